What follows belongs to an exercise in optimizing a design on an open flow for small area; a production flow would make more cautious choices. RTL that was checked went through simulation tests only; none was proved equivalent to the original. Runs are listed by start time; runs that overlapped did not see each other's results, and the first one shown may already differ from the original design. Some runs may be left out. An edit can pass the tests and still lose a function that they never use. Function not checked in runs 1 and 2: the RTL went through the layout flow alone. The clock port is modelled as an ideal driver; clocking choices that lean on that would not hold on a real chip. No activity file was given, so power comes from the tool's default toggle rates.

===== run.sh =====
#!/bin/bash
# synth_recipe.tcl (not shown) runs the flow's synth.tcl, then flattens the netlist and writes it again
# the make line also repeats each setting of config.mk as NAME=value (left out here)
make -C /OpenROAD-flow-scripts/flow DESIGN_CONFIG=/design/flow/config.mk WORK_HOME=/design/flow/orfs CLKGATE_MAP_FILE= SYNTH_SCRIPT=/design/flow/synth_recipe.tcl finish

===== config.mk =====
export PLATFORM = sky130hd
export DESIGN_NAME = main
export DESIGN_NICKNAME = main
export VERILOG_FILES = /design/flow/design.v
export SDC_FILE = /design/flow/constraint.sdc
export NUM_CORES = 4
export LEC_CHECK = 0
export CAP_MARGIN = 20
export CORE_MARGIN = 2
export CORE_UTILIZATION = 40
export PLACE_DENSITY = 0.6
export SLEW_MARGIN = 20

===== constraint.sdc =====
create_clock -name core_clock -period 20.0 [get_ports {clk}]
set_input_delay 4.0000 -clock core_clock [delete_from_list [all_inputs] [get_ports {clk}]]
set_output_delay 4.0000 -clock core_clock [all_outputs]
set_load 0.01 [all_outputs]

===== design.v =====
module SEG7_LUT(oSEG, iDIG) ;
	input wire[3:0]iDIG;  
	output reg [7:0] oSEG; 
	always@(iDIG)
	begin
		case (iDIG)
			4'h0: oSEG <= 8'b0000_0011; 
			4'h1: oSEG <= 8'b1001_1111; 
			4'h2: oSEG <= 8'b0010_0101; 
			4'h3: oSEG <= 8'b0000_1101; 
			4'h4: oSEG <= 8'b1001_1001; 
			4'h5: oSEG <= 8'b0100_1001; 
			4'h6: oSEG <= 8'b0100_0001; 
			4'h7: oSEG <= 8'b0001_1111; 
			4'h8: oSEG <= 8'b0000_0001; 
			4'h9: oSEG <= 8'b0000_1001; 
			4'ha: oSEG <= 8'b0001_0001; 
			4'hb: oSEG <= 8'b1100_0001; 
			4'hc: oSEG <= 8'b0110_0011; 
			4'hd: oSEG <= 8'b1000_0101; 
			4'he: oSEG <= 8'b0110_0001; 
			4'hf: oSEG <= 8'b0111_0001; 
		endcase
	end
endmodule
module _8bitmultclk(z,x,y,clk,en,rst_n);
	input [7:0]x,y;
	input clk,en,rst_n;
	output wire[15:0]z;
	reg [7:0]a,b;
	always@(posedge clk)
	begin
		if(!rst_n)
		begin
			a<=0;
			b<=0;
		end
		else if(en)
		begin
			a<=x;
			b<=y;
		end
	end
	assign z=x*y;
endmodule
module debounce(opt,ipt,clk,en,rst_n);
	input ipt;
	input clk,en,rst_n;
	output opt;
	reg delay0;
	reg delay1;
	reg delay2;
	always@(posedge clk or negedge rst_n)
	begin
		if(~rst_n)
		begin
			delay0<=0;
			delay1<=0;
			delay2<=0;
		end
		else if(en)
		begin
			delay0<=ipt;
			delay1<=delay0;
			delay2<=delay1;
		end
	end
	assign opt=delay0&delay1&delay2;
endmodule
module displayhex(clk,tick,seg_leds,seg_nCS,krst,rst_n,number);
	input clk,tick;
	input [23:0]number;
	input krst,rst_n;
	output wire [7:0]seg_leds;
	output reg [5:0]seg_nCS;
	reg [3:0]data;
	reg [5:0]times;
	always @ (posedge clk)
	begin
	if(~krst)
	begin
		times<=0;
		data<=0;
	end
	else if(tick)
	begin
		if(times == 0)
		begin
		data <= number[3:0];
		times<=1;
		end
		else if(times == 1)
		begin
		data <= number[7:4];
		times<=2;
		end
		else if(times == 2)
		begin
		data <= number[11:8];
		times<=3;
		end
		else if(times == 3)
		begin
		data <= number[15:12];
		times<=4;
		end
		else if(times == 4)
		begin
		data <= number[19:16];
		times<=5;
		end
		else if(times == 5)
		begin
		data <= number[23:20];
		times<=0;
		end
	end
	end
	always @ (posedge clk or negedge rst_n)
	begin
	if(~rst_n)
		seg_nCS <= 6'b11_11_11;
	else if(krst&&tick)
	begin
		if(times == 0)
		seg_nCS <= 6'b01_11_11;
		else if(times == 1)
		seg_nCS <= 6'b10_11_11;
		else if(times == 2)
		seg_nCS <= 6'b11_01_11;
		else if(times == 3)
		seg_nCS <= 6'b11_10_11;
		else if(times == 4)
		seg_nCS <= 6'b11_11_01;
		else if(times == 5)
		seg_nCS <= 6'b11_11_10;
	end
	end
	SEG7_LUT seg_leds0(seg_leds,data);
endmodule
module frediv(CLK_50M,nCR,CLK_Out,Tick);
	parameter N=25; 
	parameter CLK_Freq=50000000; 
	parameter OUT_Freq=1; 
	input nCR,CLK_50M;
	output reg CLK_Out;
	output wire Tick;
	reg[N-1:0] Count_DIV;
	wire wrap;
	assign wrap=!(Count_DIV<(CLK_Freq/(2*OUT_Freq)-1));
	assign Tick=wrap&&!CLK_Out;
	always@(posedge CLK_50M or negedge nCR)
	begin
	if(~nCR) begin 
	CLK_Out<=0;
	Count_DIV<=0;
	end
	else begin
	if(Count_DIV<(CLK_Freq/(2*OUT_Freq)-1))
	Count_DIV<=Count_DIV+1'b1;
	else begin
	Count_DIV<=0;
	CLK_Out<=~CLK_Out;
	end
	end
	end
endmodule
module ledshow(en,clk,tick,krst,rst_n,led);
	input en,clk,tick,krst,rst_n;
	output reg [7:0]led;
	reg [7:0]warfarin;
	always @ (posedge clk or negedge rst_n)
	begin
		if(!rst_n)
			led<=8'b0000_0000;
		else if(krst&&tick)
		begin
			if(en==1)
			begin
				if(warfarin==0)
					led<=8'b1000_0001;
				else if(warfarin==1)
					led<=8'b0100_0010;
				else if(warfarin==2)
					led<=8'b0010_0100;
				else if(warfarin==3)
					led<=8'b0001_1000;
				else if(warfarin==4)
					led<=8'b0010_0100;
				else if(warfarin==5)
					led<=8'b0100_0010;
				else if(warfarin==6)
					led<=8'b1000_0001;
				else if(warfarin==7)
					led<=8'b0000_0000;
			end
			else
				led<=8'b0000_0000;
		end
	end
	always @ (posedge clk)
	begin
		if(!krst)
			warfarin<=0;
		else if(tick&&en==1)
		begin
			if(warfarin==0)
				warfarin<=1;
			else if(warfarin==1)
				warfarin<=2;
			else if(warfarin==2)
				warfarin<=3;
			else if(warfarin==3)
				warfarin<=4;
			else if(warfarin==4)
				warfarin<=5;
			else if(warfarin==5)
				warfarin<=6;
			else if(warfarin==6)
				warfarin<=7;
			else if(warfarin==7)
				warfarin<=0;
		end
	end
endmodule
module main(rst_n,clk,keys,leds,seg_nCS,seg_leds);
	input rst_n;	 
	input clk;	 
	input [7:0]keys; 
	output wire  [7:0]leds; 
	output wire [5:0]seg_nCS; 
	output wire [7:0]seg_leds; 
	parameter CLK_Freq=10000;
	wire krst,key1, key2, key3, key4, key5, key6, key7; 
	wire fre1k,fre10,fre2,fre100; 
	wire tk1k,tk10,tk2,tk100; 
	reg [23:0]number; 
	reg [2:0]crtsta,nxtsta,nktsta; 
	localparam [2:0]rststa=3'b000,dpysta=3'b001,mulsta=3'b010,mdpsta=3'b011,atosta=3'b100,adpsta=3'b101;
	reg [7:0]in1,in2,atoin1,atoin2,atoin3,atoin4;
	wire [15:0]out,atoout; 
	reg en; 
	reg flag1,flag2,flag3,flag4,flag5; 
	wire [7:0]hung,melantha; 
	reg folinic; 
	assign hung=8'h00;
	assign melantha=8'h00;
	frediv #(.N(3),.CLK_Freq(CLK_Freq),.OUT_Freq(1000)) exusiai(.CLK_50M(clk),.nCR(rst_n),.CLK_Out(fre1k),.Tick(tk1k));
	frediv #(.N(6),.CLK_Freq(CLK_Freq),.OUT_Freq(100)) platinum(.CLK_50M(clk),.nCR(rst_n),.CLK_Out(fre100),.Tick(tk100));
	frediv #(.N(9),.CLK_Freq(CLK_Freq),.OUT_Freq(10)) texas(.CLK_50M(clk),.nCR(rst_n),.CLK_Out(fre10),.Tick(tk10));
	frediv #(.N(12),.CLK_Freq(CLK_Freq),.OUT_Freq(2)) cuora(.CLK_50M(clk),.nCR(rst_n),.CLK_Out(fre2),.Tick(tk2));
	debounce k1(krst,keys[0],clk,tk100,rst_n);
	debounce k2(key1,keys[1],clk,tk100,rst_n);
	debounce k3(key2,keys[2],clk,tk100,rst_n);
	debounce k4(key3,keys[3],clk,tk100,rst_n);
	debounce k5(key4,keys[4],clk,tk100,rst_n);
	debounce k6(key5,keys[5],clk,tk100,rst_n);
	debounce k7(key6,keys[6],clk,tk100,rst_n);
	debounce k8(key7,keys[7],clk,tk100,rst_n);
	always@(posedge clk)
		if(!krst)
			crtsta<=rststa;
		else if(tk1k)
		begin
			if(!key1||!key2||!key3||!key4)
				crtsta<=nxtsta;
			else if(!key5||folinic)
				crtsta<=nktsta;
		end
	always@(posedge clk or negedge rst_n)
		if(!rst_n)
		begin
			flag1<=0;
			flag2<=0;
			flag3<=0;
			flag4<=0;
		end
		else if(krst&&tk1k)
		begin
			flag1<=!key1;
			flag2<=!key2;
			flag3<=!key3;
			flag4<=!key4;
		end
	always@(posedge clk)
	begin
		if(!krst)
		begin
			in1<=0;
			in2<=0;
			nxtsta<=rststa;
		end
		else if(tk1k)
		begin
			if(!key1)
			begin
				if(!flag1)
				begin
					if(crtsta==rststa)
						nxtsta<=dpysta;
					else
						nxtsta<=rststa;
				end
			end
			if(!key2)
			begin
				if(!flag2)
				begin
					if(crtsta==mulsta)
					in1<=in1+1; 
					nxtsta<=mdpsta;
				end
				else
					nxtsta<=mulsta;
			end
			if(!key3)
			begin
				if(!flag3)
				begin
					if(crtsta==mulsta)
					in2<=in2+1; 
					nxtsta<=mdpsta;
				end
				else
					nxtsta<=mulsta;
			end
			if(!key4) 
			begin
				if(!flag4)
				begin
					if(crtsta==mdpsta)
						nxtsta<=atosta;
					else
						nxtsta<=mdpsta;
				end
			end
		end
	end
	always@(posedge clk or negedge rst_n)
		if(!rst_n)
			flag5<=0;
		else if(key7&&tk2)
			flag5<=!key5;
	always@(posedge clk)
	begin
		if(!key7)
		begin
			atoin1<=1;
			atoin2<=2;
			atoin3<=0;
			atoin4<=0;
			nktsta<=atosta;
			folinic<=0;
		end
		else if(tk2)
		begin
			if(key5)
			begin
				if(crtsta==atosta)
				begin
					atoin3<=atoin1;
					atoin4<=atoin2;
					atoin1<=atoin1+1;
					atoin2<=atoin2+1;
					folinic<=1;
					nktsta<=adpsta;
				end
				else
					nktsta<=atosta;
			end
			if(!key5) 
			begin
				if(!flag5)
				begin
					if(crtsta==atosta||crtsta==adpsta)
					begin
						nktsta<=dpysta;
						folinic<=0;
					end
					else
						nktsta<=rststa;
				end
			end
		end
	end
	_8bitmultclk poca(out,in1,in2,clk,tk10,krst);
	_8bitmultclk beagle(atoout,atoin3,atoin4,clk,tk10,key7);
	always@(*)
	begin
		number=24'h000000;
		en=0;
		if(crtsta==dpysta)
		begin
			number=24'h332002;
			en=1;
		end
		else if(crtsta==mulsta)
			number={in1,in2,hung};
		else if(crtsta==mdpsta)
			number={8'h00,out};
		else if(crtsta==atosta)
			number={atoin1,atoin2,melantha};
		else if(crtsta==adpsta)
			number={8'h00,atoout};
	end
	ledshow slience(en,clk,tk10,krst,rst_n,leds);
	displayhex magallan(clk,tk1k,seg_leds,seg_nCS,krst,rst_n,number);
endmodule

==> impl_results.md, run 1 <==
- # fillers: 2808
- Syn_nets: 1462
- R2R Path Start: in1[1]
- Library cells used by synthesis: 70
- CTS tree: built
- Drt drc: 0
- Largest net degree at the start of global routing: 71
- Synth async-reset ratio: 48.3%
- Endpoints failing setup: 0
- Hold path endpoint: exusiai.Count_DIV[0]
- Antenna violations before repair: 0
- Synth warn: 10
- Synth Flop Type: dfxtp_1
- Final ANT Viol Nets: 0
- Post-synth top area share: 14.2%
- Critical Path RT: 20340 ps
- Crit end category: flip-flop
- Vias: 8776
- Clock Path Buffers: 2
- Clock latency on the worst-skew pair: 420 ps
- HP Start: exusiai.Count_DIV[0]
- Die H: 172 um
- Postcts setup bufs: 0
- Top post-synthesis cells by area: dfrtp_1 14%, dfxtp_1 13%, fa_1 13%
- Worst reg2reg path endpoint: seg_leds[7]
- Clock transition at the registers of the reported paths: 60 ps
- WL final: 25800 um
- EDFF count, synth: 0
- Sequence of cells on the critical path: nand2_1 -> fa_1 -> fa_1 -> inv_1 -> fa_1 -> inv_1 -> fa_1 -> inv_1 -> ha_1 -> and3_1 -> a22o_1 -> or3_1 -> a31oi_1 -> nor3_1 -> a311oi_1 -> a21oi_1 -> inv_1 -> ha_1 -> nor2_1 -> mux2_2 -> a211oi_2
- Crit. Startpoint: in1[1]
- Maximum clock rate: 157 MHz
- Seq cells post-synth: 145
- Initial Util: 40.6%
- Fraction of layout cells with a size suffix above 1: 6.07%
- DR pass1 iterations: 5
- Worst setup SP type: flip-flop
- Crit Path Category: flip-flop to flip-flop
- Core Util, Final: 44.6%
- Status: no timing/DRC/antenna violations
- Final hold violation count: 0
- Most frequent cells after synthesis: 140 x nand2_1, 124 x inv_1, 107 x nor2_1, 87 x and2_1, 87 x ha_1
- 1st-iter DRT viols: 425
- HPWL after detailed placement: 19100 um
- Placed cell areas: 11800 um2
- Port Buffer Count: 29
- Cts hold-fix bufs: 0
- DR vias/cell: 5.23
- R2R depth: 21
- Diode count: 0
- RSZ-0062 raised after global routing: false
- Post_cts resized: 0
- First-pass GRT wire length: 43200 um
- Final instance area: 12400 um2
- Worst slew pin tran: 1000 ps
- DR WL/cell: 15.3 um
- Crit-path max cell delay: 740 ps
- CP arrival: 6720 ps
- Synth Area per Inst: 8.72 um2
- Syn Inst Count: 1293
- Sequential cell area: 3260 um2
- Worst hold path class: flip-flop to flip-flop
- Skew final: 8.05 ps
- Sequential element share of the synthesized area: 28.9%
- Max Cap Viol: 0
- # rows: 61
- CTS Buf Count: 17
- DIE AREA: 29500 um2
- Gp weighted congestion: 0.900
- Slowest-stage cell, CP: dfxtp_1
- Most numerous cell in the Yosys netlist: nand2_1
- Clk root buf: clkbuf_16
- Slew Viols, Final: 0
- Core area: 27800 um2
- Worst hold path depth: 1
- Min Tclk post-route: 6390 ps
- Slew margin rel.: 33.1%
- CP max FO: 12
- Die Wd: 172 um
- Grt ovf: 0
- # IOs: 32
- Number of global-route vias before repair: 8507
- H-tree depth: 4
- Setup Total Neg Slack: 0 ps
- Biggest area consumer among synthesized cells: dfrtp_1
- Clk sinks: 145
- Period Utilization, post-route: 31.9%
- Post-Syn Area: 11300 um2
- Reg2Reg Setup Slack: 13610 ps
- Area Growth Syn to Fin: 9.89%
- Total track usage: 18.3%
- Multi-input gate area: 7300 um2
- Final nets: 1458
==> worst max-delay path by stage <==
stage                   to  slack, ps  cells after the start
4_1_cts        seg_leds[4]      13660                     20
6_report       seg_leds[7]      13610                     21
2_1_floorplan  seg_leds[3]      14350                     24
3_3_place_gp   seg_leds[4]      13660                     20
5_1_grt        seg_leds[3]      13280                     22
3_5_place_dp   seg_leds[3]      13690                     22
==> final cells by class <==
type	count	area share [%]
clock inverters	9	0.465
repair buffers	36	2.73
inverters	125	3.79
well taps	378	3.82
multi-input cells	964	58.9
flip-flops and latches	145	26.3
clock buffers	22	4.01
==> layout by cell type (no fill, tap or decap), drive strengths merged, types with 9 or more instances in the layout <==
cell type,n
a211oi,12
a21oi,77
a31oi,11
and2,87
and3,22
clkbuf,22
clkdlybuf4s50,28
dfrtp,64
dfxtp,75
fa,72
ha,87
inv,125
mux2,25
mux2i,14
nand2,140
nand3,30
nand4,13
nor2,107
nor2b,15
nor3,21
o211ai,9
o21ai,47
o22ai,9
xnor2,27
xor2,36
==> critical path, delay by kind of cell (launching register included) <==
family                     cells  cell delay, ps
and+or+nand+nor                5             800
buffers and inverters          4             370
DFF                            1             740
muxes                          1             260
AOI/OAI and AO/OA              5            1460
adders and majority gates      6            2670
==> registers in the layout, indices dropped and copies added (netlist names), 7 cells and up <==
| register | cells |
|---|---|
| atoin2 | 8 |
| cuora.Count_DIV | 12 |
| atoin1 | 8 |
| atoin3 | 8 |
| atoin4 | 8 |
| seg_leds | 7 |
| in1 | 8 |
| texas.Count_DIV | 9 |
| in2 | 8 |
==> cells by family after synthesis <==
logic type / synth area share [%]
and+or+nand+nor: 20.5
AOI/OAI and AO/OA: 13.0
buffers and inverters: 6.40
adders and majority gates: 22.4
DFF: 28.9
xor gates and xnor gates: 4.89
muxes: 3.77
other: 0.0333
==> stage by stage <==
step	hold WS, ps	setup slack (ps)	std cells
after global routing	478	13280	1679
after floorplan	403	14350	1293
after CTS	430	13660	1679
final	426	13610	1679
after detailed placement	422	13690	1648
after global placement	414	13660	1648
==> per-layer routing <==
layer,vias up,track usage (%),part of all wire [%]
li1,4341,-,-
met1,4255,25.2,47
met2,151,30.7,48
met3,29,1.99,3.5
met4,0,5.01,1.5
met5,-,0,0
Power of run 1 is not shown: the default activity estimate is doubtful for this run.
==> inputs of run 2 (changes only) <==
==> design.v (replaced) <==
module debounce(opt,ipt,clk,en,rst_n);
	input ipt;
	input clk,en,rst_n;
	output opt;
	reg [1:0] cnt;
	always@(posedge clk or negedge rst_n)
		if(~rst_n)
			cnt<=2'd0;
		else if(en)
			cnt<=ipt ? {cnt[1]|cnt[0], cnt[1]|~cnt[0]} : 2'd0;
	assign opt=cnt[1]&cnt[0];
endmodule
module main(rst_n,clk,keys,leds,seg_nCS,seg_leds);
	input rst_n;
	input clk;
	input [7:0]keys;
	output wire [7:0]leds;
	output wire [5:0]seg_nCS;
	output wire [7:0]seg_leds;
	localparam [2:0]rststa=3'b000,dpysta=3'b001,mulsta=3'b010,mdpsta=3'b011,atosta=3'b100,adpsta=3'b101;
	reg [3:0]ca; 
	reg [3:0]cb; 
	reg [3:0]cc; 
	reg [2:0]cd; 
	wire a3=~ca[3]&~ca[2]&ca[1]&ca[0];
	wire a9=ca[3]&ca[0];
	wire b4=cb[2]&~cb[1]&~cb[0];
	wire b9=cb[3]&cb[0];
	wire c4=cc[2]&~cc[1]&~cc[0];
	wire c9=cc[3]&cc[0];
	wire d4=cd[2];
	wire d2=cd[1]&~cd[0];
	always@(posedge clk or negedge rst_n)
		if(!rst_n)
		begin
			ca<=4'd4;
			cb<=0;
			cc<=0;
			cd<=0;
		end
		else
		begin
			ca<=a9 ? 4'd0 : ca+1'b1;
			if(a3)
			begin
				cb<=b9 ? 4'd0 : cb+1'b1;
				if(b9)
				begin
					cc<=c9 ? 4'd0 : cc+1'b1;
					if(c9)
						cd<=d4 ? 3'd0 : cd+1'b1;
				end
			end
		end
	wire tk1k=ca[3]&~ca[0]; 
	wire tk100=a3&b4; 
	wire tk10=a3&b9&c4; 
	wire tk2=tk10&d2; 
	wire krst,key1,key2,key3,key4,key5,key7;
	debounce k1(krst,keys[0],clk,tk100,rst_n);
	debounce k2(key1,keys[1],clk,tk100,rst_n);
	debounce k3(key2,keys[2],clk,tk100,rst_n);
	debounce k4(key3,keys[3],clk,tk100,rst_n);
	debounce k5(key4,keys[4],clk,tk100,rst_n);
	debounce k6(key5,keys[5],clk,tk100,rst_n);
	debounce k8(key7,keys[7],clk,tk100,rst_n);
	reg [2:0]crtsta,nxtsta;
	reg [1:0]nktsta; 
	reg folinic;
	reg flag1,flag2,flag3,flag4,flag5;
	reg [7:0]in1,in2,atoin1;
	reg [2:0]nkt3;
	always@(*)
		case(nktsta)
			2'd0: nkt3=atosta;
			2'd1: nkt3=adpsta;
			2'd2: nkt3=dpysta;
			default: nkt3=rststa;
		endcase
	always@(posedge clk)
		if(!krst)
			crtsta<=rststa;
		else if(tk1k)
		begin
			if(!key1||!key2||!key3||!key4)
				crtsta<=nxtsta;
			else if(!key5||folinic)
				crtsta<=nkt3;
		end
	always@(posedge clk or negedge rst_n)
		if(!rst_n)
		begin
			flag1<=0;
			flag2<=0;
			flag3<=0;
			flag4<=0;
		end
		else if(krst&&tk1k)
		begin
			flag1<=!key1;
			flag2<=!key2;
			flag3<=!key3;
			flag4<=!key4;
		end
	always@(posedge clk)
	begin
		if(!krst)
		begin
			in1<=0;
			in2<=0;
			nxtsta<=rststa;
		end
		else if(tk1k)
		begin
			if(!key1&&!flag1)
				nxtsta<=(crtsta==rststa) ? dpysta : rststa;
			if(!key2)
			begin
				if(!flag2)
				begin
					if(crtsta==mulsta)
						in1<=in1+1'b1;
					nxtsta<=mdpsta;
				end
				else
					nxtsta<=mulsta;
			end
			if(!key3)
			begin
				if(!flag3)
				begin
					if(crtsta==mulsta)
						in2<=in2+1'b1;
					nxtsta<=mdpsta;
				end
				else
					nxtsta<=mulsta;
			end
			if(!key4&&!flag4)
				nxtsta<=(crtsta==mdpsta) ? atosta : mdpsta;
		end
	end
	always@(posedge clk or negedge rst_n)
		if(!rst_n)
			flag5<=0;
		else if(key7&&tk2)
			flag5<=!key5;
	wire [7:0]atoinc=atoin1+1'b1;
	always@(posedge clk)
	begin
		if(!key7)
		begin
			atoin1<=1;
			nktsta<=2'd0;
			folinic<=0;
		end
		else if(tk2)
		begin
			if(key5)
			begin
				if(crtsta==atosta)
				begin
					atoin1<=atoinc;
					folinic<=1;
					nktsta<=2'd1;
				end
				else
					nktsta<=2'd0;
			end
			else if(!flag5)
			begin
				if(crtsta==atosta||crtsta==adpsta)
				begin
					nktsta<=2'd2;
					folinic<=0;
				end
				else
					nktsta<=2'd3;
			end
		end
	end
	wire sel=(crtsta==adpsta);
	wire [7:0]xm=sel ? atoin1 : in2;
	wire [7:0]ym=sel ? atoin1 : in1;
	wire yraw=ym[ca[2:0]];
	reg bor;
	reg [7:0]acu; 
	reg [3:0]cap; 
	wire ybit=yraw^bor;
	wire [8:0]acc={1'b0,acu}+(ybit ? xm : 8'd0);
	wire zap=sel&!key7; 
	wire [2:0]times;
	wire t1=(times==3'd1);
	always@(posedge clk)
	begin
		bor<=ca[3] ? sel : bor&!yraw;
		acu<=(ca[3]|zap) ? 8'd0 : acc[8:1];
		if(zap)
			cap<=4'd0;
		else if(!ca[3]&&(!ca[2]||t1))
			cap<={acc[0],cap[3:1]};
	end
	reg [2:0]s; 
	reg g; 
	assign times=g ? ((s==3'd5) ? 3'd0 : s+1'b1) : 3'd0;
	always@(posedge clk or negedge rst_n)
		if(!rst_n)
			s<=3'd7;
		else if(krst&&tk1k)
			s<=times;
	always@(posedge clk)
		if(!krst)
			g<=0;
		else if(tk1k)
			g<=1;
	reg [3:0]nib;
	always@(*)
	begin
		nib=4'h0;
		case(crtsta)
			dpysta: case(times)
				3'd0,3'd3: nib=4'h2;
				3'd4,3'd5: nib=4'h3;
				default: nib=4'h0;
			endcase
			mulsta: case(times)
				3'd2: nib=in2[3:0];
				3'd3: nib=in2[7:4];
				3'd4: nib=in1[3:0];
				3'd5: nib=in1[7:4];
				default: nib=4'h0;
			endcase
			mdpsta,adpsta: case(times)
				3'd0,3'd1: nib=cap;
				3'd2: nib=acu[3:0];
				3'd3: nib=acu[7:4];
				default: nib=4'h0;
			endcase
			atosta: case(times)
				3'd2: nib=atoinc[3:0];
				3'd3: nib=atoinc[7:4];
				3'd4: nib=atoin1[3:0];
				3'd5: nib=atoin1[7:4];
				default: nib=4'h0;
			endcase
			default: nib=4'h0;
		endcase
	end
	reg [3:0]data;
	always@(posedge clk)
		if(!krst)
			data<=0;
		else if(tk1k)
			data<=nib;
	assign seg_nCS={s!=3'd0,s!=3'd1,s!=3'd2,s!=3'd3,s!=3'd4,s!=3'd5};
	reg [7:0]seg;
	always@(*)
		case(data)
			4'h0: seg=8'b0000_0011;
			4'h1: seg=8'b1001_1111;
			4'h2: seg=8'b0010_0101;
			4'h3: seg=8'b0000_1101;
			4'h4: seg=8'b1001_1001;
			4'h5: seg=8'b0100_1001;
			4'h6: seg=8'b0100_0001;
			4'h7: seg=8'b0001_1111;
			4'h8: seg=8'b0000_0001;
			4'h9: seg=8'b0000_1001;
			4'ha: seg=8'b0001_0001;
			4'hb: seg=8'b1100_0001;
			4'hc: seg=8'b0110_0011;
			4'hd: seg=8'b1000_0101;
			4'he: seg=8'b0110_0001;
			default: seg=8'b0111_0001;
		endcase
	assign seg_leds=seg;
	wire en=(crtsta==dpysta);
	reg [2:0]w; 
	reg [2:0]l; 
	always@(posedge clk)
		if(!krst)
			w<=0;
		else if(tk10&&en)
			w<=w+1'b1;
	always@(posedge clk or negedge rst_n)
		if(!rst_n)
			l<=3'd7;
		else if(krst&&tk10)
			l<=en ? w : 3'd7;
	wire p0=(l==3'd0)|(l==3'd6);
	wire p1=(l==3'd1)|(l==3'd5);
	wire p2=(l==3'd2)|(l==3'd4);
	wire p3=(l==3'd3);
	assign leds={p0,p1,p2,p3,p3,p2,p1,p0};
endmodule
==> run 2 against run 1 <==
Compared with the run above: clock skew is 2.9 ps lower; still clean; synthesized cell count is 48% lower; final cell count is 49% lower; global-route usage is 0.35 points lower; wire length is 47% lower.
==> impl_results.md, run 2 <==
- Setup Total Neg Slack: 0 ps (unchanged)
- Postcts setup bufs: 0 (unchanged)
- Library cells used by synthesis: 80 (was 70)
- Syn Inst Count: 675 (was 1293)
- Number of global-route vias before repair: 4477 (was 8507)
- CTS Buf Count: 9 (was 17)
- Synth Flop Type: dfxtp_1 (unchanged)
- Status: no timing/DRC/antenna violations (unchanged)
- Worst hold path class: flip-flop to flip-flop (unchanged)
- DR vias/cell: 5.49 (was 5.23)
- WL final: 13800 um (was 25800 um)
- Sequence of cells on the critical path: nor3b_4 -> inv_4 -> clkdlybuf4s50_1 (was nand2_1 -> fa_1 -> fa_1 -> inv_1 -> fa_1 -> inv_1 -> fa_1 -> inv_1 -> ha_1 -> and3_1 -> a22o_1 -> or3_1 -> a31oi_1 -> nor3_1 -> a311oi_1 -> a21oi_1 -> inv_1 -> ha_1 -> nor2_1 -> mux2_2 -> a211oi_2)
- Pre-CTS setup slack: 14280 ps (was 13690 ps)
- Final nets: 717 (was 1458)
- Crit end category: output pin (was flip-flop)
- Maximum clock rate: 164 MHz (was 157 MHz)
- DR WL/cell: 16.0 um (was 15.3 um)
- Reg2Reg Setup Slack: 15710 ps (was 13610 ps)
- Post-Syn Area: 5780 um2 (was 11300 um2)
- Synth Area per Inst: 8.57 um2 (was 8.72 um2)
- Slowest-stage cell, CP: dfstp_2 (was dfxtp_1)
- Sequential element share of the synthesized area: 38.6% (was 28.9%)
- Slew Viols, Final: 0 (unchanged)
- Post_cts resized: 0 (unchanged)
- CP arrival: 2110 ps (was 6720 ps)
- Clock Path Buffers: 2 (unchanged)
- Core area: 14000 um2 (was 27800 um2)
- Crit Path Category: flip-flop to output pin (was flip-flop to flip-flop)
- Worst vdd ir: 0.0370 mV
- Seq cells post-synth: 101 (was 145)
- Area Growth Syn to Fin: 9.93% (was 9.89%)
- Clk sinks: 101 (was 145)
- H-tree depth: 3 (was 4)
- CP max FO: 21 (was 12)
- Final setup margin: 13890 ps (was 13610 ps)
- Grt ovf: 0 (unchanged)
- Biggest area consumer among synthesized cells: dfxtp_1 (was dfrtp_1)
- Slew margin rel.: 38.5% (was 33.1%)
- DR pass1 iterations: 8 (was 5)
- Gp weighted congestion: 0.947 (was 0.900)
- Max Cap Viol: 0 (unchanged)
- Endpoints failing setup: 0 (unchanged)
- Worst setup SP type: flip-flop (unchanged)
- Clock latency on the worst-skew pair: 350 ps (was 420 ps)
- Vias: 4735 (was 8776)
- Period Utilization, post-route: 30.5% (was 31.9%)
- Post-synth top area share: 21.1% (was 14.2%)
- RSZ-0062 raised after global routing: false (unchanged)
- Diode count: 0 (unchanged)
- EDFF count, synth: 0 (unchanged)
- Synth async-reset ratio: 39.6% (was 48.3%)
- Most numerous cell in the Yosys netlist: nor2_1 (was nand2_1)
- Largest net degree at the start of global routing: 41 (was 71)
- Clk root buf: clkbuf_16 (unchanged)
- Crit-path max cell delay: 770 ps (was 740 ps)
- Port Buffer Count: 29 (unchanged)
- Total track usage: 18.0% (was 18.3%)
- Syn_nets: 714 (was 1462)
- Skew final: 5.17 ps (was 8.05 ps)
- Cts hold-fix bufs: 0 (unchanged)
- Most frequent cells after synthesis: 86 x nor2_1, 84 x nand2_1, 61 x dfxtp_1, 57 x a21oi_1, 35 x o21ai_0 (was 140 x nand2_1, 124 x inv_1, 107 x nor2_1, 87 x and2_1, 87 x ha_1)
- Critical Path RT: 16000 ps (was 20340 ps)
- Final hold violation count: 0 (unchanged)
- Synth warn: 2 (was 10)
- Die H: 124 um (was 172 um)
- Final ANT Viol Nets: 0 (unchanged)
- Most common cell after layout, fill and taps aside: nor2_1 (was nand2_1)
- # fillers: 1368 (was 2808)
- CTS tree: built (unchanged)
- # IOs: 32 (unchanged)
- DIE AREA: 15400 um2 (was 29500 um2)
- Drt drc: 0 (unchanged)
- Pwr/cell area: 60.3 nW/um2
- Worst slew pin tran: 922 ps (was 1000 ps)
- 1st-iter DRT viols: 401 (was 425)
- HPWL after detailed placement: 10100 um (was 19100 um)
- Initial Util: 41.3% (was 40.6%)
- Fraction of layout cells with a size suffix above 1: 7.47% (was 6.07%)
- Die Wd: 124 um (was 172 um)
- # rows: 43 (was 61)
- Top post-synthesis cells by area: dfxtp_1 21%, dfrtp_1 14%, ha_1 6.1% (was dfrtp_1 14%, dfxtp_1 13%, fa_1 13%)
- P_leak: 2.40 nW
- Min Tclk post-route: 6110 ps (was 6390 ps)
- Antenna violations before repair: 0 (unchanged)
- First-pass GRT wire length: 22800 um (was 43200 um)
- Commonest cells after routing, fill and taps aside: 86 x nor2_1, 84 x nand2_1, 61 x dfxtp_1 (was 140 x nand2_1, 124 x inv_1, 107 x nor2_1)
- Clock transition at the registers of the reported paths: 70 ps (was 60 ps)
run 2: changes by cell type after synthesis, sizes merged, moves of 15 or more:
cell	before	now
fa	72	1
nor2	107	87
and2	87	6
nand2	140	85
clkbuf	45	13
a21oi	77	57
dfrtp	64	33
mux2	25	3
xnor2	27	12
inv	125	27
ha	87	28
xor2	36	18
run 2: critical path: cells and delay by family (launching register included):
kind                   cells  cell delay [ps]
AND/OR/NAND/NOR            1              360
buffers and inverters      2              620
flip-flops                 1              770
run 2: area by class of cell:
type	instances	area, um2	area share (%)
well taps	180	225	3.54
inverters	28	109	1.71
clock inverters	1	7.51	0.118
flip-flops and latches	101	2230	35.1
repair buffers	30	293	4.61
clock buffers	15	268	4.21
multi-input cells	508	3220	50.7
run 2: worst paths after layout:
| check | from | end | depth (start not counted) |
|---|---|---|---|
| worst max-delay path | s[0] | seg_nCS[4] | 3 |
| worst min-delay path | nxtsta[0] | nxtsta[0] | 2 |
| worst max register to register | s[1] | seg_leds[4] | 11 |
| worst min register to register | nxtsta[0] | nxtsta[0] | 2 |
| max in group asynchronous | rst_n | ca[3] | 1 |
| min in group asynchronous | rst_n | cb[0] | 1 |
run 2: kinds of logic (layout without fill, tap and decap cells):
logic type               count (synthesis)  after routing  share of synthesized area [%]
AND/OR/NAND/NOR                        277            277                           23.9
AO/OA/AOI/OAI                          154            154                           17.3
flip-flops                             101            101                           38.6
buffers and inverters                   66             74                           5.67
XOR/XNOR                                30             30                           4.67
adder cells (fa/ha/maj)                 29             29                           6.41
multiplexers                            17             17                           3.44
other                                    1              1                         0.0649
run 2: report_power, final:
group | internal [W] | switching, W | total [W] | leakage, nW
Clock | 0.0000915 | 0.0000747 | 0.000166 | 0.130
Combinational | 0.00000346 | 0.00000584 | 0.00000930 | 1.30
Sequential | 0.000205 | 0.00000306 | 0.000208 | 0.969
Total | 0.000300 | 0.0000836 | 0.000383 | 2.40
run 2: stage by stage:
| stage | util (%) | std cells | hold slack (ps) | power, W | area [um2] |
|---|---|---|---|---|---|
| 2_1_floorplan | - | 675 | 432 | 0.000216 | 5780 |
| 3_3_place_gp | 43.5 | 847 | 449 | 0.000221 | 6080 |
| 3_5_place_dp | 43.5 | 847 | 448 | 0.000222 | 6080 |
| 4_1_cts | 45.4 | 863 | 457 | 0.000386 | 6360 |
| 5_1_grt | 45.4 | 863 | 478 | 0.000397 | 6360 |
| 6_report | 45.4 | 863 | 457 | 0.000383 | 6360 |
run 2: per-layer routing:
metal | wire length [um] | vias to the layer above | GRT usage, %
met1 | 6510 | 2214 | 24.9
met2 | 6190 | 137 | 28.0
met4 | 291 | 0 | 6.28
met3 | 774 | 21 | 3.57
li1 | - | 2363 | -
met5 | 0 | - | 0
==> inputs of run 3 (changes only) <==
==> design.v (replaced) <==
module _8bitmultclk(clk,ca,auto,zap,hinib,x,lo,acu,cap);
	input clk;
	input [3:0]ca;
	input auto,zap,hinib;
	input [7:0]x,lo;
	output reg [7:0]acu;
	output reg [3:0]cap;
	reg bor;
	wire yraw=lo[ca[2:0]];
	wire ybit=yraw^bor;
	wire [7:0]xe=x&{8{ybit}};
	wire [8:0]cy;
	wire [8:0]acc;
	assign cy[0]=1'b0;
	genvar i;
	generate
		for(i=0;i<8;i=i+1)
		begin:rc
			assign acc[i]=acu[i]^xe[i]^cy[i];
			assign cy[i+1]=(acu[i]&xe[i])|(cy[i]&(acu[i]^xe[i]));
		end
	endgenerate
	assign acc[8]=cy[8];
	always@(posedge clk)
	begin
		bor<=~ca[3]&((bor&~yraw)|(auto&(ca[2:0]==3'd0)));
		acu<=(ca[3]|zap) ? 8'd0 : acc[8:1];
		if(zap)
			cap<=4'd0;
		else if(~ca[3]&(~ca[2]|hinib))
			cap<={acc[0],cap[3:1]};
	end
endmodule
module debounce(opt,ipt,clk,en,rst_n);
	input ipt;
	input clk,en,rst_n;
	output opt;
	reg [1:0]cnt;
	always@(posedge clk or negedge rst_n)
		if(~rst_n)
			cnt<=2'b00;
		else if(en)
			cnt<={ipt&(cnt[1]|cnt[0]),ipt&~cnt[1]};
	assign opt=cnt[1]&~cnt[0];
endmodule
module displayhex(clk,tick,krst,rst_n,times,nib,seg_leds,seg_nCS);
	input clk,tick,krst,rst_n;
	input [3:0]nib;
	output wire [2:0]times;
	output wire [7:0]seg_leds;
	output wire [5:0]seg_nCS;
	reg [2:0]s;
	reg g;
	reg [3:0]data;
	assign times=g ? {s[1],s[0],~s[2]} : 3'b000;
	always@(posedge clk or negedge rst_n)
		if(!rst_n)
			s<=3'b101;
		else if(krst&&tick)
			s<=times;
	always@(posedge clk)
	begin
		if(!krst)
		begin
			g<=0;
			data<=0;
		end
		else if(tick)
		begin
			g<=1;
			data<=nib;
		end
	end
	assign seg_nCS={s!=3'b000,s!=3'b001,s!=3'b011,s!=3'b111,s!=3'b110,s!=3'b100};
	wire [15:0]sg7=16'h2812,sg6=16'hd860,sg5=16'hd004,sg4=16'h8492,sg3=16'h02ba,sg2=16'h208e,sg1=16'h1083;
	assign seg_leds={sg7[data],sg6[data],sg5[data],sg4[data],sg3[data],sg2[data],sg1[data],1'b1};
endmodule
module frediv(clk,rst_n,ca,tk1k,tk100,tk10,tk2);
	input clk,rst_n;
	output reg [3:0]ca; 
	output wire tk1k,tk100,tk10,tk2;
	reg [3:0]cb; 
	reg [3:0]cc; 
	reg [2:0]cd; 
	wire a3=~ca[2]&ca[1]&ca[0];
	wire b9=cb[3]&cb[0];
	wire c9=cc[3]&cc[0];
	always@(posedge clk or negedge rst_n)
		if(!rst_n)
		begin
			ca<=4'd4;
			cb<=0;
			cc<=0;
			cd<=0;
		end
		else
		begin
			ca<=(ca[3]&ca[0]) ? 4'd0 : ca+1'b1;
			if(a3)
			begin
				cb<=b9 ? 4'd0 : cb+1'b1;
				if(b9)
				begin
					cc<=c9 ? 4'd0 : cc+1'b1;
					if(c9)
						cd<=cd[2] ? 3'd0 : cd+1'b1;
				end
			end
		end
	assign tk1k=ca[3]&~ca[0];
	assign tk100=a3&cb[2]&~cb[1]&~cb[0];
	assign tk10=a3&b9&cc[2]&~cc[1]&~cc[0];
	assign tk2=tk10&cd[1]&~cd[0];
endmodule
module ledshow(en,clk,tick,krst,rst_n,led);
	input en,clk,tick,krst,rst_n;
	output wire [7:0]led;
	reg [2:0]w;
	reg [2:0]l;
	always@(posedge clk)
		w<={3{krst}}&(w+(tick&en));
	always@(posedge clk or negedge rst_n)
		if(!rst_n)
			l<=3'd7;
		else if(krst&&tick)
			l<=en ? w : 3'd7;
	wire p0=(l==3'd0)|(l==3'd6);
	wire p1=(l==3'd1)|(l==3'd5);
	wire p2=(l==3'd2)|(l==3'd4);
	wire p3=(l==3'd3);
	assign led={p0,p1,p2,p3,p3,p2,p1,p0};
endmodule
module main(rst_n,clk,keys,leds,seg_nCS,seg_leds);
	input rst_n;
	input clk;
	input [7:0]keys;
	output wire [7:0]leds;
	output wire [5:0]seg_nCS;
	output wire [7:0]seg_leds;
	localparam [2:0]rststa=3'b000,dpysta=3'b001,atosta=3'b010,adpsta=3'b011,mulsta=3'b110,mdpsta=3'b111;
	wire [3:0]ca;
	wire tk1k,tk100,tk10,tk2;
	frediv tb0(clk,rst_n,ca,tk1k,tk100,tk10,tk2);
	wire krst,key1,key2,key3,key4,key5,key7;
	debounce k1(krst,keys[0],clk,tk100,rst_n);
	debounce k2(key1,keys[1],clk,tk100,rst_n);
	debounce k3(key2,keys[2],clk,tk100,rst_n);
	debounce k4(key3,keys[3],clk,tk100,rst_n);
	debounce k5(key4,keys[4],clk,tk100,rst_n);
	debounce k6(key5,keys[5],clk,tk100,rst_n);
	debounce k8(key7,keys[7],clk,tk100,rst_n);
	reg [2:0]crtsta,nxtsta;
	reg [1:0]nktsta; 
	reg folinic;
	reg flag1,flag2,flag3,flag4,flag5;
	reg [7:0]in1,in2,atoin1;
	always@(posedge clk)
		if(!krst)
			crtsta<=rststa;
		else if(tk1k)
		begin
			if(!key1||!key2||!key3||!key4)
				crtsta<=nxtsta;
			else if(!key5||folinic)
				crtsta<={1'b0,nktsta};
		end
	always@(posedge clk or negedge rst_n)
		if(!rst_n)
		begin
			flag1<=0;
			flag2<=0;
			flag3<=0;
			flag4<=0;
		end
		else if(krst&&tk1k)
		begin
			flag1<=!key1;
			flag2<=!key2;
			flag3<=!key3;
			flag4<=!key4;
		end
	wire mulnow=(crtsta==mulsta);
	wire inc1=tk1k&!key2&!flag2&mulnow;
	wire inc2=tk1k&!key3&!flag3&mulnow;
	always@(posedge clk)
	begin
		in1<={8{krst}}&(in1+inc1);
		in2<={8{krst}}&(in2+inc2);
	end
	always@(posedge clk)
	begin
		if(!krst)
			nxtsta<=rststa;
		else if(tk1k)
		begin
			if(!key4&&!flag4)
				nxtsta<=(crtsta==mdpsta) ? atosta : mdpsta;
			else if(!key3)
				nxtsta<=flag3 ? mulsta : mdpsta;
			else if(!key2)
				nxtsta<=flag2 ? mulsta : mdpsta;
			else if(!key1&&!flag1)
				nxtsta<=(crtsta==rststa) ? dpysta : rststa;
		end
	end
	always@(posedge clk or negedge rst_n)
		if(!rst_n)
			flag5<=0;
		else if(key7&&tk2)
			flag5<=!key5;
	wire atonow=(crtsta==atosta);
	wire [7:0]atoinc=atoin1+1'b1;
	wire inca=tk2&key5&atonow;
	always@(posedge clk)
		atoin1<=key7 ? atoin1+inca : 8'd1;
	always@(posedge clk)
	begin
		if(!key7)
		begin
			nktsta<=atosta[1:0];
			folinic<=0;
		end
		else if(tk2)
		begin
			if(key5)
			begin
				nktsta<=atonow ? adpsta[1:0] : atosta[1:0];
				if(atonow)
					folinic<=1;
			end
			else if(!flag5)
			begin
				if(crtsta==atosta||crtsta==adpsta)
				begin
					nktsta<=dpysta[1:0];
					folinic<=0;
				end
				else
					nktsta<=rststa[1:0];
			end
		end
	end
	wire [7:0]hi=crtsta[2] ? in1 : atoin1; 
	wire [7:0]lo=crtsta[2] ? in2 : atoinc; 
	wire [2:0]times;
	wire [7:0]acu;
	wire [3:0]cap;
	wire auto=!crtsta[2];
	_8bitmultclk mul0(clk,ca,auto,auto&!key7,times==3'b001,hi,lo,acu,cap);
	reg [3:0]nib;
	always@(*)
	begin
		nib=4'h0;
		if(!crtsta[1])
		begin
			if(crtsta[0]) 
				case(times)
					3'b000,3'b111: nib=4'h2;
					3'b110,3'b100: nib=4'h3;
					default: nib=4'h0;
				endcase
		end
		else if(crtsta[0]) 
			case(times)
				3'b000,3'b001: nib=cap;
				3'b011: nib=acu[3:0];
				3'b111: nib=acu[7:4];
				default: nib=4'h0;
			endcase
		else 
			case(times)
				3'b011: nib=lo[3:0];
				3'b111: nib=lo[7:4];
				3'b110: nib=hi[3:0];
				3'b100: nib=hi[7:4];
				default: nib=4'h0;
			endcase
	end
	displayhex magallan(clk,tk1k,krst,rst_n,times,nib,seg_leds,seg_nCS);
	ledshow slience(crtsta==dpysta,clk,tk10,krst,rst_n,leds);
endmodule
==> run 3 against run 2 <==
Compared with the run above: hold slack about the same; utilization increased by 0.81 points; final cell count is 8.5% lower; highest routed layer unchanged; first-iteration DRC count down 48%; global-route usage fell by 0.41 points; clock skew is 1.4 ps higher; combinational power is 22% higher; flip-flop and latch count is 7 lower; still clean on timing, DRC and antenna.
==> impl_results.md, run 3 <==
- Maximum clock rate: 162 MHz (was 164 MHz)
- Min Tclk post-route: 6170 ps (was 6110 ps)
- Buf/Inv on CP: 2 (unchanged)
- Skew final: 6.55 ps (was 5.17 ps)
- RSZ-0062 raised after global routing: false (unchanged)
- CP max FO: 7 (was 21)
- Worst hold path class: flip-flop to flip-flop (unchanged)
- Library cells used by synthesis: 59 (was 80)
- Post-synth top area share: 20.7% (was 21.1%)
- Biggest area consumer among synthesized cells: dfxtp_1 (unchanged)
- P_leak: 2.32 nW (was 2.40 nW)
- Final hold violation count: 0 (unchanged)
- Cts hold-fix bufs: 0 (unchanged)
- # IOs: 32 (unchanged)
- DR pass1 iterations: 4 (was 8)
- Die H: 118 um (was 124 um)
- Max Cap Viol: 0 (unchanged)
- 1st-iter DRT viols: 207 (was 401)
- Post_cts resized: 0 (unchanged)
- Number of global-route vias before repair: 4149 (was 4477)
- Gp weighted congestion: 0.828 (was 0.947)
- Crit Path Category: flip-flop to output pin (unchanged)
- Status: no timing/DRC/antenna violations (unchanged)
- Vias: 4182 (was 4735)
- Period Utilization, post-route: 30.9% (was 30.5%)
- Placed Instances: 774 (was 847)
- Seq cells post-synth: 94 (was 101)
- Pwr/cell area: 63.5 nW/um2 (was 60.3 nW/um2)
- # fillers: 1250 (was 1368)
- Crit-path max cell delay: 500 ps (was 770 ps)
- Worst slew pin tran: 947 ps (was 922 ps)
- WL final: 11500 um (was 13800 um)
- Core area: 12700 um2 (was 14000 um2)
- Top post-synthesis cells by area: dfxtp_1 21%, dfrtp_1 16%, nor2_1 5.5% (was dfxtp_1 21%, dfrtp_1 14%, ha_1 6.1%)
- Delay-heaviest family, CP: buffers and inverters (was flip-flops)
- CP arrival: 2170 ps (was 2110 ps)
- Final std cells w/o fill: 790 (was 863)
- Final nets: 652 (was 717)
- Synth warn: 6 (was 2)
- CTS tree: built (unchanged)
- Postcts setup bufs: 0 (unchanged)
- Most frequent cells after synthesis: 77 x nor2_1, 69 x nand2_1, 54 x dfxtp_1, 34 x dfrtp_1, 29 x a21oi_1 (was 86 x nor2_1, 84 x nand2_1, 61 x dfxtp_1, 57 x a21oi_1, 35 x o21ai_0)
- Sequence of cells on the critical path: inv_1 -> ha_1 -> nor2b_1 -> a211oi_1 -> a21oi_1 -> clkdlybuf4s50_1 (was nor3b_4 -> inv_4 -> clkdlybuf4s50_1)
- Syn Inst Count: 606 (was 675)
- Post-Syn Area: 5220 um2 (was 5780 um2)
- EDFF count, synth: 0 (unchanged)
- Crit end category: output pin (unchanged)
- Most common cell after layout, fill and taps aside: nor2_1 (unchanged)
- Slowest-stage cell, CP: clkdlybuf4s50_1 (was dfstp_2)
- Sequential element share of the synthesized area: 40.0% (was 38.6%)
- Clk root buf: clkbuf_16 (unchanged)
- Clock transition at the registers of the reported paths: 60 ps (was 70 ps)
- Port Buffer Count: 29 (unchanged)
- DR vias/cell: 5.29 (was 5.49)
- Total track usage: 17.6% (was 18.0%)
- Drt drc: 0 (unchanged)
- Worst setup SP type: flip-flop (unchanged)
- Setup Total Neg Slack: 0 ps (unchanged)
- Largest net degree at the start of global routing: 41 (unchanged)
- HPWL after detailed placement: 8290 um (was 10100 um)
- DR WL/cell: 14.5 um (was 16.0 um)
- Initial Util: 41.2% (was 41.3%)
- DIE AREA: 14000 um2 (was 15400 um2)
- Commonest cells after routing, fill and taps aside: 77 x nor2_1, 69 x nand2_1, 54 x dfxtp_1 (was 86 x nor2_1, 84 x nand2_1, 61 x dfxtp_1)
- Clock latency on the worst-skew pair: 360 ps (was 350 ps)
- Grt ovf: 0 (unchanged)
- Clk sinks: 94 (was 101)
- First-pass GRT wire length: 19800 um (was 22800 um)
- Fraction of layout cells with a size suffix above 1: 7.28% (was 7.47%)
- Syn_nets: 645 (was 714)
- CTS Buf Count: 9 (unchanged)
- Slew Viols, Final: 0 (unchanged)
- Area Growth Syn to Fin: 12.2% (was 9.93%)
- Final ANT Viol Nets: 0 (unchanged)
- Slew margin rel.: 36.0% (was 38.5%)
- Synth Area per Inst: 8.62 um2 (was 8.57 um2)
- Die Wd: 118 um (was 124 um)
- Endpoints failing setup: 0 (unchanged)
- Antenna violations before repair: 0 (unchanged)
- Synth Flop Type: dfxtp_1 (unchanged)
- Most numerous cell in the Yosys netlist: nor2_1 (unchanged)
- Clock Path Buffers: 2 (unchanged)
- Diode count: 0 (unchanged)
- # rows: 41 (was 43)
- Worst vdd ir: 0.0398 mV (was 0.0370 mV)
- Critical Path RT: 16000 ps (about the same)
- H-tree depth: 3 (unchanged)
- Synth async-reset ratio: 42.6% (was 39.6%)
==> run 3: report_power, final <==
part | internal (W) | switching, W
Sequential | 0.000191 | 0.00000232
Clock | 0.0000945 | 0.0000730
Combinational | 0.00000416 | 0.00000716
==> run 3: worst paths after layout <==
| path | start | end | slack (ps) | cells after the start |
|---|---|---|---|---|
| max | magallan.data[1] | seg_leds[7] | 13830 | 6 |
| min | nxtsta[1] | nxtsta[1] | 460 | 2 |
| max reg2reg | crtsta[2] | mul0.acu[6] | 14720 | 19 |
| min reg2reg | nxtsta[1] | nxtsta[1] | 460 | 2 |
| max in group asynchronous | rst_n | flag2 | 15660 | 1 |
| min in group asynchronous | rst_n | tb0.cd[2] | 3770 | 1 |
==> run 3: cell type report <==
cell class,count,area [um2],area share (%)
multi-input cells,451,2870,48.9
flip-flops and latches,94,2090,35.7
repair buffers,33,315,5.38
clock buffers,15,278,4.74
well taps,172,215,3.67
inverters,24,90.1,1.54
clock inverters,1,5.00,0.0854
==> run 3: worst reg2reg max path, stage by stage, from the launching register on <==
cell and delay [ps]:
dfxtp_1 640, buf_4 380, mux4_2 550, nor2_1 100
nor2_1 50, a2bb2oi_1 170, ha_1 330, or2_2 350
fa_1 420, fa_1 400, fa_1 360, inv_1 80
fa_1 160, inv_1 50, fa_1 350, inv_1 70
fa_1 150, inv_1 50, fa_1 470, nor2_1 50
==> run 3: kinds of logic after synthesis <==
kind of cell	after synthesis	share of synthesized area [%]
multiplexers	23	4.74
other	1	0.0718
AO/OA/AOI/OAI	104	12.6
adder cells (fa/ha/maj)	29	7.95
flip-flops	94	40.0
AND/OR/NAND/NOR	268	25.2
buffers and inverters	61	5.10
XOR/XNOR	26	4.36
==> run 3: layer usage <==
| layer | part of all wire (%) | vias up | GRT usage [%] |
|---|---|---|---|
| li1 | - | 2088 | - |
| met1 | 44 | 1969 | 21.2 |
| met2 | 47 | 92 | 28.6 |
| met3 | 4.7 | 33 | 4.20 |
| met4 | 3.8 | 0 | 9.86 |
| met5 | 0 | - | 0 |
==> run 3: stage by stage <==
step                hold WS (ps)  area [um2]  setup slack, ps  utilization, %  total power, W
finish                       457        5860            13830            46.3        0.000372
global route                 492        5860            13680            46.3        0.000389
floorplan                    434        5220            14770               -        0.000203
detailed placement           451        5580            14190            44.0        0.000209
global placement             449        5580            14260            44.0        0.000208
CTS                          460        5860            13800            46.3        0.000376
==> inputs of run 4 (changes only) <==
--- a/design.v
+++ b/design.v
@@ -9,17 +9,5 @@
 	wire yraw=lo[ca[2:0]];
 	wire ybit=yraw^bor;
-	wire [7:0]xe=x&{8{ybit}};
-	wire [8:0]cy;
-	wire [8:0]acc;
-	assign cy[0]=1'b0;
-	genvar i;
-	generate
-		for(i=0;i<8;i=i+1)
-		begin:rc
-			assign acc[i]=acu[i]^xe[i]^cy[i];
-			assign cy[i+1]=(acu[i]&xe[i])|(cy[i]&(acu[i]^xe[i]));
-		end
-	endgenerate
-	assign acc[8]=cy[8];
+	wire [8:0]acc={1'b0,acu}+(ybit ? x : 8'd0);
 	always@(posedge clk)
 	begin
==> flow/run.sh (new file) <==
#!/bin/bash
# Own layout flow: the standard flow (standard.sh) with
#  - the standard synthesis, except that ABC maps the combinational logic
#    with flow/area.abc (own_synth.tcl); registers are mapped before ABC and
#    so are exactly the standard synthesis's;
#  - port buffers of the smallest buffer cell instead of the flow's default;
#  - power recovery (downsizing of cells off the critical paths) after
#    global routing.
set -euo pipefail
W=$(pwd)
bash "$W/standard.sh" \
  "SYNTH_SCRIPT=$W/flow/own_synth.tcl" \
  "BUFFER_PORTS_ARGS=-buffer_cell sky130_fd_sc_hd__buf_1" \
  "RECOVER_POWER=100" \
  finish > "$W/orfs_make.log" 2>&1
==> flow/area.abc (new file) <==
strash
ifraig
scorr
dc2
strash
&get -n
&dch -f
&nf -R 1000
&put
==> flow/own_synth.tcl (new file) <==
# Standard synthesis (synth_recipe.tcl) with one change: the ABC pass that maps
# the combinational logic uses area.abc instead of ORFS's script. Registers
# are mapped before ABC runs, so they are the standard synthesis's.
set ::own_abc_script [file join [file dirname [file normalize [info script]]] area.abc]
proc abc {args} {
  set i [lsearch -exact $args -script]
  if { $i >= 0 } {
    set args [lreplace $args [expr {$i + 1}] [expr {$i + 1}] $::own_abc_script]
  }
  yosys abc {*}$args
}
source [file join [file dirname [file dirname $::own_abc_script]] synth_recipe.tcl]
==> standard.sh (new file) <==
#!/bin/bash
# synth_recipe.tcl (not shown) runs the flow's synth.tcl, then flattens the netlist and writes it again
# the make line also repeats each setting of config.mk as NAME=value (left out here)
make -C /OpenROAD-flow-scripts/flow DESIGN_CONFIG=/design/flow/config.mk WORK_HOME=/design/flow/orfs CLKGATE_MAP_FILE= SYNTH_SCRIPT=/design/flow/synth_recipe.tcl "${@:-finish}"
removed: run.sh
==> run 4 against run 3 <==
Compared with the run above: now fails the layout checks on capacitance limit, slew limit; via count down 3.2%; combinational power up 15%; clock power is 6% lower; largest cell class unchanged; largest power group unchanged.
==> impl_results.md, run 4 <==
- Cts hold-fix bufs: 0 (unchanged)
- # IOs: 32 (unchanged)
- Gp weighted congestion: 0.870 (was 0.828)
- Syn Inst Count: 553 (was 606)
- Most frequent CP cell: clkinv_1
- Endpoints failing setup: 0 (unchanged)
- Vias: 4048 (was 4182)
- Final hold violation count: 0 (unchanged)
- DR pass1 iterations: 5 (was 4)
- CP max FO: 6 (was 7)
- First-pass GRT wire length: 17900 um (was 19800 um)
- HPWL after detailed placement: 7890 um (was 8290 um)
- Min Tclk post-route: 5940 ps (was 6170 ps)
- Post-Syn Area: 4870 um2 (was 5220 um2)
- Delay-heaviest family, CP: multiplexers (was buffers and inverters)
- Grt ovf: 0 (unchanged)
- Status: failed layout checks (was no timing/DRC/antenna violations)
- Crit end category: output pin (unchanged)
- Placed cell areas: 5110 um2 (was 5580 um2)
- Fraction of layout cells with a size suffix above 1: 2.88% (was 7.28%)
- Seq cells post-synth: 94 (unchanged)
- WL final: 10700 um (was 11500 um)
- DIE AREA: 13100 um2 (was 14000 um2)
- Final ANT Viol Nets: 0 (unchanged)
- Sequential element share of the synthesized area: 42.9% (was 40.0%)
- Sequential cell area: 2090 um2 (unchanged)
- Final nets: 626 (was 652)
- Number of global-route vias before repair: 3734 (was 4149)
- Sequence of cells on the critical path: clkinv_1 -> ha_1 -> clkinv_1 -> mux4_2 -> buf_1 (was inv_1 -> ha_1 -> nor2b_1 -> a211oi_1 -> a21oi_1 -> clkdlybuf4s50_1)
- Initial Util: 40.7% (was 41.2%)
- Clk sinks: 94 (unchanged)
- Biggest area consumer among synthesized cells: dfxtp_1 (unchanged)
- Core area: 12000 um2 (was 12700 um2)
- Max Cap Viol: 1 (was 0)
- Most common cell after layout, fill and taps aside: nor2_1 (unchanged)
- Period Utilization, post-route: 29.7% (was 30.9%)
- H-tree depth: 3 (unchanged)
- Multi-input gate area: 2680 um2 (was 2870 um2)
- # fillers: 1163 (was 1250)
- Power Total: 0.000366 W (was 0.000372 W)
- Worst setup SP type: flip-flop (unchanged)
- Synth Area per Inst: 8.81 um2 (was 8.62 um2)
- Postcts setup bufs: 0 (unchanged)
- 1st-iter DRT viols: 246 (was 207)
- # rows: 40 (was 41)
- Clock transition at the registers of the reported paths: 60 ps (about the same)
- Clock Path Buffers: 2 (unchanged)
- DR vias/cell: 5.49 (was 5.29)
- Slew Viols, Final: 41 (was 0)
- DR WL/cell: 14.4 um (was 14.5 um)
- Slew margin rel.: -43.6% (was 36.0%)
- Total track usage: 17.5% (was 17.6%)
- Placed Instances: 722 (was 774)
- Pwr/cell area: 68.0 nW/um2 (was 63.5 nW/um2)
- Clock latency on the worst-skew pair: 350 ps (was 360 ps)
- Final std cells w/o fill: 738 (was 790)
- Port Buffer Count: 29 (unchanged)
- Synth Flop Type: dfxtp_1 (unchanged)
- Die Wd: 114 um (was 118 um)
- Worst vdd ir: 0.0358 mV (was 0.0398 mV)
- Core Util, Final: 44.9% (was 46.3%)
- Diode count: 0 (unchanged)
- Final instance area: 5380 um2 (was 5860 um2)
- Crit-path max cell delay: 440 ps (was 500 ps)
- Antenna violations before repair: 0 (unchanged)
- Post-synth top area share: 22.2% (was 20.7%)
- Area Growth Syn to Fin: 10.3% (was 12.2%)
- Commonest cells after routing, fill and taps aside: 75 x nor2_1, 60 x a21oi_1, 54 x dfxtp_1 (was 77 x nor2_1, 69 x nand2_1, 54 x dfxtp_1)
- Most numerous cell in the Yosys netlist: nor2_1 (unchanged)
- Synth async-reset ratio: 42.6% (unchanged)
- EDFF count, synth: 0 (unchanged)
- RSZ-0062 raised after global routing: false (unchanged)
- Maximum clock rate: 168 MHz (was 162 MHz)
- Die H: 114 um (was 118 um)
- Synth warn: 6 (unchanged)
- Setup Total Neg Slack: 0 ps (unchanged)
- Drt drc: 0 (unchanged)
- Crit Path Category: flip-flop to output pin (unchanged)
- Library cells used by synthesis: 47 (was 59)
- Violated checks: capacitance limit, slew limit
- CTS Buf Count: 9 (unchanged)
- Clk root buf: clkbuf_16 (unchanged)
- CTS tree: built (unchanged)
- Slowest-stage cell, CP: mux4_2 (was clkdlybuf4s50_1)
- CP arrival: 1940 ps (was 2170 ps)
- Most frequent cells after synthesis: 75 x nor2_1, 60 x a21oi_1, 54 x dfxtp_1, 51 x nand2_1, 36 x o21ai_0 (was 77 x nor2_1, 69 x nand2_1, 54 x dfxtp_1, 34 x dfrtp_1, 29 x a21oi_1)
- Largest net degree at the start of global routing: 41 (unchanged)
- Skew final: 6.75 ps (was 6.55 ps)
- Top post-synthesis cells by area: dfxtp_1 22%, dfrtp_1 17%, ha_1 7.4% (was dfxtp_1 21%, dfrtp_1 16%, nor2_1 5.5%)
- Post_cts resized: 0 (unchanged)
- P_leak: 2.19 nW (was 2.32 nW)
- Critical Path RT: 16000 ps (about the same)
- Syn_nets: 593 (was 645)
- Worst slew pin tran: 2150 ps (was 947 ps)
- Worst hold path class: flip-flop to flip-flop (unchanged)
- Buf/Inv on CP: 3 (was 2)
-- run 4: cell count changes in the layout (fill, tap and decap cells not counted), moves of 9 or more --
cell | before | now
a21oi_1 | 29 | 60
buf_1 | 0 | 28
and2_0 | 0 | 13
inv_1 | 24 | 0
nor3_1 | 15 | 26
xor2_1 | 16 | 5
o21ai_0 | 27 | 36
nand2_1 | 69 | 51
clkinv_1 | 0 | 11
clkdlybuf4s50_1 | 28 | 0
and2_1 | 10 | 0
-- run 4: worst min-delay path, delay by kind of cell, from the launching register on --
family | cells | cell delay, ps
AOI/OAI and AO/OA | 1 | 50
DFF | 1 | 310
buffers and inverters | 1 | 50
-- run 4: metrics by stage --
step           hold slack (ps)  setup WS, ps
2_1_floorplan              428         14640
3_3_place_gp               439         14450
3_5_place_dp               444         14430
4_1_cts                    458         14050
5_1_grt                    485         13960
6_report                   452         14060
-- run 4: kinds of logic after synthesis --
group | synth area share, %
AND/OR/NAND/NOR | 24.0
AO/OA/AOI/OAI | 16.8
adder cells (fa/ha/maj) | 7.86
XOR/XNOR | 1.62
buffers and inverters | 2.23
flip-flops | 42.9
multiplexers | 4.47
other | 0.0769
-- run 4: final cells by class --
| type | instances | share of cell area (%) |
|---|---|---|
| inverter | 11 | 0.768 |
| timing repair buffer | 31 | 2.30 |
| tap | 147 | 3.42 |
| sequential | 94 | 38.9 |
| clock inverter | 1 | 0.0931 |
| clock buffer | 15 | 4.79 |
| multi-input combinational | 439 | 49.8 |
-- run 4: power by group --
group	internal, W	switching, W
Combinational	0.00000403	0.00000894
Sequential	0.000192	0.00000313
Clock	0.0000878	0.0000701
Total	0.000283	0.0000822
-- run 4: per-layer routing --
| layer | routed length (um) | global-route usage, % | part of all wire [%] | vias to the layer above |
|---|---|---|---|---|
| met5 | 0 | 0 | 0 | - |
| met4 | 292 | 9.02 | 2.7 | 0 |
| li1 | - | - | - | 2050 |
| met2 | 4900 | 27.0 | 46 | 78 |
| met1 | 5120 | 23.6 | 48 | 1900 |
| met3 | 352 | 2.81 | 3.3 | 20 |
-- run 4: path summary, 6_finish.rpt --
| check | endpoint | depth (start not counted) | startpoint | slack (ps) |
|---|---|---|---|---|
| max | seg_leds[4] | 5 | magallan.data[0] | 14060 |
| min | in1[7] | 2 | in1[7] | 450 |
| max reg2reg | mul0.acu[6] | 19 | atoin1[2] | 15680 |
| min reg2reg | in1[7] | 2 | in1[7] | 450 |
| max in group asynchronous | tb0.cd[1] | 1 | rst_n | 14490 |
| min in group asynchronous | k4.cnt[1] | 1 | rst_n | 4270 |
==> inputs of run 5 (changes only) <==
==> flow/run.sh (replaced) <==
#!/bin/bash
# Own layout flow: the standard flow (standard.sh) with
#  - the standard synthesis, except that ABC maps the combinational logic
#    with flow/area.abc (own_synth.tcl); registers are mapped before ABC and
#    so are exactly the standard synthesis's; full-adder extraction is
#    skipped so that ABC sees all of the logic;
#  - port buffers of the smallest buffer cell instead of the flow's default.
set -euo pipefail
W=$(pwd)
bash "$W/standard.sh" \
  "SYNTH_SCRIPT=$W/flow/own_synth.tcl" \
  "BUFFER_PORTS_ARGS=-buffer_cell sky130_fd_sc_hd__buf_1" \
  finish > "$W/orfs_make.log" 2>&1
--- a/flow/own_synth.tcl
+++ b/flow/own_synth.tcl
@@ -10,3 +10,4 @@
   yosys abc {*}$args
 }
+proc extract_fa {args} { puts "own flow: extract_fa skipped" }
 source [file join [file dirname [file dirname $::own_abc_script]] synth_recipe.tcl]
==> run 5 against run 4 <==
Compared with the run above: now clean on timing, DRC and antenna; worst setup slack better by 180 ps; combinational power hardly changed; total power is 4.0% higher; utilization is 0.34 points higher; global-route usage is 0.17 points higher; non-clock buffer count stayed put; wire length is 2.5% lower; clock skew is 1.6 ps higher; via count is 2.9% lower; hold slack hardly changed; synthesized cell count is 0.90% lower; critical endpoint unchanged.
==> impl_results.md, run 5 <==
- Clock transition at the registers of the reported paths: 70 ps (was 60 ps)
- Fin Hold WS: 452 ps (about the same)
- Final hold violation count: 0 (unchanged)
- CTS tree: built (unchanged)
- Power Total: 0.000380 W (was 0.000366 W)
- Clk sinks: 94 (unchanged)
- Core Util, Final: 45.3% (was 44.9%)
- DIE AREA: 12300 um2 (was 13100 um2)
- Clock Path Buffers: 2 (unchanged)
- Sequential element share of the synthesized area: 45.7% (was 42.9%)
- RSZ-0062 raised after global routing: false (unchanged)
- Final nets: 591 (was 626)
- Post-synth top area share: 23.7% (was 22.2%)
- Synth Area per Inst: 8.34 um2 (was 8.81 um2)
- Syn_nets: 558 (was 593)
- Worst slew pin tran: 944 ps (was 2150 ps)
- CP arrival: 1750 ps (was 1940 ps)
- Slew Viols, Final: 0 (was 41)
- Period Utilization, post-route: 28.8% (was 29.7%)
- Number of global-route vias before repair: 3776 (was 3734)
- CP max FO: 6 (unchanged)
- M1 WL: 4860 um (was 5120 um)
- First-pass GRT wire length: 18000 um (was 17900 um)
- Pwr/cell area: 74.4 nW/um2 (was 68.0 nW/um2)
- WL met2: 4950 um (was 4900 um)
- Post_cts resized: 0 (unchanged)
- 1st-iter DRT viols: 258 (was 246)
- Fraction of layout cells with a size suffix above 1: 4.27% (was 2.88%)
- Critical Path RT: 16000 ps (about the same)
- Initial Util: 40.5% (was 40.7%)
- Port Buffer Count: 29 (unchanged)
- Final setup margin: 14250 ps (was 14060 ps)
- Worst vdd ir: 0.0348 mV (was 0.0358 mV)
- EDFF count, synth: 0 (unchanged)
- Met3 wire length: 400 um (was 352 um)
- # fillers: 1125 (was 1163)
- Postcts setup bufs: 0 (unchanged)
- Core area: 11300 um2 (was 12000 um2)
- Library cells used by synthesis: 48 (was 47)
- Most frequent cells after synthesis: 76 x nand2_1, 72 x a21oi_1, 71 x nor2_1, 54 x dfxtp_1, 35 x o21ai_0 (was 75 x nor2_1, 60 x a21oi_1, 54 x dfxtp_1, 51 x nand2_1, 36 x o21ai_0)
- HPWL after detailed placement: 7510 um (was 7890 um)
- Vias: 3930 (was 4048)
- Commonest cells after routing, fill and taps aside: 76 x nand2_1, 72 x a21oi_1, 71 x nor2_1 (was 75 x nor2_1, 60 x a21oi_1, 54 x dfxtp_1)
- Clk root buf: clkbuf_16 (unchanged)
- Crit Path Category: flip-flop to output pin (unchanged)
- Final ANT Viol Nets: 0 (unchanged)
- Status: no timing/DRC/antenna violations (was failed layout checks)
- Cts hold-fix bufs: 0 (unchanged)
- Synth async-reset ratio: 42.6% (unchanged)
- DR vias/cell: 5.39 (was 5.49)
- Most common cell after layout, fill and taps aside: nand2_1 (was nor2_1)
- Sequential cell area: 2090 um2 (unchanged)
- DR pass1 iterations: 7 (was 5)
- Drt drc: 0 (unchanged)
- # rows: 39 (was 40)
- Skew final: 8.32 ps (was 6.75 ps)
- Crit end category: output pin (unchanged)
- H-tree depth: 3 (unchanged)
- P_leak: 1.96 nW (was 2.19 nW)
- CTS Buf Count: 9 (unchanged)
- Pre-CTS setup slack: 14600 ps (was 14430 ps)
- Area Growth Syn to Fin: 11.7% (was 10.3%)
- Largest net degree at the start of global routing: 41 (unchanged)
- Multi-input gate area: 2380 um2 (was 2680 um2)
- Endpoints failing setup: 0 (unchanged)
- Worst hold path class: flip-flop to flip-flop (unchanged)
- Synth Flop Type: dfxtp_1 (unchanged)
- Syn Inst Count: 548 (was 553)
- DR WL/cell: 14.3 um (was 14.4 um)
- Maximum clock rate: 174 MHz (was 168 MHz)
- Most numerous cell in the Yosys netlist: nand2_1 (was nor2_1)
- Setup Total Neg Slack: 0 ps (unchanged)
- Biggest area consumer among synthesized cells: dfxtp_1 (unchanged)
- Diode count: 0 (unchanged)
- Synth warn: 6 (unchanged)
- Max Cap Viol: 0 (was 1)
- Top post-synthesis cells by area: dfxtp_1 24%, dfrtp_1 19%, a21oi_1 7.9% (was dfxtp_1 22%, dfrtp_1 17%, ha_1 7.4%)
- Antenna violations before repair: 0 (unchanged)
- Post-Syn Area: 4570 um2 (was 4870 um2)
- Total track usage: 17.6% (was 17.5%)
- Gp weighted congestion: 0.866 (was 0.870)
- Clock latency on the worst-skew pair: 340 ps (was 350 ps)
- Seq cells post-synth: 94 (unchanged)
- Die H: 111 um (was 114 um)
- Die Wd: 111 um (was 114 um)
- Min Tclk post-route: 5750 ps (was 5940 ps)
- Grt ovf: 0 (unchanged)
- Uppermost routed layer: met4 (unchanged)
- Slew margin rel.: 36.6% (was -43.6%)
- Worst setup SP type: flip-flop (unchanged)
- WL final: 10400 um (was 10700 um)
- # IOs: 32 (unchanged)
run 5: layer usage:
metal  track usage [%]  up-vias
met4              7.25        0
met3              2.46       15
met5                 0        -
li1                  -     2026
met2              28.6       89
met1              23.8     1800
run 5: logic make-up after synthesis:
group | synth area share [%]
xor gates and xnor gates | 2.88
AOI/OAI and AO/OA | 20.2
other | 0.0821
and+or+nand+nor | 25.5
muxes | 3.50
DFF | 45.7
buffers and inverters | 2.14
run 5: path summary, 6_finish.rpt:
kind | start | endpoint | slack (ps) | cells past startpoint
setup / recovery | magallan.data[2] | seg_leds[4] | 14250 | 6
hold / removal | in1[7] | in1[7] | 450 | 1
setup reg to reg | atoin1[0] | mul0.acu[7] | 14980 | 19
hold reg to reg | in1[7] | in1[7] | 450 | 1
max in group asynchronous | rst_n | tb0.ca[0] | 15680 | 1
min in group asynchronous | rst_n | k2.cnt[1] | 3770 | 1
run 5: critical path, stage by stage (launching register included):
cell and delay [ps]:
dfxtp_1 410, clkinv_1 160, nor2_1 240, nor2_1 90, a211o_1 290, nand3_1 80, buf_1 150
run 5: area by class of cell:
class	instances	area share (%)
flip-flops and latches	94	40.9
multi-input cells	437	46.7
well taps	143	3.50
repair buffers	31	2.45
clock inverters	6	1.37
inverters	8	0.588
clock buffers	10	4.49
run 5: where the power goes:
part,switching [W],total [W],internal (W)
registers,0.00000281,0.000194,0.000192
clock network,0.0000748,0.000172,0.0000976
logic,0.00000909,0.0000132,0.00000415
run 5: metrics by stage:
stage | cells | area [um2]
final | 729 | 5100
after global placement | 713 | 4810
after global routing | 729 | 5100
after detailed placement | 713 | 4810
after CTS | 729 | 5100
after floorplan | 548 | 4570
==> inputs of run 6 (changes only) <==
--- a/design.v
+++ b/design.v
@@ -9,5 +9,17 @@
 	wire yraw=lo[ca[2:0]];
 	wire ybit=yraw^bor;
-	wire [8:0]acc={1'b0,acu}+(ybit ? x : 8'd0);
+	wire [7:0]xe=x&{8{ybit}};
+	wire [8:0]cy;
+	wire [8:0]acc;
+	assign cy[0]=1'b0;
+	genvar i;
+	generate
+		for(i=0;i<8;i=i+1)
+		begin:rc
+			assign acc[i]=acu[i]^xe[i]^cy[i];
+			assign cy[i+1]=(acu[i]&xe[i])|(cy[i]&(acu[i]^xe[i]));
+		end
+	endgenerate
+	assign acc[8]=cy[8];
 	always@(posedge clk)
 	begin
==> run.sh (new file) <==
#!/bin/bash
# synth_recipe.tcl (not shown) runs the flow's synth.tcl, then flattens the netlist and writes it again
# the make line also repeats each setting of config.mk as NAME=value (left out here)
make -C /OpenROAD-flow-scripts/flow DESIGN_CONFIG=/design/flow/config.mk WORK_HOME=/design/flow/orfs CLKGATE_MAP_FILE= SYNTH_SCRIPT=/design/flow/synth_recipe.tcl finish
--- a/config.mk
+++ b/config.mk
@@ -9,4 +9,5 @@
 export CORE_MARGIN = 2
 export CORE_UTILIZATION = 40
+export CTS_BUF_LIST = sky130_fd_sc_hd__clkbuf_4 sky130_fd_sc_hd__clkbuf_8
 export PLACE_DENSITY = 0.6
 export SLEW_MARGIN = 20
removed: flow/run.sh
removed: flow/area.abc
removed: flow/own_synth.tcl
removed: standard.sh
==> run 6 against run 5 <==
Compared with the run above: still clean on timing, DRC and antenna; maximum frequency down 7.2%; non-clock buffer count up 2; clock-buffer cell count up 5; register-to-register slack worse by 250 ps; critical path type unchanged.
==> impl_results.md, run 6 <==
- Status: no timing/DRC/antenna violations (unchanged)
- Period Utilization, post-route: 31.0% (was 28.8%)
- Cts hold-fix bufs: 0 (unchanged)
- Placed cell areas: 5580 um2 (was 4810 um2)
- Top post-synthesis cells by area: dfxtp_1 21%, dfrtp_1 16%, nor2_1 5.5% (was dfxtp_1 24%, dfrtp_1 19%, a21oi_1 7.9%)
- Delay-heaviest family, CP: buffers and inverters (was flip-flops)
- # fillers: 1266 (was 1125)
- Sequence of cells on the critical path: inv_1 -> ha_1 -> nor2b_1 -> a211oi_1 -> a21oi_1 -> clkdlybuf4s50_1 (was clkinv_1 -> nor2_1 -> nor2_1 -> a211o_1 -> nand3_1 -> buf_1)
- Biggest area consumer among synthesized cells: dfxtp_1 (unchanged)
- R2R depth: 21 (was 19)
- Post-Syn Area: 5220 um2 (was 4570 um2)
- Largest net degree at the start of global routing: 41 (unchanged)
- # IOs: 32 (unchanged)
- Worst slew pin tran: 950 ps (was 944 ps)
- Clk sinks: 94 (unchanged)
- Synth Area per Inst: 8.62 um2 (was 8.34 um2)
- Clock transition at the registers of the reported paths: 90 ps (was 70 ps)
- Initial Util: 41.2% (was 40.5%)
- Crit end category: output pin (unchanged)
- Worst vdd ir: 0.0358 mV (was 0.0348 mV)
- Total track usage: 17.1% (was 17.6%)
- R2R Path Start: crtsta[2] (was atoin1[0])
- Seq cells post-synth: 94 (unchanged)
- Syn Inst Count: 606 (was 548)
- Sequential cell area: 2090 um2 (unchanged)
- Final instance area: 5770 um2 (was 5100 um2)
- Final ANT Viol Nets: 0 (unchanged)
- Diode count: 0 (unchanged)
- Multi-input gate area: 2870 um2 (was 2380 um2)
- Worst hold path class: flip-flop to flip-flop (unchanged)
- Die H: 118 um (was 111 um)
- Reg2Reg Setup Slack: 14730 ps (was 14980 ps)
- CP max FO: 7 (was 6)
- EDFF count, synth: 0 (unchanged)
- Slew Viols, Final: 0 (unchanged)
- Syn_nets: 645 (was 558)
- Clock latency on the worst-skew pair: 380 ps (was 340 ps)
- Port Buffer Count: 29 (unchanged)
- Clk root buf: clkbuf_8 (was clkbuf_16)
- 1st-iter DRT viols: 201 (was 258)
- Pwr/cell area: 57.3 nW/um2 (was 74.4 nW/um2)
- Hold path endpoint: nxtsta[1] (was in1[7])
- Number of global-route vias before repair: 4179 (was 3776)
- Most numerous cell in the Yosys netlist: nor2_1 (was nand2_1)
- Final nets: 652 (was 591)
- Worst reg2reg path endpoint: mul0.acu[6] (was mul0.acu[7])
- Crit Path Category: flip-flop to output pin (unchanged)
- # rows: 41 (was 39)
- First-pass GRT wire length: 19500 um (was 18000 um)
- Gp weighted congestion: 0.828 (was 0.866)
- Area Growth Syn to Fin: 10.5% (was 11.7%)
- Most common cell after layout, fill and taps aside: nor2_1 (was nand2_1)
- Worst setup SP type: flip-flop (unchanged)
- DR WL/cell: 14.4 um (was 14.3 um)
- Post-synth top area share: 20.7% (was 23.7%)
- Sequential element share of the synthesized area: 40.0% (was 45.7%)
- Commonest cells after routing, fill and taps aside: 77 x nor2_1, 69 x nand2_1, 54 x dfxtp_1 (was 76 x nand2_1, 72 x a21oi_1, 71 x nor2_1)
- CP arrival: 2200 ps (was 1750 ps)
- Crit-path max cell delay: 500 ps (was 410 ps)
- DIE AREA: 14000 um2 (was 12300 um2)
- Synth Flop Type: dfxtp_1 (unchanged)
- Critical Path RT: 16000 ps (about the same)
- Final hold violation count: 0 (unchanged)
- DR vias/cell: 5.30 (was 5.39)
- HPWL after detailed placement: 8290 um (was 7510 um)
- DR pass1 iterations: 5 (was 7)
- Drt drc: 0 (unchanged)
- Synth async-reset ratio: 42.6% (unchanged)
- Most frequent cells after synthesis: 77 x nor2_1, 69 x nand2_1, 54 x dfxtp_1, 34 x dfrtp_1, 29 x a21oi_1 (was 76 x nand2_1, 72 x a21oi_1, 71 x nor2_1, 54 x dfxtp_1, 35 x o21ai_0)
- Slew margin rel.: 35.8% (was 36.6%)
- P_leak: 2.28 nW (was 1.96 nW)
- Fraction of layout cells with a size suffix above 1: 7.77% (was 4.27%)
- Maximum clock rate: 161 MHz (was 174 MHz)
- HP Start: nxtsta[1] (was in1[7])
- Core area: 12700 um2 (was 11300 um2)
- Setup Total Neg Slack: 0 ps (unchanged)
- RSZ-0062 raised after global routing: false (unchanged)
- Post_cts resized: 0 (unchanged)
- Vias: 4186 (was 3930)
- CTS tree: built (unchanged)
- H-tree depth: 3 (unchanged)
- WL final: 11400 um (was 10400 um)
- CTS Buf Count: 9 (unchanged)
- Buf/Inv on CP: 2 (unchanged)
- Max Cap Viol: 0 (unchanged)
- Die Wd: 118 um (was 111 um)
- Grt ovf: 0 (unchanged)
- Skew final: 13.1 ps (was 8.32 ps)
- Worst hold path depth: 2 (was 1)
- Postcts setup bufs: 0 (unchanged)
- Antenna violations before repair: 0 (unchanged)
- Library cells used by synthesis: 59 (was 48)
- Synth warn: 6 (unchanged)
- Endpoints failing setup: 0 (unchanged)
- Min Tclk post-route: 6200 ps (was 5750 ps)
- Clock Path Buffers: 2 (unchanged)
- Slowest-stage cell, CP: clkdlybuf4s50_1 (was dfxtp_1)
-- run 6: cell count changes in the layout (fill, tap and decap cells not counted), sizes merged, moves of 8 or more --
cell,delta
inv,+23
o21ai,-8
xor2,+9
nor3,-8
and3,-9
buf,-26
mux2i,+11
clkinv,-8
clkdlybuf4s50,+28
a21oi,-43
ha,+22
-- run 6: logic make-up (layout without fill, tap and decap cells) --
kind of cell    after synthesis  count (layout)  synth area share (%)
other cells                   1               1                0.0718
flops                        94              94                  40.0
xor+xnor                     26              26                  4.36
simple gates                268             268                  25.2
fa+ha+maj                    29              29                  7.95
mux                          23              23                  4.74
buf+inv                      61              73                  5.10
compound gates              104             104                  12.6
-- run 6: metal layers --
| metal | track usage [%] | vias up | part of all wire, % |
|---|---|---|---|
| met5 | 0 | - | 0 |
| met4 | 10.1 | 0 | 4.0 |
| met3 | 3.19 | 36 | 4.1 |
| met2 | 28.4 | 87 | 47 |
| met1 | 20.7 | 1973 | 45 |
| li1 | - | 2090 | - |
-- run 6: how the worst max path moves through the flow --
stage / startpoint / endpoint / slack [ps] / cells after the start
5_1_grt: magallan.data[0] / seg_leds[4] / 13640 / 6
6_report: magallan.data[1] / seg_leds[7] / 13800 / 6
3_3_place_gp: magallan.data[0] / seg_leds[4] / 14260 / 6
2_1_floorplan: magallan.s[2] / seg_nCS[0] / 14770 / 2
3_5_place_dp: magallan.data[1] / seg_leds[7] / 14190 / 6
4_1_cts: magallan.data[1] / seg_leds[7] / 13770 / 6
-- run 6: cell type report --
cell class / instances / share of cell area [%]
multi-input cells: 451 / 49.7
flip-flops and latches: 94 / 36.2
repair buffers: 33 / 5.46
well taps: 172 / 3.73
clock buffers: 15 / 3.25
inverters: 24 / 1.56
clock inverters: 1 / 0.0867
-- run 6: per-stage QoR --
step	total power, W	utilization [%]	instances	hold slack, ps	setup WS (ps)
2_1_floorplan	0.000203	-	606	434	14770
3_3_place_gp	0.000208	44.0	774	449	14260
3_5_place_dp	0.000209	44.0	774	451	14190
4_1_cts	0.000334	45.5	790	463	13770
5_1_grt	0.000347	45.5	790	496	13640
6_report	0.000331	45.5	790	462	13800
-- run 6: tightest hold or removal path: cells and delay by family (launching register included) --
kind / cells / cell delay, ps
flops: 1 / 320
simple gates: 1 / 50
compound gates: 1 / 50
-- run 6: power breakdown --
part,total (W),internal (W),switching (W)
combinational,0.0000114,0.00000416,0.00000720
sequential,0.000193,0.000191,0.00000230
clock,0.000126,0.0000596,0.0000667
total,0.000331,0.000255,0.0000762
==> inputs of run 7 (changes only) <==
--- a/design.v
+++ b/design.v
@@ -9,17 +9,5 @@
 	wire yraw=lo[ca[2:0]];
 	wire ybit=yraw^bor;
-	wire [7:0]xe=x&{8{ybit}};
-	wire [8:0]cy;
-	wire [8:0]acc;
-	assign cy[0]=1'b0;
-	genvar i;
-	generate
-		for(i=0;i<8;i=i+1)
-		begin:rc
-			assign acc[i]=acu[i]^xe[i]^cy[i];
-			assign cy[i+1]=(acu[i]&xe[i])|(cy[i]&(acu[i]^xe[i]));
-		end
-	endgenerate
-	assign acc[8]=cy[8];
+	wire [8:0]acc={1'b0,acu}+(ybit ? x : 8'd0);
 	always@(posedge clk)
 	begin
==> flow/run.sh (new file) <==
#!/bin/bash
# Own layout flow: the standard flow (standard.sh) with
#  - the standard synthesis, except that ABC maps the combinational logic
#    with flow/area.abc (own_synth.tcl); registers are mapped before ABC and
#    so are exactly the standard synthesis's; full-adder extraction is
#    skipped so that ABC sees all of the logic;
#  - port buffers of the smallest buffer cell instead of the flow's default.
set -euo pipefail
W=$(pwd)
bash "$W/standard.sh" \
  "SYNTH_SCRIPT=$W/flow/own_synth.tcl" \
  "BUFFER_PORTS_ARGS=-buffer_cell sky130_fd_sc_hd__buf_1" \
  "CTS_ARGS=-sink_clustering_enable -repair_clock_nets -dont_use_dummy_load -buf_list {sky130_fd_sc_hd__clkbuf_2 sky130_fd_sc_hd__clkbuf_4 sky130_fd_sc_hd__clkbuf_8} -sink_clustering_size 16" \
  finish > "$W/orfs_make.log" 2>&1
==> flow/area.abc (new file) <==
strash
ifraig
scorr
dc2
strash
&get -n
&dch -f
&nf -R 1000
&put
==> flow/own_synth.tcl (new file) <==
# Standard synthesis (synth_recipe.tcl) with one change: the ABC pass that maps
# the combinational logic uses area.abc instead of ORFS's script. Registers
# are mapped before ABC runs, so they are the standard synthesis's.
set ::own_abc_script [file join [file dirname [file normalize [info script]]] area.abc]
proc abc {args} {
  set i [lsearch -exact $args -script]
  if { $i >= 0 } {
    set args [lreplace $args [expr {$i + 1}] [expr {$i + 1}] $::own_abc_script]
  }
  yosys abc {*}$args
}
proc extract_fa {args} { puts "own flow: extract_fa skipped" }
source [file join [file dirname [file dirname $::own_abc_script]] synth_recipe.tcl]
==> standard.sh (new file) <==
#!/bin/bash
# synth_recipe.tcl (not shown) runs the flow's synth.tcl, then flattens the netlist and writes it again
# the make line also repeats each setting of config.mk as NAME=value (left out here)
make -C /OpenROAD-flow-scripts/flow DESIGN_CONFIG=/design/flow/config.mk WORK_HOME=/design/flow/orfs CLKGATE_MAP_FILE= SYNTH_SCRIPT=/design/flow/synth_recipe.tcl "${@:-finish}"
--- a/config.mk
+++ b/config.mk
@@ -9,5 +9,5 @@
 export CORE_MARGIN = 2
 export CORE_UTILIZATION = 40
-export CTS_BUF_LIST = sky130_fd_sc_hd__clkbuf_4 sky130_fd_sc_hd__clkbuf_8
+export GPL_TIMING_DRIVEN = 0
 export PLACE_DENSITY = 0.6
 export SLEW_MARGIN = 20
removed: run.sh
==> run 7 against run 6 <==
Compared with the run above: flip-flop and latch count unchanged; design area decreased by 13%; total power decreased by 6.8%; synthesized cell count decreased by 9.6%; first-iteration DRC count decreased by 2.0%; worst setup slack improved by 420 ps; clock-buffer cell count decreased by 6; die area decreased by 12%; clock power decreased by 21%; final cell count decreased by 7.6%; maximum frequency increased by 7.3%.
==> impl_results.md, run 7 <==
- Slowest-stage cell, CP: dfxtp_1 (was clkdlybuf4s50_1)
- Most common cell after layout, fill and taps aside: nand2_1 (was nor2_1)
- Worst setup SP type: flip-flop (unchanged)
- First-pass GRT wire length: 17700 um (was 19500 um)
- Buf/Inv on CP: 2 (unchanged)
- Fin Hold WS: 448 ps (was 462 ps)
- Most frequent cells after synthesis: 76 x nand2_1, 72 x a21oi_1, 71 x nor2_1, 54 x dfxtp_1, 35 x o21ai_0 (was 77 x nor2_1, 69 x nand2_1, 54 x dfxtp_1, 34 x dfrtp_1, 29 x a21oi_1)
- Fraction of layout cells with a size suffix above 1: 4.94% (was 7.77%)
- Drt drc: 0 (unchanged)
- Core area: 11300 um2 (was 12700 um2)
- GR Layer Usage met3: 3.50% (was 3.19%)
- EDFF count, synth: 0 (unchanged)
- P_leak: 1.94 nW (was 2.28 nW)
- Clk root buf: clkbuf_8 (unchanged)
- Placed Instances: 721 (was 774)
- Endpoints failing setup: 0 (unchanged)
- Met1 Use GR: 23.2% (was 20.7%)
- 1st-iter DRT viols: 197 (was 201)
- Final ANT Viol Nets: 0 (unchanged)
- Synth async-reset ratio: 42.6% (unchanged)
- Synth Flop Type: dfxtp_1 (unchanged)
- Setup Total Neg Slack: 0 ps (unchanged)
- Sequential element share of the synthesized area: 45.7% (was 40.0%)
- # IOs: 32 (unchanged)
- Worst hold path class: flip-flop to flip-flop (unchanged)
- Top post-synthesis cells by area: dfxtp_1 24%, dfrtp_1 19%, a21oi_1 7.9% (was dfxtp_1 21%, dfrtp_1 16%, nor2_1 5.5%)
- CP max FO: 6 (was 7)
- Number of global-route vias before repair: 3635 (was 4179)
- Crit-path max cell delay: 420 ps (was 500 ps)
- Min Tclk post-route: 5780 ps (was 6200 ps)
- Grt ovf: 0 (unchanged)
- Total track usage: 17.5% (was 17.1%)
- Area Growth Syn to Fin: 9.72% (was 10.5%)
- DR pass1 iterations: 4 (was 5)
- Final instance area: 5010 um2 (was 5770 um2)
- RSZ-0062 raised after global routing: false (unchanged)
- Critical Path RT: 16000 ps (about the same)
- Most crowded layer after global routing: met2 (unchanged)
- Pwr/cell area: 61.5 nW/um2 (was 57.3 nW/um2)
- Max Cap Viol: 0 (unchanged)
- Die Wd: 111 um (was 118 um)
- Status: no timing/DRC/antenna violations (unchanged)
- Maximum clock rate: 173 MHz (was 161 MHz)
- Slew margin rel.: 38.5% (was 35.8%)
- Cts hold-fix bufs: 0 (unchanged)
- Post-synth top area share: 23.7% (was 20.7%)
- Port Buffer Count: 29 (unchanged)
- Post_cts resized: 0 (unchanged)
- Grt met2 use: 29.2% (was 28.4%)
- DIE AREA: 12300 um2 (was 14000 um2)
- Sequence of cells on the critical path: clkinv_1 -> nor2_1 -> nor2_1 -> a211o_1 -> nand3_1 -> buf_1 (was inv_1 -> ha_1 -> nor2b_1 -> a211oi_1 -> a21oi_1 -> clkdlybuf4s50_1)
- Most frequent CP cell: nor2_1
- Biggest area consumer among synthesized cells: dfxtp_1 (unchanged)
- Synth warn: 6 (unchanged)
- Clock latency on the worst-skew pair: 380 ps (about the same)
- Antenna violations before repair: 0 (unchanged)
- Diode count: 0 (unchanged)
- Most numerous cell in the Yosys netlist: nand2_1 (was nor2_1)
- Vias: 3958 (was 4186)
- Initial Util: 40.5% (was 41.2%)
- Placed cell areas: 4890 um2 (was 5580 um2)
- HPWL after detailed placement: 7620 um (was 8290 um)
- Gp weighted congestion: 0.862 (was 0.828)
- Seq cells post-synth: 94 (unchanged)
- Period Utilization, post-route: 28.9% (was 31.0%)
- Crit end category: output pin (unchanged)
- CTS tree: built (unchanged)
- Synth Area per Inst: 8.34 um2 (was 8.62 um2)
- WL final: 10300 um (was 11400 um)
- Slew Viols, Final: 0 (unchanged)
- # rows: 39 (was 41)
- Syn_nets: 558 (was 645)
- Clk sinks: 94 (unchanged)
- Commonest cells after routing, fill and taps aside: 76 x nand2_1, 72 x a21oi_1, 71 x nor2_1 (was 77 x nor2_1, 69 x nand2_1, 54 x dfxtp_1)
- Library cells used by synthesis: 48 (was 59)
- DR WL/cell: 14.1 um (was 14.4 um)
- Crit Path Category: flip-flop to output pin (unchanged)
- H-tree depth: 3 (unchanged)
- Final std cells w/o fill: 730 (was 790)
- Worst slew pin tran: 916 ps (was 950 ps)
- Syn Inst Count: 548 (was 606)
- Skew final: 34.3 ps (was 13.1 ps)
- Final hold violation count: 0 (unchanged)
- Postcts setup bufs: 0 (unchanged)
- Clock transition at the registers of the reported paths: 110 ps (was 90 ps)
- Worst vdd ir: 0.0521 mV (was 0.0358 mV)
- DR vias/cell: 5.42 (was 5.30)
- Die H: 111 um (was 118 um)
- Delay-heaviest family, CP: flip-flops (was buffers and inverters)
- CP arrival: 1780 ps (was 2200 ps)
- Largest net degree at the start of global routing: 36 (was 41)
- CTS Buf Count: 9 (unchanged)
- Clock Path Buffers: 2 (unchanged)
- Final nets: 599 (was 652)
- Post-Syn Area: 4570 um2 (was 5220 um2)
[run 7: changes by cell type after synthesis, moves of 11 or more]
cell and delta:
mux2i_1 -11, ha_1 -22, clkbuf_1 -23, inv_1 -24
a21oi_1 +43
[run 7: area by class of cell]
type	count	area, um2
plain buffers	9	67.6
clock buffers	9	124
fillers	1135	6260
inverters	8	30.0
multi-input cells	437	2380
flip-flops and latches	94	2090
well taps	143	179
repair buffers	30	138
[run 7: per-stage QoR]
step	power (W)	setup WS, ps	utilization [%]
global placement	0.000211	14010	43.1
detailed placement	0.000212	14590	43.4
global route	0.000321	14080	44.5
finish	0.000308	14220	44.5
floorplan	0.000206	14830	-
CTS	0.000311	14200	44.5
[run 7: where the power goes]
part / total (W) / internal, W / switching (W)
registers: 0.000194 / 0.000192 / 0.00000283
clock network: 0.000100 / 0.0000404 / 0.0000596
logic: 0.0000138 / 0.00000470 / 0.00000910
total: 0.000308 / 0.000237 / 0.0000716
[run 7: worst register-to-register path, cell delays in order (launching register included)]
cell	delay, ps
dfxtp_1	500
and3_1	340
and3_1	290
nand3_1	160
xnor2_1	150
o21ai_0	340
mux4_2	320
a22oi_1	110
xnor2_1	740
nor2b_1	330
xor2_1	250
nand2_1	110
a21oi_1	200
a21o_1	120
nand2_1	90
a21o_1	220
a21o_1	210
a21o_1	200
a21o_1	190
a21boi_0	150
[run 7: cells by family (layout without fill, tap and decap cells)]
group	after synthesis	count (layout)	share of synthesized area, %
buffers and inverters	17	56	2.14
AO/OA/AOI/OAI	157	157	20.2
multiplexers	14	14	3.50
XOR/XNOR	15	15	2.88
flip-flops	94	94	45.7
other	1	1	0.0821
AND/OR/NAND/NOR	250	250	25.5
[run 7: path summary, 6_finish.rpt]
check                                 start      endpoint  slack, ps  cells past startpoint
min reg2reg                    slience.w[2]  slience.l[2]        450                      1
max reg2reg                       atoin1[0]   mul0.acu[7]      14880                     19
min                            slience.w[2]  slience.l[2]        450                      1
max                        magallan.data[2]   seg_leds[4]      14220                      6
max in group asynchronous             rst_n  slience.l[2]      15910                      2
min in group asynchronous             rst_n     k2.cnt[0]       3560                      1
[run 7: metal layers]
metal | wire length [um] | vias to the layer above
met5 | 0 | -
met4 | 124 | 0
met3 | 295 | 12
met2 | 4980 | 59
met1 | 4920 | 1851
li1 | - | 2036
==> inputs of run 8 (changes only) <==
--- a/flow/run.sh
+++ b/flow/run.sh
@@ -11,4 +11,4 @@
   "SYNTH_SCRIPT=$W/flow/own_synth.tcl" \
   "BUFFER_PORTS_ARGS=-buffer_cell sky130_fd_sc_hd__buf_1" \
-  "CTS_ARGS=-sink_clustering_enable -repair_clock_nets -dont_use_dummy_load -buf_list {sky130_fd_sc_hd__clkbuf_2 sky130_fd_sc_hd__clkbuf_4 sky130_fd_sc_hd__clkbuf_8} -sink_clustering_size 16" \
+  "CTS_ARGS=-sink_clustering_enable -repair_clock_nets -dont_use_dummy_load -buf_list {sky130_fd_sc_hd__clkbuf_4 sky130_fd_sc_hd__clkbuf_8}" \
   finish > "$W/orfs_make.log" 2>&1
==> run 8 against run 7 <==
Compared with the run above: total power is the same; hold slack is the same; largest cell class unchanged; synthesized cell count is the same; largest power group unchanged; first-iteration DRC count is the same; combinational power is essentially flat; still clean; worst setup slack is the same; global-route usage is the same.
==> impl_results.md, run 8 <==
- DR pass1 iterations: 4 (unchanged)
- EDFF count, synth: 0 (unchanged)
- Core Util, Final: 44.5% (unchanged)
- Pwr/cell area: 61.5 nW/um2 (unchanged)
- CP arrival: 1780 ps (about the same)
- Logic pwr share: 4.5% (about the same)
- Final instance area: 5010 um2 (unchanged)
- Synth Flop Type: dfxtp_1 (unchanged)
- Total track usage: 17.5% (unchanged)
- Sw frac: 23.2% (unchanged)
- CTS tree: built (unchanged)
- Synth async-reset ratio: 42.6% (unchanged)
- Maximum clock rate: 173 MHz (unchanged)
- Sequential element share of the synthesized area: 45.7% (unchanged)
- HPWL after detailed placement: 7620 um (unchanged)
- # rows: 39 (unchanged)
- Number of global-route vias before repair: 3635 (unchanged)
- # IOs: 32 (unchanged)
- Syn_nets: 558 (unchanged)
- Cts hold-fix bufs: 0 (unchanged)
- DR vias/cell: 5.42 (unchanged)
- Slew Viols, Final: 0 (unchanged)
- Diode count: 0 (unchanged)
- Syn Inst Count: 548 (unchanged)
- Commonest cells after routing, fill and taps aside: 76 x nand2_1, 72 x a21oi_1, 71 x nor2_1 (unchanged)
- Post_cts resized: 0 (unchanged)
- Post-Syn Area: 4570 um2 (unchanged)
- Fraction of layout cells with a size suffix above 1: 4.94% (unchanged)
- Slowest-stage cell, CP: dfxtp_1 (unchanged)
- 1st-iter DRT viols: 197 (unchanged)
- Core area: 11300 um2 (unchanged)
- Largest net degree at the start of global routing: 36 (unchanged)
- Most frequent CP cell: nor2_1 (unchanged)
- Worst vdd ir: 0.0521 mV (unchanged)
- Clk sinks: 94 (unchanged)
- Vias: 3958 (unchanged)
- Max Cap Viol: 0 (unchanged)
- Placed Instances: 721 (unchanged)
- Synth Area per Inst: 8.34 um2 (unchanged)
- Pint: 0.000237 W (unchanged)
- DIE AREA: 12300 um2 (unchanged)
- # fillers: 1135 (unchanged)
- Post-Synth Adder-Cell Area: 0% (unchanged)
- Setup Total Neg Slack: 0 ps (unchanged)
- Top post-synthesis cells by area: dfxtp_1 24%, dfrtp_1 19%, a21oi_1 7.9% (unchanged)
- Status: no timing/DRC/antenna violations (unchanged)
- Synth Area in Compound Gates: 20.2% (unchanged)
- Post-Synth XOR/XNOR Area: 2.88% (unchanged)
- Critical Path RT: 16000 ps (about the same)
- Placed cell areas: 4890 um2 (unchanged)
- Largest family of logic cells by synthesized area: simple AND/OR/NAND/NOR gates (unchanged)
- Area Growth Syn to Fin: 9.72% (unchanged)
- Skew final: 34.3 ps (unchanged)
- Clk root buf: clkbuf_8 (unchanged)
- RSZ-0062 raised after global routing: false (unchanged)
- P_leak: 1.94 nW (unchanged)
- Clock network fraction of total power: 32.5% (about the same)
- Synth warn: 6 (unchanged)
- CP max FO: 6 (unchanged)
- Crit end category: output pin (unchanged)
- First-pass GRT wire length: 17700 um (unchanged)
- Grt ovf: 0 (unchanged)
- DR WL/cell: 14.1 um (unchanged)
- Die Wd: 111 um (unchanged)
- Mux share of post-synthesis cell area: 3.50% (unchanged)
- Most frequent cells after synthesis: 76 x nand2_1, 72 x a21oi_1, 71 x nor2_1, 54 x dfxtp_1, 35 x o21ai_0 (unchanged)
- Final std cells w/o fill: 730 (unchanged)
- Most common cell after layout, fill and taps aside: nand2_1 (unchanged)
- Worst slew pin tran: 916 ps (unchanged)
- Final ANT Viol Nets: 0 (unchanged)
- Worst hold path class: flip-flop to flip-flop (unchanged)
- Final hold violation count: 0 (unchanged)
- Seq cells post-synth: 94 (unchanged)
- Clock Path Buffers: 2 (unchanged)
- Port Buffer Count: 29 (unchanged)
- H-tree depth: 3 (unchanged)
- CTS Buf Count: 9 (unchanged)
- Library cells used by synthesis: 48 (unchanged)
- NetSw: 0.0000716 W (unchanged)
- Initial Util: 40.5% (unchanged)
- Period Utilization, post-route: 28.9% (unchanged)
- Die H: 111 um (unchanged)
- Crit-path max cell delay: 420 ps (about the same)
- Flop pwr share: 63.1% (about the same)
- Gp weighted congestion: 0.862 (unchanged)
- Drt drc: 0 (unchanged)
- Min Tclk post-route: 5780 ps (unchanged)
- Worst setup SP type: flip-flop (unchanged)
- Crit Path Category: flip-flop to output pin (unchanged)
- Post-synth top area share: 23.7% (unchanged)
- WL final: 10300 um (unchanged)
- Endpoints failing setup: 0 (unchanged)
- Clock latency on the worst-skew pair: 380 ps (about the same)
- Clock transition at the registers of the reported paths: 110 ps (about the same)
- Sequence of cells on the critical path: clkinv_1 -> nor2_1 -> nor2_1 -> a211o_1 -> nand3_1 -> buf_1 (unchanged)
- Most numerous cell in the Yosys netlist: nand2_1 (unchanged)
- Postcts setup bufs: 0 (unchanged)
- Slew margin rel.: 38.5% (unchanged)
- Final nets: 599 (unchanged)
- Biggest area consumer among synthesized cells: dfxtp_1 (unchanged)
- Post-synthesis simple-gate area fraction: 25.5% (unchanged)
- Antenna violations before repair: 0 (unchanged)
-- run 8: worst max-delay path: cells and delay by family (launching register included) --
family,cells,cell delay (ps)
AND/OR/NAND/NOR,3,400
buffers and inverters,2,310
flip-flops,1,420
AO/OA/AOI/OAI,1,290
-- run 8: layout make-up --
cell class | count | area [um2] | area share (%)
Multi-Input combinational cell | 437 | 2380 | 47.6
Buffer | 9 | 67.6 | 1.35
Inverter | 8 | 30.0 | 0.599
Clock buffer | 9 | 124 | 2.47
Sequential cell | 94 | 2090 | 41.7
Tap cell | 143 | 179 | 3.57
Timing Repair Buffer | 30 | 138 | 2.75
-- run 8: path summary, 6_finish.rpt --
kind,from,endpoint,slack (ps),cells past startpoint
worst min register to register,slience.w[2],slience.l[2],450,1
max in group asynchronous,rst_n,slience.l[2],15910,2
worst max register to register,atoin1[0],mul0.acu[7],14880,19
worst min-delay path,slience.w[2],slience.l[2],450,1
worst max-delay path,magallan.data[2],seg_leds[4],14220,6
min in group asynchronous,rst_n,k2.cnt[0],3560,1
-- run 8: power groups by stage --
| stage | registers [W] | logic [W] | clock network, W |
|---|---|---|---|
| after floorplan | 0.000198 | 0.00000802 | 0 |
| after global placement | 0.000198 | 0.0000131 | 0 |
| after detailed placement | 0.000198 | 0.0000140 | 0 |
| after CTS | 0.000194 | 0.0000141 | 0.000103 |
| after global routing | 0.000195 | 0.0000158 | 0.000111 |
| final | 0.000194 | 0.0000138 | 0.000100 |
-- run 8: routing by layer --
metal | part of all wire [%] | GRT usage [%] | vias to the layer above
li1 | - | - | 2036
met2 | 48 | 29.2 | 59
met1 | 48 | 23.2 | 1851
met4 | 1.2 | 5.00 | 0
met3 | 2.9 | 3.50 | 12
met5 | 0 | 0 | -
-- run 8: kinds of logic (layout without fill, tap and decap cells) --
logic type,after synthesis,after routing
other cells,1,1
flops,94,94
xor+xnor,15,15
buf+inv,17,56
compound gates,157,157
mux,14,14
simple gates,250,250
-- run 8: through the flow --
step                      hold WS (ps)  power (W)  worst slack (ps)
after floorplan                    423   0.000206             14830
after global placement             442   0.000211             14010
after detailed placement           444   0.000212             14590
after CTS                          445   0.000311             14200
after global routing               463   0.000321             14080
final                              448   0.000308             14220
==> inputs of run 9 (changes only) <==
--- a/config.mk
+++ b/config.mk
@@ -9,5 +9,4 @@
 export CORE_MARGIN = 2
 export CORE_UTILIZATION = 40
-export GPL_TIMING_DRIVEN = 0
 export PLACE_DENSITY = 0.6
 export SLEW_MARGIN = 20
==> run 9 against run 8 <==
Compared with the run above: worst setup slack better by 18 ps; still clean; wire length is 0.70% higher; highest routed layer unchanged; flip-flop and latch count is the same; final cell count fell by 1.1%; synthesized area unchanged; combinational power decreased by 4%.
==> impl_results.md, run 9 <==
- Status: no timing/DRC/antenna violations (unchanged)
- Most common cell after layout, fill and taps aside: nand2_1 (unchanged)
- Top post-synthesis cells by area: dfxtp_1 24%, dfrtp_1 19%, a21oi_1 7.9% (unchanged)
- EDFF count, synth: 0 (unchanged)
- Crit-path max cell delay: 420 ps (about the same)
- Area Growth Syn to Fin: 7.89% (was 9.72%)
- Number of global-route vias before repair: 3767 (was 3635)
- Library cells used by synthesis: 48 (unchanged)
- WL final: 10400 um (was 10300 um)
- Most numerous cell in the Yosys netlist: nand2_1 (unchanged)
- Slowest-stage cell, CP: dfxtp_1 (unchanged)
- NetSw: 0.0000714 W (was 0.0000716 W)
- Clk sinks: 94 (unchanged)
- Post-synth top area share: 23.7% (unchanged)
- First-pass GRT wire length: 17900 um (was 17700 um)
- Seq cells post-synth: 94 (unchanged)
- Slew margin rel.: 37.2% (was 38.5%)
- Worst hold path class: flip-flop to flip-flop (unchanged)
- Final hold violation count: 0 (unchanged)
- Diode count: 0 (unchanged)
- # IOs: 32 (unchanged)
- Vias: 3897 (was 3958)
- Max Cap Viol: 0 (unchanged)
- Power Total: 0.000308 W (about the same)
- Uppermost routed layer: met4 (unchanged)
- Skew final: 24.2 ps (was 34.3 ps)
- Crit Path Category: flip-flop to output pin (unchanged)
- Maximum clock rate: 174 MHz (was 173 MHz)
- Largest net degree at the start of global routing: 41 (was 36)
- Die H: 111 um (unchanged)
- 1st-iter DRT viols: 209 (was 197)
- M1 WL: 4940 um (was 4920 um)
- H-tree depth: 3 (unchanged)
- DR WL/cell: 14.4 um (was 14.1 um)
- Synth warn: 6 (unchanged)
- Commonest cells after routing, fill and taps aside: 76 x nand2_1, 72 x a21oi_1, 71 x nor2_1 (unchanged)
- Antenna violations before repair: 0 (unchanged)
- Most frequent cells after synthesis: 76 x nand2_1, 72 x a21oi_1, 71 x nor2_1, 54 x dfxtp_1, 35 x o21ai_0 (unchanged)
- Most frequent CP cell: nor2_1 (unchanged)
- Final nets: 591 (was 599)
- Final setup margin: 14240 ps (was 14220 ps)
- Pwr/cell area: 62.4 nW/um2 (was 61.5 nW/um2)
- # fillers: 1147 (was 1135)
- Postcts setup bufs: 0 (unchanged)
- Flop pwr share: 63.2% (was 63.1%)
- Syn Inst Count: 548 (unchanged)
- Biggest area consumer among synthesized cells: dfxtp_1 (unchanged)
- Worst setup SP type: flip-flop (unchanged)
- Clk root buf: clkbuf_8 (unchanged)
- Sequence of cells on the critical path: clkinv_1 -> nor2_1 -> nor2_1 -> a211o_1 -> nand3_1 -> buf_1 (unchanged)
- Multi-input gate area: 2380 um2 (about the same)
- Placed cell areas: 4810 um2 (was 4890 um2)
- Synth async-reset ratio: 42.6% (unchanged)
- Synth Area per Inst: 8.34 um2 (unchanged)
- HPWL after detailed placement: 7510 um (was 7620 um)
- Core area: 11300 um2 (unchanged)
- DR vias/cell: 5.40 (was 5.42)
- Slew Viols, Final: 0 (unchanged)
- Clock network fraction of total power: 32.5% (about the same)
- P_leak: 1.89 nW (was 1.94 nW)
- Pint: 0.000236 W (was 0.000237 W)
- Sequential cell area: 2090 um2 (about the same)
- Endpoints failing setup: 0 (unchanged)
- Period Utilization, post-route: 28.8% (was 28.9%)
- Placed Instances: 713 (was 721)
- Total track usage: 17.6% (was 17.5%)
- Logic pwr share: 4.3% (was 4.5%)
- Drt drc: 0 (unchanged)
- Syn_nets: 558 (unchanged)
- Met3 wire length: 389 um (was 295 um)
- Final instance area: 4930 um2 (was 5010 um2)
- Final ANT Viol Nets: 0 (unchanged)
- Pre-CTS setup slack: 14600 ps (was 14590 ps)
- # rows: 39 (unchanged)
- Clock transition at the registers of the reported paths: 80 ps (was 110 ps)
- Post-Syn Area: 4570 um2 (unchanged)
- Die Wd: 111 um (unchanged)
- CP max FO: 6 (unchanged)
- Fraction of layout cells with a size suffix above 1: 3.28% (was 4.94%)
- Clock latency on the worst-skew pair: 360 ps (was 380 ps)
- DIE AREA: 12300 um2 (unchanged)
- Buf/Inv on CP: 2 (unchanged)
- CTS tree: built (unchanged)
- Clock Path Buffers: 2 (unchanged)
- CP arrival: 1760 ps (was 1780 ps)
- DR pass1 iterations: 4 (unchanged)
- Crit end category: output pin (unchanged)
- Initial Util: 40.5% (unchanged)
- Final std cells w/o fill: 722 (was 730)
- Delay-heaviest family, CP: flip-flops (unchanged)
- WL met2: 4850 um (was 4980 um)
- Worst slew pin tran: 935 ps (was 916 ps)
- Grt ovf: 0 (unchanged)
- Sw frac: 23.2% (about the same)
- Cts hold-fix bufs: 0 (unchanged)
- Critical Path RT: 16000 ps (about the same)
- RSZ-0062 raised after global routing: false (unchanged)
- Post_cts resized: 0 (unchanged)
- Min Tclk post-route: 5760 ps (was 5780 ps)
- Synth Flop Type: dfxtp_1 (unchanged)
- Sequential element share of the synthesized area: 45.7% (unchanged)
- Setup Total Neg Slack: 0 ps (unchanged)
- Port Buffer Count: 29 (unchanged)
- Gp weighted congestion: 0.866 (was 0.862)
- CTS Buf Count: 9 (unchanged)
- Worst vdd ir: 0.0334 mV (was 0.0521 mV)
[run 9: cell counts after synthesis]
Identical to the previous run, type by type.
[run 9: logic make-up after synthesis]
group | Yosys count | share of synthesized area, %
AO/OA/AOI/OAI | 157 | 20.2
XOR/XNOR | 15 | 2.88
buffers and inverters | 17 | 2.14
flip-flops | 94 | 45.7
multiplexers | 14 | 3.50
other | 1 | 0.0821
AND/OR/NAND/NOR | 250 | 25.5
[run 9: final cells by class]
class	count	share of cell area, %
Clock buffer	9	2.51
Multi-Input combinational cell	437	48.3
Tap cell	143	3.63
Inverter	8	0.609
Timing Repair Buffer	31	2.54
Sequential cell	94	42.4
[run 9: path summary, 6_finish.rpt]
kind / cells past startpoint / end / from / slack, ps
setup / recovery: 6 / seg_leds[4] / magallan.data[2] / 14240
hold / removal: 1 / in1[7] / in1[7] / 460
setup reg to reg: 19 / mul0.acu[7] / atoin1[0] / 14940
hold reg to reg: 1 / in1[7] / in1[7] / 460
max in group asynchronous: 1 / tb0.ca[0] / rst_n / 15680
min in group asynchronous: 1 / k2.cnt[1] / rst_n / 3750
[run 9: stage by stage]
stage                     hold WS, ps  util, %
after floorplan                   423        -
after global placement            439     42.6
after detailed placement          447     42.6
after CTS                         460     43.7
after global routing              485     43.7
final                             458     43.7
[run 9: worst register-to-register path, cell delays in order (launching register included)]
cell and delay (ps):
dfxtp_1 480, and3_1 370, and3_1 290, nand3_1 150, xnor2_1 150, o21ai_0 310, mux4_2 320, a22oi_1 110
xnor2_1 750, nor2b_1 330, xor2_1 250, nand2_1 110, a21oi_1 190, a21o_1 120, nand2_1 80, a21o_1 220
a21o_1 210, a21o_1 210, a21o_1 190, a21boi_0 160
[run 9: per-layer routing]
metal  up-vias  track usage (%)
li1       2010                -
met4         0             7.25
met1      1791             23.4
met3        21             2.35
met2        75             28.8
met5         -                0
[run 9: power groups by stage]
stage                     sequential, W  combinational, W  clock [W]
after global routing           0.000195         0.0000153   0.000110
final                          0.000194         0.0000133   0.000100
after CTS                      0.000194         0.0000135   0.000102
after global placement         0.000198         0.0000132          0
after detailed placement       0.000198         0.0000135          0
after floorplan                0.000198        0.00000802          0
==> inputs of run 10 (changes only) <==
--- a/flow/run.sh
+++ b/flow/run.sh
@@ -5,5 +5,6 @@
 #    so are exactly the standard synthesis's; full-adder extraction is
 #    skipped so that ABC sees all of the logic;
-#  - port buffers of the smallest buffer cell instead of the flow's default.
+#  - port buffers of the smallest buffer cell instead of the flow's default;
+#  - a clock tree of clkbuf_4/clkbuf_8 without dummy loads.
 set -euo pipefail
 W=$(pwd)
==> flow/area.abc (replaced) <==
strash
ifraig
scorr
dc2
strash
&get -n
&dch -f
&nf -R 1000 -C 32 -F 4 -A 4
&put
==> run 10 against run 9 <==
Compared with the run above: synthesized area shrank 0.88%; utilization up 0.97 points; maximum frequency about the same; hold slack worse by 0.76 ps; die area is 0.85% lower; sequential power about the same; flip-flop and latch count unchanged; register-to-register slack better by 410 ps; synthesized cell count fell by 1.8%; clock skew down 6.0 ps; non-clock buffer count is the same; worst setup slack barely moved.
==> impl_results.md, run 10 <==
- Max Cap Viol: 0 (unchanged)
- Most common cell after layout, fill and taps aside: a21oi_1 (was nand2_1)
- CTS tree: built (unchanged)
- Biggest area consumer among synthesized cells: dfxtp_1 (unchanged)
- EDFF count, synth: 0 (unchanged)
- Worst reg2reg path endpoint: mul0.acu[7] (unchanged)
- Endpoints failing setup: 0 (unchanged)
- Worst hold path depth: 1 (unchanged)
- Seq cells post-synth: 94 (unchanged)
- Number of global-route vias before repair: 3589 (was 3767)
- Top post-synthesis cells by area: dfxtp_1 24%, dfrtp_1 19%, a21oi_1 8.4% (was dfxtp_1 24%, dfrtp_1 19%, a21oi_1 7.9%)
- Setup Total Neg Slack: 0 ps (unchanged)
- Gp weighted congestion: 0.876 (was 0.866)
- WL final: 10200 um (was 10400 um)
- DR pass1 iterations: 5 (was 4)
- Slew Viols, Final: 0 (unchanged)
- Uppermost routed layer: met4 (unchanged)
- DIE AREA: 12200 um2 (was 12300 um2)
- Die Wd: 110 um (was 111 um)
- Post-synthesis simple-gate area fraction: 24.0% (was 25.5%)
- CP arrival: 1760 ps (about the same)
- Post_cts resized: 0 (unchanged)
- P_leak: 1.91 nW (was 1.89 nW)
- R2R depth: 19 (unchanged)
- Reg2Reg Setup Slack: 15350 ps (was 14940 ps)
- Met3 wire length: 423 um (was 389 um)
- Synth Area in Compound Gates: 20.8% (was 20.2%)
- Worst slew pin tran: 904 ps (was 935 ps)
- Sequential cell area: 2090 um2 (unchanged)
- Power Total: 0.000307 W (was 0.000308 W)
- Synth async-reset ratio: 42.6% (unchanged)
- Synth Area per Inst: 8.42 um2 (was 8.34 um2)
- M1 WL: 4940 um (about the same)
- Sequential element share of the synthesized area: 46.1% (was 45.7%)
- Clock transition at the registers of the reported paths: 80 ps (about the same)
- Port Buffer Count: 29 (unchanged)
- 1st-iter DRT viols: 216 (was 209)
- Fraction of layout cells with a size suffix above 1: 3.51% (was 3.28%)
- Clk sinks: 94 (unchanged)
- Die H: 110 um (was 111 um)
- Pre-CTS setup slack: 14620 ps (was 14600 ps)
- Critical Path RT: 16000 ps (about the same)
- Diode count: 0 (unchanged)
- Status: no timing/DRC/antenna violations (unchanged)
- Slew margin rel.: 39.7% (was 37.2%)
- RSZ-0062 raised after global routing: false (unchanged)
- CTS Buf Count: 9 (unchanged)
- Area Growth Syn to Fin: 7.93% (was 7.89%)
- H-tree depth: 3 (unchanged)
- DR vias/cell: 5.53 (was 5.40)
- Drt drc: 0 (unchanged)
- Vias: 3920 (was 3897)
- First-pass GRT wire length: 17300 um (was 17900 um)
- Largest family of logic cells by synthesized area: simple AND/OR/NAND/NOR gates (unchanged)
- Worst setup SP type: flip-flop (unchanged)
- HPWL after detailed placement: 7480 um (was 7510 um)
- Synth warn: 6 (unchanged)
- WL met2: 4720 um (was 4850 um)
- CP max FO: 6 (unchanged)
- Crit. Startpoint: magallan.data[2] (unchanged)
- Largest net degree at the start of global routing: 41 (unchanged)
- Final hold violation count: 0 (unchanged)
- Crit end category: output pin (unchanged)
- # fillers: 1108 (was 1147)
- Clk root buf: clkbuf_8 (unchanged)
- Final ANT Viol Nets: 0 (unchanged)
- Final setup margin: 14240 ps (about the same)
- # rows: 38 (was 39)
- Clock latency on the worst-skew pair: 360 ps (about the same)
- Total track usage: 17.1% (was 17.6%)
- Syn_nets: 548 (was 558)
- Post-Synth Adder-Cell Area: 0% (unchanged)
- Commonest cells after routing, fill and taps aside: 76 x a21oi_1, 73 x nor2_1, 66 x nand2_1 (was 76 x nand2_1, 72 x a21oi_1, 71 x nor2_1)
- Min Tclk post-route: 5760 ps (about the same)
- Crit Path Category: flip-flop to output pin (unchanged)
- Period Utilization, post-route: 28.8% (about the same)
- Grt ovf: 0 (unchanged)
- Multi-input gate area: 2340 um2 (was 2380 um2)
- Worst Setup EP: seg_leds[4] (unchanged)
- Worst vdd ir: 0.0378 mV (was 0.0334 mV)
- R2R Path Start: atoin1[0] (unchanged)
- Post-Synth XOR/XNOR Area: 3.29% (was 2.88%)
- Clock Path Buffers: 2 (unchanged)
- Synth Flop Type: dfxtp_1 (unchanged)
- Maximum clock rate: 174 MHz (about the same)
- DR WL/cell: 14.5 um (was 14.4 um)
- Initial Util: 41.4% (was 40.5%)
- Core area: 10900 um2 (was 11300 um2)
- Worst hold path class: flip-flop to flip-flop (unchanged)
- Final nets: 581 (was 591)
- Most numerous cell in the Yosys netlist: a21oi_1 (was nand2_1)
- Library cells used by synthesis: 47 (was 48)
- # IOs: 32 (unchanged)
- Post-synth top area share: 23.9% (was 23.7%)
- Postcts setup bufs: 0 (unchanged)
- Mux share of post-synthesis cell area: 3.48% (was 3.50%)
- Antenna violations before repair: 0 (unchanged)
- Most frequent cells after synthesis: 76 x a21oi_1, 73 x nor2_1, 66 x nand2_1, 54 x dfxtp_1, 38 x o21ai_0 (was 76 x nand2_1, 72 x a21oi_1, 71 x nor2_1, 54 x dfxtp_1, 35 x o21ai_0)
- Pwr/cell area: 62.9 nW/um2 (was 62.4 nW/um2)
- Cts hold-fix bufs: 0 (unchanged)
- Post-Syn Area: 4530 um2 (was 4570 um2)
- Skew final: 18.2 ps (was 24.2 ps)
- Syn Inst Count: 538 (was 548)
[run 10: cell types whose count changed in the layout (fill, tap and decap cells not counted), moves of 3 or more]
cell | previous run | this run
nand2_1 | 76 | 66
a21oi_1 | 72 | 76
nor2b_1 | 11 | 8
a22oi_1 | 5 | 0
o21ai_0 | 35 | 38
a31oi_1 | 9 | 6
a222oi_1 | 0 | 5
[run 10: layout make-up]
cell class | instances | area share [%]
Clock buffer | 9 | 2.53
Inverter | 9 | 0.691
Sequential cell | 94 | 42.7
Tap cell | 140 | 3.58
Timing Repair Buffer | 31 | 2.56
Multi-Input combinational cell | 426 | 47.9
[run 10: cells by family (layout without fill, tap and decap cells)]
family / Yosys count / after routing
flip-flops: 94 / 94
buffers and inverters: 18 / 49
XOR/XNOR: 17 / 17
multiplexers: 14 / 14
AO/OA/AOI/OAI: 160 / 160
AND/OR/NAND/NOR: 234 / 234
other: 1 / 1
[run 10: worst max-delay path, cell delays in order (launching register included)]
cell      delay [ps]
dfxtp_1          420
clkinv_1         160
nor2_1           230
nor2_1           100
a211o_1          290
nand3_1           70
buf_1            150
[run 10: layer usage]
metal,vias up,track usage (%)
met5,-,0
met4,0,6.42
met3,12,2.91
met2,91,27.2
met1,1820,23.5
li1,1997,-
[run 10: how the worst min path moves through the flow]
stage / startpoint / end / slack [ps]
2_1_floorplan: in1[7] / in1[7] / 420
3_3_place_gp: in2[7] / in2[7] / 440
3_5_place_dp: in2[7] / in2[7] / 450
4_1_cts: in2[7] / in2[7] / 460
5_1_grt: in2[7] / in2[7] / 480
6_report: in2[7] / in2[7] / 460
[run 10: power by group]
group,internal [W],total (W),switching [W]
logic,0.00000418,0.0000132,0.00000906
clock network,0.0000405,0.0000995,0.0000591
registers,0.000192,0.000195,0.00000298
[run 10: per-stage QoR]
stage          util [%]  cells  hold WS (ps)  instance area (um2)
3_5_place_dp       43.5    700           450                 4760
5_1_grt            44.7    709           479                 4890
6_report           44.7    709           457                 4890
4_1_cts            44.7    709           464                 4890
3_3_place_gp       43.5    700           443                 4760
2_1_floorplan         -    538           422                 4530
==> inputs of run 11 (changes only) <==
--- a/flow/run.sh
+++ b/flow/run.sh
@@ -12,4 +12,4 @@
   "SYNTH_SCRIPT=$W/flow/own_synth.tcl" \
   "BUFFER_PORTS_ARGS=-buffer_cell sky130_fd_sc_hd__buf_1" \
-  "CTS_ARGS=-sink_clustering_enable -repair_clock_nets -dont_use_dummy_load -buf_list {sky130_fd_sc_hd__clkbuf_4 sky130_fd_sc_hd__clkbuf_8}" \
+  "CTS_ARGS=-sink_clustering_enable -repair_clock_nets -dont_use_dummy_load -buf_list {sky130_fd_sc_hd__clkbuf_4} -root_buf sky130_fd_sc_hd__clkbuf_8 -sink_clustering_size 8" \
   finish > "$W/orfs_make.log" 2>&1
==> run 11 against run 10 <==
Compared with the run above: register-to-register slack about the same; worst setup slack is the same; clock power barely moved; maximum frequency unchanged; first-iteration DRC count did not move; utilization unchanged; flip-flop and latch count stayed put; design area unchanged; die area is the same; critical path depth unchanged; highest routed layer unchanged.
==> impl_results.md, run 11 <==
- Status: no timing/DRC/antenna violations (unchanged)
- Pint: 0.000236 W (unchanged)
- Final std cells w/o fill: 709 (unchanged)
- Max Cap Viol: 0 (unchanged)
- Final ANT Viol Nets: 0 (unchanged)
- Most common cell after layout, fill and taps aside: a21oi_1 (unchanged)
- Reg2Reg Setup Slack: 15350 ps (about the same)
- HPWL after detailed placement: 7480 um (unchanged)
- Final nets: 581 (unchanged)
- P_leak: 1.91 nW (unchanged)
- DR WL/cell: 14.5 um (unchanged)
- Initial Util: 41.4% (unchanged)
- Final setup margin: 14240 ps (unchanged)
- RSZ-0062 raised after global routing: false (unchanged)
- Endpoints failing setup: 0 (unchanged)
- Clock network fraction of total power: 32.4% (about the same)
- Die Wd: 110 um (unchanged)
- Core area: 10900 um2 (unchanged)
- Slew Viols, Final: 0 (unchanged)
- Gp weighted congestion: 0.876 (unchanged)
- H-tree depth: 3 (unchanged)
- HP Start: in2[7] (unchanged)
- Postcts setup bufs: 0 (unchanged)
- Pre-CTS setup slack: 14620 ps (unchanged)
- Logic pwr share: 4.3% (about the same)
- Library cells used by synthesis: 47 (unchanged)
- CP arrival: 1760 ps (about the same)
- Biggest area consumer among synthesized cells: dfxtp_1 (unchanged)
- # rows: 38 (unchanged)
- # IOs: 32 (unchanged)
- Most numerous cell in the Yosys netlist: a21oi_1 (unchanged)
- Min Tclk post-route: 5760 ps (unchanged)
- Worst reg2reg path endpoint: mul0.acu[7] (unchanged)
- Sw frac: 23.1% (unchanged)
- Fraction of layout cells with a size suffix above 1: 3.51% (unchanged)
- DIE AREA: 12200 um2 (unchanged)
- Synth Area per Inst: 8.42 um2 (unchanged)
- Syn Inst Count: 538 (unchanged)
- Top post-synthesis cells by area: dfxtp_1 24%, dfrtp_1 19%, a21oi_1 8.4% (unchanged)
- Pwr/cell area: 62.9 nW/um2 (unchanged)
- Clk sinks: 94 (unchanged)
- DR vias/cell: 5.53 (unchanged)
- NetSw: 0.0000711 W (unchanged)
- Period Utilization, post-route: 28.8% (unchanged)
- CTS Buf Count: 9 (unchanged)
- Syn_nets: 548 (unchanged)
- Clock transition at the registers of the reported paths: 80 ps (about the same)
- Crit end category: output pin (unchanged)
- Most frequent cells after synthesis: 76 x a21oi_1, 73 x nor2_1, 66 x nand2_1, 54 x dfxtp_1, 38 x o21ai_0 (unchanged)
- 1st-iter DRT viols: 216 (unchanged)
- Area Growth Syn to Fin: 7.93% (unchanged)
- Largest net degree at the start of global routing: 41 (unchanged)
- WL final: 10200 um (unchanged)
- Grt ovf: 0 (unchanged)
- Drt drc: 0 (unchanged)
- Slew margin rel.: 39.7% (unchanged)
- Total track usage: 17.1% (unchanged)
- Fin Hold WS: 457 ps (unchanged)
- Die H: 110 um (unchanged)
- Number of global-route vias before repair: 3589 (unchanged)
- R2R depth: 19 (unchanged)
- Clk root buf: clkbuf_8 (unchanged)
- Final hold violation count: 0 (unchanged)
- Clock latency on the worst-skew pair: 360 ps (about the same)
- Clock Path Buffers: 2 (unchanged)
- Post-Syn Area: 4530 um2 (unchanged)
- R2R Path Start: atoin1[0] (unchanged)
- Setup Total Neg Slack: 0 ps (unchanged)
- Worst hold path class: flip-flop to flip-flop (unchanged)
- Diode count: 0 (unchanged)
- Crit Path Category: flip-flop to output pin (unchanged)
- Commonest cells after routing, fill and taps aside: 76 x a21oi_1, 73 x nor2_1, 66 x nand2_1 (unchanged)
- Antenna violations before repair: 0 (unchanged)
- Vias: 3920 (unchanged)
- Skew final: 18.2 ps (unchanged)
- Worst slew pin tran: 904 ps (unchanged)
- Sequential element share of the synthesized area: 46.1% (unchanged)
- Critical Path RT: 16000 ps (about the same)
- Post-synth top area share: 23.9% (unchanged)
- Cts hold-fix bufs: 0 (unchanged)
- Synth warn: 6 (unchanged)
- Flop pwr share: 63.3% (about the same)
- CTS tree: built (unchanged)
- Synth Flop Type: dfxtp_1 (unchanged)
- Hold path endpoint: in2[7] (unchanged)
- Worst vdd ir: 0.0378 mV (unchanged)
- Seq cells post-synth: 94 (unchanged)
- Post_cts resized: 0 (unchanged)
- Worst hold path depth: 1 (unchanged)
- First-pass GRT wire length: 17300 um (unchanged)
- DR pass1 iterations: 5 (unchanged)
- EDFF count, synth: 0 (unchanged)
- Placed Instances: 700 (unchanged)
- Worst setup SP type: flip-flop (unchanged)
- Maximum clock rate: 174 MHz (unchanged)
- CP max FO: 6 (unchanged)
- Port Buffer Count: 29 (unchanged)
- Synth async-reset ratio: 42.6% (unchanged)
## run 11: cell counts after synthesis
No cell type changed its count.
## run 11: cell families (layout without fill, tap and decap cells)
logic type	after synthesis	in the layout	share of synthesized area, %
flip-flops	94	94	46.1
other	1	1	0.0828
buffers and inverters	18	49	2.24
XOR/XNOR	17	17	3.29
AND/OR/NAND/NOR	234	234	24.0
multiplexers	14	14	3.48
AO/OA/AOI/OAI	160	160	20.8
## run 11: area by class of cell
cell class | instances | area (um2)
inverter | 9 | 33.8
multi-input combinational | 426 | 2340
timing repair buffer | 31 | 125
clock buffer | 9 | 124
sequential | 94 | 2090
tap | 140 | 175
fill | 1108 | 6050
## run 11: metal layers
layer  part of all wire (%)  wire, um  track usage, %  vias up
met1                     48      4940            23.5     1820
li1                       -         -               -     1997
met4                    1.6       167            6.42        0
met5                      0         0               0        -
met2                     46      4720            27.2       91
met3                    4.1       423            2.91       12
## run 11: power groups by stage
stage,logic [W],registers [W],clock network [W]
final,0.0000132,0.000195,0.0000995
after global routing,0.0000152,0.000195,0.000113
after CTS,0.0000134,0.000194,0.000103
after detailed placement,0.0000134,0.000199,0
after global placement,0.0000131,0.000198,0
after floorplan,0.00000801,0.000198,0
## run 11: worst max-delay path, stage by stage (launching register included)
cell	delay [ps]
dfxtp_1	420
clkinv_1	160
nor2_1	230
nor2_1	100
a211o_1	290
nand3_1	70
buf_1	150
## run 11: how the worst max path moves through the flow
stage,start,cells after the start,endpoint
final,magallan.data[2],6,seg_leds[4]
after global routing,magallan.data[2],6,seg_leds[4]
after CTS,magallan.data[2],6,seg_leds[4]
after detailed placement,magallan.data[2],6,seg_leds[4]
after global placement,magallan.data[2],6,seg_leds[4]
after floorplan,magallan.data[0],3,seg_leds[6]
## run 11: stage by stage
| stage | total power [W] | area, um2 | utilization, % |
|---|---|---|---|
| floorplan | 0.000206 | 4530 | - |
| global placement | 0.000211 | 4760 | 43.5 |
| detailed placement | 0.000212 | 4760 | 43.5 |
| CTS | 0.000311 | 4890 | 44.7 |
| global route | 0.000323 | 4890 | 44.7 |
| finish | 0.000307 | 4890 | 44.7 |
==> inputs of run 12 (changes only) <==
--- a/flow/run.sh
+++ b/flow/run.sh
@@ -12,4 +12,4 @@
   "SYNTH_SCRIPT=$W/flow/own_synth.tcl" \
   "BUFFER_PORTS_ARGS=-buffer_cell sky130_fd_sc_hd__buf_1" \
-  "CTS_ARGS=-sink_clustering_enable -repair_clock_nets -dont_use_dummy_load -buf_list {sky130_fd_sc_hd__clkbuf_4} -root_buf sky130_fd_sc_hd__clkbuf_8 -sink_clustering_size 8" \
+  "CTS_ARGS=-sink_clustering_enable -repair_clock_nets -dont_use_dummy_load -buf_list {sky130_fd_sc_hd__clkbuf_16} -sink_clustering_size 100 -sink_clustering_max_diameter 1000" \
   finish > "$W/orfs_make.log" 2>&1
==> run 12 against run 11 <==
Compared with the run above: still clean on timing, DRC and antenna; design area grew 2.1%; total power grew 14%; clock skew shrank 4.1 ps; global-route usage grew 0.093 points; worst setup slack gained 29 ps; clock-buffer cell count is the same; synthesized area is the same; utilization grew 0.93 points; synthesized cell count is the same; critical endpoint unchanged; largest cell class unchanged; largest power group unchanged; highest routed layer unchanged.
==> impl_results.md, run 12 <==
- Final ANT Viol Nets: 0 (unchanged)
- Worst vdd ir: 0.0440 mV (was 0.0378 mV)
- Post-Syn Area: 4530 um2 (unchanged)
- Library cells used by synthesis: 47 (unchanged)
- EDFF count, synth: 0 (unchanged)
- Crit Path Category: flip-flop to output pin (unchanged)
- Drt drc: 0 (unchanged)
- Maximum clock rate: 174 MHz (about the same)
- Post-synth top area share: 23.9% (unchanged)
- Crit end category: output pin (unchanged)
- Min Tclk post-route: 5730 ps (was 5760 ps)
- Pwr/cell area: 70.3 nW/um2 (was 62.9 nW/um2)
- Max Cap Viol: 0 (unchanged)
- Port Buffer Count: 29 (unchanged)
- 1st-iter DRT viols: 219 (was 216)
- Slowest-stage cell, CP: dfxtp_1 (unchanged)
- Top post-synthesis cells by area: dfxtp_1 24%, dfrtp_1 19%, a21oi_1 8.4% (unchanged)
- Syn Inst Count: 538 (unchanged)
- H-tree depth: 3 (unchanged)
- Die Wd: 110 um (unchanged)
- Cts hold-fix bufs: 0 (unchanged)
- Most frequent cells after synthesis: 76 x a21oi_1, 73 x nor2_1, 66 x nand2_1, 54 x dfxtp_1, 38 x o21ai_0 (unchanged)
- Biggest area consumer among synthesized cells: dfxtp_1 (unchanged)
- Clock Path Buffers: 2 (unchanged)
- Sequential element share of the synthesized area: 46.1% (unchanged)
- P_leak: 1.96 nW (was 1.91 nW)
- Post-Synth XOR/XNOR Area: 3.29% (unchanged)
- Seq cells post-synth: 94 (unchanged)
- Critical Path RT: 16000 ps (about the same)
- Grt ovf: 0 (unchanged)
- CTS tree: built (unchanged)
- CP arrival: 1730 ps (was 1760 ps)
- First-pass GRT wire length: 17300 um (about the same)
- Area Growth Syn to Fin: 10.2% (was 7.93%)
- CP max FO: 6 (unchanged)
- Syn_nets: 548 (unchanged)
- Core Util, Final: 45.6% (was 44.7%)
- Mux share of post-synthesis cell area: 3.48% (unchanged)
- Clk root buf: clkbuf_16 (was clkbuf_8)
- Fin Hold WS: 454 ps (was 457 ps)
- # fillers: 1096 (was 1108)
- Pre-CTS setup slack: 14620 ps (unchanged)
- Status: no timing/DRC/antenna violations (unchanged)
- Endpoints failing setup: 0 (unchanged)
- R2R depth: 19 (unchanged)
- Largest family of logic cells by synthesized area: simple AND/OR/NAND/NOR gates (unchanged)
- Synth Flop Type: dfxtp_1 (unchanged)
- Core area: 10900 um2 (unchanged)
- Diode count: 0 (unchanged)
- Gp weighted congestion: 0.876 (unchanged)
- Sequence of cells on the critical path: clkinv_1 -> nor2_1 -> nor2_1 -> a211o_1 -> nand3_1 -> buf_1 (unchanged)
- Post-Synth Adder-Cell Area: 0% (unchanged)
- Worst setup SP type: flip-flop (unchanged)
- Slew Viols, Final: 0 (unchanged)
- Final setup margin: 14270 ps (was 14240 ps)
- DR WL/cell: 14.4 um (was 14.5 um)
- Largest net degree at the start of global routing: 41 (unchanged)
- Period Utilization, post-route: 28.7% (was 28.8%)
- Slew margin rel.: 39.4% (was 39.7%)
- Worst slew pin tran: 908 ps (was 904 ps)
- Final nets: 581 (unchanged)
- Skew final: 14.1 ps (was 18.2 ps)
- Vias: 3907 (was 3920)
- Final hold violation count: 0 (unchanged)
- Post_cts resized: 0 (unchanged)
- Crit-path max cell delay: 410 ps (was 420 ps)
- Clock transition at the registers of the reported paths: 60 ps (was 80 ps)
- DR pass1 iterations: 8 (was 5)
- Synth warn: 6 (unchanged)
- Synth Area per Inst: 8.42 um2 (unchanged)
- Most common cell after layout, fill and taps aside: a21oi_1 (unchanged)
- Antenna violations before repair: 0 (unchanged)
- Synth async-reset ratio: 42.6% (unchanged)
- Worst hold path class: flip-flop to flip-flop (unchanged)
- Clock latency on the worst-skew pair: 340 ps (was 360 ps)
- CTS Buf Count: 9 (unchanged)
- RSZ-0062 raised after global routing: false (unchanged)
- Fraction of layout cells with a size suffix above 1: 3.51% (unchanged)
- # IOs: 32 (unchanged)
- Post-synthesis simple-gate area fraction: 24.0% (unchanged)
- Synth Area in Compound Gates: 20.8% (unchanged)
- Most frequent CP cell: nor2_1 (unchanged)
- Commonest cells after routing, fill and taps aside: 76 x a21oi_1, 73 x nor2_1, 66 x nand2_1 (unchanged)
- WL final: 10200 um (about the same)
- Die H: 110 um (unchanged)
- DIE AREA: 12200 um2 (unchanged)
- # rows: 38 (unchanged)
- Clk sinks: 94 (unchanged)
- Setup Total Neg Slack: 0 ps (unchanged)
- Worst hold path depth: 1 (unchanged)
- Most numerous cell in the Yosys netlist: a21oi_1 (unchanged)
- DR vias/cell: 5.51 (was 5.53)
- Number of global-route vias before repair: 3608 (was 3589)
- HPWL after detailed placement: 7480 um (unchanged)
- Initial Util: 41.4% (unchanged)
- Total track usage: 17.2% (was 17.1%)
- Postcts setup bufs: 0 (unchanged)
[run 12: per-layer routing]
metal	up-vias	track usage, %	part of all wire (%)
met3	13	2.74	3.6
met2	71	27.2	46
met4	0	7.42	1.8
met1	1827	23.4	48
li1	1996	-	-
met5	-	0	0
[run 12: power by group]
group          switching, W  internal (W)  total [W]
combinational    0.00000909    0.00000418  0.0000133
clock             0.0000637     0.0000793   0.000143
sequential       0.00000296      0.000192   0.000195
total             0.0000757      0.000275   0.000351
[run 12: worst max-delay path: cells and delay by family, from the launching register on]
| family | cells | cell delay, ps |
|---|---|---|
| flip-flops | 1 | 410 |
| AO/OA/AOI/OAI | 1 | 290 |
| buffers and inverters | 2 | 310 |
| AND/OR/NAND/NOR | 3 | 400 |
[run 12: final timing paths]
kind,slack [ps],start,to
worst max-delay path,14270,magallan.data[2],seg_leds[4]
worst min-delay path,450,in2[7],in2[7]
worst max register to register,15380,atoin1[0],mul0.acu[7]
worst min register to register,450,in2[7],in2[7]
max in group asynchronous,15640,rst_n,tb0.cd[0]
min in group asynchronous,3790,rst_n,k6.cnt[1]
[run 12: metrics by stage]
step           total power (W)  cells  area (um2)
2_1_floorplan         0.000206    538        4530
3_3_place_gp          0.000211    700        4760
3_5_place_dp          0.000212    700        4760
4_1_cts               0.000356    709        4990
5_1_grt               0.000367    709        4990
6_report              0.000351    709        4990
[run 12: cells by family (layout without fill, tap and decap cells)]
family                 Yosys count  after routing
AND/OR/NAND/NOR                234            234
AO/OA/AOI/OAI                  160            160
flip-flops                      94             94
buffers and inverters           18             49
XOR/XNOR                        17             17
multiplexers                    14             14
other                            1              1
[run 12: final cells by class]
cell class	count	area [um2]	area share, %
multi-input cells	426	2340	46.9
clock buffers	9	225	4.51
flip-flops and latches	94	2090	41.9
repair buffers	31	125	2.51
well taps	140	175	3.51
inverters	9	33.8	0.677
==> inputs of run 13 (changes only) <==
--- a/flow/run.sh
+++ b/flow/run.sh
@@ -12,4 +12,4 @@
   "SYNTH_SCRIPT=$W/flow/own_synth.tcl" \
   "BUFFER_PORTS_ARGS=-buffer_cell sky130_fd_sc_hd__buf_1" \
-  "CTS_ARGS=-sink_clustering_enable -repair_clock_nets -dont_use_dummy_load -buf_list {sky130_fd_sc_hd__clkbuf_16} -sink_clustering_size 100 -sink_clustering_max_diameter 1000" \
+  "CTS_ARGS=-sink_clustering_enable -repair_clock_nets -dont_use_dummy_load -buf_list {sky130_fd_sc_hd__clkbuf_8 sky130_fd_sc_hd__clkbuf_16} -sink_clustering_size 50 -sink_clustering_max_diameter 500" \
   finish > "$W/orfs_make.log" 2>&1
==> run 13 against run 12 <==
Compared with the run above: still clean on timing, DRC and antenna; utilization stayed put; via count stayed put; die area stayed put; critical path depth stayed put; sequential power hardly changed; first-iteration DRC count stayed put; synthesized cell count stayed put; combinational power hardly changed; critical path type unchanged.
==> impl_results.md, run 13 <==
- CTS Buf Count: 9 (unchanged)
- Fraction of layout cells with a size suffix above 1: 3.51% (unchanged)
- # rows: 38 (unchanged)
- Cts hold-fix bufs: 0 (unchanged)
- EDFF count, synth: 0 (unchanged)
- Crit end category: output pin (unchanged)
- 1st-iter DRT viols: 219 (unchanged)
- Total track usage: 17.2% (unchanged)
- Die Wd: 110 um (unchanged)
- Crit Path Category: flip-flop to output pin (unchanged)
- Pre-CTS setup slack: 14620 ps (unchanged)
- Crit. Startpoint: magallan.data[2] (unchanged)
- DR WL/cell: 14.4 um (unchanged)
- Antenna violations before repair: 0 (unchanged)
- Postcts setup bufs: 0 (unchanged)
- Core area: 10900 um2 (unchanged)
- Final ANT Viol Nets: 0 (unchanged)
- Synth warn: 6 (unchanged)
- Largest net degree at the start of global routing: 41 (unchanged)
- Placed Instances: 700 (unchanged)
- Period Utilization, post-route: 28.7% (unchanged)
- R2R Path Start: atoin1[0] (unchanged)
- Slowest-stage cell, CP: dfxtp_1 (unchanged)
- Synth Area per Inst: 8.42 um2 (unchanged)
- Final setup margin: 14270 ps (unchanged)
- Buf/Inv on CP: 2 (unchanged)
- DR pass1 iterations: 8 (unchanged)
- Gp weighted congestion: 0.876 (unchanged)
- Vias: 3907 (unchanged)
- Critical Path RT: 16000 ps (about the same)
- H-tree depth: 3 (unchanged)
- Library cells used by synthesis: 47 (unchanged)
- Crit-path max cell delay: 410 ps (about the same)
- Post_cts resized: 0 (unchanged)
- HPWL after detailed placement: 7480 um (unchanged)
- Most common cell after layout, fill and taps aside: a21oi_1 (unchanged)
- Worst setup SP type: flip-flop (unchanged)
- Diode count: 0 (unchanged)
- Clock transition at the registers of the reported paths: 60 ps (about the same)
- Initial Util: 41.4% (unchanged)
- Syn_nets: 548 (unchanged)
- Slew Viols, Final: 0 (unchanged)
- Min Tclk post-route: 5730 ps (unchanged)
- Drt drc: 0 (unchanged)
- Final hold violation count: 0 (unchanged)
- Most frequent cells after synthesis: 76 x a21oi_1, 73 x nor2_1, 66 x nand2_1, 54 x dfxtp_1, 38 x o21ai_0 (unchanged)
- Final std cells w/o fill: 709 (unchanged)
- Synth Flop Type: dfxtp_1 (unchanged)
- Skew final: 14.1 ps (unchanged)
- RSZ-0062 raised after global routing: false (unchanged)
- Seq cells post-synth: 94 (unchanged)
- Maximum clock rate: 174 MHz (unchanged)
- Clock Path Buffers: 2 (unchanged)
- Synth async-reset ratio: 42.6% (unchanged)
- Grt ovf: 0 (unchanged)
- Clk sinks: 94 (unchanged)
- Sequence of cells on the critical path: clkinv_1 -> nor2_1 -> nor2_1 -> a211o_1 -> nand3_1 -> buf_1 (unchanged)
- # IOs: 32 (unchanged)
- Pwr/cell area: 70.3 nW/um2 (unchanged)
- Biggest area consumer among synthesized cells: dfxtp_1 (unchanged)
- Max Cap Viol: 0 (unchanged)
- Final nets: 581 (unchanged)
- Worst slew pin tran: 908 ps (unchanged)
- CP arrival: 1730 ps (about the same)
- Most numerous cell in the Yosys netlist: a21oi_1 (unchanged)
- Core Util, Final: 45.6% (unchanged)
- Sequential element share of the synthesized area: 46.1% (unchanged)
- P_leak: 1.96 nW (unchanged)
- Worst hold path class: flip-flop to flip-flop (unchanged)
- CP max FO: 6 (unchanged)
- Status: no timing/DRC/antenna violations (unchanged)
- CTS tree: built (unchanged)
- DR vias/cell: 5.51 (unchanged)
- Clock latency on the worst-skew pair: 340 ps (about the same)
- HP Start: in2[7] (unchanged)
- Port Buffer Count: 29 (unchanged)
- Post-Syn Area: 4530 um2 (unchanged)
- Worst vdd ir: 0.0440 mV (unchanged)
- DIE AREA: 12200 um2 (unchanged)
- Most frequent CP cell: nor2_1 (unchanged)
- Delay-heaviest family, CP: flip-flops (unchanged)
- Setup Total Neg Slack: 0 ps (unchanged)
- Syn Inst Count: 538 (unchanged)
- WL final: 10200 um (unchanged)
- Clk root buf: clkbuf_16 (unchanged)
- Commonest cells after routing, fill and taps aside: 76 x a21oi_1, 73 x nor2_1, 66 x nand2_1 (unchanged)
- Top post-synthesis cells by area: dfxtp_1 24%, dfrtp_1 19%, a21oi_1 8.4% (unchanged)
- First-pass GRT wire length: 17300 um (unchanged)
- Post-synth top area share: 23.9% (unchanged)
- Die H: 110 um (unchanged)
- Area Growth Syn to Fin: 10.2% (unchanged)
- Slew margin rel.: 39.4% (unchanged)
- Endpoints failing setup: 0 (unchanged)
- Number of global-route vias before repair: 3608 (unchanged)
==> run 13: cell counts after synthesis <==
Identical to the previous run, type by type.
==> run 13: metal layers <==
layer | vias up | share of wire, % | track usage, %
li1 | 1996 | - | -
met1 | 1827 | 48 | 23.4
met2 | 71 | 46 | 27.2
met3 | 13 | 3.6 | 2.74
met4 | 0 | 1.8 | 7.42
met5 | - | 0 | 0
==> run 13: path summary, 6_finish.rpt <==
kind | endpoint | slack [ps] | depth (start not counted)
setup / recovery | seg_leds[4] | 14270 | 6
hold / removal | in2[7] | 450 | 1
setup reg to reg | mul0.acu[7] | 15380 | 19
hold reg to reg | in2[7] | 450 | 1
max in group asynchronous | tb0.cd[0] | 15640 | 1
min in group asynchronous | k6.cnt[1] | 3790 | 1
==> run 13: cells by family after synthesis <==
family	count (synthesis)	share of synthesized area, %
simple gates	234	24.0
mux	14	3.48
compound gates	160	20.8
flops	94	46.1
xor+xnor	17	3.29
buf+inv	18	2.24
other cells	1	0.0828
==> run 13: metrics by stage <==
step / area, um2 / hold slack, ps / total power [W]
after floorplan: 4530 / 422 / 0.000206
after global placement: 4760 / 443 / 0.000211
after detailed placement: 4760 / 450 / 0.000212
after CTS: 4990 / 461 / 0.000356
after global routing: 4990 / 475 / 0.000367
final: 4990 / 454 / 0.000351
==> run 13: layout make-up <==
class / instances / area, um2
clock buffer: 9 / 225
multi-input combinational: 426 / 2340
timing repair buffer: 31 / 125
tap: 140 / 175
sequential: 94 / 2090
fill: 1096 / 5950
inverter: 9 / 33.8
==> run 13: power by group <==
part	switching, W	internal (W)	leakage [nW]	total (W)
clock network	0.0000637	0.0000793	0.111	0.000143
registers	0.00000296	0.000192	0.922	0.000195
logic	0.00000909	0.00000418	0.923	0.0000133
total	0.0000757	0.000275	1.96	0.000351
==> inputs of run 14 (changes only) <==
--- a/flow/run.sh
+++ b/flow/run.sh
@@ -12,4 +12,4 @@
   "SYNTH_SCRIPT=$W/flow/own_synth.tcl" \
   "BUFFER_PORTS_ARGS=-buffer_cell sky130_fd_sc_hd__buf_1" \
-  "CTS_ARGS=-sink_clustering_enable -repair_clock_nets -dont_use_dummy_load -buf_list {sky130_fd_sc_hd__clkbuf_8 sky130_fd_sc_hd__clkbuf_16} -sink_clustering_size 50 -sink_clustering_max_diameter 500" \
+  "CTS_ARGS=-sink_clustering_enable -repair_clock_nets -dont_use_dummy_load -buf_list {sky130_fd_sc_hd__clkbuf_16} -sink_clustering_size 100 -sink_clustering_max_diameter 1000 -sink_buffer_max_cap_derate 1.0" \
   finish > "$W/orfs_make.log" 2>&1
==> run 14 against run 13 <==
Compared with the run above: design area is the same; critical path depth is the same; die area is the same; still clean; critical path type unchanged; wire length is the same; clock-buffer cell count is the same; maximum frequency is the same; global-route usage is the same.
==> impl_results.md, run 14 <==
- Final ANT Viol Nets: 0 (unchanged)
- Die H: 110 um (unchanged)
- Worst setup SP type: flip-flop (unchanged)
- Worst hold path class: flip-flop to flip-flop (unchanged)
- Postcts setup bufs: 0 (unchanged)
- Gp weighted congestion: 0.876 (unchanged)
- Die Wd: 110 um (unchanged)
- DR pass1 iterations: 8 (unchanged)
- Synth Area per Inst: 8.42 um2 (unchanged)
- Slew margin rel.: 39.4% (unchanged)
- Fraction of layout cells with a size suffix above 1: 3.51% (unchanged)
- Min Tclk post-route: 5730 ps (unchanged)
- Clock Path Buffers: 2 (unchanged)
- Clk sinks: 94 (unchanged)
- RSZ-0062 raised after global routing: false (unchanged)
- # fillers: 1096 (unchanged)
- Met3 wire length: 373 um (unchanged)
- Synth async-reset ratio: 42.6% (unchanged)
- CTS Buf Count: 9 (unchanged)
- Crit. Startpoint: magallan.data[2] (unchanged)
- Setup Total Neg Slack: 0 ps (unchanged)
- 1st-iter DRT viols: 219 (unchanged)
- Crit Path Category: flip-flop to output pin (unchanged)
- Largest net degree at the start of global routing: 41 (unchanged)
- Multi-input gate area: 2340 um2 (unchanged)
- Synth Flop Type: dfxtp_1 (unchanged)
- EDFF count, synth: 0 (unchanged)
- Slew Viols, Final: 0 (unchanged)
- CP max FO: 6 (unchanged)
- Area Growth Syn to Fin: 10.2% (unchanged)
- Post-synth top area share: 23.9% (unchanged)
- DR WL/cell: 14.4 um (unchanged)
- Max Cap Viol: 0 (unchanged)
- WL final: 10200 um (unchanged)
- Syn Inst Count: 538 (unchanged)
- Clk root buf: clkbuf_16 (unchanged)
- Synth warn: 6 (unchanged)
- Vias: 3907 (unchanged)
- H-tree depth: 3 (unchanged)
- Number of global-route vias before repair: 3608 (unchanged)
- Cts hold-fix bufs: 0 (unchanged)
- Clock latency on the worst-skew pair: 340 ps (about the same)
- Period Utilization, post-route: 28.7% (unchanged)
- WL met2: 4710 um (unchanged)
- Sequential cell area: 2090 um2 (unchanged)
- HP Start: in2[7] (unchanged)
- Crit end category: output pin (unchanged)
- Most common cell after layout, fill and taps aside: a21oi_1 (unchanged)
- Biggest area consumer among synthesized cells: dfxtp_1 (unchanged)
- Diode count: 0 (unchanged)
- Worst slew pin tran: 908 ps (unchanged)
- Antenna violations before repair: 0 (unchanged)
- # IOs: 32 (unchanged)
- Initial Util: 41.4% (unchanged)
- CP arrival: 1730 ps (about the same)
- M1 WL: 4960 um (unchanged)
- Drt drc: 0 (unchanged)
- Reg2Reg Setup Slack: 15380 ps (about the same)
- Most frequent cells after synthesis: 76 x a21oi_1, 73 x nor2_1, 66 x nand2_1, 54 x dfxtp_1, 38 x o21ai_0 (unchanged)
- Worst reg2reg path endpoint: mul0.acu[7] (unchanged)
- Port Buffer Count: 29 (unchanged)
- Library cells used by synthesis: 47 (unchanged)
- Grt ovf: 0 (unchanged)
- Total track usage: 17.2% (unchanged)
- Uppermost routed layer: met4 (unchanged)
- Clock transition at the registers of the reported paths: 60 ps (about the same)
- Pwr/cell area: 70.3 nW/um2 (unchanged)
- Commonest cells after routing, fill and taps aside: 76 x a21oi_1, 73 x nor2_1, 66 x nand2_1 (unchanged)
- Most numerous cell in the Yosys netlist: a21oi_1 (unchanged)
- Worst vdd ir: 0.0440 mV (unchanged)
- R2R depth: 19 (unchanged)
- CTS tree: built (unchanged)
- # rows: 38 (unchanged)
- DIE AREA: 12200 um2 (unchanged)
- R2R Path Start: atoin1[0] (unchanged)
- Sequential element share of the synthesized area: 46.1% (unchanged)
- Seq cells post-synth: 94 (unchanged)
- Syn_nets: 548 (unchanged)
- Post-Syn Area: 4530 um2 (unchanged)
- Final nets: 581 (unchanged)
- Critical Path RT: 16000 ps (about the same)
- HPWL after detailed placement: 7480 um (unchanged)
- Worst hold path depth: 1 (unchanged)
- Status: no timing/DRC/antenna violations (unchanged)
- Final hold violation count: 0 (unchanged)
- Placed cell areas: 4760 um2 (unchanged)
- Post_cts resized: 0 (unchanged)
- P_leak: 1.96 nW (unchanged)
- DR vias/cell: 5.51 (unchanged)
- Hold path endpoint: in2[7] (unchanged)
- Skew final: 14.1 ps (unchanged)
- Final instance area: 4990 um2 (unchanged)
- Endpoints failing setup: 0 (unchanged)
- Core area: 10900 um2 (unchanged)
- First-pass GRT wire length: 17300 um (unchanged)
- Maximum clock rate: 174 MHz (unchanged)
- Top post-synthesis cells by area: dfxtp_1 24%, dfrtp_1 19%, a21oi_1 8.4% (unchanged)
[run 14: cell counts after synthesis]
Identical to the previous run, type by type.
[run 14: worst max path at each step]
stage                             end  slack (ps)  cells past startpoint
after floorplan           seg_leds[6]       14830                      3
after global placement    seg_leds[4]       14660                      6
after detailed placement  seg_leds[4]       14620                      6
after CTS                 seg_leds[4]       14260                      6
after global routing      seg_leds[4]       14140                      6
final                     seg_leds[4]       14270                      6
[run 14: final cells by class]
class	instances	share of cell area (%)
clock buffers	9	4.51
well taps	140	3.51
multi-input cells	426	46.9
repair buffers	31	2.51
flip-flops and latches	94	41.9
inverters	9	0.677
[run 14: per-stage QoR]
step	setup slack (ps)	total power (W)	hold slack, ps	util, %	cells
6_report	14270	0.000351	454	45.6	709
5_1_grt	14140	0.000367	475	45.6	709
3_3_place_gp	14660	0.000211	443	43.5	700
4_1_cts	14260	0.000356	461	45.6	709
2_1_floorplan	14830	0.000206	422	-	538
3_5_place_dp	14620	0.000212	450	43.5	700
[run 14: logic make-up (layout without fill, tap and decap cells)]
kind of cell	count (synthesis)	count (layout)	share of synthesized area, %
and+or+nand+nor	234	234	24.0
AOI/OAI and AO/OA	160	160	20.8
DFF	94	94	46.1
buffers and inverters	18	49	2.24
xor gates and xnor gates	17	17	3.29
muxes	14	14	3.48
other	1	1	0.0828
[run 14: routing by layer]
metal  global-route usage, %  up-vias
li1                        -     1996
met1                    23.4     1827
met2                    27.2       71
met3                    2.74       13
met4                    7.42        0
met5                       0        -
[run 14: worst max-delay path, cell delays in order (launching register included)]
cell and delay, ps:
dfxtp_1 410, clkinv_1 160, nor2_1 230, nor2_1 100
a211o_1 290, nand3_1 70, buf_1 150
[run 14: where the power goes]
part	switching [W]	internal, W	total [W]
clock	0.0000637	0.0000793	0.000143
combinational	0.00000909	0.00000418	0.0000133
sequential	0.00000296	0.000192	0.000195
==> inputs of run 15 (changes only) <==
--- a/flow/run.sh
+++ b/flow/run.sh
@@ -12,4 +12,4 @@
   "SYNTH_SCRIPT=$W/flow/own_synth.tcl" \
   "BUFFER_PORTS_ARGS=-buffer_cell sky130_fd_sc_hd__buf_1" \
-  "CTS_ARGS=-sink_clustering_enable -repair_clock_nets -dont_use_dummy_load -buf_list {sky130_fd_sc_hd__clkbuf_16} -sink_clustering_size 100 -sink_clustering_max_diameter 1000 -sink_buffer_max_cap_derate 1.0" \
+  "CTS_ARGS=-sink_clustering_enable -repair_clock_nets -dont_use_dummy_load -buf_list {sky130_fd_sc_hd__clkbuf_8} -sink_clustering_size 100 -sink_clustering_max_diameter 1000 -sink_buffer_max_cap_derate 1.0" \
   finish > "$W/orfs_make.log" 2>&1
==> run 15 against run 14 <==
Compared with the run above: still clean on timing, DRC and antenna; via count increased by 0.33%; utilization fell by 0.93 points; worst setup slack got worse by 29 ps; sequential power about the same; wire length increased by 0.25%; global-route usage is 0.093 points lower.
==> impl_results.md, run 15 <==
- Status: no timing/DRC/antenna violations (unchanged)
- Area Growth Syn to Fin: 7.93% (was 10.2%)
- Port Buffer Count: 29 (unchanged)
- DR vias/cell: 5.53 (was 5.51)
- Vias: 3920 (was 3907)
- Grt met2 use: 27.2% (about the same)
- H-tree depth: 3 (unchanged)
- Cts hold-fix bufs: 0 (unchanged)
- Post-synth top area share: 23.9% (unchanged)
- Synth Flop Type: dfxtp_1 (unchanged)
- Die Wd: 110 um (unchanged)
- Library cells used by synthesis: 47 (unchanged)
- Most common cell after layout, fill and taps aside: a21oi_1 (unchanged)
- RSZ-0062 raised after global routing: false (unchanged)
- Most frequent cells after synthesis: 76 x a21oi_1, 73 x nor2_1, 66 x nand2_1, 54 x dfxtp_1, 38 x o21ai_0 (unchanged)
- Clock transition at the registers of the reported paths: 80 ps (was 60 ps)
- Worst setup SP type: flip-flop (unchanged)
- # fillers: 1108 (was 1096)
- Clk sinks: 94 (unchanged)
- Crit Path Category: flip-flop to output pin (unchanged)
- Worst slew pin tran: 904 ps (was 908 ps)
- Clock Path Buffers: 2 (unchanged)
- Final setup margin: 14240 ps (was 14270 ps)
- 1st-iter DRT viols: 216 (was 219)
- EDFF count, synth: 0 (unchanged)
- Syn Inst Count: 538 (unchanged)
- Max Cap Viol: 0 (unchanged)
- Placed cell areas: 4760 um2 (unchanged)
- Grt ovf: 0 (unchanged)
- Antenna violations before repair: 0 (unchanged)
- WL final: 10200 um (about the same)
- DR pass1 iterations: 5 (was 8)
- First-pass GRT wire length: 17300 um (about the same)
- Clock latency on the worst-skew pair: 360 ps (was 340 ps)
- Pwr/cell area: 62.9 nW/um2 (was 70.3 nW/um2)
- Skew final: 18.2 ps (was 14.1 ps)
- Final hold violation count: 0 (unchanged)
- Post_cts resized: 0 (unchanged)
- Synth warn: 6 (unchanged)
- Worst hold path class: flip-flop to flip-flop (unchanged)
- Sequential element share of the synthesized area: 46.1% (unchanged)
- Total track usage: 17.1% (was 17.2%)
- Setup Total Neg Slack: 0 ps (unchanged)
- Slew Viols, Final: 0 (unchanged)
- Drt drc: 0 (unchanged)
- Gp weighted congestion: 0.876 (unchanged)
- CTS Buf Count: 9 (unchanged)
- Largest net degree at the start of global routing: 41 (unchanged)
- Synth async-reset ratio: 42.6% (unchanged)
- Slew margin rel.: 39.7% (was 39.4%)
- Critical Path RT: 16000 ps (about the same)
- CP max FO: 6 (unchanged)
- Min Tclk post-route: 5760 ps (was 5730 ps)
- Final std cells w/o fill: 709 (unchanged)
- Most crowded layer after global routing: met2 (unchanged)
- CP arrival: 1760 ps (was 1730 ps)
- Biggest area consumer among synthesized cells: dfxtp_1 (unchanged)
- Top post-synthesis cells by area: dfxtp_1 24%, dfrtp_1 19%, a21oi_1 8.4% (unchanged)
- Most numerous cell in the Yosys netlist: a21oi_1 (unchanged)
- Die H: 110 um (unchanged)
- Fin Hold WS: 457 ps (was 454 ps)
- Initial Util: 41.4% (unchanged)
- DIE AREA: 12200 um2 (unchanged)
- # rows: 38 (unchanged)
- Diode count: 0 (unchanged)
- Core area: 10900 um2 (unchanged)
- Number of global-route vias before repair: 3589 (was 3608)
- Fraction of layout cells with a size suffix above 1: 3.51% (unchanged)
- Final instance area: 4890 um2 (was 4990 um2)
- GR Layer Usage met3: 2.91% (was 2.74%)
- Postcts setup bufs: 0 (unchanged)
- DR WL/cell: 14.5 um (was 14.4 um)
- Worst vdd ir: 0.0378 mV (was 0.0440 mV)
- CTS tree: built (unchanged)
- Commonest cells after routing, fill and taps aside: 76 x a21oi_1, 73 x nor2_1, 66 x nand2_1 (unchanged)
- Maximum clock rate: 174 MHz (about the same)
- Seq cells post-synth: 94 (unchanged)
- Synth Area per Inst: 8.42 um2 (unchanged)
- Crit end category: output pin (unchanged)
- Placed Instances: 700 (unchanged)
- Syn_nets: 548 (unchanged)
- Clk root buf: clkbuf_8 (was clkbuf_16)
- Endpoints failing setup: 0 (unchanged)
- Final nets: 581 (unchanged)
- # IOs: 32 (unchanged)
- Pre-CTS setup slack: 14620 ps (unchanged)
- P_leak: 1.91 nW (was 1.96 nW)
- Post-Syn Area: 4530 um2 (unchanged)
- Period Utilization, post-route: 28.8% (was 28.7%)
- Met1 Use GR: 23.5% (was 23.4%)
- HPWL after detailed placement: 7480 um (unchanged)
- Final ANT Viol Nets: 0 (unchanged)
[run 15: cell types whose count changed in the layout (fill, tap and decap cells not counted)]
cell       before  now
clkbuf_8        0    9
clkbuf_16       9    0
[run 15: worst paths after layout]
path / from / to / slack [ps] / depth (start not counted)
max reg2reg: atoin1[0] / mul0.acu[7] / 15350 / 19
max in group asynchronous: rst_n / tb0.cd[0] / 15670 / 1
min reg2reg: in2[7] / in2[7] / 460 / 1
min: in2[7] / in2[7] / 460 / 1
max: magallan.data[2] / seg_leds[4] / 14240 / 6
min in group asynchronous: rst_n / k6.cnt[1] / 3760 / 1
[run 15: cell families after synthesis]
kind of cell,after synthesis,share of synthesized area (%)
mux,14,3.48
buf+inv,18,2.24
xor+xnor,17,3.29
other cells,1,0.0828
flops,94,46.1
compound gates,160,20.8
simple gates,234,24.0
[run 15: worst max-delay path, cell delays in order (launching register included)]
cell	delay, ps
dfxtp_1	420
clkinv_1	160
nor2_1	230
nor2_1	100
a211o_1	290
nand3_1	70
buf_1	150
[run 15: per-layer routing]
metal | vias up | part of all wire (%)
met1 | 1820 | 48
met4 | 0 | 1.6
met3 | 12 | 4.1
li1 | 1997 | -
met2 | 91 | 46
met5 | - | 0
[run 15: per-stage QoR]
stage / utilization, % / power [W]
after global placement: 43.5 / 0.000211
after floorplan: - / 0.000206
after CTS: 44.7 / 0.000311
after global routing: 44.7 / 0.000323
final: 44.7 / 0.000307
after detailed placement: 43.5 / 0.000212
[run 15: final cells by class]
class	instances	area, um2	area share (%)
well taps	140	175	3.58
flip-flops and latches	94	2090	42.7
repair buffers	31	125	2.56
multi-input cells	426	2340	47.9
clock buffers	9	124	2.53
inverters	9	33.8	0.691
[run 15: power by group]
| part | switching (W) | internal (W) | leakage, nW | total [W] |
|---|---|---|---|---|
| clock network | 0.0000591 | 0.0000405 | 0.0647 | 0.0000995 |
| registers | 0.00000298 | 0.000192 | 0.922 | 0.000195 |
| logic | 0.00000906 | 0.00000418 | 0.923 | 0.0000132 |
| total | 0.0000711 | 0.000236 | 1.91 | 0.000307 |
==> inputs of run 16 (changes only) <==
==> flow/run.sh (replaced) <==
#!/bin/bash
# Own layout flow: the standard flow (standard.sh) with
#  - the standard synthesis, except for how the combinational logic is
#    mapped (own_synth.tcl): full-adder extraction is skipped, and ABC runs
#    each of the scripts flow/a*.abc, keeping the smallest result. Registers
#    are mapped before ABC, so they are exactly the standard synthesis's;
#  - global placement without timing-driven mode, after removing synthesis's
#    port buffers as timing-driven mode would (pre_gpl.tcl);
#  - port buffers of the smallest buffer cell instead of the flow's default;
#  - a clock tree of clkbuf_4/clkbuf_8 without dummy loads.
set -euo pipefail
W=$(pwd)
bash "$W/standard.sh" \
  "SYNTH_SCRIPT=$W/flow/own_synth.tcl" \
  "PRE_GLOBAL_PLACE_TCL=$W/flow/pre_gpl.tcl" \
  "BUFFER_PORTS_ARGS=-buffer_cell sky130_fd_sc_hd__buf_1" \
  "CTS_ARGS=-sink_clustering_enable -repair_clock_nets -dont_use_dummy_load -buf_list {sky130_fd_sc_hd__clkbuf_4 sky130_fd_sc_hd__clkbuf_8}" \
  finish > "$W/orfs_make.log" 2>&1
==> flow/a01.abc (new file) <==
strash
ifraig
scorr
dc2
strash
&get -n
&dch -f
&nf -R 1000 -C 32 -F 4 -A 4
&put
==> flow/a02.abc (new file) <==
strash
ifraig
scorr
dc2
strash
&get -n
&dch -f
&nf -R 1000 -C 32
&put
==> flow/a04.abc (new file) <==
strash
ifraig
scorr
dc2
strash
&get -n
&dch
&nf -R 1000 -C 32
&put
==> flow/a05.abc (new file) <==
strash
ifraig
scorr
dc2
strash
&get -n
&dch -f
&nf -R 1000 -C 32 -F 8 -A 8
&put
==> flow/a06.abc (new file) <==
strash
ifraig
scorr
dc2
strash
&get -n
&dch -f
&nf -R 1000 -C 24 -F 4 -A 4
&put
==> flow/own_synth.tcl (replaced) <==
# Standard synthesis (synth_recipe.tcl) with two changes to how the
# combinational logic is mapped; registers are mapped before either, so they
# are exactly the standard synthesis's.
#  - Full-adder extraction is skipped, so that ABC sees all of the logic.
#  - ABC maps the logic with each of the scripts a*.abc here, and the
#    smallest result (by liberty cell area) is kept.
set ::own_dir [file dirname [file normalize [info script]]]
proc extract_fa {args} { puts "own flow: extract_fa skipped" }
proc abc {args} {
  set i [lsearch -exact $args -script]
  set best {}
  set best_area {}
  yosys design -save own_pre_abc
  foreach script [lsort [glob -directory $::own_dir a*.abc]] {
    yosys design -load own_pre_abc
    set a [lreplace $args [expr {$i + 1}] [expr {$i + 1}] $script]
    if { [catch { yosys abc {*}$a } err] } {
      puts "own flow: ABC script [file tail $script] failed: $err"
      continue
    }
    set lib_args {}
    foreach lib $::env(LIB_FILES) { lappend lib_args -liberty $lib }
    set txt [yosys tee -q -s result.string stat {*}$lib_args]
    regexp {Chip area for module '[^']*': ([0-9.]+)} $txt -> area
    puts "own flow: ABC script [file tail $script]: area $area"
    if { $best_area eq {} || $area < $best_area } {
      set best_area $area
      set best $script
    }
  }
  yosys design -load own_pre_abc
  if { $best eq {} } {
    set best [lindex $args [expr {$i + 1}]]
  }
  puts "own flow: keeping ABC script [file tail $best] (area $best_area)"
  yosys abc {*}[lreplace $args [expr {$i + 1}] [expr {$i + 1}] $best]
}
source [file join [file dirname $::own_dir] synth_recipe.tcl]
==> flow/pre_gpl.tcl (new file) <==
# Own flow, before global placement (which runs without timing-driven mode):
# remove the buffers synthesis put on ports, as timing-driven placement would
# do first; the ports get their own buffers right after this.
remove_buffers
--- a/config.mk
+++ b/config.mk
@@ -9,4 +9,5 @@
 export CORE_MARGIN = 2
 export CORE_UTILIZATION = 40
+export GPL_TIMING_DRIVEN = 0
 export PLACE_DENSITY = 0.6
 export SLEW_MARGIN = 20
removed: flow/area.abc
==> run 16 against run 15 <==
Compared with the run above: die area unchanged; critical endpoint unchanged; sequential share of layout area about the same; register-to-register slack about the same; maximum frequency down 1.0%.
==> impl_results.md, run 16 <==
- Status: no timing/DRC/antenna violations (unchanged)
- Vias: 3901 (was 3920)
- Clk sinks: 94 (unchanged)
- DR pass1 iterations: 5 (unchanged)
- Synth Area per Inst: 8.42 um2 (unchanged)
- Crit end category: output pin (unchanged)
- Max Cap Viol: 0 (unchanged)
- Crit Path Category: flip-flop to output pin (unchanged)
- Slew Viols, Final: 0 (unchanged)
- Post-synth top area share: 23.9% (unchanged)
- Largest net degree at the start of global routing: 33 (was 41)
- Final nets: 580 (was 581)
- Core area: 10900 um2 (unchanged)
- Core Util, Final: 44.8% (was 44.7%)
- Seq cells post-synth: 94 (unchanged)
- Worst hold path class: flip-flop to flip-flop (unchanged)
- Post-Syn Area: 4530 um2 (unchanged)
- Met3 wire length: 371 um (was 423 um)
- Top post-synthesis cells by area: dfxtp_1 24%, dfrtp_1 19%, a21oi_1 8.4% (unchanged)
- WL met2: 4750 um (was 4720 um)
- Clock latency on the worst-skew pair: 360 ps (about the same)
- Clock transition at the registers of the reported paths: 90 ps (was 80 ps)
- Synth warn: 6 (unchanged)
- RSZ-0062 raised after global routing: false (unchanged)
- # IOs: 32 (unchanged)
- Worst vdd ir: 0.0361 mV (was 0.0378 mV)
- Final ANT Viol Nets: 0 (unchanged)
- Maximum clock rate: 172 MHz (was 174 MHz)
- First-pass GRT wire length: 17600 um (was 17300 um)
- Antenna violations before repair: 0 (unchanged)
- Grt ovf: 0 (unchanged)
- Biggest area consumer among synthesized cells: dfxtp_1 (unchanged)
- Cts hold-fix bufs: 0 (unchanged)
- Synth Flop Type: dfxtp_1 (unchanged)
- Commonest cells after routing, fill and taps aside: 76 x a21oi_1, 73 x nor2_1, 66 x nand2_1 (unchanged)
- Final hold violation count: 0 (unchanged)
- Syn Inst Count: 538 (unchanged)
- DR vias/cell: 5.51 (was 5.53)
- Critical Path RT: 16000 ps (about the same)
- Worst slew pin tran: 828 ps (was 904 ps)
- Skew final: 20.6 ps (was 18.2 ps)
- M1 WL: 4930 um (was 4940 um)
- R2R Path Start: atoin1[0] (unchanged)
- # rows: 38 (unchanged)
- HPWL after detailed placement: 7540 um (was 7480 um)
- EDFF count, synth: 0 (unchanged)
- 1st-iter DRT viols: 227 (was 216)
- Diode count: 0 (unchanged)
- Pwr/cell area: 63.2 nW/um2 (was 62.9 nW/um2)
- Postcts setup bufs: 0 (unchanged)
- Clk root buf: clkbuf_8 (unchanged)
- Drt drc: 0 (unchanged)
- Power Total: 0.000309 W (was 0.000307 W)
- WL final: 10200 um (about the same)
- Gp weighted congestion: 0.874 (was 0.876)
- Synth async-reset ratio: 42.6% (unchanged)
- DR WL/cell: 14.5 um (about the same)
- Number of global-route vias before repair: 3715 (was 3589)
- Most frequent cells after synthesis: 76 x a21oi_1, 73 x nor2_1, 66 x nand2_1, 54 x dfxtp_1, 38 x o21ai_0 (unchanged)
- Port Buffer Count: 29 (unchanged)
- Crit. Startpoint: magallan.data[2] (unchanged)
- Total track usage: 17.1% (about the same)
- CTS Buf Count: 9 (unchanged)
- Area Growth Syn to Fin: 8.07% (was 7.93%)
- Syn_nets: 548 (unchanged)
- H-tree depth: 3 (unchanged)
- Uppermost routed layer: met4 (unchanged)
- Post_cts resized: 0 (unchanged)
- HP Start: slience.w[2] (was in2[7])
- Most common cell after layout, fill and taps aside: a21oi_1 (unchanged)
- Sequential element share of the synthesized area: 46.1% (unchanged)
- CP arrival: 1820 ps (was 1760 ps)
- CTS tree: built (unchanged)
- P_leak: 1.91 nW (about the same)
- Die H: 110 um (unchanged)
- CP max FO: 6 (unchanged)
- Clock Path Buffers: 2 (unchanged)
- Most numerous cell in the Yosys netlist: a21oi_1 (unchanged)
- Period Utilization, post-route: 29.1% (was 28.8%)
- Fraction of layout cells with a size suffix above 1: 3.52% (was 3.51%)
- Setup Total Neg Slack: 0 ps (unchanged)
- DIE AREA: 12200 um2 (unchanged)
- Library cells used by synthesis: 47 (unchanged)
- Worst setup SP type: flip-flop (unchanged)
- Die Wd: 110 um (unchanged)
- Endpoints failing setup: 0 (unchanged)
- Min Tclk post-route: 5820 ps (was 5760 ps)
- Slew margin rel.: 44.8% (was 39.7%)
- Initial Util: 41.4% (unchanged)
==> run 16: cell count changes in the layout (fill, tap and decap cells not counted) <==
cell,change
buf_4,-2
buf_12,+1
dfxtp_2,+1
dfxtp_1,-1
==> run 16: cell families after synthesis <==
kind of cell           share of synthesized area (%)
buffers and inverters                           2.24
other                                         0.0828
flip-flops                                      46.1
XOR/XNOR                                        3.29
AO/OA/AOI/OAI                                   20.8
multiplexers                                    3.48
AND/OR/NAND/NOR                                 24.0
==> run 16: final cells by class <==
cell class / count / area (um2)
Sequential cell: 94 / 2090
Fill cell: 1108 / 6040
Tap cell: 140 / 175
Timing Repair Buffer: 30 / 130
Multi-Input combinational cell: 426 / 2340
Inverter: 9 / 33.8
Clock buffer: 9 / 124
==> run 16: path summary, 6_finish.rpt <==
check	endpoint	slack [ps]	cells after the start
max	seg_leds[4]	14180	6
min reg2reg	slience.w[2]	460	1
min	slience.w[2]	460	1
max in group asynchronous	slience.l[0]	15930	2
max reg2reg	mul0.acu[7]	15350	19
min in group asynchronous	k2.cnt[0]	3540	1
==> run 16: worst max-delay path, stage by stage, from the launching register on <==
cell	delay (ps)
dfxtp_1	430
clkinv_1	170
nor2_1	250
nor2_1	100
a211o_1	290
nand3_1	70
buf_1	150
==> run 16: metrics by stage <==
| step | setup WS [ps] | hold WS, ps | std cells | area, um2 |
|---|---|---|---|---|
| global placement | 14030 | 442 | 698 | 4750 |
| CTS | 14200 | 465 | 708 | 4890 |
| global route | 14080 | 478 | 708 | 4890 |
| detailed placement | 14580 | 445 | 699 | 4770 |
| floorplan | 14830 | 422 | 538 | 4530 |
| finish | 14180 | 460 | 708 | 4890 |
==> run 16: layer usage <==
| metal | global-route usage (%) | up-vias |
|---|---|---|
| met1 | 23.3 | 1824 |
| met5 | 0 | - |
| li1 | - | 1991 |
| met4 | 5.75 | 0 |
| met3 | 3.07 | 18 |
| met2 | 27.6 | 68 |
==> run 16: where the power goes <==
| part | switching (W) | total, W | internal (W) |
|---|---|---|---|
| logic | 0.00000900 | 0.0000134 | 0.00000441 |
| clock network | 0.0000608 | 0.000101 | 0.0000405 |
| registers | 0.00000304 | 0.000195 | 0.000192 |
| total | 0.0000728 | 0.000309 | 0.000236 |
==> inputs of run 17 (changes only) <==
==> flow/run.sh (replaced) <==
#!/bin/bash
# Own layout flow: the standard flow (standard.sh) with
#  - the standard synthesis, except that ABC maps the combinational logic
#    with flow/area.abc (own_synth.tcl); registers are mapped before ABC and
#    so are exactly the standard synthesis's; full-adder extraction is
#    skipped so that ABC sees all of the logic;
#  - port buffers of the smallest buffer cell instead of the flow's default;
#  - a clock tree of clkbuf_4/clkbuf_8 without dummy loads.
set -euo pipefail
W=$(pwd)
bash "$W/standard.sh" \
  "SYNTH_SCRIPT=$W/flow/own_synth.tcl" \
  "BUFFER_PORTS_ARGS=-buffer_cell sky130_fd_sc_hd__buf_1" \
  "CTS_ARGS=-sink_clustering_enable -repair_clock_nets -dont_use_dummy_load -buf_list {sky130_fd_sc_hd__clkbuf_4 sky130_fd_sc_hd__clkbuf_8}" \
  finish > "$W/orfs_make.log" 2>&1
==> flow/area.abc (new file) <==
strash
ifraig
scorr
dc2
strash
&get -n
&dch -f
&nf -R 1000 -C 32 -F 4 -A 4
&put
==> flow/own_synth.tcl (replaced) <==
# Standard synthesis (synth_recipe.tcl) with one change: the ABC pass that maps
# the combinational logic uses area.abc instead of ORFS's script. Registers
# are mapped before ABC runs, so they are the standard synthesis's.
set ::own_abc_script [file join [file dirname [file normalize [info script]]] area.abc]
proc abc {args} {
  set i [lsearch -exact $args -script]
  if { $i >= 0 } {
    set args [lreplace $args [expr {$i + 1}] [expr {$i + 1}] $::own_abc_script]
  }
  yosys abc {*}$args
}
proc extract_fa {args} { puts "own flow: extract_fa skipped" }
source [file join [file dirname [file dirname $::own_abc_script]] synth_recipe.tcl]
--- a/config.mk
+++ b/config.mk
@@ -8,6 +8,5 @@
 export CAP_MARGIN = 20
 export CORE_MARGIN = 2
-export CORE_UTILIZATION = 40
-export GPL_TIMING_DRIVEN = 0
-export PLACE_DENSITY = 0.6
+export CORE_UTILIZATION = 65
+export PLACE_DENSITY = 0.8
 export SLEW_MARGIN = 20
removed: flow/a01.abc
removed: flow/a02.abc
removed: flow/a04.abc
removed: flow/a05.abc
removed: flow/a06.abc
removed: flow/pre_gpl.tcl
==> run 17 against run 16 <==
Compared with the run above: worst setup slack better by 44 ps; register-to-register slack got worse by 20 ps; clock power down 4%; design area fell by 1.8%; global-route usage rose by 10 points; still clean on timing, DRC and antenna; hold slack lost 3.0 ps; final cell count down 8.5%; wire length down 4.1%; total power is 1.5% lower; via count up 2.1%; synthesized cell count stayed put.
==> impl_results.md, run 17 <==
- Top post-synthesis cells by area: dfxtp_1 24%, dfrtp_1 19%, a21oi_1 8.4% (unchanged)
- Post-Syn Area: 4530 um2 (unchanged)
- Clock latency on the worst-skew pair: 360 ps (about the same)
- Worst setup SP type: flip-flop (unchanged)
- Gp weighted congestion: 0.878 (was 0.874)
- Die H: 87.5 um (was 110 um)
- Pwr/cell area: 63.4 nW/um2 (was 63.2 nW/um2)
- Die Wd: 87.5 um (was 110 um)
- Vias: 3981 (was 3901)
- Postcts setup bufs: 0 (unchanged)
- Cts hold-fix bufs: 0 (unchanged)
- Most common cell after layout, fill and taps aside: a21oi_1 (unchanged)
- RSZ-0062 raised after global routing: false (unchanged)
- EDFF count, synth: 0 (unchanged)
- Post-Synth Adder-Cell Area: 0% (unchanged)
- Worst hold path depth: 1 (unchanged)
- Clock Path Buffers: 2 (unchanged)
- Final nets: 580 (unchanged)
- Diode count: 0 (unchanged)
- Initial Util: 67.0% (was 41.4%)
- DR WL/cell: 15.2 um (was 14.5 um)
- 1st-iter DRT viols: 295 (was 227)
- Syn_nets: 548 (unchanged)
- DR vias/cell: 6.14 (was 5.51)
- Post-Synth XOR/XNOR Area: 3.29% (unchanged)
- Clock transition at the registers of the reported paths: 80 ps (was 90 ps)
- Post-synth top area share: 23.9% (unchanged)
- Synth warn: 6 (unchanged)
- Min Tclk post-route: 5770 ps (was 5820 ps)
- Worst hold path class: flip-flop to flip-flop (unchanged)
- Crit. Startpoint: magallan.data[2] (unchanged)
- P_leak: 1.91 nW (about the same)
- R2R depth: 20 (was 19)
- Skew final: 26.8 ps (was 20.6 ps)
- Number of global-route vias before repair: 3613 (was 3715)
- Clk root buf: clkbuf_8 (unchanged)
- Sequential element share of the synthesized area: 46.1% (unchanged)
- Seq cells post-synth: 94 (unchanged)
- H-tree depth: 3 (unchanged)
- Final ANT Viol Nets: 0 (unchanged)
- Worst reg2reg path endpoint: mul0.acu[6] (was mul0.acu[7])
- Core area: 6760 um2 (was 10900 um2)
- # rows: 30 (was 38)
- # IOs: 32 (unchanged)
- Post-synthesis simple-gate area fraction: 24.0% (unchanged)
- Most numerous cell in the Yosys netlist: a21oi_1 (unchanged)
- Fraction of layout cells with a size suffix above 1: 3.35% (was 3.52%)
- CTS Buf Count: 9 (unchanged)
- Crit end category: output pin (unchanged)
- R2R Path Start: atoin1[0] (unchanged)
- Period Utilization, post-route: 28.9% (was 29.1%)
- Synth Area per Inst: 8.42 um2 (unchanged)
- Mux share of post-synthesis cell area: 3.48% (unchanged)
- Max Cap Viol: 0 (unchanged)
- CTS tree: built (unchanged)
- Crit Path Category: flip-flop to output pin (unchanged)
- Maximum clock rate: 173 MHz (was 172 MHz)
- Worst slew pin tran: 875 ps (was 828 ps)
- First-pass GRT wire length: 16200 um (was 17600 um)
- Slew Viols, Final: 0 (unchanged)
- Endpoints failing setup: 0 (unchanged)
- Post_cts resized: 0 (unchanged)
- Status: no timing/DRC/antenna violations (unchanged)
- Worst Setup EP: seg_leds[4] (unchanged)
- DR pass1 iterations: 5 (unchanged)
- HPWL after detailed placement: 7190 um (was 7540 um)
- WL final: 9830 um (was 10200 um)
- Antenna violations before repair: 0 (unchanged)
- Grt ovf: 0 (unchanged)
- Worst vdd ir: 0.0476 mV (was 0.0361 mV)
- Fin Hold WS: 457 ps (was 460 ps)
- Reg2Reg Setup Slack: 15330 ps (was 15350 ps)
- Drt drc: 0 (unchanged)
- Area Growth Syn to Fin: 6.10% (was 8.07%)
- Most frequent cells after synthesis: 76 x a21oi_1, 73 x nor2_1, 66 x nand2_1, 54 x dfxtp_1, 38 x o21ai_0 (unchanged)
- Largest net degree at the start of global routing: 41 (was 33)
- Biggest area consumer among synthesized cells: dfxtp_1 (unchanged)
- Setup Total Neg Slack: 0 ps (unchanged)
- Synth async-reset ratio: 42.6% (unchanged)
- Synth Flop Type: dfxtp_1 (unchanged)
- Largest family of logic cells by synthesized area: simple AND/OR/NAND/NOR gates (unchanged)
- Syn Inst Count: 538 (unchanged)
- Critical Path RT: 16000 ps (about the same)
- Synth Area in Compound Gates: 20.8% (unchanged)
- Final hold violation count: 0 (unchanged)
- Clk sinks: 94 (unchanged)
- Total track usage: 27.2% (was 17.1%)
- Port Buffer Count: 29 (unchanged)
- Commonest cells after routing, fill and taps aside: 76 x a21oi_1, 73 x nor2_1, 66 x nand2_1 (unchanged)
- Library cells used by synthesis: 47 (unchanged)
- Slew margin rel.: 41.7% (was 44.8%)
- CP arrival: 1770 ps (was 1820 ps)
- CP max FO: 6 (unchanged)
- DIE AREA: 7650 um2 (was 12200 um2)
==> run 17: changes by cell type in the layout (fill, tap and decap cells not counted) <==
cell	delta
buf_12	-1
buf_4	+1
dfxtp_1	+1
dfxtp_2	-1
==> run 17: report_power, final <==
| part | total (W) | switching [W] | internal [W] |
|---|---|---|---|
| Clock | 0.0000972 | 0.0000568 | 0.0000404 |
| Combinational | 0.0000130 | 0.00000902 | 0.00000402 |
| Sequential | 0.000194 | 0.00000293 | 0.000192 |
==> run 17: layout make-up <==
cell class | instances | area (um2)
multi-input cells | 426 | 2340
flip-flops and latches | 94 | 2090
fillers | 552 | 1950
clock buffers | 9 | 124
repair buffers | 30 | 118
well taps | 80 | 100
inverters | 9 | 33.8
==> run 17: layer usage <==
metal / track usage, % / part of all wire (%)
met5: 0 / 0
met4: 10.5 / 2.3
met3: 6.26 / 4.8
met2: 45.2 / 49
met1: 34.3 / 44
==> run 17: kinds of logic (layout without fill, tap and decap cells) <==
logic type	count (synthesis)	count (layout)
buf+inv	18	48
xor+xnor	17	17
simple gates	234	234
flops	94	94
mux	14	14
other cells	1	1
compound gates	160	160
==> run 17: worst min path at each step <==
stage / startpoint / end
6_report: in2[7] / in2[7]
3_5_place_dp: slience.w[2] / slience.w[2]
4_1_cts: slience.w[2] / slience.w[2]
3_3_place_gp: slience.w[2] / slience.w[2]
2_1_floorplan: in1[7] / in1[7]
5_1_grt: folinic / folinic
==> run 17: stage by stage <==
step	power, W	area, um2	cells	setup slack [ps]	util (%)
floorplan	0.000206	4530	538	14830	-
global placement	0.000211	4680	639	14660	69.3
detailed placement	0.000211	4680	639	14590	69.3
CTS	0.000307	4800	648	14230	71.1
global route	0.000318	4810	648	14080	71.1
finish	0.000305	4810	648	14230	71.1
==> run 17: worst max-delay path, stage by stage (launching register included) <==
cell and delay [ps]:
dfxtp_1 430, clkinv_1 170, nor2_1 240, nor2_1 90, a211o_1 290, nand3_1 70, buf_1 150
==> inputs of run 18 (changes only) <==
--- a/flow/run.sh
+++ b/flow/run.sh
@@ -12,4 +12,4 @@
   "SYNTH_SCRIPT=$W/flow/own_synth.tcl" \
   "BUFFER_PORTS_ARGS=-buffer_cell sky130_fd_sc_hd__buf_1" \
-  "CTS_ARGS=-sink_clustering_enable -repair_clock_nets -dont_use_dummy_load -buf_list {sky130_fd_sc_hd__clkbuf_4 sky130_fd_sc_hd__clkbuf_8}" \
+  "CTS_ARGS=-sink_clustering_enable -repair_clock_nets -dont_use_dummy_load -buf_list {sky130_fd_sc_hd__buf_6}" \
   finish > "$W/orfs_make.log" 2>&1
==> run 18 against run 17 <==
Compared with the run above: non-clock buffer count stayed put; utilization is 0.33 points lower; final cell count stayed put; via count is 0.20% higher; wire length is 0.28% higher; hold slack better by 0.79 ps; clock-buffer cell count stayed put; maximum frequency is 0.54% higher; largest power group unchanged; sequential share of layout area is 0.20 points higher; synthesized area stayed put; combinational power hardly changed; first-iteration DRC count is 17% lower.
==> impl_results.md, run 18 <==
- Final ANT Viol Nets: 0 (unchanged)
- Post_cts resized: 0 (unchanged)
- Syn Inst Count: 538 (unchanged)
- Drt drc: 0 (unchanged)
- Logic pwr share: 4.4% (was 4.3%)
- DR vias/cell: 6.16 (was 6.14)
- Maximum clock rate: 174 MHz (was 173 MHz)
- CTS Buf Count: 9 (unchanged)
- Sequential element share of the synthesized area: 46.1% (unchanged)
- Reg2Reg Setup Slack: 15360 ps (was 15330 ps)
- HPWL after detailed placement: 7190 um (unchanged)
- Antenna violations before repair: 0 (unchanged)
- CP arrival: 1740 ps (was 1770 ps)
- NetSw: 0.0000698 W (was 0.0000688 W)
- Worst slew pin tran: 859 ps (was 875 ps)
- Vias: 3989 (was 3981)
- Min Tclk post-route: 5740 ps (was 5770 ps)
- Synth Flop Type: dfxtp_1 (unchanged)
- Number of global-route vias before repair: 3592 (was 3613)
- Sw frac: 23.2% (was 22.6%)
- Final nets: 580 (unchanged)
- Most crowded layer after global routing: met2 (unchanged)
- Most common cell after layout, fill and taps aside: a21oi_1 (unchanged)
- HP Start: slience.w[2] (was in2[7])
- CTS tree: built (unchanged)
- Final std cells w/o fill: 648 (unchanged)
- Area Growth Syn to Fin: 5.61% (was 6.10%)
- Post-Synth XOR/XNOR Area: 3.29% (unchanged)
- Pre-CTS setup slack: 14590 ps (unchanged)
- Clk sinks: 94 (unchanged)
- 1st-iter DRT viols: 244 (was 295)
- Placed Instances: 639 (unchanged)
- Crit-path max cell delay: 430 ps (about the same)
- Top post-synthesis cells by area: dfxtp_1 24%, dfrtp_1 19%, a21oi_1 8.4% (unchanged)
- Worst vdd ir: 0.0476 mV (about the same)
- Library cells used by synthesis: 47 (unchanged)
- Synth async-reset ratio: 42.6% (unchanged)
- Die H: 87.5 um (unchanged)
- Total track usage: 27.1% (was 27.2%)
- DR pass1 iterations: 6 (was 5)
- Most frequent CP cell: nor2_1 (unchanged)
- Core Util, Final: 70.8% (was 71.1%)
- R2R Path Start: atoin1[0] (unchanged)
- Sequence of cells on the critical path: clkinv_1 -> nor2_1 -> nor2_1 -> a211o_1 -> nand3_1 -> buf_1 (unchanged)
- Skew final: 30.5 ps (was 26.8 ps)
- Post-Syn Area: 4530 um2 (unchanged)
- EDFF count, synth: 0 (unchanged)
- Met1 Use GR: 34.4% (was 34.3%)
- Final hold violation count: 0 (unchanged)
- Largest net degree at the start of global routing: 41 (unchanged)
- GR Layer Usage met3: 6.07% (was 6.26%)
- CP max FO: 6 (unchanged)
- Clock network fraction of total power: 30.8% (was 31.9%)
- Setup Total Neg Slack: 0 ps (unchanged)
- Seq cells post-synth: 94 (unchanged)
- Slew Viols, Final: 0 (unchanged)
- Pint: 0.000231 W (was 0.000236 W)
- Die Wd: 87.5 um (unchanged)
- Pwr/cell area: 62.8 nW/um2 (was 63.4 nW/um2)
- Post-Synth Adder-Cell Area: 0% (unchanged)
- Gp weighted congestion: 0.878 (unchanged)
- Largest family of logic cells by synthesized area: simple AND/OR/NAND/NOR gates (unchanged)
- First-pass GRT wire length: 16200 um (about the same)
- Synth Area in Compound Gates: 20.8% (unchanged)
- R2R depth: 20 (unchanged)
- # fillers: 552 (unchanged)
- Syn_nets: 548 (unchanged)
- Worst hold path class: flip-flop to flip-flop (unchanged)
- Most numerous cell in the Yosys netlist: a21oi_1 (unchanged)
- Post-synthesis simple-gate area fraction: 24.0% (unchanged)
- Initial Util: 67.0% (unchanged)
- Crit Path Category: flip-flop to output pin (unchanged)
- Most frequent cells after synthesis: 76 x a21oi_1, 73 x nor2_1, 66 x nand2_1, 54 x dfxtp_1, 38 x o21ai_0 (unchanged)
- Crit end category: output pin (unchanged)
- Buf/Inv on CP: 2 (unchanged)
- Grt ovf: 0 (unchanged)
- DR WL/cell: 15.2 um (about the same)
- Critical Path RT: 16000 ps (about the same)
- Max Cap Viol: 0 (unchanged)
- Synth Area per Inst: 8.42 um2 (unchanged)
- Final setup margin: 14260 ps (was 14230 ps)
- Clk root buf: buf_6 (was clkbuf_8)
- Grt met2 use: 45.7% (was 45.2%)
- Fin Hold WS: 458 ps (was 457 ps)
- Worst reg2reg path endpoint: mul0.acu[6] (unchanged)
- Clock latency on the worst-skew pair: 330 ps (was 360 ps)
- Delay-heaviest family, CP: flip-flops (unchanged)
- Clock Path Buffers: 2 (unchanged)
- # rows: 30 (unchanged)
- DIE AREA: 7650 um2 (unchanged)
- Flop pwr share: 64.8% (was 63.8%)
- Endpoints failing setup: 0 (unchanged)
- Biggest area consumer among synthesized cells: dfxtp_1 (unchanged)
- Status: no timing/DRC/antenna violations (unchanged)
- Slowest-stage cell, CP: dfxtp_1 (unchanged)
- Worst hold path depth: 1 (unchanged)
- Cts hold-fix bufs: 0 (unchanged)
- Commonest cells after routing, fill and taps aside: 76 x a21oi_1, 73 x nor2_1, 66 x nand2_1 (unchanged)
- Post-synth top area share: 23.9% (unchanged)
- P_leak: 1.89 nW (was 1.91 nW)
- Worst setup SP type: flip-flop (unchanged)
- Mux share of post-synthesis cell area: 3.48% (unchanged)
- RSZ-0062 raised after global routing: false (unchanged)
- Hold path endpoint: slience.w[2] (was in2[7])
- Port Buffer Count: 29 (unchanged)
- Synth warn: 6 (unchanged)
- Slew margin rel.: 42.7% (was 41.7%)
- Diode count: 0 (unchanged)
- Fraction of layout cells with a size suffix above 1: 3.35% (unchanged)
- Clock transition at the registers of the reported paths: 90 ps (was 80 ps)
- # IOs: 32 (unchanged)
- H-tree depth: 3 (unchanged)
- WL final: 9860 um (was 9830 um)
- Period Utilization, post-route: 28.7% (was 28.9%)
- Core area: 6760 um2 (unchanged)
- Postcts setup bufs: 0 (unchanged)
[run 18: cell count changes in the layout (fill, tap and decap cells not counted)]
cell and change:
buf_6 +9, clkbuf_8 -9
[run 18: kinds of logic (layout without fill, tap and decap cells)]
group	after synthesis	after routing
simple gates	234	234
compound gates	160	160
flops	94	94
buf+inv	18	48
xor+xnor	17	17
mux	14	14
other cells	1	1
[run 18: layout make-up]
type	instances	area [um2]	area share [%]
Clock buffer	9	101	2.12
Tap cell	80	100	2.09
Inverter	9	33.8	0.706
Sequential cell	94	2090	43.7
Timing Repair Buffer	30	118	2.46
Multi-Input combinational cell	426	2340	48.9
[run 18: how the worst max path moves through the flow]
stage,from,end,slack [ps],depth (start not counted)
finish,magallan.data[2],seg_leds[4],14260,6
global route,magallan.data[2],seg_leds[7],14110,6
global placement,magallan.data[2],seg_leds[4],14660,6
detailed placement,magallan.data[2],seg_leds[4],14590,6
CTS,magallan.data[2],seg_leds[4],14260,6
floorplan,magallan.data[0],seg_leds[6],14830,3
[run 18: through the flow]
step,power [W],instance area [um2]
floorplan,0.000206,4530
global placement,0.000211,4680
detailed placement,0.000211,4680
CTS,0.000302,4780
global route,0.000313,4780
finish,0.000300,4780
[run 18: metal layers]
layer	wire (um)	part of all wire (%)
met1	4290	43
met2	4890	50
met3	490	5.0
met4	195	2.0
met5	0	0
[run 18: power groups by stage]
stage	logic, W	clock network (W)	registers [W]
4_1_cts	0.0000131	0.0000946	0.000195
5_1_grt	0.0000147	0.000103	0.000195
3_5_place_dp	0.0000130	0	0.000198
2_1_floorplan	0.00000801	0	0.000198
6_report	0.0000131	0.0000926	0.000195
3_3_place_gp	0.0000126	0	0.000198
==> inputs of run 19 (changes only) <==
--- a/flow/run.sh
+++ b/flow/run.sh
@@ -12,4 +12,4 @@
   "SYNTH_SCRIPT=$W/flow/own_synth.tcl" \
   "BUFFER_PORTS_ARGS=-buffer_cell sky130_fd_sc_hd__buf_1" \
-  "CTS_ARGS=-sink_clustering_enable -repair_clock_nets -dont_use_dummy_load -buf_list {sky130_fd_sc_hd__buf_6}" \
+  "CTS_ARGS=-sink_clustering_enable -repair_clock_nets -dont_use_dummy_load -buf_list {sky130_fd_sc_hd__buf_4} -root_buf sky130_fd_sc_hd__buf_8" \
   finish > "$W/orfs_make.log" 2>&1
==> run 19 against run 18 <==
Compared with the run above: first-iteration DRC count shrank 6.6%; wire length fell by 0.58%; critical path depth is the same; maximum frequency up 0.22%; via count increased by 0.25%; clock power rose by 19%; design area rose by 0.71%; die area is the same; worst setup slack better by 13 ps; largest cell class unchanged.
==> impl_results.md, run 19 <==
- Post-Syn Area: 4530 um2 (unchanged)
- Worst reg2reg path endpoint: mul0.acu[6] (unchanged)
- Slew margin rel.: 42.6% (was 42.7%)
- Crit. Startpoint: magallan.data[2] (unchanged)
- Post-synth top area share: 23.9% (unchanged)
- WL final: 9800 um (was 9860 um)
- Synth warn: 6 (unchanged)
- Clock Path Buffers: 2 (unchanged)
- Die H: 87.5 um (unchanged)
- Port Buffer Count: 29 (unchanged)
- First-pass GRT wire length: 16300 um (was 16200 um)
- Power Total: 0.000318 W (was 0.000300 W)
- R2R Path Start: atoin1[0] (unchanged)
- Fraction of layout cells with a size suffix above 1: 3.35% (unchanged)
- Most frequent cells after synthesis: 76 x a21oi_1, 73 x nor2_1, 66 x nand2_1, 54 x dfxtp_1, 38 x o21ai_0 (unchanged)
- Top post-synthesis cells by area: dfxtp_1 24%, dfrtp_1 19%, a21oi_1 8.4% (unchanged)
- HPWL after detailed placement: 7190 um (unchanged)
- Antenna violations before repair: 0 (unchanged)
- Final ANT Viol Nets: 0 (unchanged)
- Largest net degree at the start of global routing: 41 (unchanged)
- Pwr/cell area: 66.0 nW/um2 (was 62.8 nW/um2)
- Reg2Reg Setup Slack: 15340 ps (was 15360 ps)
- Seq cells post-synth: 94 (unchanged)
- R2R depth: 20 (unchanged)
- P_leak: 1.91 nW (was 1.89 nW)
- Core Util, Final: 71.3% (was 70.8%)
- Worst slew pin tran: 860 ps (was 859 ps)
- RSZ-0062 raised after global routing: false (unchanged)
- Slew Viols, Final: 0 (unchanged)
- Clk root buf: buf_8 (was buf_6)
- Cts hold-fix bufs: 0 (unchanged)
- Biggest area consumer among synthesized cells: dfxtp_1 (unchanged)
- Clock transition at the registers of the reported paths: 80 ps (was 90 ps)
- DIE AREA: 7650 um2 (unchanged)
- DR WL/cell: 15.1 um (was 15.2 um)
- Diode count: 0 (unchanged)
- Number of global-route vias before repair: 3620 (was 3592)
- Maximum clock rate: 174 MHz (about the same)
- 1st-iter DRT viols: 228 (was 244)
- Drt drc: 0 (unchanged)
- Syn Inst Count: 538 (unchanged)
- Die Wd: 87.5 um (unchanged)
- Most frequent CP cell: nor2_1 (unchanged)
- Status: no timing/DRC/antenna violations (unchanged)
- Postcts setup bufs: 0 (unchanged)
- Total track usage: 27.4% (was 27.1%)
- Period Utilization, post-route: 28.7% (about the same)
- H-tree depth: 3 (unchanged)
- Commonest cells after routing, fill and taps aside: 76 x a21oi_1, 73 x nor2_1, 66 x nand2_1 (unchanged)
- Setup Total Neg Slack: 0 ps (unchanged)
- Min Tclk post-route: 5730 ps (was 5740 ps)
- Clk sinks: 94 (unchanged)
- Worst hold path class: flip-flop to flip-flop (unchanged)
- Crit end category: output pin (unchanged)
- Vias: 3999 (was 3989)
- Final nets: 580 (unchanged)
- Clock latency on the worst-skew pair: 320 ps (was 330 ps)
- Post_cts resized: 0 (unchanged)
- Sequence of cells on the critical path: clkinv_1 -> nor2_1 -> nor2_1 -> a211o_1 -> nand3_1 -> buf_1 (unchanged)
- Library cells used by synthesis: 47 (unchanged)
- Initial Util: 67.0% (unchanged)
- Sequential element share of the synthesized area: 46.1% (unchanged)
- Crit-path max cell delay: 420 ps (was 430 ps)
- DR vias/cell: 6.17 (was 6.16)
- Max Cap Viol: 0 (unchanged)
- Most numerous cell in the Yosys netlist: a21oi_1 (unchanged)
- Synth Flop Type: dfxtp_1 (unchanged)
- EDFF count, synth: 0 (unchanged)
- # rows: 30 (unchanged)
- Synth Area per Inst: 8.42 um2 (unchanged)
- HP Start: slience.w[2] (unchanged)
- Final hold violation count: 0 (unchanged)
- Worst Setup EP: seg_leds[4] (unchanged)
- Core area: 6760 um2 (unchanged)
- Area Growth Syn to Fin: 6.35% (was 5.61%)
- Endpoints failing setup: 0 (unchanged)
- Synth async-reset ratio: 42.6% (unchanged)
- CTS tree: built (unchanged)
- DR pass1 iterations: 5 (was 6)
- Worst vdd ir: 0.0495 mV (was 0.0476 mV)
- Syn_nets: 548 (unchanged)
- CP arrival: 1730 ps (was 1740 ps)
- CP max FO: 6 (unchanged)
- Worst setup SP type: flip-flop (unchanged)
- Slowest-stage cell, CP: dfxtp_1 (unchanged)
- Crit Path Category: flip-flop to output pin (unchanged)
- # IOs: 32 (unchanged)
- Gp weighted congestion: 0.878 (unchanged)
- Grt ovf: 0 (unchanged)
- CTS Buf Count: 9 (unchanged)
- Critical Path RT: 16000 ps (about the same)
- Skew final: 26.9 ps (was 30.5 ps)
- Most common cell after layout, fill and taps aside: a21oi_1 (unchanged)
run 19: cell counts after synthesis:
Identical to the previous run, type by type.
run 19: cell type report:
type / count / area (um2)
inverter: 9 / 33.8
multi-input combinational: 426 / 2340
timing repair buffer: 30 / 118
fill: 554 / 1940
sequential: 94 / 2090
clock buffer: 9 / 135
tap: 80 / 100
run 19: logic make-up after synthesis:
kind of cell              Yosys count  share of synthesized area (%)
and+or+nand+nor                   234                           24.0
muxes                              14                           3.48
xor gates and xnor gates           17                           3.29
other                               1                         0.0828
AOI/OAI and AO/OA                 160                           20.8
DFF                                94                           46.1
buffers and inverters              18                           2.24
run 19: where the power goes:
part | switching, W | internal, W | leakage, nW
Clock | 0.0000615 | 0.0000486 | 0.0668
Sequential | 0.00000293 | 0.000192 | 0.922
Combinational | 0.00000901 | 0.00000402 | 0.918
Total | 0.0000734 | 0.000245 | 1.91
run 19: worst min-delay path by stage:
stage | end | cells after the start
finish | slience.w[2] | 1
detailed placement | slience.w[2] | 1
floorplan | in1[7] | 1
global route | folinic | 2
global placement | slience.w[2] | 1
CTS | slience.w[2] | 1
run 19: metrics by stage:
step / hold WS (ps) / area, um2 / instances / setup slack, ps
final: 456 / 4820 / 648 / 14270
after global routing: 496 / 4820 / 648 / 14110
after detailed placement: 446 / 4680 / 639 / 14590
after floorplan: 422 / 4530 / 538 / 14830
after CTS: 460 / 4810 / 648 / 14270
after global placement: 440 / 4680 / 639 / 14660
run 19: layer usage:
metal	up-vias	track usage (%)	part of all wire, %
met2	112	45.6	49
met1	1873	34.0	43
met3	24	7.39	4.9
li1	1990	-	-
met5	-	0	0
met4	0	10.6	2.5
run 19: critical path: cells and delay by family, from the launching register on:
family / cells / cell delay, ps
AOI/OAI and AO/OA: 1 / 290
buffers and inverters: 2 / 320
DFF: 1 / 420
and+or+nand+nor: 3 / 400
==> inputs of run 20 (changes only) <==
==> flow/run.sh (replaced) <==
#!/bin/bash
# Own layout flow: the standard flow (standard.sh) with
#  - the standard synthesis, except for how the combinational logic is
#    mapped (own_synth.tcl): full-adder extraction is skipped, and ABC runs
#    each of the scripts flow/a*.abc, keeping the smallest result. Registers
#    are mapped before ABC, so they are exactly the standard synthesis's;
#  - port buffers of the smallest buffer cell instead of the flow's default;
#  - a clock tree of buf_4 without dummy loads, with the buffers whose
#    clock sinks would see a high slew upsized to buf_6 (post_cts.tcl).
# Each tool's log is in orfs/logs/; make's output is in orfs_make.log.
set -euo pipefail
W=$(pwd)
bash "$W/standard.sh" \
  "SYNTH_SCRIPT=$W/flow/own_synth.tcl" \
  "BUFFER_PORTS_ARGS=-buffer_cell sky130_fd_sc_hd__buf_1" \
  "CTS_ARGS=-sink_clustering_enable -repair_clock_nets -dont_use_dummy_load -buf_list {sky130_fd_sc_hd__buf_4}" \
  "POST_CTS_TCL=$W/flow/post_cts.tcl" \
  finish > "$W/orfs_make.log" 2>&1
==> flow/a01.abc (new file) <==
strash
ifraig
scorr
dc2
strash
&get -n
&dch -f
&nf -R 1000 -C 32 -F 4 -A 4
&put
==> flow/a02.abc (new file) <==
strash
ifraig
scorr
dc2
strash
&get -n
&dch -f
&nf -R 1000 -C 32
&put
==> flow/a04.abc (new file) <==
strash
ifraig
scorr
dc2
strash
&get -n
&dch
&nf -R 1000 -C 32
&put
==> flow/a05.abc (new file) <==
strash
ifraig
scorr
dc2
strash
&get -n
&dch -f
&nf -R 1000 -C 32 -F 8 -A 8
&put
==> flow/a06.abc (new file) <==
strash
ifraig
scorr
dc2
strash
&get -n
&dch -f
&nf -R 1000 -C 24 -F 4 -A 4
&put
==> flow/own_synth.tcl (replaced) <==
# Standard synthesis (synth_recipe.tcl) with two changes to how the
# combinational logic is mapped; registers are mapped before either, so they
# are exactly the standard synthesis's.
#  - Full-adder extraction is skipped, so that ABC sees all of the logic.
#  - ABC maps the logic with each of the scripts a*.abc here, and the
#    smallest result (by liberty cell area) is kept.
set ::own_dir [file dirname [file normalize [info script]]]
proc extract_fa {args} { puts "own flow: extract_fa skipped" }
proc abc {args} {
  set i [lsearch -exact $args -script]
  set best {}
  set best_area {}
  yosys design -save own_pre_abc
  foreach script [lsort [glob -directory $::own_dir a*.abc]] {
    yosys design -load own_pre_abc
    set a [lreplace $args [expr {$i + 1}] [expr {$i + 1}] $script]
    if { [catch { yosys abc {*}$a } err] } {
      puts "own flow: ABC script [file tail $script] failed: $err"
      continue
    }
    set lib_args {}
    foreach lib $::env(LIB_FILES) { lappend lib_args -liberty $lib }
    set txt [yosys tee -q -s result.string stat {*}$lib_args]
    regexp {Chip area for module '[^']*': ([0-9.]+)} $txt -> area
    puts "own flow: ABC script [file tail $script]: area $area"
    if { $best_area eq {} || $area < $best_area } {
      set best_area $area
      set best $script
    }
  }
  yosys design -load own_pre_abc
  if { $best eq {} } {
    set best [lindex $args [expr {$i + 1}]]
  }
  puts "own flow: keeping ABC script [file tail $best] (area $best_area)"
  yosys abc {*}[lreplace $args [expr {$i + 1}] [expr {$i + 1}] $best]
}
source [file join [file dirname $::own_dir] synth_recipe.tcl]
==> flow/post_cts.tcl (new file) <==
estimate_parasitics -placement
set own_resized 0
foreach inst [[ord::get_db_block] getInsts] {
  set name [$inst getName]
  if { ![string match "clkbuf_*" $name] } { continue }
  if { [[$inst getMaster] getName] ne "sky130_fd_sc_hd__buf_4" } { continue }
  set worst 0
  foreach pin [get_pins -of_objects [get_nets -of_objects [get_pins $name/X]]] {
    set s [get_property $pin slew_max]
    if { $s > $worst } { set worst $s }
  }
  if { $worst > 0.100 } {
    replace_cell $name sky130_fd_sc_hd__buf_6
    incr own_resized
  }
}
puts "own flow: upsized $own_resized clock buffers to buf_6"
if { $own_resized > 0 } {
  detailed_placement
  check_placement -verbose
}
removed: flow/area.abc
==> run 20 against run 19 <==
Compared with the run above: utilization shrank 0.67 points; critical path depth unchanged; synthesized area did not move; still clean; critical endpoint unchanged; non-clock buffer count unchanged; critical path type unchanged; sequential share of layout area increased by 0.41 points; clock power down about 20%; design area decreased by 0.93%.
==> impl_results.md, run 20 <==
- Status: no timing/DRC/antenna violations (unchanged)
- Syn_nets: 548 (unchanged)
- Synth warn: 6 (unchanged)
- Library cells used by synthesis: 47 (unchanged)
- Slew margin rel.: 42.1% (was 42.6%)
- Crit end category: output pin (unchanged)
- Crit. Startpoint: magallan.data[2] (unchanged)
- Min Tclk post-route: 5780 ps (was 5730 ps)
- # IOs: 32 (unchanged)
- HPWL after detailed placement: 7190 um (unchanged)
- Worst setup SP type: flip-flop (unchanged)
- Gp weighted congestion: 0.878 (unchanged)
- CP arrival: 1780 ps (was 1730 ps)
- Biggest area consumer among synthesized cells: dfxtp_1 (unchanged)
- Most numerous cell in the Yosys netlist: a21oi_1 (unchanged)
- 1st-iter DRT viols: 255 (was 228)
- Post-Syn Area: 4530 um2 (unchanged)
- Port Buffer Count: 29 (unchanged)
- Total track usage: 27.3% (was 27.4%)
- DIE AREA: 7650 um2 (unchanged)
- Final nets: 580 (unchanged)
- Commonest cells after routing, fill and taps aside: 76 x a21oi_1, 73 x nor2_1, 66 x nand2_1 (unchanged)
- Syn Inst Count: 538 (unchanged)
- Clk sinks: 94 (unchanged)
- Crit-path max cell delay: 440 ps (was 420 ps)
- Placed cell areas: 4680 um2 (unchanged)
- RSZ-0062 raised after global routing: false (unchanged)
- CP max FO: 6 (unchanged)
- Die H: 87.5 um (unchanged)
- First-pass GRT wire length: 16200 um (was 16300 um)
- Skew final: 28.0 ps (was 26.9 ps)
- Crit Path Category: flip-flop to output pin (unchanged)
- Power Total: 0.000295 W (was 0.000318 W)
- Slowest-stage cell, CP: dfxtp_1 (unchanged)
- Die Wd: 87.5 um (unchanged)
- Diode count: 0 (unchanged)
- Clock transition at the registers of the reported paths: 90 ps (was 80 ps)
- Delay-heaviest family, CP: flip-flops (unchanged)
- P_leak: 1.89 nW (was 1.91 nW)
- Critical Path RT: 16000 ps (about the same)
- Post-synth top area share: 23.9% (unchanged)
- Worst slew pin tran: 868 ps (was 860 ps)
- HP Start: in2[7] (was slience.w[2])
- Setup Total Neg Slack: 0 ps (unchanged)
- Largest net degree at the start of global routing: 41 (unchanged)
- Area Growth Syn to Fin: 5.36% (was 6.35%)
- Period Utilization, post-route: 28.9% (was 28.7%)
- WL final: 9820 um (was 9800 um)
- Endpoints failing setup: 0 (unchanged)
- Slew Viols, Final: 0 (unchanged)
- Sequential element share of the synthesized area: 46.1% (unchanged)
- Max Cap Viol: 0 (unchanged)
- Synth async-reset ratio: 42.6% (unchanged)
- Synth Flop Type: dfxtp_1 (unchanged)
- Antenna violations before repair: 0 (unchanged)
- Sequence of cells on the critical path: clkinv_1 -> nor2_1 -> nor2_1 -> a211o_1 -> nand3_1 -> buf_1 (unchanged)
- Met3 wire length: 484 um (was 479 um)
- Most frequent CP cell: nor2_1 (unchanged)
- # fillers: 554 (unchanged)
- Worst vdd ir: 0.0476 mV (was 0.0495 mV)
- CTS tree: built (unchanged)
- Vias: 3977 (was 3999)
- R2R Path Start: atoin1[0] (unchanged)
- Clock latency on the worst-skew pair: 330 ps (was 320 ps)
- Final hold violation count: 0 (unchanged)
- Number of global-route vias before repair: 3603 (was 3620)
- Synth Area per Inst: 8.42 um2 (unchanged)
- DR WL/cell: 15.2 um (was 15.1 um)
- Final instance area: 4770 um2 (was 4820 um2)
- Drt drc: 0 (unchanged)
- M1 WL: 4260 um (was 4250 um)
- Most frequent cells after synthesis: 76 x a21oi_1, 73 x nor2_1, 66 x nand2_1, 54 x dfxtp_1, 38 x o21ai_0 (unchanged)
- # rows: 30 (unchanged)
- Worst hold path class: flip-flop to flip-flop (unchanged)
- Initial Util: 67.0% (unchanged)
- Uppermost routed layer: met4 (unchanged)
- Grt ovf: 0 (unchanged)
- Seq cells post-synth: 94 (unchanged)
- Most common cell after layout, fill and taps aside: a21oi_1 (unchanged)
- Buf/Inv on CP: 2 (unchanged)
- Final ANT Viol Nets: 0 (unchanged)
- WL met2: 4860 um (was 4820 um)
- EDFF count, synth: 0 (unchanged)
- DR vias/cell: 6.14 (was 6.17)
- Maximum clock rate: 173 MHz (was 174 MHz)
- Top post-synthesis cells by area: dfxtp_1 24%, dfrtp_1 19%, a21oi_1 8.4% (unchanged)
- DR pass1 iterations: 6 (was 5)
- Pwr/cell area: 61.9 nW/um2 (was 66.0 nW/um2)
- Core area: 6760 um2 (unchanged)
- Fraction of layout cells with a size suffix above 1: 3.35% (unchanged)
==> run 20: cell counts after synthesis <==
No cell type changed its count.
==> run 20: kinds of logic after synthesis <==
family,share of synthesized area (%)
simple gates,24.0
compound gates,20.8
flops,46.1
buf+inv,2.24
xor+xnor,3.29
mux,3.48
other cells,0.0828
==> run 20: cell type report <==
type,instances,area [um2],share of cell area (%)
repair buffers,30,118,2.46
inverters,9,33.8,0.708
well taps,80,100,2.10
clock buffers,9,90.1,1.89
flip-flops and latches,94,2090,43.8
multi-input cells,426,2340,49.1
==> run 20: worst register-to-register path: stages (launching register included) <==
cell and delay [ps]:
dfxtp_1 480, and3_1 310, and3_1 310, nand3_1 150, xnor2_1 170, o21ai_0 160, mux4_2 500, a21oi_1 300
xor2_1 340, nor2_1 160, xor2_1 220, nand2_1 100, a21oi_1 200, a21o_1 130, nand2_1 90, a21o_1 220
a21o_1 200, a21o_1 210, a21o_1 190, a21boi_0 150
==> run 20: per-stage QoR <==
step / instances / hold slack, ps / util [%] / setup slack [ps]
floorplan: 538 / 422 / - / 14830
global placement: 639 / 440 / 69.3 / 14660
detailed placement: 639 / 446 / 69.3 / 14590
global route: 648 / 498 / 70.6 / 14080
finish: 648 / 457 / 70.6 / 14220
==> run 20: report_power, final <==
part / total [W] / switching (W) / internal [W] / leakage [nW]
registers: 0.000195 / 0.00000293 / 0.000192 / 0.922
clock network: 0.0000875 / 0.0000565 / 0.0000310 / 0.0507
logic: 0.0000131 / 0.00000912 / 0.00000402 / 0.918
total: 0.000295 / 0.0000686 / 0.000227 / 1.89
==> run 20: worst paths after layout <==
kind / to / slack, ps / cells past startpoint
max in group asynchronous: magallan.s[1] / 15670 / 1
min in group asynchronous: tb0.ca[0] / 3780 / 1
max: seg_leds[4] / 14220 / 6
min: in2[7] / 460 / 1
max reg2reg: mul0.acu[7] / 15340 / 19
min reg2reg: in2[7] / 460 / 1
==> run 20: metal layers <==
layer	vias to the layer above	track usage [%]
li1	1989	-
met1	1867	34.4
met2	97	45.4
met3	24	6.16
met4	0	10.9
met5	-	0
==> inputs of run 21 (changes only) <==
--- a/config.mk
+++ b/config.mk
@@ -8,5 +8,5 @@
 export CAP_MARGIN = 20
 export CORE_MARGIN = 2
-export CORE_UTILIZATION = 65
-export PLACE_DENSITY = 0.8
+export CORE_UTILIZATION = 75
+export PLACE_DENSITY = 0.88
 export SLEW_MARGIN = 20
==> run 21 against run 20 <==
Compared with the run above: synthesized area unchanged; utilization increased by 10 points; design area decreased by 0.21%; non-clock buffer count unchanged; worst setup slack improved by 55 ps; critical endpoint unchanged; largest power group unchanged; highest routed layer unchanged.
==> impl_results.md, run 21 <==
- Status: no timing/DRC/antenna violations (unchanged)
- EDFF count, synth: 0 (unchanged)
- Mux share of post-synthesis cell area: 3.48% (unchanged)
- Final setup margin: 14270 ps (was 14220 ps)
- Most common cell after layout, fill and taps aside: a21oi_1 (unchanged)
- Syn_nets: 548 (unchanged)
- Synth async-reset ratio: 42.6% (unchanged)
- Synth Area per Inst: 8.42 um2 (unchanged)
- Most numerous cell in the Yosys netlist: a21oi_1 (unchanged)
- Synth Flop Type: dfxtp_1 (unchanged)
- DR vias/cell: 6.34 (was 6.14)
- Most frequent cells after synthesis: 76 x a21oi_1, 73 x nor2_1, 66 x nand2_1, 54 x dfxtp_1, 38 x o21ai_0 (unchanged)
- Max Cap Viol: 0 (unchanged)
- Setup Total Neg Slack: 0 ps (unchanged)
- Crit-path max cell delay: 420 ps (was 440 ps)
- Gp weighted congestion: 0.925 (was 0.878)
- Delay-heaviest family, CP: flip-flops (unchanged)
- Synth Area in Compound Gates: 20.8% (unchanged)
- Final std cells w/o fill: 643 (was 648)
- Port Buffer Count: 29 (unchanged)
- P_leak: 1.89 nW (about the same)
- RSZ-0062 raised after global routing: false (unchanged)
- Seq cells post-synth: 94 (unchanged)
- Diode count: 0 (unchanged)
- Min Tclk post-route: 5730 ps (was 5780 ps)
- Largest net degree at the start of global routing: 41 (unchanged)
- HP Start: in1[7] (was in2[7])
- Slowest-stage cell, CP: dfxtp_1 (unchanged)
- Pre-CTS setup slack: 14630 ps (was 14590 ps)
- R2R depth: 19 (unchanged)
- Worst vdd ir: 0.0600 mV (was 0.0476 mV)
- Drt drc: 0 (unchanged)
- Most frequent CP cell: nor2_1 (unchanged)
- Clock latency on the worst-skew pair: 330 ps (about the same)
- Biggest area consumer among synthesized cells: dfxtp_1 (unchanged)
- Clock transition at the registers of the reported paths: 90 ps (about the same)
- Worst hold path class: flip-flop to flip-flop (unchanged)
- Buf/Inv on CP: 2 (unchanged)
- Die H: 81.7 um (was 87.5 um)
- Post-Syn Area: 4530 um2 (unchanged)
- Syn Inst Count: 538 (unchanged)
- 1st-iter DRT viols: 405 (was 255)
- Critical Path RT: 16000 ps (about the same)
- Die Wd: 81.7 um (was 87.5 um)
- Core area: 5890 um2 (was 6760 um2)
- Endpoints failing setup: 0 (unchanged)
- DIE AREA: 6680 um2 (was 7650 um2)
- Final hold violation count: 0 (unchanged)
- Post-synthesis simple-gate area fraction: 24.0% (unchanged)
- Worst slew pin tran: 865 ps (was 868 ps)
- Largest family of logic cells by synthesized area: simple AND/OR/NAND/NOR gates (unchanged)
- Area Growth Syn to Fin: 5.14% (was 5.36%)
- Post-Synth Adder-Cell Area: 0% (unchanged)
- First-pass GRT wire length: 16300 um (was 16200 um)
- Placed cell areas: 4670 um2 (was 4680 um2)
- Final instance area: 4760 um2 (was 4770 um2)
- Slew margin rel.: 42.3% (was 42.1%)
- DR pass1 iterations: 6 (unchanged)
- Final ANT Viol Nets: 0 (unchanged)
- Placed Instances: 634 (was 639)
- Grt ovf: 0 (unchanged)
- Crit Path Category: flip-flop to output pin (unchanged)
- Fraction of layout cells with a size suffix above 1: 3.35% (unchanged)
- Reg2Reg Setup Slack: 15320 ps (was 15340 ps)
- CP max FO: 6 (unchanged)
- # fillers: 431 (was 554)
- Final nets: 580 (unchanged)
- # IOs: 32 (unchanged)
- Vias: 4074 (was 3977)
- Synth warn: 6 (unchanged)
- Worst reg2reg path endpoint: mul0.acu[7] (unchanged)
- Top post-synthesis cells by area: dfxtp_1 24%, dfrtp_1 19%, a21oi_1 8.4% (unchanged)
- Pwr/cell area: 61.6 nW/um2 (was 61.9 nW/um2)
- Crit end category: output pin (unchanged)
- CTS tree: built (unchanged)
- DR WL/cell: 16.0 um (was 15.2 um)
- HPWL after detailed placement: 7370 um (was 7190 um)
- Maximum clock rate: 175 MHz (was 173 MHz)
- Sequential element share of the synthesized area: 46.1% (unchanged)
- Initial Util: 77.0% (was 67.0%)
- Slew Viols, Final: 0 (unchanged)
- Post-Synth XOR/XNOR Area: 3.29% (unchanged)
- R2R Path Start: atoin1[0] (unchanged)
- Core Util, Final: 80.9% (was 70.6%)
- Library cells used by synthesis: 47 (unchanged)
- Period Utilization, post-route: 28.6% (was 28.9%)
- Number of global-route vias before repair: 3624 (was 3603)
- Commonest cells after routing, fill and taps aside: 76 x a21oi_1, 73 x nor2_1, 66 x nand2_1 (unchanged)
- Total track usage: 32.2% (was 27.3%)
- Post-synth top area share: 23.9% (unchanged)
- Skew final: 22.2 ps (was 28.0 ps)
- Hold path endpoint: in1[7] (was in2[7])
- WL final: 10300 um (was 9820 um)
- Clk sinks: 94 (unchanged)
- CP arrival: 1730 ps (was 1780 ps)
- Antenna violations before repair: 0 (unchanged)
- Worst hold path depth: 1 (unchanged)
- Sequence of cells on the critical path: clkinv_1 -> nor2_1 -> nor2_1 -> a211o_1 -> nand3_1 -> buf_1 (unchanged)
- # rows: 28 (was 30)
- Worst setup SP type: flip-flop (unchanged)
## run 21: cell counts after synthesis
No cell type changed its count.
## run 21: worst max path at each step
stage,depth (start not counted),to,slack (ps),startpoint
detailed placement,6,seg_leds[4],14630,magallan.data[2]
global placement,6,seg_leds[4],14690,magallan.data[2]
global route,6,seg_leds[4],14100,magallan.data[2]
floorplan,3,seg_leds[6],14830,magallan.data[0]
finish,6,seg_leds[4],14270,magallan.data[2]
## run 21: cell families after synthesis
| kind of cell | after synthesis |
|---|---|
| AND/OR/NAND/NOR | 234 |
| XOR/XNOR | 17 |
| AO/OA/AOI/OAI | 160 |
| multiplexers | 14 |
| buffers and inverters | 18 |
| flip-flops | 94 |
| other | 1 |
## run 21: cell type report
class | instances | area, um2 | share of cell area [%]
Clock buffer | 9 | 86.3 | 1.81
Inverter | 9 | 33.8 | 0.709
Multi-Input combinational cell | 426 | 2340 | 49.2
Sequential cell | 94 | 2090 | 43.9
Tap cell | 75 | 93.8 | 1.97
Timing Repair Buffer | 30 | 118 | 2.47
## run 21: power breakdown
part | internal, W | total, W | switching, W
combinational | 0.00000402 | 0.0000132 | 0.00000915
sequential | 0.000192 | 0.000195 | 0.00000309
clock | 0.0000297 | 0.0000857 | 0.0000560
total | 0.000225 | 0.000294 | 0.0000682
## run 21: metal layers
metal	GRT usage, %	wire, um	vias up
met4	12.2	227	0
met1	37.9	4210	1911
li1	-	-	1984
met3	8.24	610	27
met5	0	0	-
met2	56.5	5220	152
## run 21: metrics by stage
| step | power [W] | hold slack, ps |
|---|---|---|
| after global placement | 0.000211 | 440 |
| after floorplan | 0.000206 | 422 |
| after global routing | 0.000302 | 472 |
| final | 0.000294 | 463 |
| after detailed placement | 0.000212 | 443 |
## run 21: worst register-to-register path: stages, from the launching register on
cell	delay (ps)
dfxtp_1	470
and3_1	310
and3_1	320
nand3_1	150
xnor2_1	150
o21ai_0	170
mux4_2	510
a21oi_1	310
xor2_1	340
nor2_1	150
xor2_1	240
nand2_1	110
a21oi_1	190
a21o_1	120
nand2_1	80
a21o_1	220
a21o_1	210
a21o_1	210
a21o_1	190
a21boi_0	150

what the ideal ports hide:
How much do the figures lean on ideal ports? The routed layouts below were timed once more, with nothing changed but the port constraints. Step 1 (the two cells are an assumption about what drives the block):
set clk [get_ports {clk}]
set_driving_cell -lib_cell sky130_fd_sc_hd__clkbuf_16 $clk
set_driving_cell -lib_cell sky130_fd_sc_hd__buf_2 [delete_from_list [all_inputs] $clk]
Step 2, shift: input delay + t, output delay - t, t = (earliest + latest rising clock arrival at the registers) / 2. This alone moves slack from input paths to output paths. Slacks: ideal ports / drivers / drivers and shift; pairs: ideal ports / drivers.
run | t (ns) | setup slack, ns | worst setup path after step 2 | clock arrival spread, ns
run 1 | 0.458 | 13.613 / 13.613 / 13.613 | register to register | 0.010 / 0.009
run 2 | 0.386 | 13.892 / 13.853 / 14.238 | register to output | 0.007 / 0.007
run 3 | 0.391 | 13.830 / 13.792 / 14.183 | register to output | 0.007 / 0.007
run 4 | 0.387 | 14.063 / 14.026 / 14.103 | input, reset recovery | 0.007 / 0.007
run 5 | 0.374 | 14.246 / 14.210 / 14.584 | register to output | 0.008 / 0.008
run 6 | 0.405 | 13.802 / 13.772 / 14.178 | register to output | 0.013 / 0.013
run 7 | 0.397 | 14.222 / 14.189 / 14.587 | register to output | 0.035 / 0.035
run 8 | 0.397 | 14.222 / 14.189 / 14.587 | register to output | 0.035 / 0.035
run 9 | 0.385 | 14.239 / 14.205 / 14.590 | register to output | 0.025 / 0.024
run 10 | 0.385 | 14.240 / 14.208 / 14.593 | register to output | 0.018 / 0.018
run 11 | 0.385 | 14.240 / 14.208 / 14.593 | register to output | 0.018 / 0.018
run 12 | 0.370 | 14.269 / 14.230 / 14.600 | register to output | 0.014 / 0.014
run 13 | 0.370 | 14.269 / 14.230 / 14.600 | register to output | 0.014 / 0.014
run 14 | 0.370 | 14.269 / 14.230 / 14.600 | register to output | 0.014 / 0.014
run 15 | 0.385 | 14.240 / 14.208 / 14.593 | register to output | 0.018 / 0.018
run 16 | 0.382 | 14.182 / 14.150 / 14.532 | register to output | 0.020 / 0.021
run 17 | 0.379 | 14.226 / 14.193 / 14.572 | register to output | 0.026 / 0.027
run 18 | 0.345 | 14.256 / 14.224 / 14.569 | register to output | 0.031 / 0.031
run 19 | 0.339 | 14.269 / 14.234 / 14.573 | register to output | 0.027 / 0.027
run 20 | 0.349 | 14.218 / 14.186 / 14.535 | register to output | 0.028 / 0.028
run 21 | 0.348 | 14.273 / 14.240 / 14.588 | register to output | 0.022 / 0.022
The worst setup slack also covers recovery checks on asynchronous resets.
